From an optimization exercise on the open Yosys and OpenROAD flow, aimed at small area; shortcuts taken in it are not production practice.
Where RTL was checked, it was by simulation tests only, not by an equivalence proof against the original.
Runs are listed by start time; runs that overlapped did not see each other's results, and the first one shown may already differ from the original design.
The series may have gaps, and a smaller design here may also do less where the tests do not look.
For runs 7, 8, 10 and 14 to 20, only the layout was checked, not whether the RTL still works.

<file path="flow/run.sh">
#!/bin/bash
# synth_recipe.tcl (not shown) runs the flow's synth.tcl, then flattens the netlist and writes it again
# the make line also repeats each setting of config.mk as NAME=value (left out here)
make -C /OpenROAD-flow-scripts/flow DESIGN_CONFIG=/design/flow/config.mk WORK_HOME=/design/flow/orfs CLKGATE_MAP_FILE= SYNTH_SCRIPT=/design/flow/synth_recipe.tcl finish
</file>
<file path="flow/config.mk">
export PLATFORM = sky130hd
export DESIGN_NAME = PSEC6_spi
export DESIGN_NICKNAME = PSEC6_spi
export VERILOG_FILES = /design/flow/design.v
export SDC_FILE = /design/flow/constraint.sdc
export NUM_CORES = 4
export LEC_CHECK = 0
export CAP_MARGIN = 20
export CORE_MARGIN = 2
export CORE_UTILIZATION = 40
export SLEW_MARGIN = 20
</file>
<file path="flow/constraint.sdc">
create_clock -name core_clock -period 25.0 [get_ports {spi_clk}]
set_input_delay 5.0000 -clock core_clock [delete_from_list [all_inputs] [get_ports {spi_clk}]]
set_output_delay 5.0000 -clock core_clock [all_outputs]
set_load 0.01 [all_outputs]
</file>
<file path="flow/design.v">
module latched_rw_reg #(
    parameter logic [7:0] RESET_VAL = 8'h00
) (
    input logic spi_clk,    
    input logic rstn,
    input logic [7:0] data,
    input logic latch_en,
    output logic [7:0] stored_data
);
    always_ff @(negedge spi_clk or negedge rstn) begin
        if (!rstn) begin
            stored_data <= RESET_VAL;
        end
        else if (latch_en) begin
            stored_data <= data;
        end
    end
endmodule
module serdes (
    input logic spi_clk,  
    input logic pico,  
    input logic cs,  
    input logic rstn,  
    output logic [7:0] byte_deser  
);
    logic full_rstn;
    assign full_rstn = cs && rstn;
    always_ff @(posedge spi_clk or negedge full_rstn) begin
        if (!full_rstn) begin
            byte_deser <= 8'b0;
        end
        else begin
            byte_deser <= {byte_deser[6:0], pico};
        end
    end
endmodule
typedef enum logic {
    SPI_ADDR,
    SPI_DATA
} spi_state_t;
module addr_logic (
    input logic spi_clk,
    input logic cs,
    input logic rstn,
    input logic [7:0] byte_deser,  
    output logic is_write,  
    output logic [6:0] addr,  
    output logic [7:0] wdata  
);
    logic [2:0] spi_clk_counter;  
    logic byte_flag;
    spi_state_t spi_state;
    logic full_rstn;
    assign full_rstn = cs && rstn;
    always_ff @(posedge spi_clk or negedge full_rstn) begin
        if (!full_rstn) begin
            spi_clk_counter <= '0;
        end
        else begin
            spi_clk_counter <= spi_clk_counter + 3'd1;
        end
    end 
    assign byte_flag = (spi_clk_counter == 0);
    assign wdata = byte_deser;  
    always_ff @(negedge spi_clk or negedge full_rstn) begin
        if (!full_rstn) begin
            is_write <= 1'b0;
            addr <= '0;
            spi_state <= SPI_ADDR;
        end
        else if (byte_flag) begin
            case (spi_state)
                SPI_ADDR: begin
                    is_write <= byte_deser[7];
                    addr <= byte_deser[6:0];
                    spi_state <= SPI_DATA;
                end
                SPI_DATA: begin
                    if (!is_write) begin
                        addr <= addr + 7'd1;  
                        spi_state <= SPI_DATA;  
                    end
                    else begin 
                        addr <= addr;
                        spi_state <= SPI_ADDR;
                    end
                end
                default: begin
                    spi_state <= SPI_ADDR;
                end
            endcase
        end
    end
endmodule
module spi_frontend (
    input logic spi_clk,
    input logic pico,
    input logic cs,
    input logic rstn,
    output logic is_write,
    output logic [6:0] addr,
    output logic [7:0] wdata
);
    logic [7:0] byte_deser;
    serdes input_deserializer (
        .spi_clk (spi_clk),
        .pico (pico),
        .cs (cs),
        .rstn (rstn),
        .byte_deser(byte_deser)
    );
    addr_logic addressing_logic (
        .spi_clk (spi_clk),
        .cs (cs),
        .rstn (rstn),
        .byte_deser (byte_deser),
        .is_write (is_write),
        .addr (addr),
        .wdata (wdata)
    );
endmodule
module wr_regs #(
    parameter integer NUM_WR_REGS = 11,
    parameter logic [7:0] VCO_DIGITAL_BAND_RST_VAL = 8'h3f,
    parameter logic [7:0] TRIGGER_CHANNEL_MASK_RST_VAL = 8'hff,
    parameter logic [7:0] INSTRUCTION_RST_VAL = 8'h00,
    parameter logic [7:0] MODE_RST_VAL = 8'h03,
    parameter logic [7:0] DISC_POLARITY_RST_VAL = 8'hff,
    parameter logic [7:0] REF_CLK_SEL_RST_VAL = 8'h04,
    parameter logic [7:0] SLOW_MODE_RST_VAL = 8'h00,
    parameter logic [7:0] PFD_SWITCH_RST_VAL = 8'h01,
    parameter logic [7:0] PLL_SWITCH_RST_VAL = 8'h00,
    parameter logic [7:0] TEST_POINT_CONTROL_RST_VAL = 8'h00,
    parameter logic [7:0] LPF_RESISTOR_SEL_RST_VAL = 8'h1f
) (
    input logic spi_clk,
    input logic cs,
    input logic rstn,
    input logic is_write,
    input logic [6:0] addr,
    input logic [7:0] wdata,
    output logic [5:0] vco_digital_band,  
    output logic [7:0] trigger_channel_mask,  
    output logic [1:0] instruction,  
    output logic [1:0] mode,  
    output logic [7:0] disc_polarity,  
    output logic [2:0] ref_clk_sel,  
    output logic slow_mode,  
    output logic pfd_switch,  
    output logic pll_switch,  
    output logic [7:0] test_point_control,  
    output logic [7:0] lpf_resistor_sel,  
    output logic poci_spi,
    output logic start_write
);
    logic full_rstn;
    logic [7:0] rdata;
    logic rdata_ready_flag;  
    logic [7:0] int_vco_digital_band; 
    logic [7:0] int_trigger_channel_mask; 
    logic [7:0] int_instruction; 
    logic [7:0] int_mode; 
    logic [7:0] int_disc_polarity; 
    logic [7:0] int_ref_clk_sel; 
    logic [7:0] int_slow_mode; 
    logic [7:0] int_pfd_switch; 
    logic [7:0] int_pll_switch; 
    logic [7:0] int_test_point_control;
    logic [7:0] int_lpf_resistor_sel; 
    logic [6:0] addr_one;
    logic [6:0] addr_two;
    logic [NUM_WR_REGS-1:0] data_reg_latch_signal;
    logic [NUM_WR_REGS-1:0] data_reg_addr_latch_signal;
    logic data_reg_wdata_flag_latch_signal;
    logic [15:0] spi_clk_counter;
    logic [15:0] aligned_counter;
    assign aligned_counter = spi_clk_counter - 16'd1;
    assign full_rstn = rstn & cs;
    assign data_reg_latch_signal = data_reg_addr_latch_signal & {NUM_WR_REGS{data_reg_wdata_flag_latch_signal}};  
    assign start_write = data_reg_latch_signal[2] && (wdata[1:0] == 2'd3);
    always_comb begin
        vco_digital_band = int_vco_digital_band[5:0];   
        trigger_channel_mask = int_trigger_channel_mask;
        instruction = int_instruction[1:0];             
        mode = int_mode[1:0];                          
        disc_polarity = int_disc_polarity;             
        ref_clk_sel = int_ref_clk_sel[2:0];           
        slow_mode = int_slow_mode[0];                 
        pfd_switch = int_pfd_switch[0];        
        pll_switch = int_pll_switch[0];  
        test_point_control = int_test_point_control;
        lpf_resistor_sel = int_lpf_resistor_sel;             
    end 
    always_ff @(posedge spi_clk or negedge full_rstn) begin
        if (!full_rstn) begin
            spi_clk_counter <= '0;
            addr_one <= '0;
            addr_two <= '0;
        end
        else begin
            spi_clk_counter <= spi_clk_counter + 1;
            addr_one <= addr;
            addr_two <= addr_one;
        end 
    end
    assign data_reg_wdata_flag_latch_signal = is_write && (spi_clk_counter[3:0] == 4'd0) && (spi_clk_counter != '0) && (spi_clk_counter != 16'd8); 
    always_comb begin
        unique case (addr_two)
            7'd1: data_reg_addr_latch_signal = 'b000_0000_0001;  
            7'd2: data_reg_addr_latch_signal = 'b000_0000_0010;  
            7'd3: data_reg_addr_latch_signal = 'b000_0000_0100;  
            7'd4: data_reg_addr_latch_signal = 'b000_0000_1000;  
            7'd5: data_reg_addr_latch_signal = 'b000_0001_0000;  
            7'd6: data_reg_addr_latch_signal = 'b000_0010_0000;  
            7'd7: data_reg_addr_latch_signal = 'b000_0100_0000;  
            7'd8: data_reg_addr_latch_signal = 'b000_1000_0000;  
            7'd9: data_reg_addr_latch_signal = 'b001_0000_0000;  
            7'd10: data_reg_addr_latch_signal = 'b010_0000_0000;  
            7'd11: data_reg_addr_latch_signal = 'b100_0000_0000;  
            default: data_reg_addr_latch_signal = '0;
        endcase
    end
    assign rdata_ready_flag = (spi_clk_counter[2:0] == 'd0) && (spi_clk_counter != 16'd0);
    always_ff @(posedge spi_clk or negedge full_rstn) begin
        if (!full_rstn) begin
            rdata <= '0;
        end
        else begin
            unique case (addr)
                7'd1: rdata <= int_vco_digital_band;
                7'd2: rdata <= int_trigger_channel_mask; 
                7'd3: rdata <= int_instruction;
                7'd4: rdata <= int_mode;
                7'd5: rdata <= int_disc_polarity;
                7'd6: rdata <= int_ref_clk_sel;
                7'd7: rdata <= int_slow_mode;
                7'd8: rdata <= int_pfd_switch;
                7'd9: rdata <= int_pll_switch;
                7'd10: rdata <= int_test_point_control;
                7'd11: rdata <= int_lpf_resistor_sel;
                default: rdata <= '0;
            endcase
        end
    end 
    always_comb begin
        if (!full_rstn || spi_clk_counter <= 16'd8) begin
            poci_spi = 1'b0;
        end
        else if (is_write && (aligned_counter[3] == 1'b0)) begin
            poci_spi = 1'b0;
        end
        else begin
            poci_spi = rdata[-spi_clk_counter[2:0]];  
        end
    end 
    latched_rw_reg #(
        .RESET_VAL (VCO_DIGITAL_BAND_RST_VAL)
    ) vco_digital_band_reg (
        .spi_clk (spi_clk),
        .rstn (rstn), 
        .data (wdata), 
        .latch_en (data_reg_latch_signal[0]),
        .stored_data (int_vco_digital_band)
    );
    latched_rw_reg #(
        .RESET_VAL (TRIGGER_CHANNEL_MASK_RST_VAL)
    ) trigger_channel_mask_reg (
        .spi_clk (spi_clk),
        .rstn (rstn), 
        .data (wdata), 
        .latch_en (data_reg_latch_signal[1]), 
        .stored_data (int_trigger_channel_mask)
    );
    latched_rw_reg #(
        .RESET_VAL (INSTRUCTION_RST_VAL)
    ) instruction_reg (
        .spi_clk (spi_clk),
        .rstn (full_rstn), 
        .data (wdata), 
        .latch_en (data_reg_latch_signal[2]), 
        .stored_data (int_instruction)
    );  
    latched_rw_reg #(
        .RESET_VAL (MODE_RST_VAL)
    ) mode_reg (
        .spi_clk (spi_clk),
        .rstn (rstn), 
        .data (wdata), 
        .latch_en (data_reg_latch_signal[3]), 
        .stored_data (int_mode)
    );
    latched_rw_reg #(
        .RESET_VAL (DISC_POLARITY_RST_VAL)
    ) disc_polarity_reg (
        .spi_clk (spi_clk),
        .rstn (rstn), 
        .data (wdata), 
        .latch_en (data_reg_latch_signal[4]), 
        .stored_data (int_disc_polarity)
    );
    latched_rw_reg #(
        .RESET_VAL (REF_CLK_SEL_RST_VAL)
    ) ref_clk_sel_reg (
        .spi_clk (spi_clk),
        .rstn (rstn), 
        .data (wdata), 
        .latch_en (data_reg_latch_signal[5]), 
        .stored_data (int_ref_clk_sel)
    );
    latched_rw_reg #(
        .RESET_VAL (SLOW_MODE_RST_VAL)
    ) slow_mode_reg (
        .spi_clk (spi_clk),
        .rstn (rstn), 
        .data (wdata), 
        .latch_en (data_reg_latch_signal[6]), 
        .stored_data (int_slow_mode)
    );
    latched_rw_reg #(
        .RESET_VAL (PFD_SWITCH_RST_VAL)
    ) pfd_switch_reg (
        .spi_clk (spi_clk),
        .rstn (rstn), 
        .data (wdata), 
        .latch_en (data_reg_latch_signal[7]), 
        .stored_data (int_pfd_switch)
    );
    latched_rw_reg #(
        .RESET_VAL (PLL_SWITCH_RST_VAL)
    ) pll_switch_reg (
        .spi_clk (spi_clk),
        .rstn (rstn), 
        .data (wdata), 
        .latch_en (data_reg_latch_signal[8]), 
        .stored_data (int_pll_switch)
    );
    latched_rw_reg #(
        .RESET_VAL (TEST_POINT_CONTROL_RST_VAL)
    ) test_point_control_reg (
        .spi_clk (spi_clk),
        .rstn (rstn), 
        .data (wdata), 
        .latch_en (data_reg_latch_signal[9]), 
        .stored_data (int_test_point_control)
    );
    latched_rw_reg #(
        .RESET_VAL (LPF_RESISTOR_SEL_RST_VAL)
    ) lpf_resistor_sel_reg (
        .spi_clk (spi_clk),
        .rstn (rstn), 
        .data (wdata), 
        .latch_en (data_reg_latch_signal[10]), 
        .stored_data (int_lpf_resistor_sel)
    );
endmodule
module inst_driver (
    input logic [1:0] inst_reg,
    input logic cs,
    input logic rstn,
    input logic inst_stop,  
    input logic spi_clk,
    input logic start_write,  
    input logic [7:0] stop_request,
    input logic [7:0] trigger_channel_mask,
    output logic inst_rst,
    output logic inst_readout,
    output logic inst_start,
    output logic clk_enable,
    output logic trigger_out
);
    logic full_rstn;
    assign full_rstn = cs && rstn;
    assign trigger_out = |(stop_request & trigger_channel_mask);
    always_comb begin
        if (!full_rstn) begin
            inst_rst = 0;
            inst_readout = 0;
            inst_start = 0;
        end 
        else if (inst_reg == 2'd1) begin  
            inst_rst = 1;
            inst_readout = 0;
            inst_start = 0;
        end
        else if (inst_reg == 2'd2) begin  
            inst_rst = 0;
            inst_readout = 1;
            inst_start = 0;
        end
        else if (inst_reg == 2'd3) begin  
            inst_rst = 0;
            inst_readout = 0;
            inst_start = 1;
        end
        else begin  
            inst_rst = 0;
            inst_readout = 0;
            inst_start = 0;
        end
    end 
    logic clk_enable_rstn;
    assign clk_enable_rstn = rstn & ~inst_stop;
    always_ff @(negedge spi_clk or negedge clk_enable_rstn) begin
        if (!clk_enable_rstn) begin
            clk_enable <= 1'b0;
        end
        else if (start_write) begin
            clk_enable <= 1'b1;
        end
    end
endmodule
module addr_to_ch_select #(
    parameter integer CH_REG_START_ADDR = 12,  
    parameter integer CH_REG_STOP_ADDR = 67  
) (
    input logic rstn,
    input logic cs,
    input logic spi_clk,
    input logic [6:0] addr,
    output logic [2:0] select_reg
);
    logic full_rstn;
    logic [6:0] addr_one;  
    assign full_rstn = cs && rstn;
    always_ff @(posedge spi_clk or negedge full_rstn) begin
        if (!full_rstn) begin
            addr_one <= '0;
        end 
        else begin
            addr_one <= addr;
        end
    end
    always_comb begin
        if (addr_one >= 7'd12 && addr_one <= 7'd18)      select_reg = addr_one - 7'd12;
        else if (addr_one >= 7'd19 && addr_one <= 7'd25) select_reg = addr_one - 7'd19;
        else if (addr_one >= 7'd26 && addr_one <= 7'd32) select_reg = addr_one - 7'd26;
        else if (addr_one >= 7'd33 && addr_one <= 7'd39) select_reg = addr_one - 7'd33;
        else if (addr_one >= 7'd40 && addr_one <= 7'd46) select_reg = addr_one - 7'd40;
        else if (addr_one >= 7'd47 && addr_one <= 7'd53) select_reg = addr_one - 7'd47;
        else if (addr_one >= 7'd54 && addr_one <= 7'd60) select_reg = addr_one - 7'd54;
        else if (addr_one >= 7'd61 && addr_one <= 7'd67) select_reg = addr_one - 7'd61;
        else                                              select_reg = 3'd7;
    end
endmodule
module ref_clk_sel_decoder (
    input logic rstn,
    input logic [2:0] ref_clk_sel,
    output logic [4:0] tgate_control  
);
    always_comb begin
        if (!rstn) begin
            tgate_control = 5'b00010;
        end
        else begin
            unique case (ref_clk_sel) 
                3'd0 : tgate_control = 5'b00001;
                3'd1 : tgate_control = 5'b00010;
                3'd2 : tgate_control = 5'b00100;
                3'd3 : tgate_control = 5'b01000;
                3'd4 : tgate_control = 5'b10000;
                default : tgate_control = 5'b00010;  
            endcase
        end
    end
endmodule
module readout_mux #(
    parameter integer CH_REG_START_ADDR = 12, 
    parameter integer CH_REG_STOP_ADDR = 67,
    parameter integer NUM_REGS_PER_CH = 7
) (
    input logic spi_clk, 
    input logic [7:0] poci_ch, 
    input logic poci_spi, 
    input logic cs,
    input logic rstn,
    input logic [6:0] addr, 
    output logic poci
);
    logic full_rstn;
    logic [6:0] addr_one;
    assign full_rstn = cs & rstn;
    always_ff @(posedge spi_clk or negedge full_rstn) begin
        if (!full_rstn) begin
            addr_one <= '0;
        end
        else begin
            addr_one <= addr;
        end
    end
    always_comb begin
        if (addr_one == 7'd0)                            poci = 1'b0;
        else if (addr_one >= 7'd12 && addr_one <= 7'd18) poci = poci_ch[0];
        else if (addr_one >= 7'd19 && addr_one <= 7'd25) poci = poci_ch[1];
        else if (addr_one >= 7'd26 && addr_one <= 7'd32) poci = poci_ch[2];
        else if (addr_one >= 7'd33 && addr_one <= 7'd39) poci = poci_ch[3];
        else if (addr_one >= 7'd40 && addr_one <= 7'd46) poci = poci_ch[4];
        else if (addr_one >= 7'd47 && addr_one <= 7'd53) poci = poci_ch[5];
        else if (addr_one >= 7'd54 && addr_one <= 7'd60) poci = poci_ch[6];
        else if (addr_one >= 7'd61 && addr_one <= 7'd67) poci = poci_ch[7];
        else                                              poci = poci_spi;
    end
endmodule
module PSEC6_spi (
    input logic rstn,  
    input logic spi_clk,
    input logic pico,
    input logic cs,  
    input logic trigger_in,  
    input logic [7:0] poci_ch,  
    input logic [7:0] stop_request,
    output logic poci,
    output logic trigger_out,
    output logic [7:0] test_point_control,  
    output logic clk_enable,
    output logic [5:0] vco_digital_band,  
    output logic [4:0] ref_clk_tgate_control,  
    output logic slow_mode,  
    output logic pfd_switch,  
    output logic pll_switch,  
    output logic [7:0] lpf_resistor_sel,  
    output logic [1:0] mode,  
    output logic [7:0] disc_polarity,  
    output logic [2:0] select_reg,  
    output logic inst_rst,  
    output logic inst_readout,  
    output logic inst_start  
);
    logic is_write;
    logic [7:0] wdata;
    logic [6:0] addr;
    logic [1:0] instruction;
    logic [2:0] ref_clk_sel;
    logic [7:0] trigger_channel_mask;
    logic poci_spi;
    logic start_write;
    spi_frontend frontend (
        .spi_clk (spi_clk),
        .pico (pico),
        .cs (cs),
        .rstn (rstn),
        .is_write (is_write),
        .addr (addr),
        .wdata (wdata)
    );
    wr_regs data_registers (
        .spi_clk(spi_clk),
        .cs (cs),
        .rstn (rstn),
        .is_write (is_write),
        .addr (addr),
        .wdata (wdata),
        .vco_digital_band (vco_digital_band),
        .trigger_channel_mask (trigger_channel_mask),
        .instruction (instruction),
        .mode (mode),
        .disc_polarity (disc_polarity),
        .ref_clk_sel (ref_clk_sel),
        .slow_mode (slow_mode),
        .pfd_switch (pfd_switch),
        .pll_switch (pll_switch),
        .test_point_control (test_point_control),
        .lpf_resistor_sel (lpf_resistor_sel),
        .poci_spi (poci_spi),
        .start_write (start_write)
    );
    inst_driver instruction_pulse_gen (
        .inst_reg (instruction),
        .cs (cs),
        .rstn (rstn),
        .inst_stop (trigger_in),
        .spi_clk (spi_clk),
        .start_write (start_write),
        .stop_request (stop_request),
        .trigger_channel_mask(trigger_channel_mask),
        .trigger_out(trigger_out),
        .inst_rst (inst_rst),
        .inst_readout (inst_readout),
        .inst_start (inst_start),
        .clk_enable (clk_enable)
    );
    addr_to_ch_select counter_readout_select (
        .rstn (rstn),
        .cs (cs),
        .spi_clk (spi_clk),
        .addr (addr),
        .select_reg (select_reg)
    );
    ref_clk_sel_decoder ref_clk_control (
        .rstn (rstn),
        .ref_clk_sel (ref_clk_sel),
        .tgate_control (ref_clk_tgate_control)
    );
    readout_mux readout_select (
        .spi_clk (spi_clk),
        .poci_ch (poci_ch),
        .poci_spi (poci_spi),
        .cs (cs),
        .rstn (rstn),
        .addr (addr),
        .poci (poci)
    );
endmodule
</file>
==> run notes, run 1 <==
run status=no timing/DRC/antenna violations; later-pin clock latency in the skew report=0.45 ns; netlist area before placement=7230 sq um; unrepaired setup endpoints after global routing=false; actual transition at the worst max-transition pin=1.00 ns; wire length of the first global-routing pass=31,600 um; detailed-route wire length per cell=21.1 um; number of nets in the layout=737; DR pass1 iterations=5; Max Slew Vio Count=0; area added between synthesis and finish=21.0%; wirelength, routed=19,800 um; Root Buffer Master=sky130_fd_sc_hd__clkbuf_16; initial cell density of the core=40.5%; fraction of registers with async set/reset=100%; Crit. End Element=output pin; First DRT Iteration DRCs=588; post-CTS repair timing setup buffer count=0; number of instances in the synthesized netlist=614; number of synthesized register bits=147; vias per inst=5.88; share of the yosys chip area belonging to registers=51.4%; Hold Path Cell Cnt=1; aggregate global-route resource usage=21.1%; DR vias=5,531; warning count from the yosys run=14; critical setup path kind=register to output pin; floorplan die area=19,200 sq um; count of flip-flops with a built-in enable after synthesis=0; die boundary height=138 um; count of pins on the block boundary=70; number of antenna-violating nets in the routed design=0; crit path max fanout=8; Clock Sinks=147; placed wire-length estimate after detailed placement=13,900 um; reg2reg path depth=5; # resized after CTS=0; hold crit path type=register to register; count of unique library cells instantiated by Yosys=72; Clock H-tree levels=4; antenna diode count=0; largest buffer count on any clock path=2; pin count of the biggest net entering global routing=71; initial antenna violation count=0; CTS tree=yes; number of failing setup endpoints in the final timing report=0; post-route DRC violation count=0; most used flip-flop cell after synthesis=sky130_fd_sc_hd__dfrtn_1; data required time of the worst path=20.00 ns; clock transition at the register clock pins on the worst setup and hold paths after CTS=0.06 ns; final setup skew=0.0575 ns; number of buffers created by CTS=17; final hold violation count=0; overflow left after global routing=0; port buffer count=69; Crit path arrival time=14.81 ns; overall die width=138 um; total number of placement rows=49; Placeable Area=17,800 sq um; RD Place Congestion=0.905; total negative slack=0 ns; worst slew slack as a fraction of its limit=32.9%; ratio of cells with drive above 1 in the final layout=24.7%; critical path startpoint category=register; vias in the first global route=5,576; syn_area_per_cell=11.8 sq um; quantity of hold-fixing buffers added after cts=0; Max-Cap Viols=0
-- logic make-up (layout without fill, tap and decap cells) --
family,Yosys count,after routing,synth area share [%]
and+or+nand+nor,178,178,13.8
buffers and inverters,52,150,3.18
DFF,147,147,51.4
muxes,98,98,15.5
adders and majority gates,17,17,2.94
AOI/OAI and AO/OA,107,107,11.4
xor gates and xnor gates,15,15,1.82
-- final cells by class --
class / count / area, sq um
clock buffer: 19 / 454
clock inverter: 44 / 231
fill: 1563 / 9090
inverter: 14 / 52.6
multi-input combinational: 415 / 3290
sequential: 147 / 3720
tap: 229 / 287
timing repair buffer: 73 / 718
-- path summary, 6_finish.rpt --
check	from	slack, ns	end
worst max register to register	data_registers.spi_clk_counter[3]	9.63	data_registers.pll_switch_reg.stored_data[7]
min in group asynchronous	cs	5.28	frontend.input_deserializer.byte_deser[2]
worst min register to register	frontend.addressing_logic.spi_clk_counter[0]	0.45	frontend.addressing_logic.spi_clk_counter[0]
worst min-delay path	frontend.addressing_logic.spi_clk_counter[0]	0.45	frontend.addressing_logic.spi_clk_counter[0]
worst max-delay path	frontend.addressing_logic.is_write	5.19	poci
max in group asynchronous	rstn	6.65	data_registers.instruction_reg.stored_data[1]
-- sequential cells by signal, indices dropped and copies added (netlist names), 3 cells and up --
register	count
data_registers.mode_reg.stored_data	8
data_registers.trigger_channel_mask_reg.stored_data	8
data_registers.lpf_resistor_sel_reg.stored_data	8
frontend.input_deserializer.byte_deser	8
data_registers.addr_two	7
data_registers.vco_digital_band_reg.stored_data	8
data_registers.test_point_control_reg.stored_data	8
data_registers.spi_clk_counter	16
data_registers.pfd_switch_reg.stored_data	8
data_registers.instruction_reg.stored_data	8
data_registers.slow_mode_reg.stored_data	8
data_registers.disc_polarity_reg.stored_data	8
readout_select.addr_one	6
data_registers.ref_clk_sel_reg.stored_data	8
frontend.addressing_logic.addr	7
data_registers.rdata	8
data_registers.pll_switch_reg.stored_data	8
frontend.addressing_logic.spi_clk_counter	3
-- critical path, cell delays in order, from the launching register on --
cell and delay [ns]:
sky130_fd_sc_hd__dfrtn_1 0.53, sky130_fd_sc_hd__nand2_1 0.08, sky130_fd_sc_hd__o41ai_1 0.28, sky130_fd_sc_hd__nor4_1 0.10, sky130_fd_sc_hd__a311oi_1 0.32, sky130_fd_sc_hd__o21ai_0 0.12, sky130_fd_sc_hd__clkdlybuf4s50_1 0.49
-- synth_stat cells (3+ instances only) --
master	instances	area (sq um)
sky130_fd_sc_hd__and2_1	6	37.5
sky130_fd_sc_hd__a222oi_1	24	240
sky130_fd_sc_hd__a211oi_1	3	22.5
sky130_fd_sc_hd__nor3b_1	4	30.0
sky130_fd_sc_hd__ha_1	17	213
sky130_fd_sc_hd__mux2i_1	6	60.1
sky130_fd_sc_hd__dfrtp_1	49	1230
sky130_fd_sc_hd__nor2b_1	13	81.3
sky130_fd_sc_hd__mux2_2	90	1010
sky130_fd_sc_hd__dfstp_2	31	815
sky130_fd_sc_hd__nand3_1	13	65.1
sky130_fd_sc_hd__o22ai_1	4	25.0
sky130_fd_sc_hd__inv_1	15	56.3
sky130_fd_sc_hd__nand2b_1	6	37.5
sky130_fd_sc_hd__buf_1	4	15.0
sky130_fd_sc_hd__nor4_1	6	37.5
sky130_fd_sc_hd__o21ai_0	15	75.1
sky130_fd_sc_hd__dfrtn_1	67	1680
sky130_fd_sc_hd__nor2_1	30	113
sky130_fd_sc_hd__a22oi_1	13	97.6
sky130_fd_sc_hd__and3_1	18	113
sky130_fd_sc_hd__nand2_2	3	18.8
sky130_fd_sc_hd__xnor2_1	10	87.6
sky130_fd_sc_hd__clkbuf_1	21	78.8
sky130_fd_sc_hd__nand4_1	5	31.3
sky130_fd_sc_hd__nor3_1	8	40.0
sky130_fd_sc_hd__and3b_1	4	35.0
sky130_fd_sc_hd__nand2_1	40	150
sky130_fd_sc_hd__xor2_1	5	43.8
sky130_fd_sc_hd__a21oi_1	16	80.1
sky130_fd_sc_hd__buf_4	8	60.1
sky130_fd_sc_hd__buf_2	4	20.0
-- metrics by stage --
step                      cell area (sq um)  setup WS (ns)  instances  hold WS [ns]  utilization (%)
after floorplan                        7230           4.53        614         0.349                -
after global placement                 8060           5.61        879         0.428             45.2
after detailed placement               8070           5.61        879         0.443             45.2
after CTS                              8750           5.18        941         0.452             49.0
after global routing                   8750           4.95        941         0.465             49.0
final                                  8750           5.19        941         0.448             49.0
-- cell usage in the layout (no fill, tap or decap), types with 3 or more instances in the layout --
master,Yosys,routed
sky130_fd_sc_hd__nor3_1,8,8
sky130_fd_sc_hd__o22ai_1,4,4
sky130_fd_sc_hd__inv_1,15,45
sky130_fd_sc_hd__o21ai_0,15,15
sky130_fd_sc_hd__dfrtn_1,67,67
sky130_fd_sc_hd__and3_1,18,18
sky130_fd_sc_hd__nor3b_2,2,3
sky130_fd_sc_hd__a22oi_1,13,13
sky130_fd_sc_hd__mux2_2,90,90
sky130_fd_sc_hd__dfstp_2,31,31
sky130_fd_sc_hd__dfrtp_1,49,49
sky130_fd_sc_hd__clkinv_4,0,5
sky130_fd_sc_hd__inv_8,0,4
sky130_fd_sc_hd__mux2i_1,6,6
sky130_fd_sc_hd__nand2b_1,6,6
sky130_fd_sc_hd__nor2_1,30,30
sky130_fd_sc_hd__buf_4,8,5
sky130_fd_sc_hd__a222oi_1,24,24
sky130_fd_sc_hd__ha_1,17,17
sky130_fd_sc_hd__xor2_1,5,5
sky130_fd_sc_hd__and3b_1,4,4
sky130_fd_sc_hd__a21oi_1,16,16
sky130_fd_sc_hd__a211oi_1,3,3
sky130_fd_sc_hd__nand2_2,3,3
sky130_fd_sc_hd__nand3_1,13,13
sky130_fd_sc_hd__clkdlybuf4s50_1,0,68
sky130_fd_sc_hd__nor4_1,6,6
sky130_fd_sc_hd__nor3b_1,4,3
sky130_fd_sc_hd__nor2b_1,13,13
sky130_fd_sc_hd__xnor2_1,10,10
sky130_fd_sc_hd__nand4_1,5,5
sky130_fd_sc_hd__nand2_1,40,40
sky130_fd_sc_hd__clkbuf_16,0,18
sky130_fd_sc_hd__and2_1,6,6
-- layer usage --
metal	global-route usage [%]	wire, um	vias to the layer above	part of all wire, %
met3	2.74	1010	36	5.1
met5	0	0	-	0
li1	-	-	2464	-
met1	28.8	8610	2838	43
met4	7.52	395	0	2.0
met2	34.9	9810	193	49
Power of run 1 is not shown: the default activity estimate is doubtful for this run.
==> inputs of run 2 (changes only) <==
==> flow/design.v (replaced) <==
module PSEC6_spi (
    input logic rstn,  
    input logic spi_clk,
    input logic pico,
    input logic cs,  
    input logic trigger_in,  
    input logic [7:0] poci_ch,  
    input logic [7:0] stop_request,
    output logic poci,
    output logic trigger_out,
    output logic [7:0] test_point_control,  
    output logic clk_enable,
    output logic [5:0] vco_digital_band,  
    output logic [4:0] ref_clk_tgate_control,  
    output logic slow_mode,  
    output logic pfd_switch,  
    output logic pll_switch,  
    output logic [7:0] lpf_resistor_sel,  
    output logic [1:0] mode,  
    output logic [7:0] disc_polarity,  
    output logic [2:0] select_reg,  
    output logic inst_rst,  
    output logic inst_readout,  
    output logic inst_start  
);
    logic full_rstn;
    assign full_rstn = cs & rstn;
    logic [7:0] sr;       
    logic [3:0] cnt;      
    logic       past8;    
    logic [6:0] addr;     
    logic       wr_q;     
    logic       rd0;      
    logic       is_write;
    logic [7:0] r_vco, r_mask, r_inst, r_mode, r_pol, r_ref, r_slow, r_pfd, r_pll, r_tpc, r_lpf;
    always_ff @(posedge spi_clk) begin
        sr <= {sr[6:0], pico};
    end
    logic byte_end;    
    logic addr_byte;   
    assign byte_end  = (cnt[2:0] == 3'd0) & (past8 | cnt[3]);
    assign addr_byte = cnt[3] & (~past8 | wr_q);
    always_ff @(posedge spi_clk or negedge full_rstn) begin
        if (!full_rstn) begin
            cnt <= '0;
            past8 <= 1'b0;
            wr_q <= 1'b0;
            addr <= '0;
        end
        else begin
            cnt <= cnt + 4'd1;
            if (cnt == 4'd8) past8 <= 1'b1;
            wr_q <= is_write;
            if (byte_end) begin
                if (addr_byte) addr <= sr[6:0];
                else if (!wr_q) addr <= addr + 7'd1;
            end
        end
    end
    always_ff @(negedge spi_clk or negedge full_rstn) begin
        if (!full_rstn) begin
            is_write <= 1'b0;
        end
        else if ((cnt[2:0] == 3'd0) & cnt[3] & (~past8 | is_write)) begin
            is_write <= sr[7];
        end
    end
    logic we;
    assign we = is_write & (cnt == 4'd0) & past8;
    always_ff @(negedge spi_clk or negedge rstn) begin
        if (!rstn) begin
            r_vco  <= 8'h3f;
            r_mask <= 8'hff;
            r_mode <= 8'h03;
            r_pol  <= 8'hff;
            r_ref  <= 8'h04;
            r_slow <= 8'h00;
            r_pfd  <= 8'h01;
            r_pll  <= 8'h00;
            r_tpc  <= 8'h00;
            r_lpf  <= 8'h1f;
        end
        else if (we) begin
            if (addr == 7'd1)  r_vco  <= sr;
            if (addr == 7'd2)  r_mask <= sr;
            if (addr == 7'd4)  r_mode <= sr;
            if (addr == 7'd5)  r_pol  <= sr;
            if (addr == 7'd6)  r_ref  <= sr;
            if (addr == 7'd7)  r_slow <= sr;
            if (addr == 7'd8)  r_pfd  <= sr;
            if (addr == 7'd9)  r_pll  <= sr;
            if (addr == 7'd10) r_tpc  <= sr;
            if (addr == 7'd11) r_lpf  <= sr;
        end
    end
    always_ff @(negedge spi_clk or negedge full_rstn) begin
        if (!full_rstn) begin
            r_inst <= 8'h00;
        end
        else if (we & (addr == 7'd3)) begin
            r_inst <= sr;
        end
    end
    logic clk_enable_rstn;
    assign clk_enable_rstn = rstn & ~trigger_in;
    always_ff @(negedge spi_clk or negedge clk_enable_rstn) begin
        if (!clk_enable_rstn) begin
            clk_enable <= 1'b0;
        end
        else if (we & (addr == 7'd3) & (sr[1:0] == 2'd3)) begin
            clk_enable <= 1'b1;
        end
    end
    logic [7:0] rdata;
    always_comb begin
        case (addr)
            7'd1:  rdata = r_vco;
            7'd2:  rdata = r_mask;
            7'd3:  rdata = r_inst;
            7'd4:  rdata = r_mode;
            7'd5:  rdata = r_pol;
            7'd6:  rdata = r_ref;
            7'd7:  rdata = r_slow;
            7'd8:  rdata = r_pfd;
            7'd9:  rdata = r_pll;
            7'd10: rdata = r_tpc;
            7'd11: rdata = r_lpf;
            default: rdata = 8'h00;
        endcase
    end
    always_ff @(posedge spi_clk) begin
        rd0 <= rdata[0];
    end
    logic poci_spi;
    always_comb begin
        if (!past8) poci_spi = 1'b0;
        else if (is_write & ((cnt - 4'd1) < 4'd8)) poci_spi = 1'b0;
        else if (cnt[2:0] == 3'd0) poci_spi = rd0;
        else poci_spi = rdata[3'd0 - cnt[2:0]];
    end
    logic in_ch;
    logic [4:0] s1;
    logic [3:0] s2;
    logic [2:0] ch_idx;
    logic [2:0] ch;
    assign in_ch = (addr >= 7'd12) & (addr <= 7'd67);
    assign s1 = {2'b0, addr[2:0]} + {2'b0, addr[5:3]} + {4'b0, addr[6]} + 5'd2;
    assign s2 = {1'b0, s1[2:0]} + {2'b0, s1[4:3]};
    assign ch_idx = (s2 >= 4'd7) ? 3'(s2 - 4'd7) : s2[2:0];    
    assign ch = ch_idx - addr[2:0] + 3'd4;                     
    assign select_reg = in_ch ? ch_idx : 3'd7;
    assign poci = in_ch ? poci_ch[ch] : poci_spi;
    assign vco_digital_band = r_vco[5:0];
    assign mode = r_mode[1:0];
    assign disc_polarity = r_pol;
    assign slow_mode = r_slow[0];
    assign pfd_switch = r_pfd[0];
    assign pll_switch = r_pll[0];
    assign test_point_control = r_tpc;
    assign lpf_resistor_sel = r_lpf;
    assign trigger_out = |(stop_request & r_mask);
    assign inst_rst     = (r_inst[1:0] == 2'd1);
    assign inst_readout = (r_inst[1:0] == 2'd2);
    assign inst_start   = (r_inst[1:0] == 2'd3);
    always_comb begin
        if (!rstn) ref_clk_tgate_control = 5'b00010;
        else begin
            case (r_ref[2:0])
                3'd0: ref_clk_tgate_control = 5'b00001;
                3'd2: ref_clk_tgate_control = 5'b00100;
                3'd3: ref_clk_tgate_control = 5'b01000;
                3'd4: ref_clk_tgate_control = 5'b10000;
                default: ref_clk_tgate_control = 5'b00010;
            endcase
        end
    end
endmodule
==> run 2 against run 1 <==
Effect of this change:
- cell count decreased by 21%
- clock skew is 0.0080 ns higher
- non-clock buffer count is 2 higher
- wire length decreased by 24%
- sequential share of layout area down 2.1 points
- area after synthesis down 21%
- flip-flop and latch count decreased by 35
- first-iteration DRC count down 50%
- critical path type unchanged
==> run notes, run 2 <==
Crit. End Element=output pin; register-to-register path setup slack=9.90 ns; Max-Cap Viols=0; clock transition at the register clock pins on the worst setup and hold paths after CTS=0.05 ns; warning count from the yosys run=1; share of the yosys chip area belonging to registers=48.7%; wirelength, routed=15,100 um; list of most frequent post-synthesis cells=59 x sky130_fd_sc_hd__dfrtn_1, 58 x sky130_fd_sc_hd__mux2_1, 33 x sky130_fd_sc_hd__mux2_2; top library cells by usage in the layout, fill and taps aside=68 x sky130_fd_sc_hd__clkdlybuf4s50_1, 59 x sky130_fd_sc_hd__dfrtn_1, 58 x sky130_fd_sc_hd__mux2_1, 46 x sky130_fd_sc_hd__inv_1, 33 x sky130_fd_sc_hd__mux2_2; aggregate global-route resource usage=21.2%; die boundary height=124 um; detailed-route wire length per cell=20.2 um; hold crit path type=register to register; critical path startpoint category=register; placed wire-length estimate after detailed placement=10,500 um; area taken by multi-input logic gates=2710 sq um; number of antenna-violating nets in the routed design=0; total number of placement rows=43; portion of netlist area occupied by mux cells=19.5%; main combinational cell family by area after synthesis=multiplexers; total negative slack=0 ns; most used flip-flop cell after synthesis=sky130_fd_sc_hd__dfrtn_1; wire length of the first global-routing pass=24,300 um; floorplan die area=15,300 sq um; pre-CTS setup slack=5.30 ns; reg2reg path depth=7; DR vias=4,244; # resized after CTS=0; unrepaired setup endpoints after global routing=false; worst slew slack as a fraction of its limit=48.8%; count of flip-flops with a built-in enable after synthesis=0; port buffer count=69; Clock H-tree levels=3; Yosys top cell by area=sky130_fd_sc_hd__dfrtn_1; fraction of registers with async set/reset=92.0%; Max Slew Vio Count=0; initial cell density of the core=41.2%; antenna diode count=0; post-synthesis share of cell area spent on and, or, nand and nor gates=9.24%; largest buffer count on any clock path=2; CTS tree=yes; run status=no timing/DRC/antenna violations; Crit path arrival time=15.14 ns; actual transition at the worst max-transition pin=0.767 ns; register area=2800 sq um; ranking of synthesized cells by area=sky130_fd_sc_hd__dfrtn_1 26%, sky130_fd_sc_hd__dfstp_2 14%, sky130_fd_sc_hd__mux2_1 11%; number of instances in the synthesized netlist=480; count of unique library cells instantiated by Yosys=59; ratio of cells with drive above 1 in the final layout=18.0%; Worst Min Path Start=r_pll[1]; most common library cell in the layout ignoring fill and taps=sky130_fd_sc_hd__clkdlybuf4s50_1; number of nets in the layout=602; Synth Area in XOR/XNOR=1.37%; First DRT Iteration DRCs=295; DR pass1 iterations=8; quantity of hold-fixing buffers added after cts=0; reg2reg end=r_ref[0]; overall die width=124 um; RD Place Congestion=0.899; r2r startpoint=cnt[0]; Endpoint, Worst Hold=r_pll[1]; synthesized-area fraction occupied by adder cells=4.75%; data required time of the worst path=20.00 ns; Root Buffer Master=sky130_fd_sc_hd__clkbuf_16; overflow left after global routing=0; post-route DRC violation count=0; count of pins on the block boundary=70; fraction of synthesized cell area taken by the top area cell type=25.7%; vias in the first global route=4,298; Hold Path Cell Cnt=1; Layout Utilization=49.6%; crit path max fanout=3; vias per inst=5.69; fraction of the mapped netlist area in compound gates=12.4%; critical setup path kind=register to output pin; number of failing setup endpoints in the final timing report=0; cell with the most instances after synthesis=sky130_fd_sc_hd__dfrtn_1; netlist area before placement=5740 sq um; pin count of the biggest net entering global routing=60; initial antenna violation count=0; Clock Sinks=112; final hold violation count=0; number of buffers created by CTS=9; # fillers=1,245; final setup skew=0.0655 ns; post-layout worst setup margin=4.86 ns; area added between synthesis and finish=20.5%; later-pin clock latency in the skew report=0.41 ns; Placeable Area=13,900 sq um; syn_area_per_cell=12.0 sq um; number of synthesized register bits=112; post-CTS repair timing setup buffer count=0
-- run 2: cell types whose count changed in the layout (fill, tap and decap cells not counted), moves of 9 or more --
cell	previous run	this run
sky130_fd_sc_hd__dfxtp_1	0	9
sky130_fd_sc_hd__dfrtp_1	49	13
sky130_fd_sc_hd__mux2_1	0	58
sky130_fd_sc_hd__a222oi_1	24	14
sky130_fd_sc_hd__nand2_1	40	24
sky130_fd_sc_hd__nor2_1	30	9
sky130_fd_sc_hd__clkbuf_16	18	9
sky130_fd_sc_hd__and3_1	18	2
sky130_fd_sc_hd__mux2_2	90	33
-- run 2: per-stage QoR --
| stage | cell area [sq um] | hold slack (ns) | instances |
|---|---|---|---|
| 6_report | 6920 | 0.436 | 746 |
| 5_1_grt | 6920 | 0.446 | 746 |
| 4_1_cts | 6920 | 0.442 | 746 |
| 3_5_place_dp | 6530 | 0.442 | 700 |
| 3_3_place_gp | 6530 | 0.429 | 700 |
| 2_1_floorplan | 5740 | 0.354 | 480 |
-- run 2: logic make-up after synthesis --
| group | Yosys count |
|---|---|
| xor+xnor | 9 |
| mux | 98 |
| compound gates | 98 |
| simple gates | 92 |
| flops | 112 |
| buf+inv | 51 |
| fa+ha+maj | 20 |
-- run 2: cell type report --
cell class / instances / area share, %
inverter: 15 / 0.814
sequential: 112 / 40.4
clock buffer: 13 / 3.62
clock inverter: 34 / 2.08
timing repair buffer: 75 / 10.6
multi-input combinational: 317 / 39.2
tap: 180 / 3.26
-- run 2: worst max-delay path, stage by stage (launching register included) --
cell	delay, ns
sky130_fd_sc_hd__dfstp_2	0.54
sky130_fd_sc_hd__a222oi_1	0.12
sky130_fd_sc_hd__a211o_1	0.35
sky130_fd_sc_hd__o211ai_2	0.09
sky130_fd_sc_hd__nor4_1	0.06
sky130_fd_sc_hd__nor4_1	0.30
sky130_fd_sc_hd__a31o_1	0.23
sky130_fd_sc_hd__clkdlybuf4s50_1	0.56
-- run 2: worst max path at each step --
| stage | slack, ns | depth (start not counted) | end | start |
|---|---|---|---|---|
| floorplan | 6.00 | 6 | poci | r_vco[0] |
| global placement | 5.33 | 7 | poci | r_vco[0] |
| detailed placement | 5.30 | 7 | poci | r_vco[0] |
| CTS | 4.87 | 7 | poci | r_vco[0] |
| global route | 4.68 | 7 | poci | r_vco[0] |
| finish | 4.86 | 7 | poci | r_vco[0] |
-- run 2: layer usage --
layer / track usage [%] / vias to the layer above / share of wire, %
li1: - / 1932 / -
met1: 30.1 / 2165 / 46
met2: 33.2 / 132 / 48
met3: 4.58 / 15 / 4.8
met4: 5.26 / 0 / 1.2
met5: 0 / - / 0
Power of run 2 is not shown: the default activity estimate is doubtful for this run.
==> inputs of run 3 (changes only) <==
--- a/flow/config.mk
+++ b/flow/config.mk
@@ -9,3 +9,4 @@
 export CORE_MARGIN = 2
 export CORE_UTILIZATION = 40
+export CTS_BUF_LIST = sky130_fd_sc_hd__clkbuf_4 sky130_fd_sc_hd__clkbuf_8
 export SLEW_MARGIN = 20
==> run 3 against run 2 <==
Effect of this change:
- still clean
- core utilization decreased by 0.65 points
- first-iteration DRC count increased by 2.4%
- critical path depth unchanged
- register-to-register slack about the same
- area after synthesis unchanged
- clock-buffer cell count unchanged
- cell count unchanged
- wire length decreased by 0.35%
- sequential share of layout area increased by 0.53 points
- hold slack improved by 0.0013 ns
- die area unchanged
- critical endpoint unchanged
- highest routed layer unchanged
==> run notes, run 3 <==
run status=no timing/DRC/antenna violations; pre-CTS setup slack=5.30 ns; vias per inst=5.75; worst slew slack as a fraction of its limit=47.0%; total number of placement rows=43; post-layout worst setup margin=4.80 ns; number of synthesized register bits=112; number of instances in the synthesized netlist=480; Root Buffer Master=sky130_fd_sc_hd__clkbuf_8; top library cells by usage in the layout, fill and taps aside=68 x sky130_fd_sc_hd__clkdlybuf4s50_1, 59 x sky130_fd_sc_hd__dfrtn_1, 58 x sky130_fd_sc_hd__mux2_1, 46 x sky130_fd_sc_hd__inv_1, 33 x sky130_fd_sc_hd__mux2_2; reg2reg path depth=7; Max-Cap Viols=0; buffers and inverters on the worst path=1; number of nets in the layout=602; Hold Path Cell Cnt=1; unrepaired setup endpoints after global routing=false; aggregate global-route resource usage=21.2%; Yosys top cell by area=sky130_fd_sc_hd__dfrtn_1; hold crit path type=register to register; die boundary height=124 um; count of unique library cells instantiated by Yosys=59; data required time of the worst path=20.00 ns; later-pin clock latency in the skew report=0.43 ns; count of pins on the block boundary=70; critical path startpoint category=register; post-CTS repair timing setup buffer count=0; wire length of the first global-routing pass=24,200 um; number of buffers created by CTS=9; Crit path arrival time=15.20 ns; r2r startpoint=cnt[0]; reg2reg end=r_ref[0]; DR vias=4,286; RD Place Congestion=0.899; crit path max fanout=3; cell with the most instances after synthesis=sky130_fd_sc_hd__dfrtn_1; fraction of synthesized cell area taken by the top area cell type=25.7%; CTS tree=yes; library cell contributing the largest single delay on the critical path=sky130_fd_sc_hd__a222oi_1; netlist area before placement=5740 sq um; wirelength, routed=15,000 um; quantity of hold-fixing buffers added after cts=0; initial antenna violation count=0; total negative slack=0 ns; stage delay of the slowest cell on the critical path=0.49 ns; Max Slew Vio Count=0; Top delay family on crit path=compound AO/OA/AOI/OAI gates; ranking of synthesized cells by area=sky130_fd_sc_hd__dfrtn_1 26%, sky130_fd_sc_hd__dfstp_2 14%, sky130_fd_sc_hd__mux2_1 11%; warning count from the yosys run=1; actual transition at the worst max-transition pin=0.786 ns; vias in the first global route=4,291; count of flip-flops with a built-in enable after synthesis=0; clock transition at the register clock pins on the worst setup and hold paths after CTS=0.07 ns; pin count of the biggest net entering global routing=60; overflow left after global routing=0; most common library cell in the layout ignoring fill and taps=sky130_fd_sc_hd__clkdlybuf4s50_1; DR pass1 iterations=6; ratio of cells with drive above 1 in the final layout=18.6%; register area=2800 sq um; list of most frequent post-synthesis cells=59 x sky130_fd_sc_hd__dfrtn_1, 58 x sky130_fd_sc_hd__mux2_1, 33 x sky130_fd_sc_hd__mux2_2; First DRT Iteration DRCs=302; largest buffer count on any clock path=2; antenna diode count=0; area taken by multi-input logic gates=2710 sq um; placed wire-length estimate after detailed placement=10,500 um; Crit. End Element=output pin; detailed-route wire length per cell=20.2 um; most used flip-flop cell after synthesis=sky130_fd_sc_hd__dfrtn_1; floorplan die area=15,300 sq um; # resized after CTS=0; initial cell density of the core=41.2%; number of antenna-violating nets in the routed design=0; cell occurring most often along the worst timing path=sky130_fd_sc_hd__nor4_1; share of the yosys chip area belonging to registers=48.7%; # fillers=1,260; final hold violation count=0; register-to-register path setup slack=9.90 ns; critical setup path kind=register to output pin; post-route DRC violation count=0; cells traversed along the worst timing path=a222oi_1 > a211o_1 > o211ai_2 > nor4_1 > nor4_1 > a31o_1 > clkdlybuf4s50_1; syn_area_per_cell=12.0 sq um; number of failing setup endpoints in the final timing report=0; Clock Sinks=112; port buffer count=69; overall die width=124 um; fraction of registers with async set/reset=92.0%; area added between synthesis and finish=18.9%; final setup skew=0.0734 ns; Clock H-tree levels=3; Placeable Area=13,900 sq um; Endpoint, Worst Hold=clk_enable; Worst Min Path Start=clk_enable
-- run 3: cell counts after synthesis --
No cell type changed its count.
-- run 3: cell type report --
class                      count  share of cell area, %
clock buffer                  13                   2.35
multi-input combinational    317                   39.7
timing repair buffer          75                   10.7
clock inverter                34                   2.11
tap                          180                   3.30
inverter                      15                  0.825
sequential                   112                   41.0
-- run 3: worst max path at each step --
stage / depth (start not counted) / endpoint / from / slack, ns
4_1_cts: 7 / poci / r_vco[0] / 4.86
5_1_grt: 7 / poci / r_vco[0] / 4.66
2_1_floorplan: 6 / poci / r_vco[0] / 6.00
3_3_place_gp: 7 / poci / r_vco[0] / 5.33
6_report: 7 / poci / r_vco[0] / 4.80
3_5_place_dp: 7 / poci / r_vco[0] / 5.30
-- run 3: metal layers --
layer	up-vias	routed length [um]	global-route usage (%)
li1	1932	-	-
met2	151	7120	32.9
met3	18	962	4.44
met4	0	201	6.11
met5	-	0	0
met1	2185	6760	30.0
-- run 3: cells by family after synthesis --
| family | after synthesis | share of synthesized area, % |
|---|---|---|
| compound gates | 98 | 12.4 |
| buf+inv | 51 | 4.08 |
| simple gates | 92 | 9.24 |
| fa+ha+maj | 20 | 4.75 |
| mux | 98 | 19.5 |
| xor+xnor | 9 | 1.37 |
| flops | 112 | 48.7 |
-- run 3: through the flow --
step                area [sq um]  hold WS (ns)  utilization (%)  cells
finish                      6830         0.437             49.0    746
global route                6830         0.447             49.0    746
CTS                         6830         0.443             49.0    746
detailed placement          6530         0.442             46.8    700
global placement            6530         0.429             46.8    700
floorplan                   5740         0.354                -    480
Power of run 3 is not shown: the default activity estimate is doubtful for this run.
==> inputs of run 4 (changes only) <==
==> flow/flow/run.sh (new file) <==
#!/bin/bash
set -euo pipefail
export BUFFER_PORTS_ARGS="-buffer_cell sky130_fd_sc_hd__buf_1"
bash standard.sh > standard.log 2>&1
==> flow/standard.sh (new file) <==
#!/bin/bash
# synth_recipe.tcl (not shown) runs the flow's synth.tcl, then flattens the netlist and writes it again
# the make line also repeats each setting of config.mk as NAME=value (left out here)
make -C /OpenROAD-flow-scripts/flow DESIGN_CONFIG=/design/flow/config.mk WORK_HOME=/design/flow/orfs CLKGATE_MAP_FILE= SYNTH_SCRIPT=/design/flow/synth_recipe.tcl "${@:-finish}"
removed: flow/run.sh
==> run 4 against run 3 <==
Effect of this change:
- still clean on timing, DRC and antenna
- core utilization is 2.8 points lower
- cell count is 0.13% lower
- first-iteration DRC count is 50% higher
- hold slack worse by 0.023 ns
- flip-flop and latch count stayed put
- critical endpoint unchanged
- largest cell class unchanged
- highest routed layer unchanged
==> run notes, run 4 <==
total negative slack=0 ns; wirelength, routed=15,100 um; # resized after CTS=0; warning count from the yosys run=1; largest buffer count on any clock path=2; list of most frequent post-synthesis cells=59 x sky130_fd_sc_hd__dfrtn_1, 58 x sky130_fd_sc_hd__mux2_1, 33 x sky130_fd_sc_hd__mux2_2; number of antenna-violating nets in the routed design=0; placed wire-length estimate after detailed placement=10,500 um; number of buffers created by CTS=9; crit path max fanout=3; Root Buffer Master=sky130_fd_sc_hd__clkbuf_8; syn_area_per_cell=12.0 sq um; overflow left after global routing=0; number of nets in the layout=601; fraction of synthesized cell area taken by the top area cell type=25.7%; antenna diode count=0; port buffer count=69; detailed-route wire length per cell=20.2 um; final setup skew=0.0566 ns; netlist area before placement=5740 sq um; later-pin clock latency in the skew report=0.42 ns; number of failing setup endpoints in the final timing report=0; max layer used=met4; number of instances in the synthesized netlist=480; area added between synthesis and finish=12.1%; met3 layer wire length in the routed design=719 um; initial antenna violation count=0; Crit path arrival time=14.80 ns; count of unique library cells instantiated by Yosys=59; quantity of hold-fixing buffers added after cts=0; Layout Utilization=46.2%; # fillers=1,315; Clock H-tree levels=3; floorplan die area=15,300 sq um; actual transition at the worst max-transition pin=0.813 ns; post-route DRC violation count=0; routed length on met2=7310 um; ranking of synthesized cells by area=sky130_fd_sc_hd__dfrtn_1 26%, sky130_fd_sc_hd__dfstp_2 14%, sky130_fd_sc_hd__mux2_1 11%; share of the yosys chip area belonging to registers=48.7%; Placeable Area=13,900 sq um; fraction of registers with async set/reset=92.0%; total number of placement rows=43; unrepaired setup endpoints after global routing=false; hold crit path type=register to register; clock transition at the register clock pins on the worst setup and hold paths after CTS=0.07 ns; Yosys top cell by area=sky130_fd_sc_hd__dfrtn_1; vias per inst=5.70; CTS tree=yes; Max Slew Vio Count=0; register-to-register path setup slack=9.84 ns; cell with the most instances after synthesis=sky130_fd_sc_hd__dfrtn_1; RD Place Congestion=0.879; Clock Sinks=112; die boundary height=124 um; data required time of the worst path=20.00 ns; met1 wire length=6910 um; critical setup path kind=register to output pin; most used flip-flop cell after synthesis=sky130_fd_sc_hd__dfrtn_1; Crit. End Element=output pin; critical path startpoint category=register; run status=no timing/DRC/antenna violations; DR pass1 iterations=6; post-CTS repair timing setup buffer count=0; number of synthesized register bits=112; Max-Cap Viols=0; count of pins on the block boundary=70; First DRT Iteration DRCs=454; vias in the first global route=4,256; top library cells by usage in the layout, fill and taps aside=68 x sky130_fd_sc_hd__buf_1, 59 x sky130_fd_sc_hd__dfrtn_1, 58 x sky130_fd_sc_hd__mux2_1, 46 x sky130_fd_sc_hd__inv_1, 33 x sky130_fd_sc_hd__mux2_2; count of flip-flops with a built-in enable after synthesis=0; DR vias=4,249; initial cell density of the core=41.2%; aggregate global-route resource usage=20.9%; final hold violation count=0; ratio of cells with drive above 1 in the final layout=18.6%; pin count of the biggest net entering global routing=54; worst slew slack as a fraction of its limit=45.8%; overall die width=124 um; most common library cell in the layout ignoring fill and taps=sky130_fd_sc_hd__buf_1; wire length of the first global-routing pass=24,000 um
run 4: worst paths after layout:
kind / start / to / cells after the start
worst max-delay path: r_vco[0] / poci / 7
worst min-delay path: clk_enable / clk_enable / 1
worst max register to register: cnt[0] / r_slow[1] / 7
worst min register to register: clk_enable / clk_enable / 1
max in group asynchronous: rstn / clk_enable / 3
min in group asynchronous: cs / past8 / 2
run 4: area by class of cell:
type	instances	area [sq um]	share of cell area, %
tap	180	225	3.50
timing repair buffer	74	300	4.66
inverter	15	56.3	0.874
clock buffer	10	131	2.04
multi-input combinational	317	2710	42.1
clock inverter	37	216	3.36
sequential	112	2800	43.4
run 4: critical path, stage by stage, from the launching register on:
cell                       delay (ns)
sky130_fd_sc_hd__dfstp_2         0.54
sky130_fd_sc_hd__a222oi_1        0.11
sky130_fd_sc_hd__a211o_1         0.35
sky130_fd_sc_hd__o211ai_2        0.09
sky130_fd_sc_hd__nor4_1          0.06
sky130_fd_sc_hd__nor4_1          0.30
sky130_fd_sc_hd__a31o_1          0.25
sky130_fd_sc_hd__buf_1           0.17
run 4: per-stage QoR:
stage | hold WS [ns] | instances | area [sq um] | setup WS, ns
after floorplan | 0.354 | 480 | 5740 | 6.00
after global placement | 0.418 | 699 | 6090 | 5.67
after detailed placement | 0.418 | 699 | 6090 | 5.64
after CTS | 0.419 | 745 | 6440 | 5.19
after global routing | 0.447 | 745 | 6440 | 5.11
final | 0.414 | 745 | 6440 | 5.20
run 4: cells by family (layout without fill, tap and decap cells):
logic type	after synthesis	after routing	share of synthesized area (%)
DFF	112	112	48.7
AOI/OAI and AO/OA	98	98	12.4
muxes	98	98	19.5
and+or+nand+nor	92	92	9.24
buffers and inverters	51	136	4.08
adders and majority gates	20	20	4.75
xor gates and xnor gates	9	9	1.37
run 4: per-layer routing:
| layer | track usage, % | vias up |
|---|---|---|
| li1 | - | 1937 |
| met1 | 28.8 | 2166 |
| met2 | 33.9 | 132 |
| met3 | 4.95 | 14 |
| met4 | 3.91 | 0 |
| met5 | 0 | - |
Power of run 4 is not shown: the default activity estimate is doubtful for this run.
==> inputs of run 5 (changes only) <==
==> flow/flow/run.sh (replaced) <==
#!/bin/bash
set -euo pipefail
export BUFFER_PORTS_ARGS="-buffer_cell sky130_fd_sc_hd__buf_1"
export REMOVE_ABC_BUFFERS=1
export CTS_ARGS="-sink_clustering_enable -repair_clock_nets -dont_use_dummy_load -buf_list {sky130_fd_sc_hd__clkbuf_16} -sink_clustering_size 60 -sink_clustering_max_diameter 300"
bash standard.sh > standard.log 2>&1
--- a/flow/config.mk
+++ b/flow/config.mk
@@ -9,4 +9,3 @@
 export CORE_MARGIN = 2
 export CORE_UTILIZATION = 40
-export CTS_BUF_LIST = sky130_fd_sc_hd__clkbuf_4 sky130_fd_sc_hd__clkbuf_8
 export SLEW_MARGIN = 20
==> run 5 against run 4 <==
Effect of this change:
- still clean on timing, DRC and antenna
- flip-flop and latch count unchanged
- clock skew rose by 0.024 ns
- core utilization did not move
- hold slack improved by 0.0093 ns
- clock-buffer cell count shrank 1
- via count shrank 1.8%
- area after synthesis unchanged
- cell count down 0.81%
==> run notes, run 5 <==
post-route DRC violation count=0; top library cells by usage in the layout, fill and taps aside=68 x sky130_fd_sc_hd__buf_1, 59 x sky130_fd_sc_hd__dfrtn_1, 58 x sky130_fd_sc_hd__mux2_1, 46 x sky130_fd_sc_hd__inv_1, 33 x sky130_fd_sc_hd__mux2_2; Placeable Area=13,900 sq um; Root Buffer Master=sky130_fd_sc_hd__clkbuf_16; DR vias=4,171; vias in the first global route=4,213; warning count from the yosys run=1; synthesized-area fraction occupied by adder cells=4.75%; later-pin clock latency in the skew report=0.42 ns; vias per inst=5.64; # fillers=1,323; critical setup path kind=register to output pin; ranking of synthesized cells by area=sky130_fd_sc_hd__dfrtn_1 26%, sky130_fd_sc_hd__dfstp_2 14%, sky130_fd_sc_hd__mux2_1 11%; Yosys top cell by area=sky130_fd_sc_hd__dfrtn_1; overflow left after global routing=0; CTS tree=yes; initial cell density of the core=41.2%; share of the yosys chip area belonging to registers=48.7%; Clock Sinks=112; wire length of the first global-routing pass=23,200 um; worst slew slack as a fraction of its limit=40.0%; stage delay of the slowest cell on the critical path=0.54 ns; Crit. End Element=output pin; largest buffer count on any clock path=2; reg2reg path depth=7; run status=no timing/DRC/antenna violations; wirelength, routed=14,600 um; aggregate global-route resource usage=20.1%; fraction of registers with async set/reset=92.0%; cell with the most instances after synthesis=sky130_fd_sc_hd__dfrtn_1; quantity of hold-fixing buffers added after cts=0; data required time of the worst path=20.00 ns; Hold Slack=0.424 ns; antenna diode count=0; Max Slew Vio Count=0; fraction of the mapped netlist area in compound gates=12.4%; die boundary height=124 um; syn_area_per_cell=12.0 sq um; Synth Area in XOR/XNOR=1.37%; most common library cell in the layout ignoring fill and taps=sky130_fd_sc_hd__buf_1; number of instances in the synthesized netlist=480; final setup skew=0.0805 ns; RD Place Congestion=0.928; fraction of synthesized cell area taken by the top area cell type=25.7%; unrepaired setup endpoints after global routing=false; count of pins on the block boundary=70; post-synthesis share of cell area spent on and, or, nand and nor gates=9.24%; Max-Cap Viols=0; area added between synthesis and finish=12.1%; netlist area before placement=5740 sq um; critical path startpoint category=register; number of synthesized register bits=112; port buffer count=69; main combinational cell family by area after synthesis=multiplexers; detailed-route wire length per cell=19.7 um; list of most frequent post-synthesis cells=59 x sky130_fd_sc_hd__dfrtn_1, 58 x sky130_fd_sc_hd__mux2_1, 33 x sky130_fd_sc_hd__mux2_2; total negative slack=0 ns; number of antenna-violating nets in the routed design=0; pin count of the biggest net entering global routing=44; clock transition at the register clock pins on the worst setup and hold paths after CTS=0.05 ns; cell occurring most often along the worst timing path=sky130_fd_sc_hd__nor4_1; number of failing setup endpoints in the final timing report=0; Crit path arrival time=14.69 ns; overall die width=124 um; library cell contributing the largest single delay on the critical path=sky130_fd_sc_hd__dfstp_2; ratio of cells with drive above 1 in the final layout=17.5%; cells traversed along the worst timing path=a222oi_1 > a211o_1 > o211ai_2 > nor4_1 > nor4_1 > a31o_1 > buf_1; number of nets in the layout=602; crit path max fanout=3; Hold Path Cell Cnt=1; floorplan die area=15,300 sq um; First DRT Iteration DRCs=309; # resized after CTS=0; count of flip-flops with a built-in enable after synthesis=0; initial antenna violation count=0; most used flip-flop cell after synthesis=sky130_fd_sc_hd__dfrtn_1; final hold violation count=0; count of unique library cells instantiated by Yosys=59; placed wire-length estimate after detailed placement=10,100 um; number of buffers created by CTS=9; hold crit path type=register to register; portion of netlist area occupied by mux cells=19.5%; Clock H-tree levels=3; post-CTS repair timing setup buffer count=0; total number of placement rows=43; DR pass1 iterations=7; actual transition at the worst max-transition pin=0.899 ns
[run 5: stage by stage]
stage | utilization [%] | setup WS [ns] | cell area [sq um] | std cells
final | 46.2 | 5.31 | 6440 | 739
after global routing | 46.2 | 5.12 | 6440 | 739
after CTS | 46.2 | 5.28 | 6440 | 739
after detailed placement | 43.8 | 5.70 | 6100 | 700
after global placement | 43.8 | 5.71 | 6100 | 700
after floorplan | - | 5.94 | 5570 | 445
[run 5: cells by family (layout without fill, tap and decap cells)]
logic type	after synthesis	in the layout
AND/OR/NAND/NOR	92	92
adder cells (fa/ha/maj)	20	20
buffers and inverters	51	130
AO/OA/AOI/OAI	98	98
XOR/XNOR	9	9
flip-flops	112	112
multiplexers	98	98
[run 5: final timing paths]
| path | to | slack (ns) | startpoint |
|---|---|---|---|
| max in group asynchronous | is_write | 6.48 | rstn |
| min | clk_enable | 0.42 | clk_enable |
| min reg2reg | clk_enable | 0.42 | clk_enable |
| max reg2reg | r_slow[1] | 9.93 | cnt[0] |
| min in group asynchronous | cnt[1] | 4.75 | cs |
| max | poci | 5.31 | r_vco[0] |
[run 5: layer usage]
layer,global-route usage [%],share of wire [%],up-vias
met3,3.71,4.9,16
met1,27.6,47,2105
li1,-,-,1934
met2,32.7,47,116
met5,0,0,-
met4,5.40,1.5,0
[run 5: cell type report]
class,count,area (sq um),area share (%)
Timing Repair Buffer,75,308,4.78
Sequential cell,112,2800,43.4
Multi-Input combinational cell,317,2710,42.1
Clock buffer,9,225,3.50
Inverter,15,56.3,0.874
Clock inverter,31,116,1.81
Tap cell,180,225,3.50
[run 5: worst max-delay path: cells and delay by family, from the launching register on]
kind            cells  cell delay (ns)
buf+inv             1             0.16
compound gates      4             0.73
simple gates        2             0.35
flops               1             0.54
Power of run 5 is not shown: the default activity estimate is doubtful for this run.
==> inputs of run 6 (changes only) <==
==> flow/flow/run.sh (replaced) <==
#!/bin/bash
set -euo pipefail
export BUFFER_PORTS_ARGS="-buffer_cell sky130_fd_sc_hd__buf_1"
export REMOVE_ABC_BUFFERS=1
export CTS_ARGS="-sink_clustering_enable -repair_clock_nets -dont_use_dummy_load -buf_list {sky130_fd_sc_hd__clkbuf_4 sky130_fd_sc_hd__clkbuf_8}"
bash standard.sh > standard.log 2>&1
==> run 6 against run 5 <==
Effect of this change:
- worst setup slack got worse by 0.010 ns
- via count decreased by 0.43%
- still clean on timing, DRC and antenna
- register-to-register slack got worse by 0.04 ns
- first-iteration DRC count increased by 11%
- synthesized cell count unchanged
- die area unchanged
- largest cell class unchanged
- critical path depth unchanged
==> run notes, run 6 <==
Hold Path Cell Cnt=1; # resized after CTS=0; Clock H-tree levels=3; Placeable Area=13,900 sq um; fraction of registers with async set/reset=92.0%; antenna diode count=0; reg2reg path depth=7; fraction of synthesized cell area taken by the top area cell type=25.7%; global-route track usage on met3=3.57%; post-CTS repair timing setup buffer count=0; cells traversed along the worst timing path=a222oi_1 > a211o_1 > o211ai_2 > nor4_1 > nor4_1 > a31o_1 > buf_1; total number of placement rows=43; unrepaired setup endpoints after global routing=false; netlist area before placement=5740 sq um; Max-Cap Viols=0; placed wire-length estimate after detailed placement=10,100 um; port buffer count=69; ratio of cells with drive above 1 in the final layout=17.5%; buffers and inverters on the worst path=1; final hold violation count=0; post-route DRC violation count=0; global-route met1 utilization=27.3%; RD Place Congestion=0.928; final setup skew=0.0846 ns; count of pins on the block boundary=70; most common library cell in the layout ignoring fill and taps=sky130_fd_sc_hd__buf_1; DR vias=4,153; warning count from the yosys run=1; initial cell density of the core=41.2%; data required time of the worst path=20.00 ns; most crowded layer after global routing=met2; First DRT Iteration DRCs=343; critical path depth=7; CTS tree=yes; later-pin clock latency in the skew report=0.42 ns; syn_area_per_cell=12.0 sq um; Crit. End Element=output pin; overflow left after global routing=0; clock transition at the register clock pins on the worst setup and hold paths after CTS=0.06 ns; count of unique library cells instantiated by Yosys=59; Crit path arrival time=14.70 ns; overall die width=124 um; share of the yosys chip area belonging to registers=48.7%; vias per inst=5.62; cell with the most instances after synthesis=sky130_fd_sc_hd__dfrtn_1; critical path startpoint category=register; largest buffer count on any clock path=2; wirelength, routed=14,600 um; vias in the first global route=4,219; detailed-route wire length per cell=19.8 um; top library cells by usage in the layout, fill and taps aside=68 x sky130_fd_sc_hd__buf_1, 59 x sky130_fd_sc_hd__dfrtn_1, 58 x sky130_fd_sc_hd__mux2_1, 46 x sky130_fd_sc_hd__inv_1, 33 x sky130_fd_sc_hd__mux2_2; worst slew slack as a fraction of its limit=41.3%; hold crit path type=register to register; list of most frequent post-synthesis cells=59 x sky130_fd_sc_hd__dfrtn_1, 58 x sky130_fd_sc_hd__mux2_1, 33 x sky130_fd_sc_hd__mux2_2; actual transition at the worst max-transition pin=0.881 ns; stage delay of the slowest cell on the critical path=0.54 ns; most used flip-flop cell after synthesis=sky130_fd_sc_hd__dfrtn_1; met2 track demand over resource in global routing=32.9%; number of failing setup endpoints in the final timing report=0; number of nets in the layout=602; initial antenna violation count=0; number of antenna-violating nets in the routed design=0; pin count of the biggest net entering global routing=44; Max Slew Vio Count=0; total negative slack=0 ns; Yosys top cell by area=sky130_fd_sc_hd__dfrtn_1; number of instances in the synthesized netlist=480; DR pass1 iterations=6; number of buffers created by CTS=9; wire length of the first global-routing pass=23,200 um; Root Buffer Master=sky130_fd_sc_hd__clkbuf_8; run status=no timing/DRC/antenna violations; aggregate global-route resource usage=20.0%; number of synthesized register bits=112; critical setup path kind=register to output pin; count of flip-flops with a built-in enable after synthesis=0; quantity of hold-fixing buffers added after cts=0; Clock Sinks=112; crit path max fanout=3; library cell contributing the largest single delay on the critical path=sky130_fd_sc_hd__dfstp_2; Top delay family on crit path=compound AO/OA/AOI/OAI gates; floorplan die area=15,300 sq um; cell occurring most often along the worst timing path=sky130_fd_sc_hd__nor4_1; area added between synthesis and finish=10.4%; ranking of synthesized cells by area=sky130_fd_sc_hd__dfrtn_1 26%, sky130_fd_sc_hd__dfstp_2 14%, sky130_fd_sc_hd__mux2_1 11%; die boundary height=124 um
[run 6: changes by cell type in the layout (fill, tap and decap cells not counted)]
cell,previous run,this run
sky130_fd_sc_hd__clkbuf_8,0,9
sky130_fd_sc_hd__clkbuf_16,9,0
[run 6: final timing paths]
check | startpoint | endpoint | slack (ns)
worst max-delay path | r_vco[0] | poci | 5.30
max in group asynchronous | rstn | is_write | 6.50
worst max register to register | cnt[0] | r_ref[0] | 9.89
worst min register to register | clk_enable | clk_enable | 0.42
min in group asynchronous | cs | cnt[1] | 4.72
worst min-delay path | clk_enable | clk_enable | 0.42
[run 6: final cells by class]
type	count	area [sq um]
clock buffer	9	124
inverter	15	56.3
fill	1334	7600
multi-input combinational	317	2710
timing repair buffer	75	308
tap	180	225
clock inverter	31	116
sequential	112	2800
[run 6: cell families (layout without fill, tap and decap cells)]
logic type | count (synthesis) | in the layout | share of synthesized area (%)
mux | 98 | 98 | 19.5
flops | 112 | 112 | 48.7
buf+inv | 51 | 130 | 4.08
fa+ha+maj | 20 | 20 | 4.75
xor+xnor | 9 | 9 | 1.37
compound gates | 98 | 98 | 12.4
simple gates | 92 | 92 | 9.24
[run 6: worst register-to-register path, delay by kind of cell, from the launching register on]
family	cells	cell delay (ns)
fa+ha+maj	1	0.19
buf+inv	1	0.20
flops	1	0.48
mux	1	0.41
simple gates	4	1.16
[run 6: layer usage]
layer  vias up  routed length [um]  share of wire (%)
met5         -                   0                  0
li1       1936                   -                  -
met2       122                6940                 48
met4         0                 217                1.5
met1      2080                6720                 46
met3        15                 720                4.9
[run 6: metrics by stage]
| step | worst slack (ns) | utilization [%] | hold WS (ns) | instance area (sq um) | cells |
|---|---|---|---|---|---|
| detailed placement | 5.70 | 43.8 | 0.418 | 6100 | 700 |
| global route | 5.10 | 45.5 | 0.450 | 6340 | 739 |
| global placement | 5.71 | 43.8 | 0.427 | 6100 | 700 |
| CTS | 5.26 | 45.5 | 0.426 | 6340 | 739 |
| floorplan | 5.94 | - | 0.417 | 5570 | 445 |
| finish | 5.30 | 45.5 | 0.419 | 6340 | 739 |
Power of run 6 is not shown: the default activity estimate is doubtful for this run.
==> inputs of run 7 (changes only) <==
--- a/flow/design.v
+++ b/flow/design.v
@@ -36,4 +36,5 @@
     always_ff @(posedge spi_clk) begin
         sr <= {sr[6:0], pico};
+        wr_q <= is_write;    
     end
     logic byte_end;    
@@ -45,5 +46,4 @@
             cnt <= '0;
             past8 <= 1'b0;
-            wr_q <= 1'b0;
             addr <= '0;
         end
@@ -51,5 +51,4 @@
             cnt <= cnt + 4'd1;
             if (cnt == 4'd8) past8 <= 1'b1;
-            wr_q <= is_write;
             if (byte_end) begin
                 if (addr_byte) addr <= sr[6:0];
@@ -68,30 +67,45 @@
     logic we;
     assign we = is_write & (cnt == 4'd0) & past8;
+    localparam logic [7:0] RV_VCO  = 8'h3f;
+    localparam logic [7:0] RV_MASK = 8'hff;
+    localparam logic [7:0] RV_MODE = 8'h03;
+    localparam logic [7:0] RV_POL  = 8'hff;
+    localparam logic [7:0] RV_REF  = 8'h04;
+    localparam logic [7:0] RV_PFD  = 8'h01;
+    localparam logic [7:0] RV_LPF  = 8'h1f;
+    logic [7:0] x_vco, x_mask, x_mode, x_pol, x_ref, x_pfd, x_lpf;
     always_ff @(negedge spi_clk or negedge rstn) begin
         if (!rstn) begin
-            r_vco  <= 8'h3f;
-            r_mask <= 8'hff;
-            r_mode <= 8'h03;
-            r_pol  <= 8'hff;
-            r_ref  <= 8'h04;
-            r_slow <= 8'h00;
-            r_pfd  <= 8'h01;
-            r_pll  <= 8'h00;
-            r_tpc  <= 8'h00;
-            r_lpf  <= 8'h1f;
+            x_vco  <= '0;
+            x_mask <= '0;
+            x_mode <= '0;
+            x_pol  <= '0;
+            x_ref  <= '0;
+            r_slow <= '0;
+            x_pfd  <= '0;
+            r_pll  <= '0;
+            r_tpc  <= '0;
+            x_lpf  <= '0;
         end
         else if (we) begin
-            if (addr == 7'd1)  r_vco  <= sr;
-            if (addr == 7'd2)  r_mask <= sr;
-            if (addr == 7'd4)  r_mode <= sr;
-            if (addr == 7'd5)  r_pol  <= sr;
-            if (addr == 7'd6)  r_ref  <= sr;
+            if (addr == 7'd1)  x_vco  <= sr ^ RV_VCO;
+            if (addr == 7'd2)  x_mask <= sr ^ RV_MASK;
+            if (addr == 7'd4)  x_mode <= sr ^ RV_MODE;
+            if (addr == 7'd5)  x_pol  <= sr ^ RV_POL;
+            if (addr == 7'd6)  x_ref  <= sr ^ RV_REF;
             if (addr == 7'd7)  r_slow <= sr;
-            if (addr == 7'd8)  r_pfd  <= sr;
+            if (addr == 7'd8)  x_pfd  <= sr ^ RV_PFD;
             if (addr == 7'd9)  r_pll  <= sr;
             if (addr == 7'd10) r_tpc  <= sr;
-            if (addr == 7'd11) r_lpf  <= sr;
+            if (addr == 7'd11) x_lpf  <= sr ^ RV_LPF;
         end
     end
+    assign r_vco  = x_vco  ^ RV_VCO;
+    assign r_mask = x_mask ^ RV_MASK;
+    assign r_mode = x_mode ^ RV_MODE;
+    assign r_pol  = x_pol  ^ RV_POL;
+    assign r_ref  = x_ref  ^ RV_REF;
+    assign r_pfd  = x_pfd  ^ RV_PFD;
+    assign r_lpf  = x_lpf  ^ RV_LPF;
     always_ff @(negedge spi_clk or negedge full_rstn) begin
         if (!full_rstn) begin
==> run 7 against run 6 <==
Effect of this change:
- cell area down 1.4%
- sequential share of layout area fell by 0.073 points
- via count is 8.9% higher
- register-to-register slack worse by 0.65 ns
- non-clock buffer count shrank 1
- area after synthesis up 0.74%
- wire length increased by 7.4%
- clock skew is 0.047 ns lower
- worst setup slack worse by 0.27 ns
- still clean
==> run notes, run 7 <==
run status=no timing/DRC/antenna violations; data required time of the worst path=20.00 ns; number of buffers created by CTS=9; count of unique library cells instantiated by Yosys=63; Clock Sinks=112; stage delay of the slowest cell on the critical path=0.46 ns; global-route met1 utilization=29.2%; Top delay family on crit path=compound AO/OA/AOI/OAI gates; library cell contributing the largest single delay on the critical path=sky130_fd_sc_hd__a311oi_1; placed cell count=790; ratio of cells with drive above 1 in the final layout=6.95%; list of most frequent post-synthesis cells=90 x sky130_fd_sc_hd__dfrtn_1, 72 x sky130_fd_sc_hd__nand2_1, 49 x sky130_fd_sc_hd__inv_1; final setup skew=0.0373 ns; global-route track usage on met3=3.14%; antenna diode count=0; syn_area_per_cell=10.1 sq um; initial antenna violation count=0; critical path startpoint category=register; fraction of the mapped netlist area in compound gates=15.3%; detailed-route wire length per cell=19.6 um; number of antenna-violating nets in the routed design=0; number of non-filler instances in the completed layout=799; Root Buffer Master=sky130_fd_sc_hd__clkbuf_8; netlist area before placement=5780 sq um; warning count from the yosys run=1; overall die width=124 um; count of flip-flops with a built-in enable after synthesis=0; area after detailed placement=6120 sq um; die boundary height=124 um; critical setup path kind=register to output pin; post-synthesis share of cell area spent on and, or, nand and nor gates=12.5%; Synth Area in XOR/XNOR=1.06%; Yosys top cell by area=sky130_fd_sc_hd__dfrtn_1; clock transition at the register clock pins on the worst setup and hold paths after CTS=0.07 ns; fraction of synthesized cell area taken by the top area cell type=38.9%; number of nets in the layout=662; # fillers=1,388; portion of netlist area occupied by mux cells=12.4%; ranking of synthesized cells by area=sky130_fd_sc_hd__dfrtn_1 39%, sky130_fd_sc_hd__mux2_1 7.8%, sky130_fd_sc_hd__dfrtp_1 5.2%; cells traversed along the worst timing path=nand2b_1 > a311oi_1 > nor4_1 > a2111oi_2 > nand3_1 > o311ai_2 > buf_1; area added between synthesis and finish=8.03%; number of synthesized register bits=112; hold crit path type=register to register; cell with the most instances after synthesis=sky130_fd_sc_hd__dfrtn_1; synthesized-area fraction occupied by adder cells=4.72%; most crowded layer after global routing=met2; DR pass1 iterations=5; vias per inst=5.66; floorplan die area=15,400 sq um; met2 track demand over resource in global routing=31.8%; Max-Cap Viols=0; number of failing setup endpoints in the final timing report=0; Clock H-tree levels=3; # resized after CTS=0; post-route DRC violation count=0; unrepaired setup endpoints after global routing=false; fraction of registers with async set/reset=91.1%; post-CTS repair timing setup buffer count=0; wire length of the first global-routing pass=25,000 um; overflow left after global routing=0; initial cell density of the core=41.4%; Crit path arrival time=14.97 ns; CTS tree=yes; quantity of hold-fixing buffers added after cts=0; total number of placement rows=43; main combinational cell family by area after synthesis=compound AO/OA/AOI/OAI gates; buffers and inverters on the worst path=1; worst slew slack as a fraction of its limit=43.0%; post-layout instance area=6250 sq um; aggregate global-route resource usage=20.7%; Crit. End Element=output pin; top library cells by usage in the layout, fill and taps aside=90 x sky130_fd_sc_hd__dfrtn_1, 72 x sky130_fd_sc_hd__nand2_1, 68 x sky130_fd_sc_hd__buf_1, 49 x sky130_fd_sc_hd__inv_1, 40 x sky130_fd_sc_hd__mux2_1; wirelength, routed=15,700 um; First DRT Iteration DRCs=349; pin count of the biggest net entering global routing=52; crit path max fanout=3; vias in the first global route=4,496; actual transition at the worst max-transition pin=0.853 ns; Max Slew Vio Count=0; register area=2750 sq um; later-pin clock latency in the skew report=0.39 ns; DR vias=4,524; area taken by multi-input logic gates=2660 sq um; port buffer count=69; final hold violation count=0; largest buffer count on any clock path=2; Hold Slack=0.434 ns; total negative slack=0 ns; Placeable Area=14,000 sq um; number of instances in the synthesized netlist=574; most used flip-flop cell after synthesis=sky130_fd_sc_hd__dfrtn_1; RD Place Congestion=0.929; count of pins on the block boundary=70; placed wire-length estimate after detailed placement=10,900 um; most common library cell in the layout ignoring fill and taps=sky130_fd_sc_hd__dfrtn_1; share of the yosys chip area belonging to registers=47.6%
## run 7: worst paths after layout
kind                                  from    endpoint  slack (ns)  depth (start not counted)
max in group asynchronous             rstn   r_inst[7]        6.75                          2
min in group asynchronous               cs     addr[5]        4.72                          2
worst min register to register  clk_enable  clk_enable        0.43                          1
worst min-delay path            clk_enable  clk_enable        0.43                          1
worst max register to register     addr[0]    x_ref[0]        9.24                          6
worst max-delay path              x_lpf[4]        poci        5.03                          7
## run 7: kinds of logic after synthesis
family                     after synthesis
AOI/OAI and AO/OA                      136
xor gates and xnor gates                 7
muxes                                   62
buffers and inverters                   88
adders and majority gates               20
DFF                                    112
and+or+nand+nor                        149
## run 7: per-layer routing
layer  wire length (um)  vias up
met4                367        0
met5                  0        -
met3                744       19
met1               7310     2291
met2               7250      105
li1                   -     2109
## run 7: area by class of cell
| class | count | area share (%) |
|---|---|---|
| Multi-Input combinational cell | 374 | 42.6 |
| Timing Repair Buffer | 74 | 4.81 |
| Inverter | 50 | 3.00 |
| Tap cell | 180 | 3.60 |
| Sequential cell | 112 | 44.1 |
| Clock buffer | 9 | 1.98 |
## run 7: stage by stage
| step | worst slack [ns] | utilization (%) |
|---|---|---|
| 2_1_floorplan | 5.91 | - |
| 3_3_place_gp | 5.51 | 43.8 |
| 3_5_place_dp | 5.48 | 43.8 |
| 4_1_cts | 5.07 | 44.7 |
| 5_1_grt | 4.94 | 44.7 |
| 6_report | 5.03 | 44.7 |
Power of run 7 is not shown: the default activity estimate is doubtful for this run.
==> inputs of run 8 (changes only) <==
--- a/flow/design.v
+++ b/flow/design.v
@@ -36,5 +36,4 @@
     always_ff @(posedge spi_clk) begin
         sr <= {sr[6:0], pico};
-        wr_q <= is_write;    
     end
     logic byte_end;    
@@ -42,8 +41,12 @@
     assign byte_end  = (cnt[2:0] == 3'd0) & (past8 | cnt[3]);
     assign addr_byte = cnt[3] & (~past8 | wr_q);
+    logic ld_addr, inc_addr;
+    assign ld_addr  = byte_end & addr_byte;
+    assign inc_addr = byte_end & ~addr_byte & ~wr_q;
     always_ff @(posedge spi_clk or negedge full_rstn) begin
         if (!full_rstn) begin
             cnt <= '0;
             past8 <= 1'b0;
+            wr_q <= 1'b0;
             addr <= '0;
         end
@@ -51,8 +54,6 @@
             cnt <= cnt + 4'd1;
             if (cnt == 4'd8) past8 <= 1'b1;
-            if (byte_end) begin
-                if (addr_byte) addr <= sr[6:0];
-                else if (!wr_q) addr <= addr + 7'd1;
-            end
+            wr_q <= is_write;
+            addr <= (ld_addr ? sr[6:0] : addr) + {6'd0, inc_addr};
         end
     end
@@ -67,45 +68,30 @@
     logic we;
     assign we = is_write & (cnt == 4'd0) & past8;
-    localparam logic [7:0] RV_VCO  = 8'h3f;
-    localparam logic [7:0] RV_MASK = 8'hff;
-    localparam logic [7:0] RV_MODE = 8'h03;
-    localparam logic [7:0] RV_POL  = 8'hff;
-    localparam logic [7:0] RV_REF  = 8'h04;
-    localparam logic [7:0] RV_PFD  = 8'h01;
-    localparam logic [7:0] RV_LPF  = 8'h1f;
-    logic [7:0] x_vco, x_mask, x_mode, x_pol, x_ref, x_pfd, x_lpf;
     always_ff @(negedge spi_clk or negedge rstn) begin
         if (!rstn) begin
-            x_vco  <= '0;
-            x_mask <= '0;
-            x_mode <= '0;
-            x_pol  <= '0;
-            x_ref  <= '0;
-            r_slow <= '0;
-            x_pfd  <= '0;
-            r_pll  <= '0;
-            r_tpc  <= '0;
-            x_lpf  <= '0;
+            r_vco  <= 8'h3f;
+            r_mask <= 8'hff;
+            r_mode <= 8'h03;
+            r_pol  <= 8'hff;
+            r_ref  <= 8'h04;
+            r_slow <= 8'h00;
+            r_pfd  <= 8'h01;
+            r_pll  <= 8'h00;
+            r_tpc  <= 8'h00;
+            r_lpf  <= 8'h1f;
         end
         else if (we) begin
-            if (addr == 7'd1)  x_vco  <= sr ^ RV_VCO;
-            if (addr == 7'd2)  x_mask <= sr ^ RV_MASK;
-            if (addr == 7'd4)  x_mode <= sr ^ RV_MODE;
-            if (addr == 7'd5)  x_pol  <= sr ^ RV_POL;
-            if (addr == 7'd6)  x_ref  <= sr ^ RV_REF;
+            if (addr == 7'd1)  r_vco  <= sr;
+            if (addr == 7'd2)  r_mask <= sr;
+            if (addr == 7'd4)  r_mode <= sr;
+            if (addr == 7'd5)  r_pol  <= sr;
+            if (addr == 7'd6)  r_ref  <= sr;
             if (addr == 7'd7)  r_slow <= sr;
-            if (addr == 7'd8)  x_pfd  <= sr ^ RV_PFD;
+            if (addr == 7'd8)  r_pfd  <= sr;
             if (addr == 7'd9)  r_pll  <= sr;
             if (addr == 7'd10) r_tpc  <= sr;
-            if (addr == 7'd11) x_lpf  <= sr ^ RV_LPF;
+            if (addr == 7'd11) r_lpf  <= sr;
         end
     end
-    assign r_vco  = x_vco  ^ RV_VCO;
-    assign r_mask = x_mask ^ RV_MASK;
-    assign r_mode = x_mode ^ RV_MODE;
-    assign r_pol  = x_pol  ^ RV_POL;
-    assign r_ref  = x_ref  ^ RV_REF;
-    assign r_pfd  = x_pfd  ^ RV_PFD;
-    assign r_lpf  = x_lpf  ^ RV_LPF;
     always_ff @(negedge spi_clk or negedge full_rstn) begin
         if (!full_rstn) begin
@@ -154,13 +140,18 @@
     end
     logic in_ch;
-    logic [4:0] s1;
-    logic [3:0] s2;
-    logic [2:0] ch_idx;
-    logic [2:0] ch;
+    logic [2:0] ch;       
+    logic [2:0] ch_idx;   
+    always_comb begin
+        ch = 3'd0;
+        if (addr >= 7'd19) ch = 3'd1;
+        if (addr >= 7'd26) ch = 3'd2;
+        if (addr >= 7'd33) ch = 3'd3;
+        if (addr >= 7'd40) ch = 3'd4;
+        if (addr >= 7'd47) ch = 3'd5;
+        if (addr >= 7'd54) ch = 3'd6;
+        if (addr >= 7'd61) ch = 3'd7;
+    end
     assign in_ch = (addr >= 7'd12) & (addr <= 7'd67);
-    assign s1 = {2'b0, addr[2:0]} + {2'b0, addr[5:3]} + {4'b0, addr[6]} + 5'd2;
-    assign s2 = {1'b0, s1[2:0]} + {2'b0, s1[4:3]};
-    assign ch_idx = (s2 >= 4'd7) ? 3'(s2 - 4'd7) : s2[2:0];    
-    assign ch = ch_idx - addr[2:0] + 3'd4;                     
+    assign ch_idx = addr[2:0] + 3'd4 + ch;    
     assign select_reg = in_ch ? ch_idx : 3'd7;
     assign poci = in_ch ? poci_ch[ch] : poci_spi;
==> run 8 against run 7 <==
Effect of this change:
- still clean
- critical path depth increased by 1
- worst setup slack improved by 0.064 ns
- via count decreased by 5.2%
- cell count decreased by 4.0%
- hold slack got worse by 0.0065 ns
- core utilization decreased by 0.15 points
- critical endpoint unchanged
==> run notes, run 8 <==
data required time of the worst path=20.00 ns; wire length of the first global-routing pass=25,400 um; actual transition at the worst max-transition pin=1.07 ns; fraction of synthesized cell area taken by the top area cell type=25.2%; Crit. End Element=output pin; aggregate global-route resource usage=20.9%; register-to-register path setup slack=9.20 ns; floorplan die area=15,600 sq um; DR vias=4,291; initial cell density of the core=40.6%; Endpoint, Worst Hold=clk_enable; r2r startpoint=cnt[0]; reg2reg path depth=7; vias per inst=5.59; Max-Cap Viols=0; quantity of hold-fixing buffers added after cts=0; placed wire-length estimate after detailed placement=11,100 um; Placeable Area=14,400 sq um; overall die width=125 um; critical path startpoint category=register; Yosys top cell by area=sky130_fd_sc_hd__dfrtn_1; die boundary height=125 um; Crit path arrival time=14.91 ns; final setup skew=0.0716 ns; number of failing setup endpoints in the final timing report=0; fraction of registers with async set/reset=92.0%; critical setup path kind=register to output pin; syn_area_per_cell=11.5 sq um; list of most frequent post-synthesis cells=93 x sky130_fd_sc_hd__mux2_2, 59 x sky130_fd_sc_hd__dfrtn_1, 31 x sky130_fd_sc_hd__dfstp_2; Worst Min Path Start=clk_enable; area added between synthesis and finish=9.68%; number of synthesized register bits=112; largest buffer count on any clock path=2; ratio of cells with drive above 1 in the final layout=28.3%; most used flip-flop cell after synthesis=sky130_fd_sc_hd__dfrtn_1; reg2reg end=r_tpc[2]; area taken by multi-input logic gates=2790 sq um; hold crit path type=register to register; vias in the first global route=4,450; number of antenna-violating nets in the routed design=0; run status=no timing/DRC/antenna violations; crit path max fanout=3; number of buffers created by CTS=9; initial antenna violation count=0; detailed-route wire length per cell=20.6 um; number of instances in the synthesized netlist=509; warning count from the yosys run=1; Clock Sinks=112; pin count of the biggest net entering global routing=58; total number of placement rows=44; # resized after CTS=0; met3 layer wire length in the routed design=840 um; post-CTS repair timing setup buffer count=0; number of nets in the layout=614; Hold Path Cell Cnt=1; routed length on met2=7290 um; top library cells by usage in the layout, fill and taps aside=93 x sky130_fd_sc_hd__mux2_2, 68 x sky130_fd_sc_hd__buf_1, 59 x sky130_fd_sc_hd__dfrtn_1, 43 x sky130_fd_sc_hd__inv_1, 31 x sky130_fd_sc_hd__dfstp_2; Clock H-tree levels=3; antenna diode count=0; Worst Setup SP=r_pol[4]; clock transition at the register clock pins on the worst setup and hold paths after CTS=0.06 ns; post-route DRC violation count=0; overflow left after global routing=0; # fillers=1,388; count of flip-flops with a built-in enable after synthesis=0; Layout Utilization=44.5%; Hold Slack=0.427 ns; Root Buffer Master=sky130_fd_sc_hd__clkbuf_8; count of unique library cells instantiated by Yosys=69; count of pins on the block boundary=70; netlist area before placement=5850 sq um; total negative slack=0 ns; RD Place Congestion=0.917; met1 wire length=7370 um; ranking of synthesized cells by area=sky130_fd_sc_hd__dfrtn_1 25%, sky130_fd_sc_hd__mux2_2 18%, sky130_fd_sc_hd__dfstp_2 14%; most common library cell in the layout ignoring fill and taps=sky130_fd_sc_hd__mux2_2; final hold violation count=0; cell with the most instances after synthesis=sky130_fd_sc_hd__mux2_2; share of the yosys chip area belonging to registers=47.8%; register area=2800 sq um; wirelength, routed=15,800 um; worst slew slack as a fraction of its limit=28.7%; unrepaired setup endpoints after global routing=false; Max Slew Vio Count=0; DR pass1 iterations=5; port buffer count=69; First DRT Iteration DRCs=294; later-pin clock latency in the skew report=0.43 ns; CTS tree=yes; max layer used=met4
[run 8: cell count changes in the layout (fill, tap and decap cells not counted), moves of 14 or more]
cell and change:
sky130_fd_sc_hd__mux2i_1 +14, sky130_fd_sc_hd__o21ai_1 -27, sky130_fd_sc_hd__dfrtn_1 -31, sky130_fd_sc_hd__dfstp_2 +31
sky130_fd_sc_hd__nand2_1 -47, sky130_fd_sc_hd__mux2_1 -40, sky130_fd_sc_hd__mux2_2 +75
[run 8: how the worst max path moves through the flow]
stage,to,slack (ns),cells after the start
6_report,poci,5.09,8
3_5_place_dp,poci,5.54,8
3_3_place_gp,poci,5.55,8
5_1_grt,poci,4.92,8
4_1_cts,poci,5.10,8
2_1_floorplan,poci,5.76,7
[run 8: logic make-up (layout without fill, tap and decap cells)]
group	count (synthesis)	in the layout	share of synthesized area (%)
xor+xnor	11	11	1.65
fa+ha+maj	8	8	1.71
flops	112	112	47.8
buf+inv	54	128	4.60
mux	111	111	21.4
compound gates	88	88	11.2
simple gates	125	125	11.6
[run 8: per-stage QoR]
step / setup slack, ns / instance area, sq um / cells
final: 5.09 / 6420 / 767
after global routing: 4.92 / 6420 / 767
after CTS: 5.10 / 6420 / 767
after detailed placement: 5.54 / 6180 / 728
after global placement: 5.55 / 6180 / 728
after floorplan: 5.76 / 5630 / 468
[run 8: final cells by class]
class	count	share of cell area, %
multi-input combinational	343	43.5
clock buffer	9	1.93
clock inverter	31	1.81
inverter	12	0.701
tap	184	3.59
sequential	112	43.6
timing repair buffer	76	4.91
[run 8: layer usage]
metal / up-vias / track usage (%)
li1: 1990 / -
met1: 2165 / 29.2
met2: 112 / 32.5
met3: 24 / 4.66
met4: 0 / 6.80
met5: - / 0
[run 8: critical path, stage by stage (launching register included)]
cell and delay, ns:
sky130_fd_sc_hd__dfstp_2 0.53, sky130_fd_sc_hd__mux2i_1 0.06, sky130_fd_sc_hd__or2_2 0.28, sky130_fd_sc_hd__a31oi_1 0.17, sky130_fd_sc_hd__o21ai_0 0.14, sky130_fd_sc_hd__a221oi_2 0.26
sky130_fd_sc_hd__nor3_1 0.10, sky130_fd_sc_hd__a211oi_2 0.24, sky130_fd_sc_hd__buf_1 0.20
Power of run 8 is not shown: the default activity estimate is doubtful for this run.
==> inputs of run 9 (changes only) <==
--- a/flow/design.v
+++ b/flow/design.v
@@ -41,7 +41,4 @@
     assign byte_end  = (cnt[2:0] == 3'd0) & (past8 | cnt[3]);
     assign addr_byte = cnt[3] & (~past8 | wr_q);
-    logic ld_addr, inc_addr;
-    assign ld_addr  = byte_end & addr_byte;
-    assign inc_addr = byte_end & ~addr_byte & ~wr_q;
     always_ff @(posedge spi_clk or negedge full_rstn) begin
         if (!full_rstn) begin
@@ -55,5 +52,8 @@
             if (cnt == 4'd8) past8 <= 1'b1;
             wr_q <= is_write;
-            addr <= (ld_addr ? sr[6:0] : addr) + {6'd0, inc_addr};
+            if (byte_end) begin
+                if (addr_byte) addr <= sr[6:0];
+                else if (!wr_q) addr <= addr + 7'd1;
+            end
         end
     end
@@ -140,18 +140,13 @@
     end
     logic in_ch;
-    logic [2:0] ch;       
-    logic [2:0] ch_idx;   
-    always_comb begin
-        ch = 3'd0;
-        if (addr >= 7'd19) ch = 3'd1;
-        if (addr >= 7'd26) ch = 3'd2;
-        if (addr >= 7'd33) ch = 3'd3;
-        if (addr >= 7'd40) ch = 3'd4;
-        if (addr >= 7'd47) ch = 3'd5;
-        if (addr >= 7'd54) ch = 3'd6;
-        if (addr >= 7'd61) ch = 3'd7;
-    end
+    logic [4:0] s1;
+    logic [3:0] s2;
+    logic [2:0] ch_idx;
+    logic [2:0] ch;
     assign in_ch = (addr >= 7'd12) & (addr <= 7'd67);
-    assign ch_idx = addr[2:0] + 3'd4 + ch;    
+    assign s1 = {2'b0, addr[2:0]} + {2'b0, addr[5:3]} + {4'b0, addr[6]} + 5'd2;
+    assign s2 = {1'b0, s1[2:0]} + {2'b0, s1[4:3]};
+    assign ch_idx = (s2 >= 4'd7) ? 3'(s2 - 4'd7) : s2[2:0];    
+    assign ch = ch_idx - addr[2:0] + 3'd4;                     
     assign select_reg = in_ch ? ch_idx : 3'd7;
     assign poci = in_ch ? poci_ch[ch] : poci_spi;
==> flow/flow/run.sh (replaced) <==
#!/bin/bash
# The standard layout, with three changes:
#  - the standard synthesis's combinational logic is re-mapped by ABC for area (registers untouched),
#  - each port gets the smallest buffer,
#  - the clock tree uses small clock buffers and no dummy loads.
set -euo pipefail
W=$(pwd)
R=$W/orfs/results/$FLOW_PLATFORM/PSEC6_spi/base
LIB=$FLOW_HOME/platforms/$FLOW_PLATFORM/lib/sky130_fd_sc_hd__tt_025C_1v80.lib
YOSYS=$FLOW_HOME/../tools/install/yosys/bin/yosys
[[ -x $YOSYS ]] || YOSYS=yosys

export BUFFER_PORTS_ARGS="-buffer_cell sky130_fd_sc_hd__buf_1"
export REMOVE_ABC_BUFFERS=1
export CTS_ARGS="-sink_clustering_enable -repair_clock_nets -dont_use_dummy_load -buf_list {sky130_fd_sc_hd__clkbuf_4 sky130_fd_sc_hd__clkbuf_8}"

bash standard.sh synth > synth.log 2>&1

DONT=$(grep -o 'sky130_fd_sc_hd__\(probe\|lpflow\)[a-z0-9_]*' $FLOW_HOME/platforms/$FLOW_PLATFORM/config.mk | sort -u | sed 's/^/-dont_use /' | tr '\n' ' ')
cp $R/1_2_yosys.v $W/std_1_2_yosys.v
sed -e "s#@LIB@#$LIB#g" -e "s#@IN@#$W/std_1_2_yosys.v#" -e "s#@OUT@#$R/1_2_yosys.v#" -e "s#@TOP@#$FLOW_TOP#" \
    -e "s#@DONTUSE@#$DONT#" -e "s#@SCRIPT@#$W/flow/remap.abc#" flow/remap.ys.in > remap.ys
$YOSYS -s remap.ys > remap.log 2>&1
rm -f $R/1_synth.odb $R/1_synth.sdc

bash standard.sh > standard.log 2>&1
==> flow/flow/remap.abc (new file) <==
strash
dch
amap
==> flow/flow/remap.ys.in (new file) <==
# Re-map the standard synthesis's combinational logic for area; registers are kept as they are.
read_liberty -ignore_miss_func @LIB@
blackbox sky130_fd_sc_hd__df* sky130_fd_sc_hd__sdf* sky130_fd_sc_hd__edf* sky130_fd_sc_hd__sedf* sky130_fd_sc_hd__dl* sky130_fd_sc_hd__conb_1
read_verilog @IN@
hierarchy -top @TOP@
flatten
opt_clean -purge
stat
abc -liberty @LIB@ @DONTUSE@ -script @SCRIPT@
opt_clean -purge
hilomap -singleton -hicell sky130_fd_sc_hd__conb_1 HI -locell sky130_fd_sc_hd__conb_1 LO
insbuf -buf sky130_fd_sc_hd__buf_1 A X
splitnets
opt_clean -purge
rename -hide w:*.*
rename -enumerate -pattern rmw_% w:*
rename -enumerate -pattern rmc_% c:*
check
stat -liberty @LIB@
write_verilog -noattr -noexpr -nohex -nodec @OUT@
==> run 9 against run 8 <==
Effect of this change:
- non-clock buffer count fell by 2
- critical path depth rose by 2
- flip-flop and latch count did not move
- largest cell class unchanged
==> run notes, run 9 <==
run status=no timing/DRC/antenna violations; total negative slack=0 ns; quantity of hold-fixing buffers added after cts=0; Crit. End Element=output pin; Root Buffer Master=sky130_fd_sc_hd__clkbuf_8; wire length of the first global-routing pass=25,400 um; ratio of cells with drive above 1 in the final layout=6.70%; number of buffers created by CTS=9; number of nets in the layout=725; later-pin clock latency in the skew report=0.43 ns; vias in the first global route=4,667; data required time of the worst path=20.00 ns; floorplan die area=14,000 sq um; syn_area_per_cell=8.44 sq um; post-route DRC violation count=0; netlist area before placement=5240 sq um; total number of placement rows=41; Crit path arrival time=15.26 ns; hold crit path type=register to register; reg2reg end=r_pfd[1]; overall die width=118 um; overflow left after global routing=0; number of non-filler instances in the completed layout=874; detailed-route wire length per cell=18.1 um; clock transition at the register clock pins on the worst setup and hold paths after CTS=0.09 ns; met3 layer wire length in the routed design=1100 um; pin count of the biggest net entering global routing=80; post-CTS repair timing setup buffer count=0; number of antenna-violating nets in the routed design=0; die boundary height=118 um; aggregate global-route resource usage=23.6%; Max Slew Vio Count=0; placed cell count=835; DR pass1 iterations=5; Worst Setup SP=r_ref[2]; last element of the critical path=poci; final hold violation count=0; number of instances in the synthesized netlist=621; First DRT Iteration DRCs=364; wirelength, routed=15,800 um; area added between synthesis and finish=12.2%; port buffer count=69; initial cell density of the core=41.2%; count of pins on the block boundary=70; final setup skew=0.0693 ns; # resized after CTS=0; RD Place Congestion=0.895; CTS tree=yes; most common library cell in the layout ignoring fill and taps=sky130_fd_sc_hd__clkinv_1; actual transition at the worst max-transition pin=0.989 ns; unrepaired setup endpoints after global routing=false; placed wire-length estimate after detailed placement=11,300 um; vias per inst=5.48; DR vias=4,791; r2r startpoint=addr[0]; critical setup path kind=register to output pin; antenna diode count=0; worst slew slack as a fraction of its limit=34.0%; critical path startpoint category=register; max layer used=met4; largest buffer count on any clock path=2; register-to-register path setup slack=8.50 ns; warning count from the yosys run=1; Clock H-tree levels=3; met1 wire length=7230 um; Placeable Area=12,700 sq um; Max-Cap Viols=0; initial antenna violation count=0; Clock Sinks=112; routed length on met2=7090 um; crit path max fanout=3; number of failing setup endpoints in the final timing report=0; top library cells by usage in the layout, fill and taps aside=106 x sky130_fd_sc_hd__clkinv_1, 100 x sky130_fd_sc_hd__nand2_1, 83 x sky130_fd_sc_hd__o21ai_0, 75 x sky130_fd_sc_hd__nor2_1, 68 x sky130_fd_sc_hd__buf_1; reg2reg path depth=9
run 9: how the worst min path moves through the flow:
stage | slack [ns] | to | cells after the start | from
floorplan | 0.34 | sr[3] | 0 | sr[2]
global placement | 0.34 | sr[7] | 0 | sr[6]
detailed placement | 0.34 | sr[7] | 0 | sr[6]
CTS | 0.36 | sr[7] | 0 | sr[6]
global route | 0.36 | sr[7] | 0 | sr[6]
finish | 0.36 | sr[7] | 0 | sr[6]
run 9: layout make-up:
class	count	area, sq um
clock buffer	9	124
tap	172	215
multi-input combinational	401	2040
fill	1348	6850
clock inverter	31	116
timing repair buffer	74	304
sequential	112	2800
inverter	75	282
run 9: stage by stage:
step | setup slack (ns) | hold WS [ns] | utilization, % | instance area [sq um]
after floorplan | 5.75 | 0.338 | - | 5120
after global placement | 5.18 | 0.345 | 44.2 | 5630
after detailed placement | 5.18 | 0.343 | 44.3 | 5640
after CTS | 4.73 | 0.359 | 46.2 | 5880
after global routing | 4.53 | 0.362 | 46.2 | 5880
final | 4.74 | 0.357 | 46.2 | 5880
run 9: metal layers:
metal	global-route usage [%]	vias up
met5	0	-
met4	9.38	0
met3	3.81	22
met2	36.5	189
met1	33.3	2271
li1	-	2309
run 9: worst max-delay path: stages (launching register included):
cell	delay, ns
sky130_fd_sc_hd__dfstp_2	0.53
sky130_fd_sc_hd__clkinv_1	0.12
sky130_fd_sc_hd__o22ai_1	0.15
sky130_fd_sc_hd__a221oi_1	0.08
sky130_fd_sc_hd__o21ai_0	0.27
sky130_fd_sc_hd__o32a_1	0.22
sky130_fd_sc_hd__a21oi_1	0.07
sky130_fd_sc_hd__o41ai_1	0.39
sky130_fd_sc_hd__o2111ai_1	0.23
sky130_fd_sc_hd__o31ai_1	0.12
sky130_fd_sc_hd__buf_1	0.17
Power of run 9 is not shown: the default activity estimate is doubtful for this run.
==> inputs of run 10 (changes only) <==
==> flow/design.v: back to that of run 7 <==
==> run 10 against run 9 <==
Effect of this change:
- core utilization fell by 0.41 points
- die area shrank 0.76%
- sequential share of layout area fell by 0.14 points
- still clean
- largest cell class unchanged
==> run notes, run 10 <==
run status=no timing/DRC/antenna violations; number of failing setup endpoints in the final timing report=0; overflow left after global routing=0; Max-Cap Viols=0; r2r startpoint=addr[0]; area added between synthesis and finish=11.6%; netlist area before placement=5200 sq um; Root Buffer Master=sky130_fd_sc_hd__clkbuf_8; worst slew slack as a fraction of its limit=33.6%; overall die width=118 um; post-CTS repair timing setup buffer count=0; post-route DRC violation count=0; later-pin clock latency in the skew report=0.38 ns; hold crit path type=register to register; final setup skew=0.0414 ns; RD Place Congestion=0.962; Worst Min Path Start=clk_enable; placed wire-length estimate after detailed placement=12,000 um; Clock Sinks=112; largest buffer count on any clock path=2; number of antenna-violating nets in the routed design=0; wirelength, routed=16,600 um; Placeable Area=12,700 sq um; CTS tree=yes; Max Slew Vio Count=0; number of buffers created by CTS=9; number of nets in the layout=706; unrepaired setup endpoints after global routing=false; final hold violation count=0; placed cell count=846; # resized after CTS=0; critical path startpoint category=register; pin count of the biggest net entering global routing=82; area after detailed placement=5670 sq um; DR pass1 iterations=5; Worst Setup SP=x_pfd[5]; most common library cell in the layout ignoring fill and taps=sky130_fd_sc_hd__clkinv_1; total negative slack=0 ns; quantity of hold-fixing buffers added after cts=0; vias in the first global route=4,755; ratio of cells with drive above 1 in the final layout=2.34%; detailed-route wire length per cell=19.4 um; Layout Utilization=45.8%; Clock H-tree levels=3; crit path max fanout=2; wire length of the first global-routing pass=26,300 um; clock transition at the register clock pins on the worst setup and hold paths after CTS=0.07 ns; Crit. End Element=output pin; number of instances in the synthesized netlist=611; floorplan die area=13,900 sq um; data required time of the worst path=20.00 ns; vias per inst=5.69; Crit path arrival time=15.17 ns; die boundary height=118 um; actual transition at the worst max-transition pin=0.989 ns; critical setup path kind=register to output pin; post-layout instance area=5800 sq um; number of non-filler instances in the completed layout=855; syn_area_per_cell=8.51 sq um; top library cells by usage in the layout, fill and taps aside=128 x sky130_fd_sc_hd__clkinv_1, 95 x sky130_fd_sc_hd__o22ai_1, 94 x sky130_fd_sc_hd__nor2_1, 90 x sky130_fd_sc_hd__dfrtn_1, 68 x sky130_fd_sc_hd__buf_1; count of pins on the block boundary=70; First DRT Iteration DRCs=481; aggregate global-route resource usage=24.3%; initial cell density of the core=41.0%; antenna diode count=0; DR vias=4,866; port buffer count=69; warning count from the yosys run=1; initial antenna violation count=0; total number of placement rows=41
[run 10: worst max-delay path, stage by stage, from the launching register on]
cell	delay, ns
sky130_fd_sc_hd__dfrtn_1	0.40
sky130_fd_sc_hd__clkinv_1	0.07
sky130_fd_sc_hd__o22ai_1	0.16
sky130_fd_sc_hd__a221oi_1	0.10
sky130_fd_sc_hd__nor2_1	0.10
sky130_fd_sc_hd__nor2_1	0.06
sky130_fd_sc_hd__o21ai_0	0.10
sky130_fd_sc_hd__a2111oi_0	0.10
sky130_fd_sc_hd__or4_1	0.57
sky130_fd_sc_hd__nor3_1	0.23
sky130_fd_sc_hd__a41oi_1	0.11
sky130_fd_sc_hd__o31ai_1	0.13
sky130_fd_sc_hd__buf_1	0.18
[run 10: worst paths after layout]
| kind | end | slack [ns] | cells past startpoint |
|---|---|---|---|
| max | poci | 4.83 | 12 |
| min | clk_enable | 0.43 | 1 |
| max reg2reg | x_pol[7] | 8.76 | 8 |
| min reg2reg | clk_enable | 0.43 | 1 |
| max in group asynchronous | r_inst[3] | 6.62 | 5 |
| min in group asynchronous | cnt[0] | 4.70 | 3 |
[run 10: metrics by stage]
stage                     setup slack, ns  hold WS [ns]
after floorplan                      5.74         0.381
after global placement               5.32         0.413
after detailed placement             5.21         0.414
after CTS                            4.83         0.426
after global routing                 4.61         0.461
final                                4.83         0.425
[run 10: layout make-up]
class	count	area, sq um
repair buffers	74	304
fillers	1302	6870
flip-flops and latches	112	2750
clock buffers	9	124
multi-input cells	360	1930
well taps	172	215
inverters	128	480
[run 10: layer usage]
| layer | routed length [um] | vias up | GRT usage, % |
|---|---|---|---|
| met1 | 7480 | 2347 | 34.1 |
| li1 | - | 2280 | - |
| met5 | 0 | - | 0 |
| met4 | 390 | 0 | 7.61 |
| met3 | 1090 | 37 | 4.89 |
| met2 | 7650 | 202 | 37.9 |
Power of run 10 is not shown: the default activity estimate is doubtful for this run.
==> inputs of run 11 (changes only) <==
--- a/flow/design.v
+++ b/flow/design.v
@@ -127,19 +127,11 @@
     end
     logic [7:0] rdata;
+    logic [10:0] rsel;
     always_comb begin
-        case (addr)
-            7'd1:  rdata = r_vco;
-            7'd2:  rdata = r_mask;
-            7'd3:  rdata = r_inst;
-            7'd4:  rdata = r_mode;
-            7'd5:  rdata = r_pol;
-            7'd6:  rdata = r_ref;
-            7'd7:  rdata = r_slow;
-            7'd8:  rdata = r_pfd;
-            7'd9:  rdata = r_pll;
-            7'd10: rdata = r_tpc;
-            7'd11: rdata = r_lpf;
-            default: rdata = 8'h00;
-        endcase
+        for (int i = 0; i < 11; i++) rsel[i] = (addr == 7'(i + 1));
+        rdata = ({8{rsel[0]}} & r_vco) | ({8{rsel[1]}} & r_mask) | ({8{rsel[2]}} & r_inst)
+              | ({8{rsel[3]}} & r_mode) | ({8{rsel[4]}} & r_pol) | ({8{rsel[5]}} & r_ref)
+              | ({8{rsel[6]}} & r_slow) | ({8{rsel[7]}} & r_pfd) | ({8{rsel[8]}} & r_pll)
+              | ({8{rsel[9]}} & r_tpc) | ({8{rsel[10]}} & r_lpf);
     end
     always_ff @(posedge spi_clk) begin
@@ -154,13 +146,18 @@
     end
     logic in_ch;
-    logic [4:0] s1;
-    logic [3:0] s2;
+    logic [2:0] ch;
     logic [2:0] ch_idx;
-    logic [2:0] ch;
+    always_comb begin
+        ch = 3'd0;
+        if (addr >= 7'd19) ch = 3'd1;
+        if (addr >= 7'd26) ch = 3'd2;
+        if (addr >= 7'd33) ch = 3'd3;
+        if (addr >= 7'd40) ch = 3'd4;
+        if (addr >= 7'd47) ch = 3'd5;
+        if (addr >= 7'd54) ch = 3'd6;
+        if (addr >= 7'd61) ch = 3'd7;
+    end
     assign in_ch = (addr >= 7'd12) & (addr <= 7'd67);
-    assign s1 = {2'b0, addr[2:0]} + {2'b0, addr[5:3]} + {4'b0, addr[6]} + 5'd2;
-    assign s2 = {1'b0, s1[2:0]} + {2'b0, s1[4:3]};
-    assign ch_idx = (s2 >= 4'd7) ? 3'(s2 - 4'd7) : s2[2:0];    
-    assign ch = ch_idx - addr[2:0] + 3'd4;                     
+    assign ch_idx = addr[2:0] + 3'd4 + ch;
     assign select_reg = in_ch ? ch_idx : 3'd7;
     assign poci = in_ch ? poci_ch[ch] : poci_spi;
--- a/flow/flow/run.sh
+++ b/flow/flow/run.sh
@@ -17,5 +17,5 @@
 bash standard.sh synth > synth.log 2>&1
 
-DONT=$(grep -o 'sky130_fd_sc_hd__\(probe\|lpflow\)[a-z0-9_]*' $FLOW_HOME/platforms/$FLOW_PLATFORM/config.mk | sort -u | sed 's/^/-dont_use /' | tr '\n' ' ')
+DONT="$(grep -o 'sky130_fd_sc_hd__\(probe\|lpflow\)[a-z0-9_]*' $FLOW_HOME/platforms/$FLOW_PLATFORM/config.mk | sort -u | sed 's/^/-dont_use /' | tr '\n' ' ') -dont_use *clkbuf* -dont_use *clkinv* -dont_use *dly* -dont_use *buf_* -dont_use sky130_fd_sc_hd__inv_2 -dont_use sky130_fd_sc_hd__inv_4 -dont_use sky130_fd_sc_hd__inv_6 -dont_use sky130_fd_sc_hd__inv_8 -dont_use sky130_fd_sc_hd__inv_12 -dont_use sky130_fd_sc_hd__inv_16"
 cp $R/1_2_yosys.v $W/std_1_2_yosys.v
 sed -e "s#@LIB@#$LIB#g" -e "s#@IN@#$W/std_1_2_yosys.v#" -e "s#@OUT@#$R/1_2_yosys.v#" -e "s#@TOP@#$FLOW_TOP#" \
==> run 11 against run 10 <==
Effect of this change:
- highest routed layer unchanged
- first-iteration DRC count is 1.0% lower
- via count rose by 0.82%
- clock-buffer cell count stayed put
- largest cell class unchanged
- core utilization is 0.27 points lower
- clock skew shrank 0.0099 ns
- worst setup slack improved by 0.13 ns
- hold slack better by 0.0097 ns
- non-clock buffer count shrank 1
- register-to-register slack about the same
- critical endpoint unchanged
- wire length grew 9.1%
- cell area decreased by 1.4%
- still clean on timing, DRC and antenna
==> run notes, run 11 <==
run status=no timing/DRC/antenna violations; detailed-route wire length per cell=21.8 um; reg2reg end=r_slow[6]; post-route DRC violation count=0; wire length of the first global-routing pass=27,200 um; syn_area_per_cell=8.71 sq um; vias in the first global route=4,614; floorplan die area=13,700 sq um; # fillers=1,289; stage delay of the slowest cell on the critical path=0.48 ns; CTS tree=yes; vias per inst=5.90; Endpoint, Worst Hold=x_mode[3]; actual transition at the worst max-transition pin=1.05 ns; number of instances in the synthesized netlist=589; Placeable Area=12,600 sq um; DR vias=4,906; ratio of cells with drive above 1 in the final layout=2.27%; die boundary height=117 um; r2r startpoint=addr[5]; Worst Min Path Start=x_mode[3]; DR pass1 iterations=5; antenna diode count=0; placed wire-length estimate after detailed placement=13,300 um; aggregate global-route resource usage=27.4%; First DRT Iteration DRCs=476; quantity of hold-fixing buffers added after cts=0; warning count from the yosys run=1; data required time of the worst path=20.00 ns; total number of placement rows=41; overall die width=117 um; Root Buffer Master=sky130_fd_sc_hd__clkbuf_8; hold crit path type=register to register; Max Slew Vio Count=0; worst slew slack as a fraction of its limit=29.6%; initial antenna violation count=0; cells traversed along the worst timing path=nor2_1 > a2111oi_0 > nor3_1 > nor4_1 > nor4_1 > nor4_1 > o41ai_1 > buf_1; reg2reg path depth=11; count of pins on the block boundary=70; clock transition at the register clock pins on the worst setup and hold paths after CTS=0.06 ns; pin count of the biggest net entering global routing=56; register-to-register path setup slack=8.77 ns; Max-Cap Viols=0; Clock H-tree levels=3; crit path max fanout=2; post-CTS repair timing setup buffer count=0; critical setup path kind=register to output pin; port buffer count=69; unrepaired setup endpoints after global routing=false; area added between synthesis and finish=11.6%; most common library cell in the layout ignoring fill and taps=sky130_fd_sc_hd__inv_1; number of antenna-violating nets in the routed design=0; netlist area before placement=5130 sq um; library cell contributing the largest single delay on the critical path=sky130_fd_sc_hd__a2111oi_0; initial cell density of the core=40.8%; number of nets in the layout=683; largest buffer count on any clock path=2; Hold Path Cell Cnt=2; Crit. End Element=output pin; top library cells by usage in the layout, fill and taps aside=120 x sky130_fd_sc_hd__inv_1, 90 x sky130_fd_sc_hd__dfrtn_1, 83 x sky130_fd_sc_hd__o22ai_1, 80 x sky130_fd_sc_hd__nor2_1, 68 x sky130_fd_sc_hd__buf_1; Crit path arrival time=15.04 ns; total negative slack=0 ns; # resized after CTS=0; cell occurring most often along the worst timing path=sky130_fd_sc_hd__nor4_1; Clock Sinks=112; critical path startpoint category=register; later-pin clock latency in the skew report=0.39 ns; wirelength, routed=18,100 um; RD Place Congestion=1.04; number of buffers created by CTS=9; final hold violation count=0; Hold Slack=0.435 ns; number of failing setup endpoints in the final timing report=0; final setup skew=0.0315 ns; overflow left after global routing=0
-- run 11: metrics by stage --
stage                     instances  setup slack (ns)  utilization (%)  cell area, sq um
final                           832              4.96             45.5              5720
after global routing            832              4.88             45.5              5720
after CTS                       832              5.04             45.5              5720
after detailed placement        823              5.43             44.5              5600
after global placement          823              5.48             44.5              5600
after floorplan                 578              5.84                -              5090
-- run 11: worst max-delay path by stage --
stage	from	to	slack, ns	cells after the start
floorplan	r_tpc[0]	poci	5.84	8
global placement	r_inst[4]	poci	5.48	9
detailed placement	x_mask[4]	poci	5.43	8
CTS	x_mask[4]	poci	5.04	8
global route	x_ref[0]	poci	4.88	9
finish	x_mask[4]	poci	4.96	8
-- run 11: worst max-delay path, delay by kind of cell (launching register included) --
kind                   cells  cell delay, ns
flip-flops                 1            0.42
AO/OA/AOI/OAI              2            0.64
buffers and inverters      1            0.16
AND/OR/NAND/NOR            5            0.97
-- run 11: area by class of cell --
class / instances / area (sq um) / share of cell area (%)
flip-flops and latches: 112 / 2750 / 48.1
inverters: 120 / 450 / 7.87
multi-input cells: 346 / 1890 / 33.0
clock buffers: 9 / 124 / 2.17
well taps: 172 / 215 / 3.76
repair buffers: 73 / 293 / 5.12
-- run 11: per-layer routing --
metal / wire length (um) / GRT usage, % / share of wire [%]
met3: 1290 / 5.20 / 7.1
met1: 8190 / 39.5 / 45
met4: 633 / 11.3 / 3.5
met5: 0 / 0 / 0
met2: 8020 / 40.5 / 44
Power of run 11 is not shown: the default activity estimate is doubtful for this run.
==> inputs of run 12 (changes only) <==
==> flow/flow/run.sh (replaced) <==
#!/bin/bash
# The standard layout, with three changes:
#  - the standard synthesis's combinational logic is re-mapped by ABC for area (registers are
#    kept as the standard synthesis made them); several ABC runs are tried and the smallest kept,
#  - each port gets the smallest buffer,
#  - the clock tree uses small clock buffers and no dummy loads.
set -euo pipefail
W=$(pwd)
R=$W/orfs/results/$FLOW_PLATFORM/PSEC6_spi/base
LIB=$FLOW_HOME/platforms/$FLOW_PLATFORM/lib/sky130_fd_sc_hd__tt_025C_1v80.lib
YOSYS=$FLOW_HOME/../tools/install/yosys/bin/yosys
[[ -x $YOSYS ]] || YOSYS=yosys
NJ=${NUM_CORES:-4}

export BUFFER_PORTS_ARGS="-buffer_cell sky130_fd_sc_hd__buf_1"
export REMOVE_ABC_BUFFERS=1
export CTS_ARGS="-sink_clustering_enable -repair_clock_nets -dont_use_dummy_load -buf_list {sky130_fd_sc_hd__clkbuf_4 sky130_fd_sc_hd__clkbuf_8}"

bash standard.sh synth > synth.log 2>&1

DONT="$(grep -o 'sky130_fd_sc_hd__\(probe\|lpflow\)[a-z0-9_]*' $FLOW_HOME/platforms/$FLOW_PLATFORM/config.mk | sort -u | sed 's/^/-dont_use /' | tr '\n' ' ')"
for c in buf_2 buf_4 buf_6 buf_8 buf_12 buf_16 inv_2 inv_4 inv_6 inv_8 inv_12 inv_16; do DONT="$DONT -dont_use sky130_fd_sc_hd__$c"; done
DONT="$DONT -dont_use *clkbuf* -dont_use *clkinv* -dont_use *dly* -dont_use *bufbuf* -dont_use *bufinv*"
cp $R/1_2_yosys.v $W/std_1_2_yosys.v

mkdir -p $W/remap
# candidate ABC scripts: plain area mapping, and deep AIG synthesis with several seeds
printf 'strash\ndch\namap\n' > $W/remap/c0.abc
for s in 0 1 2 3 4 5 6 7; do
  printf 'strash\n&get -n\n&deepsyn -T 30 -S %d\n&put\ndch -f\namap -A 20 -F 2\n' $s > $W/remap/c$((s+1)).abc
done
run_one() {
  local n=$1
  sed -e "s#@LIB@#$LIB#g" -e "s#@IN@#$W/std_1_2_yosys.v#" -e "s#@OUT@#$W/remap/$n.v#" -e "s#@TOP@#$FLOW_TOP#" \
      -e "s#@DONTUSE@#$DONT#" -e "s#@SCRIPT@#$W/remap/$n.abc#" flow/remap.ys.in > $W/remap/$n.ys
  $YOSYS -s $W/remap/$n.ys > $W/remap/$n.log 2>&1 || true
}
i=0
for f in $W/remap/c*.abc; do
  n=$(basename $f .abc)
  run_one $n &
  i=$((i+1))
  if (( i % NJ == 0 )); then wait; fi
done
wait
best=""; besta=""
for f in $W/remap/c*.log; do
  n=$(basename $f .log)
  a=$(grep "Chip area for module" $f | tail -1 | awk '{print $NF}')
  [[ -n "$a" && -s $W/remap/$n.v ]] || continue
  echo "$n $a" >> $W/remap/areas.txt
  if [[ -z "$besta" ]] || awk -v a=$a -v b=$besta 'BEGIN{exit !(a<b)}'; then best=$n; besta=$a; fi
done
echo "best $best $besta" >> $W/remap/areas.txt
cp $W/remap/$best.v $R/1_2_yosys.v
rm -f $R/1_synth.odb $R/1_synth.sdc

bash standard.sh > standard.log 2>&1
removed: flow/flow/remap.abc
==> run 12 against run 11 <==
Effect of this change:
- still clean
- first-iteration DRC count is 24% lower
- critical path depth down 2
- synthesized cell count down 7.0%
- global-route usage down 3.3 points
==> run notes, run 12 <==
run status=no timing/DRC/antenna violations; RD Place Congestion=0.889; DR vias=4,465; worst slew slack as a fraction of its limit=29.4%; number of failing setup endpoints in the final timing report=0; Crit path arrival time=14.74 ns; Clock Sinks=112; unrepaired setup endpoints after global routing=false; Worst Setup SP=x_ref[1]; number of instances in the synthesized netlist=548; critical setup path kind=register to output pin; Clock H-tree levels=3; number of antenna-violating nets in the routed design=0; critical path startpoint category=register; # resized after CTS=0; data required time of the worst path=20.00 ns; placed wire-length estimate after detailed placement=10,700 um; # fillers=1,208; Placeable Area=12,000 sq um; overflow left after global routing=0; total number of placement rows=40; antenna diode count=0; Max Slew Vio Count=0; count of pins on the block boundary=70; Max-Cap Viols=0; post-CTS repair timing setup buffer count=0; Crit. End Element=output pin; syn_area_per_cell=8.93 sq um; total negative slack=0 ns; ratio of cells with drive above 1 in the final layout=2.59%; area added between synthesis and finish=11.5%; Hold Path Cell Cnt=0; netlist area before placement=4900 sq um; CTS tree=yes; quantity of hold-fixing buffers added after cts=0; reg2reg path depth=7; First DRT Iteration DRCs=361; wire length of the first global-routing pass=23,900 um; aggregate global-route resource usage=24.1%; detailed-route wire length per cell=19.6 um; crit path max fanout=3; initial cell density of the core=40.9%; r2r startpoint=addr[4]; floorplan die area=13,100 sq um; pin count of the biggest net entering global routing=82; Worst Min Path Start=sr[6]; top library cells by usage in the layout, fill and taps aside=121 x sky130_fd_sc_hd__nor2_1, 90 x sky130_fd_sc_hd__dfrtn_1, 82 x sky130_fd_sc_hd__inv_1, 68 x sky130_fd_sc_hd__buf_1, 61 x sky130_fd_sc_hd__o22ai_1; post-route DRC violation count=0; Root Buffer Master=sky130_fd_sc_hd__clkbuf_8; overall die width=115 um; largest buffer count on any clock path=2; later-pin clock latency in the skew report=0.38 ns; clock transition at the register clock pins on the worst setup and hold paths after CTS=0.09 ns; final setup skew=0.0394 ns; port buffer count=69; die boundary height=115 um; initial antenna violation count=0; number of nets in the layout=641; number of buffers created by CTS=9; final hold violation count=0; wirelength, routed=15,000 um; warning count from the yosys run=1; vias in the first global route=4,278; DR pass1 iterations=6; actual transition at the worst max-transition pin=1.05 ns; most common library cell in the layout ignoring fill and taps=sky130_fd_sc_hd__nor2_1; vias per inst=5.84; hold crit path type=register to register
-- run 12: final timing paths --
| kind | end | slack (ns) |
|---|---|---|
| worst max-delay path | poci | 5.26 |
| worst min-delay path | sr[7] | 0.41 |
| worst max register to register | x_lpf[4] | 9.22 |
| worst min register to register | sr[7] | 0.41 |
| max in group asynchronous | r_inst[4] | 6.74 |
| min in group asynchronous | cnt[3] | 4.70 |
-- run 12: per-layer routing --
metal | global-route usage (%) | vias up | wire (um)
met3 | 4.45 | 29 | 1070
met5 | 0 | - | 0
met1 | 34.5 | 2168 | 6870
li1 | - | 2060 | -
met4 | 10.8 | 0 | 481
met2 | 35.6 | 208 | 6560
-- run 12: final cells by class --
cell class | instances | area (sq um) | share of cell area [%]
inverter | 82 | 308 | 5.64
timing repair buffer | 72 | 289 | 5.29
clock buffer | 9 | 124 | 2.27
multi-input combinational | 343 | 1800 | 33.0
sequential | 112 | 2750 | 50.4
tap | 147 | 184 | 3.37
-- run 12: worst max-delay path, cell delays in order (launching register included) --
cell                        delay [ns]
sky130_fd_sc_hd__dfrtn_1          0.45
sky130_fd_sc_hd__o22ai_1          0.10
sky130_fd_sc_hd__a2111oi_0        0.66
sky130_fd_sc_hd__o41ai_1          0.15
sky130_fd_sc_hd__o311a_1          0.18
sky130_fd_sc_hd__o32ai_1          0.16
sky130_fd_sc_hd__buf_1            0.20
-- run 12: through the flow --
stage | worst slack (ns) | utilization, % | cell area, sq um | std cells | hold slack (ns)
2_1_floorplan | 6.07 | - | 4850 | 537 | 0.365
3_3_place_gp | 5.67 | 44.5 | 5320 | 755 | 0.392
3_5_place_dp | 5.68 | 44.5 | 5320 | 755 | 0.394
4_1_cts | 5.29 | 45.5 | 5440 | 764 | 0.410
5_1_grt | 5.17 | 45.6 | 5460 | 765 | 0.429
6_report | 5.26 | 45.6 | 5460 | 765 | 0.406
Power of run 12 is not shown: the default activity estimate is doubtful for this run.
==> inputs of run 13 (changes only) <==
--- a/flow/flow/run.sh
+++ b/flow/flow/run.sh
@@ -28,5 +28,5 @@
 printf 'strash\ndch\namap\n' > $W/remap/c0.abc
 for s in 0 1 2 3 4 5 6 7; do
-  printf 'strash\n&get -n\n&deepsyn -T 30 -S %d\n&put\ndch -f\namap -A 20 -F 2\n' $s > $W/remap/c$((s+1)).abc
+  printf 'strash\n&get -n\n&deepsyn -T 30 -S %d\n&put\ndch -f\namap -A 50 -F 4 -C 2000\n' $s > $W/remap/c$((s+1)).abc
 done
 run_one() {
--- a/flow/config.mk
+++ b/flow/config.mk
@@ -9,3 +9,4 @@
 export CORE_MARGIN = 2
 export CORE_UTILIZATION = 40
+export GPL_TIMING_DRIVEN = 0
 export SLEW_MARGIN = 20
==> run 13 against run 12 <==
Effect of this change:
- via count decreased by 0.49%
- cell area about the same
- synthesized cell count decreased by 2.7%
- hold slack improved by 0.0080 ns
- first-iteration DRC count increased by 1.7%
- global-route usage decreased by 0.58 points
- die area decreased by 0.44%
- clock-buffer cell count unchanged
- flip-flop and latch count unchanged
- register-to-register slack about the same
==> run notes, run 13 <==
number of antenna-violating nets in the routed design=0; actual transition at the worst max-transition pin=1.06 ns; antenna diode count=0; Clock H-tree levels=3; pin count of the biggest net entering global routing=31; detailed-route wire length per cell=20.1 um; floorplan die area=13,100 sq um; number of instances in the synthesized netlist=533; placed cell count=741; hold crit path type=register to register; total number of placement rows=40; # fillers=1,183; unrepaired setup endpoints after global routing=false; port buffer count=69; Max Slew Vio Count=0; clock transition at the register clock pins on the worst setup and hold paths after CTS=0.07 ns; initial cell density of the core=40.7%; critical setup path kind=register to output pin; Clock Sinks=112; warning count from the yosys run=1; stage delay of the slowest cell on the critical path=0.51 ns; post-CTS repair timing setup buffer count=0; aggregate global-route resource usage=23.5%; top library cells by usage in the layout, fill and taps aside=107 x sky130_fd_sc_hd__nor2_1, 90 x sky130_fd_sc_hd__dfrtn_1, 83 x sky130_fd_sc_hd__inv_1, 68 x sky130_fd_sc_hd__buf_1, 66 x sky130_fd_sc_hd__o22ai_1; final setup skew=0.0386 ns; Hold Path Cell Cnt=1; number of non-filler instances in the completed layout=750; count of pins on the block boundary=70; critical path startpoint category=register; cells traversed along the worst timing path=inv_1 > nor2_1 > a2111oi_0 > a211oi_1 > o41ai_1 > a222oi_1 > o32ai_1 > buf_1; total negative slack=0 ns; number of failing setup endpoints in the final timing report=0; die boundary height=114 um; largest buffer count on any clock path=2; number of nets in the layout=626; worst slew slack as a fraction of its limit=29.4%; placed wire-length estimate after detailed placement=10,900 um; Root Buffer Master=sky130_fd_sc_hd__clkbuf_8; # resized after CTS=0; DR vias=4,443; most common library cell in the layout ignoring fill and taps=sky130_fd_sc_hd__nor2_1; ratio of cells with drive above 1 in the final layout=2.32%; Crit path arrival time=14.96 ns; wirelength, routed=15,000 um; vias per inst=5.92; number of buffers created by CTS=9; initial antenna violation count=0; library cell contributing the largest single delay on the critical path=sky130_fd_sc_hd__a222oi_1; First DRT Iteration DRCs=367; quantity of hold-fixing buffers added after cts=0; run status=no timing/DRC/antenna violations; DR pass1 iterations=5; area taken by multi-input logic gates=1770 sq um; Max-Cap Viols=0; wire length of the first global-routing pass=23,100 um; area added between synthesis and finish=11.9%; final hold violation count=0; Crit. End Element=output pin; syn_area_per_cell=9.14 sq um; register area=2750 sq um; crit path max fanout=3; CTS tree=yes; Placeable Area=12,000 sq um; Layout Utilization=45.6%; later-pin clock latency in the skew report=0.39 ns; RD Place Congestion=0.910; Hold Slack=0.414 ns; netlist area before placement=4870 sq um; overall die width=114 um; vias in the first global route=4,156; post-route DRC violation count=0; overflow left after global routing=0; data required time of the worst path=20.00 ns; reg2reg path depth=8
[run 13: final timing paths]
check	slack (ns)	startpoint	endpoint
max	5.04	x_pol[1]	poci
min	0.41	clk_enable	clk_enable
max reg2reg	9.23	addr[0]	x_vco[4]
min reg2reg	0.41	clk_enable	clk_enable
max in group asynchronous	6.51	rstn	r_inst[0]
min in group asynchronous	4.75	cs	cnt[0]
[run 13: routing by layer]
| layer | up-vias | share of wire, % | global-route usage [%] |
|---|---|---|---|
| met2 | 186 | 46 | 36.8 |
| met3 | 23 | 6.1 | 3.07 |
| met4 | 0 | 2.2 | 8.70 |
| met5 | - | 0 | 0 |
| met1 | 2198 | 46 | 33.5 |
| li1 | 2036 | - | - |
[run 13: per-stage QoR]
step                      cell area (sq um)  worst slack (ns)
after detailed placement               5330              5.49
after floorplan                        4830              5.99
final                                  5450              5.04
after CTS                              5450              5.09
after global placement                 5280              1.84
after global routing                   5450              4.91
[run 13: critical path, delay by kind of cell (launching register included)]
kind,cells,cell delay (ns)
simple gates,1,0.10
flops,1,0.40
buf+inv,2,0.23
compound gates,5,1.36
[run 13: cell type report]
cell class | count | share of cell area (%)
repair buffers | 72 | 5.71
inverters | 83 | 5.71
clock buffers | 9 | 2.27
flip-flops and latches | 112 | 50.5
multi-input cells | 327 | 32.5
well taps | 147 | 3.37
Power of run 13 is not shown: the default activity estimate is doubtful for this run.
==> inputs of run 14 (changes only) <==
--- a/flow/design.v
+++ b/flow/design.v
@@ -46,13 +46,14 @@
             cnt <= '0;
             past8 <= 1'b0;
-            addr <= '0;
         end
         else begin
             cnt <= cnt + 4'd1;
             if (cnt == 4'd8) past8 <= 1'b1;
-            if (byte_end) begin
-                if (addr_byte) addr <= sr[6:0];
-                else if (!wr_q) addr <= addr + 7'd1;
-            end
+        end
+    end
+    always_ff @(posedge spi_clk) begin
+        if (byte_end) begin
+            if (addr_byte) addr <= sr[6:0];
+            else if (!wr_q) addr <= addr + 7'd1;
         end
     end
@@ -158,5 +159,5 @@
         if (addr >= 7'd61) ch = 3'd7;
     end
-    assign in_ch = (addr >= 7'd12) & (addr <= 7'd67);
+    assign in_ch = past8 & (addr >= 7'd12) & (addr <= 7'd67);
     assign ch_idx = addr[2:0] + 3'd4 + ch;
     assign select_reg = in_ch ? ch_idx : 3'd7;
--- a/flow/flow/run.sh
+++ b/flow/flow/run.sh
@@ -4,5 +4,6 @@
 #    kept as the standard synthesis made them); several ABC runs are tried and the smallest kept,
 #  - each port gets the smallest buffer,
-#  - the clock tree uses small clock buffers and no dummy loads.
+#  - the clock tree uses small clock buffers and no dummy loads,
+#  - after synthesis the resizer may use only small buffers.
 set -euo pipefail
 W=$(pwd)
@@ -56,3 +57,5 @@
 rm -f $R/1_synth.odb $R/1_synth.sdc
 
+# after synthesis, keep the resizer to small buffers
+export DONT_USE_CELLS="sky130_fd_sc_hd__buf_6 sky130_fd_sc_hd__buf_8 sky130_fd_sc_hd__buf_12 sky130_fd_sc_hd__buf_16"
 bash standard.sh > standard.log 2>&1
==> run 14 against run 13 <==
Effect of this change:
- first-iteration DRC count rose by 33%
- cell count rose by 0.80%
- non-clock buffer count rose by 3
- worst setup slack improved by 0.11 ns
- critical endpoint unchanged
- largest cell class unchanged
==> run notes, run 14 <==
post-route DRC violation count=0; reg2reg end=x_ref[1]; register-to-register path setup slack=9.21 ns; netlist area before placement=4900 sq um; vias in the first global route=4,065; aggregate global-route resource usage=22.5%; top library cells by usage in the layout, fill and taps aside=102 x sky130_fd_sc_hd__nor2_1, 91 x sky130_fd_sc_hd__inv_1, 90 x sky130_fd_sc_hd__dfrtn_1, 68 x sky130_fd_sc_hd__buf_1, 61 x sky130_fd_sc_hd__a21oi_1; quantity of hold-fixing buffers added after cts=0; post-layout instance area=5560 sq um; Top delay family on crit path=compound AO/OA/AOI/OAI gates; total negative slack=0 ns; crit path max fanout=4; wire length of the first global-routing pass=22,400 um; pre-CTS setup slack=5.59 ns; overall die width=115 um; Crit path arrival time=14.85 ns; data required time of the worst path=20.00 ns; cell occurring most often along the worst timing path=sky130_fd_sc_hd__nor2_1; number of antenna-violating nets in the routed design=0; DR vias=4,393; actual transition at the worst max-transition pin=1.09 ns; syn_area_per_cell=9.15 sq um; number of nets in the layout=632; number of buffers created by CTS=9; CTS tree=yes; final hold violation count=0; library cell contributing the largest single delay on the critical path=sky130_fd_sc_hd__o41ai_1; wirelength, routed=14,500 um; Max Slew Vio Count=0; initial antenna violation count=0; ratio of cells with drive above 1 in the final layout=3.61%; placed wire-length estimate after detailed placement=10,900 um; Clock Sinks=112; clock transition at the register clock pins on the worst setup and hold paths after CTS=0.09 ns; post-CTS repair timing setup buffer count=0; number of failing setup endpoints in the final timing report=0; vias per inst=5.81; area added between synthesis and finish=13.4%; reg2reg path depth=7; most common library cell in the layout ignoring fill and taps=sky130_fd_sc_hd__nor2_1; post-layout worst setup margin=5.15 ns; Endpoint, Worst Hold=sr[7]; Crit. End Element=output pin; buffers and inverters on the worst path=2; stage delay of the slowest cell on the critical path=0.44 ns; largest buffer count on any clock path=2; area after detailed placement=5430 sq um; cells traversed along the worst timing path=inv_1 > o22ai_1 > a2111oi_0 > a32oi_1 > nor2_1 > a31oi_1 > nor2_1 > o41ai_1 > buf_1; Worst Min Path Start=sr[6]; number of instances in the synthesized netlist=536; hold crit path type=register to register; DR pass1 iterations=6; critical path startpoint category=register; overflow left after global routing=0; detailed-route wire length per cell=19.1 um; floorplan die area=13,200 sq um; Hold Path Cell Cnt=0; pin count of the biggest net entering global routing=26; die boundary height=115 um; warning count from the yosys run=1; antenna diode count=0; later-pin clock latency in the skew report=0.37 ns; count of pins on the block boundary=70; First DRT Iteration DRCs=487; Worst Setup SP=r_inst[1]; unrepaired setup endpoints after global routing=false; critical setup path kind=register to output pin; Root Buffer Master=sky130_fd_sc_hd__clkbuf_8; r2r startpoint=addr[5]; # resized after CTS=0; worst slew slack as a fraction of its limit=26.8%; run status=no timing/DRC/antenna violations; Clock H-tree levels=3; port buffer count=69; Layout Utilization=46.3%; Max-Cap Viols=0; total number of placement rows=40; initial cell density of the core=40.8%; final setup skew=0.0330 ns; Placeable Area=12,000 sq um; RD Place Congestion=0.976
-- run 14: layer usage --
metal	global-route usage (%)	share of wire [%]	up-vias	wire length (um)
li1	-	-	2047	-
met1	31.6	44	2164	6410
met2	36.1	48	152	6910
met3	2.59	5.3	30	769
met4	8.84	2.5	0	364
met5	0	0	-	0
-- run 14: metrics by stage --
| step | hold WS [ns] | cells |
|---|---|---|
| finish | 0.407 | 756 |
| global route | 0.413 | 756 |
| CTS | 0.404 | 756 |
| detailed placement | 0.392 | 747 |
| global placement | 0.388 | 741 |
| floorplan | 0.365 | 525 |
-- run 14: area by class of cell --
cell class                 count  area (sq um)
clock buffer                   9           124
fill                        1210          6450
inverter                      91           342
multi-input combinational    322          1760
sequential                   112          2790
tap                          147           184
timing repair buffer          75           365
-- run 14: how the worst max path moves through the flow --
stage	slack, ns	to	cells after the start
4_1_cts	5.18	poci	9
6_report	5.15	poci	9
2_1_floorplan	5.98	poci	7
3_3_place_gp	2.34	r_inst[6]	3
5_1_grt	4.98	poci	9
3_5_place_dp	5.59	poci	9
Power of run 14 is not shown: the default activity estimate is doubtful for this run.
==> inputs of run 15 (changes only) <==
--- a/flow/flow/run.sh
+++ b/flow/flow/run.sh
@@ -58,4 +58,4 @@
 
 # after synthesis, keep the resizer to small buffers
-export DONT_USE_CELLS="sky130_fd_sc_hd__buf_6 sky130_fd_sc_hd__buf_8 sky130_fd_sc_hd__buf_12 sky130_fd_sc_hd__buf_16"
+export DONT_USE_CELLS="sky130_fd_sc_hd__buf_4 sky130_fd_sc_hd__buf_6 sky130_fd_sc_hd__buf_8 sky130_fd_sc_hd__buf_12 sky130_fd_sc_hd__buf_16"
 bash standard.sh > standard.log 2>&1
==> run 15 against run 14 <==
Effect of this change:
- worst setup slack did not move
- clock-buffer cell count did not move
- first-iteration DRC count did not move
- clock skew did not move
==> run notes, run 15 <==
hold crit path type=register to register; top library cells by usage in the layout, fill and taps aside=102 x sky130_fd_sc_hd__nor2_1, 91 x sky130_fd_sc_hd__inv_1, 90 x sky130_fd_sc_hd__dfrtn_1, 68 x sky130_fd_sc_hd__buf_1, 61 x sky130_fd_sc_hd__a21oi_1; largest buffer count on any clock path=2; syn_area_per_cell=9.15 sq um; Crit path arrival time=14.85 ns; overflow left after global routing=0; r2r startpoint=addr[5]; DR vias=4,393; critical setup path kind=register to output pin; total negative slack=0 ns; reg2reg end=x_ref[1]; quantity of hold-fixing buffers added after cts=0; Endpoint, Worst Hold=sr[7]; initial cell density of the core=40.8%; Hold Path Cell Cnt=0; vias in the first global route=4,065; register-to-register path setup slack=9.21 ns; DR pass1 iterations=6; placed wire-length estimate after detailed placement=10,900 um; initial antenna violation count=0; # fillers=1,210; wire length of the first global-routing pass=22,400 um; RD Place Congestion=0.976; First DRT Iteration DRCs=487; antenna diode count=0; crit path max fanout=4; unrepaired setup endpoints after global routing=false; die boundary height=115 um; Worst Min Path Start=sr[6]; number of instances in the synthesized netlist=536; final hold violation count=0; worst slew slack as a fraction of its limit=26.8%; reg2reg path depth=7; warning count from the yosys run=1; later-pin clock latency in the skew report=0.37 ns; Root Buffer Master=sky130_fd_sc_hd__clkbuf_8; vias per inst=5.81; netlist area before placement=4900 sq um; CTS tree=yes; Clock H-tree levels=3; Crit. End Element=output pin; final setup skew=0.0330 ns; most common library cell in the layout ignoring fill and taps=sky130_fd_sc_hd__nor2_1; total number of placement rows=40; Max Slew Vio Count=0; pre-CTS setup slack=5.59 ns; ratio of cells with drive above 1 in the final layout=3.61%; aggregate global-route resource usage=22.5%; detailed-route wire length per cell=19.1 um; number of nets in the layout=632; port buffer count=69; wirelength, routed=14,500 um; count of pins on the block boundary=70; Placeable Area=12,000 sq um; post-CTS repair timing setup buffer count=0; floorplan die area=13,200 sq um; critical path startpoint category=register; Max-Cap Viols=0; placed cell count=747; number of failing setup endpoints in the final timing report=0; Clock Sinks=112; # resized after CTS=0; actual transition at the worst max-transition pin=1.09 ns; overall die width=115 um; number of antenna-violating nets in the routed design=0; data required time of the worst path=20.00 ns; run status=no timing/DRC/antenna violations; clock transition at the register clock pins on the worst setup and hold paths after CTS=0.09 ns; post-route DRC violation count=0; post-layout worst setup margin=5.15 ns; number of buffers created by CTS=9; area added between synthesis and finish=13.4%; number of non-filler instances in the completed layout=756; pin count of the biggest net entering global routing=26
-- run 15: worst max path at each step --
stage	start	end	slack [ns]	cells past startpoint
after floorplan	r_tpc[3]	poci	5.98	7
after global placement	rstn	r_inst[6]	2.34	3
after detailed placement	r_inst[1]	poci	5.59	9
after CTS	r_inst[1]	poci	5.18	9
after global routing	r_inst[1]	poci	4.98	9
final	r_inst[1]	poci	5.15	9
-- run 15: metrics by stage --
stage / cell area (sq um) / util [%] / hold slack [ns]
after floorplan: 4860 / - / 0.365
after global placement: 5300 / 44.2 / 0.388
after detailed placement: 5430 / 45.2 / 0.392
after CTS: 5560 / 46.3 / 0.404
after global routing: 5560 / 46.3 / 0.413
final: 5560 / 46.3 / 0.407
-- run 15: per-layer routing --
metal	up-vias	GRT usage, %	wire length, um
li1	2047	-	-
met2	152	36.1	6910
met1	2164	31.6	6410
met4	0	8.84	364
met5	-	0	0
met3	30	2.59	769
-- run 15: cell type report --
cell class / instances / area [sq um] / share of cell area (%)
Clock buffer: 9 / 124 / 2.23
Sequential cell: 112 / 2790 / 50.1
Timing Repair Buffer: 75 / 365 / 6.57
Inverter: 91 / 342 / 6.14
Tap cell: 147 / 184 / 3.31
Multi-Input combinational cell: 322 / 1760 / 31.6
-- run 15: worst max-delay path, stage by stage, from the launching register on --
cell                        delay [ns]
sky130_fd_sc_hd__dfrtn_1          0.41
sky130_fd_sc_hd__inv_1            0.10
sky130_fd_sc_hd__o22ai_1          0.20
sky130_fd_sc_hd__a2111oi_0        0.10
sky130_fd_sc_hd__a32oi_1          0.24
sky130_fd_sc_hd__nor2_1           0.05
sky130_fd_sc_hd__a31oi_1          0.18
sky130_fd_sc_hd__nor2_1           0.06
sky130_fd_sc_hd__o41ai_1          0.44
sky130_fd_sc_hd__buf_1            0.21
Power of run 15 is not shown: the default activity estimate is doubtful for this run.
==> inputs of run 16 (changes only) <==
--- a/flow/flow/run.sh
+++ b/flow/flow/run.sh
@@ -5,5 +5,6 @@
 #  - each port gets the smallest buffer,
 #  - the clock tree uses small clock buffers and no dummy loads,
-#  - after synthesis the resizer may use only small buffers.
+#  - the reset input's ~90 loads are split among a few small buffers up front, so the resizer
+#    does not build a chain of large buffers for it.
 set -euo pipefail
 W=$(pwd)
@@ -54,8 +55,6 @@
 done
 echo "best $best $besta" >> $W/remap/areas.txt
-cp $W/remap/$best.v $R/1_2_yosys.v
+python3 flow/fanout.py $W/remap/$best.v $R/1_2_yosys.v rstn:24 sky130_fd_sc_hd__buf_2 > $W/remap/fanout.log 2>&1
 rm -f $R/1_synth.odb $R/1_synth.sdc
 
-# after synthesis, keep the resizer to small buffers
-export DONT_USE_CELLS="sky130_fd_sc_hd__buf_4 sky130_fd_sc_hd__buf_6 sky130_fd_sc_hd__buf_8 sky130_fd_sc_hd__buf_12 sky130_fd_sc_hd__buf_16"
 bash standard.sh > standard.log 2>&1
==> flow/flow/fanout.py (new file) <==
#!/usr/bin/env python3
"""Split the loads of high-fanout nets of a yosys-written netlist among small buffers.

usage: fanout.py IN.v OUT.v NET:GROUP[,NET:GROUP...] BUFCELL
Each listed net's load pins (one '.PIN(net)' connection per line, as yosys writes them) are
split, in netlist order, into groups of at most GROUP loads, each driven by its own BUFCELL
whose input is the original net."""
import re, sys

src, dst, spec, cell = sys.argv[1:5]
lines = open(src).read().split('\n')
out_mod_end = max(i for i, l in enumerate(lines) if l.strip() == 'endmodule')
extra_decl, extra_inst = [], []
for item in spec.split(','):
    net, group = item.split(':')
    group = int(group)
    pat = re.compile(r'^(\s*\.\w+\()' + re.escape(net) + r'(\)\,?\s*)$')
    loads = [i for i, l in enumerate(lines) if pat.match(l)]
    # skip connections that are outputs of cells (drivers) -- a port net has none
    if len(loads) <= group:
        continue
    ngroups = (len(loads) + group - 1) // group
    per = (len(loads) + ngroups - 1) // ngroups
    for g in range(ngroups):
        bn = f'{net}_fo{g}'
        extra_decl.append(f'  wire {bn};')
        extra_inst.append(f'  {cell} {bn}_buf (\n    .A({net}),\n    .X({bn})\n  );')
        for i in loads[g * per:(g + 1) * per]:
            lines[i] = pat.sub(lambda m: m.group(1) + bn + m.group(2), lines[i])
# declarations go right after the module header's port list ends (first line ending with ');')
hdr = next(i for i, l in enumerate(lines) if l.rstrip().endswith(');'))
lines = lines[:hdr + 1] + extra_decl + lines[hdr + 1:out_mod_end] + extra_inst + lines[out_mod_end:]
open(dst, 'w').write('\n'.join(lines))
==> run 16 against run 15 <==
Effect of this change:
- global-route usage down 0.10 points
- hold slack better by 0.00066 ns
- area after synthesis up 0.41%
- die area up 0.39%
- via count down 1.2%
- sequential share of layout area up 0.41 points
- clock-buffer cell count unchanged
- register-to-register slack better by 0.13 ns
- worst setup slack better by 0.0033 ns
- wire length down 0.30%
- cell count down 0.13%
- synthesized cell count up 0.75%
==> run notes, run 16 <==
data required time of the worst path=20.00 ns; most crowded layer after global routing=met2; pin count of the biggest net entering global routing=34; DR pass1 iterations=6; overall die width=115 um; RD Place Congestion=0.974; Crit path arrival time=14.84 ns; met2 track demand over resource in global routing=36.4%; global-route met1 utilization=30.6%; number of buffers created by CTS=9; initial antenna violation count=0; Crit. End Element=output pin; overflow left after global routing=0; antenna diode count=0; vias in the first global route=4,204; count of pins on the block boundary=70; number of instances in the synthesized netlist=540; critical path startpoint category=register; port buffer count=69; First DRT Iteration DRCs=424; die boundary height=115 um; Clock H-tree levels=3; most common library cell in the layout ignoring fill and taps=sky130_fd_sc_hd__nor2_1; Clock Sinks=112; placed wire-length estimate after detailed placement=10,800 um; initial cell density of the core=41.0%; area added between synthesis and finish=12.0%; number of antenna-violating nets in the routed design=0; total negative slack=0 ns; clock transition at the register clock pins on the worst setup and hold paths after CTS=0.10 ns; netlist area before placement=4920 sq um; detailed-route wire length per cell=19.1 um; hold crit path type=register to register; aggregate global-route resource usage=22.4%; post-CTS repair timing setup buffer count=0; final setup skew=0.0363 ns; top library cells by usage in the layout, fill and taps aside=103 x sky130_fd_sc_hd__nor2_1, 91 x sky130_fd_sc_hd__inv_1, 90 x sky130_fd_sc_hd__dfrtn_1, 68 x sky130_fd_sc_hd__buf_1, 61 x sky130_fd_sc_hd__a21oi_1; Placeable Area=12,000 sq um; critical setup path kind=register to output pin; worst slew slack as a fraction of its limit=29.4%; # fillers=1,181; syn_area_per_cell=9.12 sq um; crit path max fanout=4; placed cell count=746; wirelength, routed=14,400 um; run status=no timing/DRC/antenna violations; vias per inst=5.75; warning count from the yosys run=1; Max Slew Vio Count=0; wire length of the first global-routing pass=22,400 um; total number of placement rows=40; CTS tree=yes; DR vias=4,339; number of non-filler instances in the completed layout=755; Root Buffer Master=sky130_fd_sc_hd__clkbuf_8; global-route track usage on met3=4.38%; final hold violation count=0; largest buffer count on any clock path=2; # resized after CTS=0; number of failing setup endpoints in the final timing report=0; quantity of hold-fixing buffers added after cts=0; floorplan die area=13,200 sq um; later-pin clock latency in the skew report=0.37 ns; Max-Cap Viols=0; number of nets in the layout=631; post-route DRC violation count=0; unrepaired setup endpoints after global routing=false; actual transition at the worst max-transition pin=1.05 ns; ratio of cells with drive above 1 in the final layout=3.29%
run 16: final cells by class:
class | count | area (sq um) | share of cell area, %
sequential | 112 | 2790 | 50.6
tap | 147 | 184 | 3.34
inverter | 91 | 342 | 6.19
multi-input combinational | 322 | 1750 | 31.8
clock buffer | 9 | 124 | 2.25
timing repair buffer | 74 | 323 | 5.85
run 16: final timing paths:
| check | startpoint | to | slack [ns] | cells after the start |
|---|---|---|---|---|
| min in group asynchronous | cs | past8 | 4.87 | 2 |
| max reg2reg | addr[3] | r_inst[1] | 9.34 | 9 |
| min | sr[6] | sr[7] | 0.41 | 0 |
| max | r_inst[1] | poci | 5.16 | 9 |
| max in group asynchronous | rstn | r_inst[7] | 6.61 | 3 |
| min reg2reg | sr[6] | sr[7] | 0.41 | 0 |
run 16: stage by stage:
stage                     instance area (sq um)  utilization [%]  setup slack, ns  hold slack (ns)
after CTS                                  5510             45.9             5.19            0.410
after floorplan                            4860                -             5.98            0.365
final                                      5510             45.9             5.16            0.408
after global routing                       5510             45.9             4.96            0.421
after detailed placement                   5390             44.9             5.59            0.390
after global placement                     5300             44.2             2.35            0.391
run 16: worst max-delay path, stage by stage, from the launching register on:
cell and delay, ns:
sky130_fd_sc_hd__dfrtn_1 0.41, sky130_fd_sc_hd__inv_1 0.10, sky130_fd_sc_hd__o22ai_1 0.21, sky130_fd_sc_hd__a2111oi_0 0.10, sky130_fd_sc_hd__a32oi_1 0.23, sky130_fd_sc_hd__nor2_1 0.06, sky130_fd_sc_hd__a31oi_1 0.16, sky130_fd_sc_hd__nor2_1 0.06
sky130_fd_sc_hd__o41ai_1 0.47, sky130_fd_sc_hd__buf_1 0.21
run 16: routing by layer:
layer	wire length, um	vias to the layer above	part of all wire [%]
met3	925	21	6.4
met1	6310	2100	44
met4	278	0	1.9
met5	0	-	0
met2	6900	183	48
li1	-	2035	-
Power of run 16 is not shown: the default activity estimate is doubtful for this run.
==> inputs of run 17 (changes only) <==
--- a/flow/flow/run.sh
+++ b/flow/flow/run.sh
@@ -16,5 +16,5 @@
 
 export BUFFER_PORTS_ARGS="-buffer_cell sky130_fd_sc_hd__buf_1"
-export REMOVE_ABC_BUFFERS=1
+export REMOVE_ABC_BUFFERS=0
 export CTS_ARGS="-sink_clustering_enable -repair_clock_nets -dont_use_dummy_load -buf_list {sky130_fd_sc_hd__clkbuf_4 sky130_fd_sc_hd__clkbuf_8}"
 
==> run 17 against run 16 <==
Effect of this change:
- sequential share of layout area shrank 0.17 points
- cell area grew 0.34%
- die area is the same
- via count grew 1.8%
- clock skew is essentially flat
- critical path depth shrank 3
- clock-buffer cell count is the same
- worst setup slack lost 0.0087 ns
==> run notes, run 17 <==
run status=no timing/DRC/antenna violations; RD Place Congestion=0.961; number of failing setup endpoints in the final timing report=0; Max-Cap Viols=0; critical path startpoint category=register; Root Buffer Master=sky130_fd_sc_hd__clkbuf_8; number of instances in the synthesized netlist=540; worst slew slack as a fraction of its limit=31.8%; syn_area_per_cell=9.12 sq um; post-CTS repair timing setup buffer count=0; # resized after CTS=0; post-layout instance area=5530 sq um; vias per inst=5.76; wirelength, routed=15,100 um; overflow left after global routing=0; # fillers=1,211; Crit path arrival time=14.85 ns; overall die width=115 um; pin count of the biggest net entering global routing=22; later-pin clock latency in the skew report=0.38 ns; quantity of hold-fixing buffers added after cts=0; detailed-route wire length per cell=19.7 um; hold crit path type=register to register; routed length on met2=6860 um; met1 wire length=6850 um; r2r startpoint=addr[3]; First DRT Iteration DRCs=486; crit path max fanout=3; post-route DRC violation count=0; wire length of the first global-routing pass=23,100 um; largest buffer count on any clock path=2; max layer used=met4; number of antenna-violating nets in the routed design=0; Hold Slack=0.413 ns; final hold violation count=0; vias in the first global route=4,088; Max Slew Vio Count=0; area after detailed placement=5410 sq um; final setup skew=0.0360 ns; area added between synthesis and finish=12.4%; initial antenna violation count=0; initial cell density of the core=41.0%; Clock H-tree levels=3; clock transition at the register clock pins on the worst setup and hold paths after CTS=0.10 ns; Worst Setup SP=x_lpf[4]; placed wire-length estimate after detailed placement=11,200 um; data required time of the worst path=20.00 ns; unrepaired setup endpoints after global routing=false; Worst Min Path Start=sr[6]; floorplan die area=13,200 sq um; total negative slack=0 ns; critical setup path kind=register to output pin; met3 layer wire length in the routed design=950 um; aggregate global-route resource usage=23.4%; library cell contributing the largest single delay on the critical path=sky130_fd_sc_hd__a2111oi_0; stage delay of the slowest cell on the critical path=0.64 ns; Clock Sinks=112; DR vias=4,417; cells traversed along the worst timing path=inv_1 > a222oi_1 > o21ai_0 > a2111oi_0 > o41ai_1 > buf_1; ratio of cells with drive above 1 in the final layout=3.55%; Placeable Area=12,000 sq um; number of buffers created by CTS=9; count of pins on the block boundary=70; die boundary height=115 um; Crit. End Element=output pin; total number of placement rows=40; antenna diode count=0; number of nets in the layout=643; actual transition at the worst max-transition pin=1.02 ns; DR pass1 iterations=7; most common library cell in the layout ignoring fill and taps=sky130_fd_sc_hd__nor2_1; top library cells by usage in the layout, fill and taps aside=102 x sky130_fd_sc_hd__nor2_1, 91 x sky130_fd_sc_hd__inv_1, 90 x sky130_fd_sc_hd__dfrtn_1, 79 x sky130_fd_sc_hd__buf_1, 61 x sky130_fd_sc_hd__a21oi_1; warning count from the yosys run=1; port buffer count=68; netlist area before placement=4920 sq um; CTS tree=yes
[run 17: area by class of cell]
class | instances | area, sq um | area share (%)
multi-input combinational | 322 | 1760 | 31.8
timing repair buffer | 71 | 278 | 5.02
buffer | 15 | 61.3 | 1.11
clock buffer | 9 | 124 | 2.24
sequential | 112 | 2790 | 50.4
inverter | 91 | 342 | 6.17
tap | 147 | 184 | 3.32
[run 17: through the flow]
step / setup WS, ns / cells / util, %
after floorplan: 5.98 / 540 / -
after global placement: 5.54 / 755 / 44.6
after detailed placement: 5.60 / 758 / 45.0
after CTS: 5.17 / 767 / 46.0
final: 5.15 / 767 / 46.1
after global routing: 5.13 / 767 / 46.1
[run 17: worst paths after layout]
kind	slack, ns	depth (start not counted)	end
worst max register to register	9.46	8	r_inst[4]
worst min register to register	0.41	0	sr[7]
min in group asynchronous	4.81	2	past8
worst max-delay path	5.15	6	poci
max in group asynchronous	6.65	3	is_write
worst min-delay path	0.41	0	sr[7]
[run 17: per-layer routing]
| layer | GRT usage [%] | vias to the layer above |
|---|---|---|
| met5 | 0 | - |
| met4 | 9.16 | 0 |
| met3 | 3.69 | 25 |
| met2 | 36.0 | 195 |
| met1 | 33.4 | 2136 |
| li1 | - | 2061 |
[run 17: worst max-delay path: cells and delay by family, from the launching register on]
| kind | cells | cell delay [ns] |
|---|---|---|
| buf+inv | 2 | 0.24 |
| compound gates | 4 | 1.38 |
| flops | 1 | 0.39 |
Power of run 17 is not shown: the default activity estimate is doubtful for this run.
==> inputs of run 18 (changes only) <==
--- a/flow/flow/remap.ys.in
+++ b/flow/flow/remap.ys.in
@@ -5,4 +5,5 @@
 hierarchy -top @TOP@
 flatten
+rename -hide w:* i:* o:* %u %d
 opt_clean -purge
 stat
==> run 18 against run 17 <==
Effect of this change:
- still clean
- first-iteration DRC count is 15% lower
- synthesized cell count is 2.0% lower
- die area is 0.81% lower
- critical endpoint unchanged
==> run notes, run 18 <==
Max Slew Vio Count=0; post-CTS repair timing setup buffer count=0; RD Place Congestion=0.963; crit path max fanout=3; quantity of hold-fixing buffers added after cts=0; total number of placement rows=40; initial antenna violation count=0; unrepaired setup endpoints after global routing=false; Hold Slack=0.401 ns; actual transition at the worst max-transition pin=1.13 ns; syn_area_per_cell=9.23 sq um; pin count of the biggest net entering global routing=22; Clock Sinks=112; Crit. End Element=output pin; register-to-register path setup slack=9.26 ns; area taken by multi-input logic gates=1750 sq um; Clock H-tree levels=3; ratio of cells with drive above 1 in the final layout=3.45%; clock transition at the register clock pins on the worst setup and hold paths after CTS=0.11 ns; later-pin clock latency in the skew report=0.38 ns; worst slew slack as a fraction of its limit=24.4%; CTS tree=yes; detailed-route wire length per cell=19.8 um; Placeable Area=12,000 sq um; largest buffer count on any clock path=2; netlist area before placement=4880 sq um; stage delay of the slowest cell on the critical path=0.65 ns; DR pass1 iterations=5; number of nets in the layout=632; DR vias=4,346; post-route DRC violation count=0; critical path startpoint category=register; final setup skew=0.0481 ns; aggregate global-route resource usage=23.9%; initial cell density of the core=40.8%; Root Buffer Master=sky130_fd_sc_hd__clkbuf_8; vias in the first global route=4,174; Max-Cap Viols=0; # fillers=1,180; Top delay family on crit path=compound AO/OA/AOI/OAI gates; wire length of the first global-routing pass=23,300 um; data required time of the worst path=20.00 ns; cells traversed along the worst timing path=inv_1 > a222oi_1 > o21ai_0 > a2111oi_0 > o41ai_1 > buf_1; final hold violation count=0; First DRT Iteration DRCs=411; number of antenna-violating nets in the routed design=0; run status=no timing/DRC/antenna violations; top library cells by usage in the layout, fill and taps aside=103 x sky130_fd_sc_hd__nor2_1, 91 x sky130_fd_sc_hd__inv_1, 90 x sky130_fd_sc_hd__dfrtn_1, 68 x sky130_fd_sc_hd__buf_1, 61 x sky130_fd_sc_hd__a21oi_1; most common library cell in the layout ignoring fill and taps=sky130_fd_sc_hd__nor2_1; library cell contributing the largest single delay on the critical path=sky130_fd_sc_hd__a2111oi_0; number of failing setup endpoints in the final timing report=0; die boundary height=114 um; critical setup path kind=register to output pin; antenna diode count=0; vias per inst=5.75; area added between synthesis and finish=12.5%; wirelength, routed=15,000 um; port buffer count=68; overall die width=114 um; warning count from the yosys run=1; number of buffers created by CTS=9; placed wire-length estimate after detailed placement=11,100 um; count of pins on the block boundary=70; register area=2790 sq um; number of instances in the synthesized netlist=529; # resized after CTS=0; Crit path arrival time=14.93 ns; total negative slack=0 ns; hold crit path type=register to register; overflow left after global routing=0; floorplan die area=13,100 sq um; buffers and inverters on the worst path=2
-- run 18: cell count changes in the layout (fill, tap and decap cells not counted), sizes merged --
cell  before  now
buf       86   75
-- run 18: metrics by stage --
stage          setup WS [ns]  cell area [sq um]  utilization (%)  cells
2_1_floorplan           5.98               4880                -    529
6_report                5.07               5490             45.9    756
4_1_cts                 5.15               5490             45.9    756
5_1_grt                 5.02               5490             45.9    756
3_3_place_gp            5.54               5320             44.5    744
3_5_place_dp            5.58               5370             44.9    747
-- run 18: area by class of cell --
class / count / share of cell area, %
well taps: 147 / 3.35
clock buffers: 9 / 2.26
flip-flops and latches: 112 / 50.8
plain buffers: 4 / 0.365
inverters: 91 / 6.22
multi-input cells: 322 / 32.0
repair buffers: 71 / 5.06
-- run 18: per-layer routing --
layer  GRT usage, %  vias to the layer above  share of wire [%]
li1               -                     2041                  -
met3           3.97                       24                7.4
met1           34.1                     2109                 44
met5              0                        -                  0
met4           9.11                        0                2.7
met2           36.6                      172                 46
-- run 18: final timing paths --
path	end	cells after the start	start
hold / removal	sr[7]	0	sr[6]
hold reg to reg	sr[7]	0	sr[6]
max in group asynchronous	r_inst[1]	3	rstn
setup reg to reg	x_ref[0]	7	addr[5]
setup / recovery	poci	6	x_lpf[4]
min in group asynchronous	past8	2	cs
Power of run 18 is not shown: the default activity estimate is doubtful for this run.
==> inputs of run 19 (changes only) <==
--- a/flow/flow/run.sh
+++ b/flow/flow/run.sh
@@ -17,5 +17,5 @@
 export BUFFER_PORTS_ARGS="-buffer_cell sky130_fd_sc_hd__buf_1"
 export REMOVE_ABC_BUFFERS=0
-export CTS_ARGS="-sink_clustering_enable -repair_clock_nets -dont_use_dummy_load -buf_list {sky130_fd_sc_hd__clkbuf_4 sky130_fd_sc_hd__clkbuf_8}"
+export CTS_ARGS="-repair_clock_nets -dont_use_dummy_load -buf_list {sky130_fd_sc_hd__clkbuf_8}"
 
 bash standard.sh synth > synth.log 2>&1
==> run 19 against run 18 <==
Effect of this change:
- wire length unchanged
- critical endpoint unchanged
- critical path depth unchanged
- clock-buffer cell count unchanged
- core utilization unchanged
- register-to-register slack about the same
- still clean
- sequential share of layout area unchanged
==> run notes, run 19 <==
DR pass1 iterations=5; library cell contributing the largest single delay on the critical path=sky130_fd_sc_hd__a2111oi_0; post-CTS repair timing setup buffer count=0; CTS tree=yes; floorplan die area=13,100 sq um; Root Buffer Master=sky130_fd_sc_hd__clkbuf_8; placed wire-length estimate after detailed placement=11,100 um; antenna diode count=0; actual transition at the worst max-transition pin=1.13 ns; total negative slack=0 ns; Hold Path Cell Cnt=0; largest buffer count on any clock path=2; port buffer count=68; quantity of hold-fixing buffers added after cts=0; wire length of the first global-routing pass=23,300 um; worst slew slack as a fraction of its limit=24.4%; reg2reg path depth=7; netlist area before placement=4880 sq um; top library cells by usage in the layout, fill and taps aside=103 x sky130_fd_sc_hd__nor2_1, 91 x sky130_fd_sc_hd__inv_1, 90 x sky130_fd_sc_hd__dfrtn_1, 68 x sky130_fd_sc_hd__buf_1, 61 x sky130_fd_sc_hd__a21oi_1; vias per inst=5.75; area added between synthesis and finish=12.5%; # resized after CTS=0; number of failing setup endpoints in the final timing report=0; # fillers=1,180; crit path max fanout=3; First DRT Iteration DRCs=411; Clock H-tree levels=3; wirelength, routed=15,000 um; most common library cell in the layout ignoring fill and taps=sky130_fd_sc_hd__nor2_1; overall die width=114 um; Top delay family on crit path=compound AO/OA/AOI/OAI gates; vias in the first global route=4,174; aggregate global-route resource usage=23.9%; clock transition at the register clock pins on the worst setup and hold paths after CTS=0.11 ns; unrepaired setup endpoints after global routing=false; ratio of cells with drive above 1 in the final layout=3.45%; Max Slew Vio Count=0; run status=no timing/DRC/antenna violations; later-pin clock latency in the skew report=0.38 ns; Max-Cap Viols=0; data required time of the worst path=20.00 ns; DR vias=4,346; RD Place Congestion=0.963; critical setup path kind=register to output pin; number of nets in the layout=632; final hold violation count=0; warning count from the yosys run=1; number of buffers created by CTS=9; syn_area_per_cell=9.23 sq um; post-route DRC violation count=0; stage delay of the slowest cell on the critical path=0.65 ns; die boundary height=114 um; Clock Sinks=112; Crit. End Element=output pin; number of antenna-violating nets in the routed design=0; pin count of the biggest net entering global routing=22; initial cell density of the core=40.8%; final setup skew=0.0481 ns; number of instances in the synthesized netlist=529; total number of placement rows=40; overflow left after global routing=0; Placeable Area=12,000 sq um; count of pins on the block boundary=70; critical path startpoint category=register; cells traversed along the worst timing path=inv_1 > a222oi_1 > o21ai_0 > a2111oi_0 > o41ai_1 > buf_1; Crit path arrival time=14.93 ns; hold crit path type=register to register; buffers and inverters on the worst path=2; initial antenna violation count=0; detailed-route wire length per cell=19.8 um; critical path depth=6
run 19: per-stage QoR:
stage	std cells	util (%)	hold WS, ns	area, sq um	setup WS, ns
6_report	756	45.9	0.401	5490	5.07
5_1_grt	756	45.9	0.430	5490	5.02
4_1_cts	756	45.9	0.409	5490	5.15
3_5_place_dp	747	44.9	0.389	5370	5.58
3_3_place_gp	744	44.5	0.398	5320	5.54
2_1_floorplan	529	-	0.365	4880	5.98
run 19: area by class of cell:
type | count | area, sq um | share of cell area (%)
Timing Repair Buffer | 71 | 278 | 5.06
Buffer | 4 | 20.0 | 0.365
Tap cell | 147 | 184 | 3.35
Inverter | 91 | 342 | 6.22
Sequential cell | 112 | 2790 | 50.8
Multi-Input combinational cell | 322 | 1750 | 32.0
Clock buffer | 9 | 124 | 2.26
run 19: routing by layer:
metal  up-vias  global-route usage, %  part of all wire, %
li1       2041                      -                    -
met1      2109                   34.1                   44
met2       172                   36.6                   46
met3        24                   3.97                  7.4
met4         0                   9.11                  2.7
met5         -                      0                    0
run 19: path summary, 6_finish.rpt:
| path | from | to | slack [ns] |
|---|---|---|---|
| min in group asynchronous | cs | past8 | 4.79 |
| max in group asynchronous | rstn | r_inst[1] | 6.67 |
| worst max register to register | addr[5] | x_ref[0] | 9.26 |
| worst min register to register | sr[6] | sr[7] | 0.40 |
| worst max-delay path | x_lpf[4] | poci | 5.07 |
| worst min-delay path | sr[6] | sr[7] | 0.40 |
Power of run 19 is not shown: the default activity estimate is doubtful for this run.
==> inputs of run 20 (changes only) <==
--- a/flow/flow/run.sh
+++ b/flow/flow/run.sh
@@ -17,5 +17,5 @@
 export BUFFER_PORTS_ARGS="-buffer_cell sky130_fd_sc_hd__buf_1"
 export REMOVE_ABC_BUFFERS=0
-export CTS_ARGS="-repair_clock_nets -dont_use_dummy_load -buf_list {sky130_fd_sc_hd__clkbuf_8}"
+export CTS_ARGS="-sink_clustering_enable -sink_clustering_size 30 -sink_clustering_max_diameter 400 -sink_clustering_levels 1 -repair_clock_nets -dont_use_dummy_load -buf_list {sky130_fd_sc_hd__clkbuf_16}"
 
 bash standard.sh synth > synth.log 2>&1
==> run 20 against run 19 <==
Effect of this change:
- still clean on timing, DRC and antenna
- wire length is 0.15% lower
- flip-flop and latch count stayed put
- global-route usage is 0.094 points lower
- die area stayed put
- critical path type unchanged
==> run notes, run 20 <==
port buffer count=68; overflow left after global routing=0; total negative slack=0 ns; Clock Sinks=112; data required time of the worst path=20.00 ns; actual transition at the worst max-transition pin=1.12 ns; number of failing setup endpoints in the final timing report=0; quantity of hold-fixing buffers added after cts=0; final setup skew=0.0151 ns; initial cell density of the core=40.8%; netlist area before placement=4880 sq um; wire length of the first global-routing pass=23,300 um; detailed-route wire length per cell=19.8 um; reg2reg path depth=7; vias per inst=5.75; floorplan die area=13,100 sq um; register-to-register path setup slack=9.26 ns; run status=no timing/DRC/antenna violations; number of instances in the synthesized netlist=529; RD Place Congestion=0.963; critical setup path kind=register to output pin; post-route DRC violation count=0; total number of placement rows=40; top library cells by usage in the layout, fill and taps aside=103 x sky130_fd_sc_hd__nor2_1, 91 x sky130_fd_sc_hd__inv_1, 90 x sky130_fd_sc_hd__dfrtn_1, 68 x sky130_fd_sc_hd__buf_1, 61 x sky130_fd_sc_hd__a21oi_1; pin count of the biggest net entering global routing=22; overall die width=114 um; most common library cell in the layout ignoring fill and taps=sky130_fd_sc_hd__nor2_1; placed wire-length estimate after detailed placement=11,100 um; stage delay of the slowest cell on the critical path=0.63 ns; r2r startpoint=addr[5]; crit path max fanout=3; warning count from the yosys run=1; area taken by multi-input logic gates=1750 sq um; First DRT Iteration DRCs=392; ratio of cells with drive above 1 in the final layout=3.45%; Max-Cap Viols=0; unrepaired setup endpoints after global routing=false; vias in the first global route=4,172; Endpoint, Worst Hold=sr[7]; CTS tree=yes; # resized after CTS=0; cells traversed along the worst timing path=inv_1 > a222oi_1 > o21ai_0 > a2111oi_0 > o41ai_1 > buf_1; number of antenna-violating nets in the routed design=0; number of buffers created by CTS=9; initial antenna violation count=0; aggregate global-route resource usage=23.8%; count of pins on the block boundary=70; hold crit path type=register to register; largest buffer count on any clock path=2; wirelength, routed=15,000 um; DR vias=4,350; post-CTS repair timing setup buffer count=0; Worst Min Path Start=sr[6]; Placeable Area=12,000 sq um; Top delay family on crit path=compound AO/OA/AOI/OAI gates; die boundary height=114 um; Hold Path Cell Cnt=0; antenna diode count=0; # fillers=1,166; Root Buffer Master=sky130_fd_sc_hd__clkbuf_16; syn_area_per_cell=9.23 sq um; library cell contributing the largest single delay on the critical path=sky130_fd_sc_hd__a2111oi_0; Max Slew Vio Count=0; later-pin clock latency in the skew report=0.35 ns; buffers and inverters on the worst path=2; Clock H-tree levels=3; critical path startpoint category=register; clock transition at the register clock pins on the worst setup and hold paths after CTS=0.07 ns; Crit. End Element=output pin; reg2reg end=x_ref[2]; DR pass1 iterations=6; area added between synthesis and finish=14.5%; register area=2790 sq um; number of nets in the layout=632; worst slew slack as a fraction of its limit=24.8%; final hold violation count=0; Crit path arrival time=14.88 ns
==> run 20: cell types whose count changed in the layout (fill, tap and decap cells not counted) <==
cell,before,now
sky130_fd_sc_hd__clkbuf_16,0,9
sky130_fd_sc_hd__clkbuf_8,9,0
==> run 20: worst max-delay path by stage <==
stage,end,slack (ns),depth (start not counted),start
CTS,poci,5.17,6,x_lpf[4]
detailed placement,poci,5.58,6,x_lpf[4]
floorplan,poci,5.98,7,r_tpc[3]
global placement,poci,5.54,6,x_lpf[4]
finish,poci,5.12,6,x_lpf[4]
global route,poci,5.03,6,x_lpf[4]
==> run 20: metrics by stage <==
stage               std cells  hold slack, ns  util [%]  instance area (sq um)  setup slack (ns)
floorplan                 529           0.365         -                   4880              5.98
global placement          744           0.398      44.5                   5320              5.54
detailed placement        747           0.389      44.9                   5370              5.58
CTS                       756           0.403      46.7                   5590              5.17
global route              756           0.424      46.7                   5590              5.03
finish                    756           0.399      46.7                   5590              5.12
==> run 20: layout make-up <==
class | count | area share [%]
Sequential cell | 112 | 49.9
Multi-Input combinational cell | 322 | 31.4
Inverter | 91 | 6.11
Timing Repair Buffer | 71 | 4.97
Clock buffer | 9 | 4.03
Tap cell | 147 | 3.29
Buffer | 4 | 0.358
==> run 20: per-layer routing <==
metal | vias up | GRT usage [%] | wire, um
li1 | 2047 | - | -
met1 | 2106 | 33.9 | 6790
met2 | 175 | 36.5 | 6860
met3 | 22 | 4.55 | 951
met4 | 0 | 8.37 | 371
met5 | - | 0 | 0
Power of run 20 is not shown: the default activity estimate is doubtful for this run.
==> inputs of run 21 (changes only) <==
--- a/flow/design.v
+++ b/flow/design.v
@@ -46,14 +46,13 @@
             cnt <= '0;
             past8 <= 1'b0;
+            addr <= '0;
         end
         else begin
             cnt <= cnt + 4'd1;
             if (cnt == 4'd8) past8 <= 1'b1;
-        end
-    end
-    always_ff @(posedge spi_clk) begin
-        if (byte_end) begin
-            if (addr_byte) addr <= sr[6:0];
-            else if (!wr_q) addr <= addr + 7'd1;
+            if (byte_end) begin
+                if (addr_byte) addr <= sr[6:0];
+                else if (!wr_q) addr <= addr + 7'd1;
+            end
         end
     end
@@ -159,5 +158,5 @@
         if (addr >= 7'd61) ch = 3'd7;
     end
-    assign in_ch = past8 & (addr >= 7'd12) & (addr <= 7'd67);
+    assign in_ch = (addr >= 7'd12) & (addr <= 7'd67);
     assign ch_idx = addr[2:0] + 3'd4 + ch;
     assign select_reg = in_ch ? ch_idx : 3'd7;
--- a/flow/flow/run.sh
+++ b/flow/flow/run.sh
@@ -17,5 +17,5 @@
 export BUFFER_PORTS_ARGS="-buffer_cell sky130_fd_sc_hd__buf_1"
 export REMOVE_ABC_BUFFERS=0
-export CTS_ARGS="-sink_clustering_enable -sink_clustering_size 30 -sink_clustering_max_diameter 400 -sink_clustering_levels 1 -repair_clock_nets -dont_use_dummy_load -buf_list {sky130_fd_sc_hd__clkbuf_16}"
+export CTS_ARGS="-sink_clustering_enable -repair_clock_nets -dont_use_dummy_load -buf_list {sky130_fd_sc_hd__clkbuf_4 sky130_fd_sc_hd__clkbuf_8}"
 
 bash standard.sh synth > synth.log 2>&1
==> run 21 against run 20 <==
Effect of this change:
- first-iteration DRC count up 5.9%
- cell count fell by 0.66%
- wire length rose by 2.5%
- clock skew rose by 0.048 ns
- global-route usage increased by 0.87 points
- critical path depth is 1 higher
- hold slack improved by 0.025 ns
- worst setup slack lost 0.14 ns
- via count up 0.71%
- synthesized cell count down 0.57%
- sequential share of layout area rose by 0.81 points
==> run notes, run 21 <==
vias in the first global route=4,268; ratio of cells with drive above 1 in the final layout=2.65%; vias per inst=5.83; Crit path arrival time=15.02 ns; register area=2750 sq um; number of failing setup endpoints in the final timing report=0; antenna diode count=0; Clock Sinks=112; final setup skew=0.0635 ns; overflow left after global routing=0; RD Place Congestion=0.872; initial antenna violation count=0; port buffer count=68; initial cell density of the core=40.7%; syn_area_per_cell=9.22 sq um; pre-CTS setup slack=5.47 ns; # resized after CTS=0; number of nets in the layout=627; final hold violation count=0; number of antenna-violating nets in the routed design=0; die boundary height=114 um; critical setup path kind=register to output pin; library cell contributing the largest single delay on the critical path=sky130_fd_sc_hd__a2111oi_0; most common library cell in the layout ignoring fill and taps=sky130_fd_sc_hd__nor2_1; post-CTS repair timing setup buffer count=0; worst slew slack as a fraction of its limit=26.2%; wirelength, routed=15,300 um; top library cells by usage in the layout, fill and taps aside=106 x sky130_fd_sc_hd__nor2_1, 90 x sky130_fd_sc_hd__dfrtn_1, 83 x sky130_fd_sc_hd__inv_1, 68 x sky130_fd_sc_hd__buf_1, 66 x sky130_fd_sc_hd__o22ai_1; actual transition at the worst max-transition pin=1.10 ns; total number of placement rows=40; critical path startpoint category=register; Max Slew Vio Count=0; detailed-route wire length per cell=20.4 um; Root Buffer Master=sky130_fd_sc_hd__clkbuf_8; crit path max fanout=3; floorplan die area=13,000 sq um; pin count of the biggest net entering global routing=22; Crit. End Element=output pin; number of buffers created by CTS=9; wire length of the first global-routing pass=23,800 um; largest buffer count on any clock path=2; netlist area before placement=4850 sq um; Max-Cap Viols=0; placed wire-length estimate after detailed placement=11,100 um; number of non-filler instances in the completed layout=751; count of pins on the block boundary=70; overall die width=114 um; hold crit path type=register to register; Placeable Area=11,900 sq um; Hold Slack=0.424 ns; clock transition at the register clock pins on the worst setup and hold paths after CTS=0.12 ns; DR vias=4,381; area added between synthesis and finish=11.9%; First DRT Iteration DRCs=415; stage delay of the slowest cell on the critical path=0.74 ns; warning count from the yosys run=1; # fillers=1,232; post-layout worst setup margin=4.98 ns; DR pass1 iterations=5; unrepaired setup endpoints after global routing=false; aggregate global-route resource usage=24.7%; number of instances in the synthesized netlist=526; placed cell count=742; later-pin clock latency in the skew report=0.40 ns; area taken by multi-input logic gates=1770 sq um; Clock H-tree levels=3; CTS tree=yes; quantity of hold-fixing buffers added after cts=0; post-route DRC violation count=0; run status=no timing/DRC/antenna violations; cells traversed along the worst timing path=o22ai_1 > a2111oi_0 > a211oi_1 > o41ai_1 > a222oi_1 > o32ai_1 > buf_1; total negative slack=0 ns; data required time of the worst path=20.00 ns
run 21: path summary, 6_finish.rpt:
path,from,end,slack [ns],cells past startpoint
min,sr[6],sr[7],0.42,0
min in group asynchronous,cs,cnt[0],4.62,2
max,x_ref[1],poci,4.98,7
min reg2reg,sr[6],sr[7],0.42,0
max reg2reg,addr[0],x_vco[0],9.22,8
max in group asynchronous,rstn,is_write,6.79,4
run 21: per-stage QoR:
step / area [sq um] / utilization, %
2_1_floorplan: 4850 / -
3_3_place_gp: 5290 / 44.4
3_5_place_dp: 5310 / 44.5
4_1_cts: 5430 / 45.6
5_1_grt: 5430 / 45.6
6_report: 5430 / 45.6
run 21: area by class of cell:
type	instances	share of cell area (%)
multi-input combinational	327	32.6
timing repair buffer	69	4.91
clock buffer	9	2.28
tap	147	3.39
sequential	112	50.7
buffer	4	0.369
inverter	83	5.74
run 21: worst max-delay path, delay by kind of cell, from the launching register on:
family                 cells  cell delay [ns]
DFF                        1             0.45
buffers and inverters      1             0.19
AOI/OAI and AO/OA          6             1.52
run 21: per-layer routing:
layer,wire length (um),GRT usage [%]
met1,6750,33.9
met2,7300,39.2
met3,960,4.98
met4,324,8.46
met5,0,0
Power of run 21 is not shown: the default activity estimate is doubtful for this run.
==> inputs of run 22 (changes only) <==
--- a/flow/flow/run.sh
+++ b/flow/flow/run.sh
@@ -27,31 +27,43 @@
 
 mkdir -p $W/remap
-# candidate ABC scripts: plain area mapping, and deep AIG synthesis with several seeds
-printf 'strash\ndch\namap\n' > $W/remap/c0.abc
-for s in 0 1 2 3 4 5 6 7; do
-  printf 'strash\n&get -n\n&deepsyn -T 30 -S %d\n&put\ndch -f\namap -A 50 -F 4 -C 2000\n' $s > $W/remap/c$((s+1)).abc
-done
-run_one() {
-  local n=$1
-  sed -e "s#@LIB@#$LIB#g" -e "s#@IN@#$W/std_1_2_yosys.v#" -e "s#@OUT@#$W/remap/$n.v#" -e "s#@TOP@#$FLOW_TOP#" \
+run_one() {  # run_one NAME INPUT: re-map INPUT with the ABC script remap/NAME.abc
+  local n=$1 in=$2
+  sed -e "s#@LIB@#$LIB#g" -e "s#@IN@#$in#" -e "s#@OUT@#$W/remap/$n.v#" -e "s#@TOP@#$FLOW_TOP#" \
       -e "s#@DONTUSE@#$DONT#" -e "s#@SCRIPT@#$W/remap/$n.abc#" flow/remap.ys.in > $W/remap/$n.ys
   $YOSYS -s $W/remap/$n.ys > $W/remap/$n.log 2>&1 || true
 }
-i=0
-for f in $W/remap/c*.abc; do
-  n=$(basename $f .abc)
-  run_one $n &
-  i=$((i+1))
-  if (( i % NJ == 0 )); then wait; fi
-done
-wait
-best=""; besta=""
-for f in $W/remap/c*.log; do
-  n=$(basename $f .log)
-  a=$(grep "Chip area for module" $f | tail -1 | awk '{print $NF}')
-  [[ -n "$a" && -s $W/remap/$n.v ]] || continue
-  echo "$n $a" >> $W/remap/areas.txt
-  if [[ -z "$besta" ]] || awk -v a=$a -v b=$besta 'BEGIN{exit !(a<b)}'; then best=$n; besta=$a; fi
-done
+run_round() {  # run_round INPUT NAME...: run each candidate, NUM_CORES at a time
+  local in=$1; shift
+  local i=0
+  for n in "$@"; do
+    run_one $n $in &
+    i=$((i+1))
+    if (( i % NJ == 0 )); then wait; fi
+  done
+  wait
+}
+pick_best() {  # pick_best NAME...: the candidate with the smallest cell area
+  best=""; besta=""
+  for n in "$@"; do
+    a=$(grep "Chip area for module" $W/remap/$n.log 2>/dev/null | tail -1 | awk '{print $NF}')
+    [[ -n "$a" && -s $W/remap/$n.v ]] || continue
+    echo "$n $a" >> $W/remap/areas.txt
+    if [[ -z "$besta" ]] || awk -v a=$a -v b=$besta 'BEGIN{exit !(a<b)}'; then best=$n; besta=$a; fi
+  done
+}
+deep() { printf 'strash\n&get -n\n&deepsyn -T 30 -S %d\n&put\ndch -f\namap -A 50 -F 4 -C 2000\n' $1; }
+
+# round 1, from the standard synthesis: plain area mapping, and deep AIG synthesis with 8 seeds
+printf 'strash\ndch\namap\n' > $W/remap/a0.abc
+names="a0"
+for s in 0 1 2 3 4 5 6 7; do deep $s > $W/remap/a$((s+1)).abc; names="$names a$((s+1))"; done
+run_round $W/std_1_2_yosys.v $names
+pick_best $names
+r1=$best; r1a=$besta
+# round 2, from round 1's best: 4 more seeds
+names2=""
+for s in 10 11 12 13; do deep $s > $W/remap/b$s.abc; names2="$names2 b$s"; done
+run_round $W/remap/$r1.v $names2
+pick_best $r1 $names2
 echo "best $best $besta" >> $W/remap/areas.txt
 python3 flow/fanout.py $W/remap/$best.v $R/1_2_yosys.v rstn:24 sky130_fd_sc_hd__buf_2 > $W/remap/fanout.log 2>&1
==> run 22 against run 21 <==
Effect of this change:
- core utilization hardly changed
- die area grew 0.19%
- clock-buffer cell count stayed put
- via count shrank 0.27%
- non-clock buffer count rose by 2
- synthesized cell count rose by 1.1%
- wire length shrank 1.1%
- largest cell class unchanged
==> run notes, run 22 <==
hold crit path type=register to register; Clock H-tree levels=3; port buffer count=68; most common library cell in the layout ignoring fill and taps=sky130_fd_sc_hd__nor2_1; post-layout worst setup margin=5.12 ns; antenna diode count=0; die boundary height=114 um; RD Place Congestion=0.879; CTS tree=yes; library cell contributing the largest single delay on the critical path=sky130_fd_sc_hd__dfrtn_1; Placeable Area=12,000 sq um; cells traversed along the worst timing path=nor3_1 > a221oi_1 > nor2_1 > nor2_1 > o221a_1 > o41ai_1 > o2111ai_1 > o21ai_0 > buf_1; Max Slew Vio Count=0; critical setup path kind=register to output pin; critical path depth=9; data required time of the worst path=20.00 ns; Crit path arrival time=14.88 ns; critical path startpoint category=register; unrepaired setup endpoints after global routing=false; syn_area_per_cell=9.14 sq um; wirelength, routed=15,200 um; # resized after CTS=0; area added between synthesis and finish=12.3%; run status=no timing/DRC/antenna violations; First DRT Iteration DRCs=348; warning count from the yosys run=1; ratio of cells with drive above 1 in the final layout=3.10%; overall die width=114 um; top library cells by usage in the layout, fill and taps aside=104 x sky130_fd_sc_hd__nor2_1, 90 x sky130_fd_sc_hd__dfrtn_1, 82 x sky130_fd_sc_hd__inv_1, 68 x sky130_fd_sc_hd__buf_1, 67 x sky130_fd_sc_hd__o22ai_1; number of antenna-violating nets in the routed design=0; number of failing setup endpoints in the final timing report=0; vias per inst=5.76; Top delay family on crit path=compound AO/OA/AOI/OAI gates; Max-Cap Viols=0; netlist area before placement=4860 sq um; detailed-route wire length per cell=20.0 um; Clock Sinks=112; post-layout instance area=5460 sq um; Crit. End Element=output pin; worst slew slack as a fraction of its limit=30.5%; later-pin clock latency in the skew report=0.37 ns; overflow left after global routing=0; area after detailed placement=5320 sq um; number of instances in the synthesized netlist=532; actual transition at the worst max-transition pin=1.04 ns; DR vias=4,369; total negative slack=0 ns; number of nets in the layout=635; initial cell density of the core=40.6%; pre-CTS setup slack=5.57 ns; quantity of hold-fixing buffers added after cts=0; vias in the first global route=4,245; reg2reg path depth=8; Layout Utilization=45.6%; wire length of the first global-routing pass=23,700 um; DR pass1 iterations=5; cell occurring most often along the worst timing path=sky130_fd_sc_hd__nor2_1; total number of placement rows=40; aggregate global-route resource usage=24.1%; post-route DRC violation count=0; placed wire-length estimate after detailed placement=11,000 um; crit path max fanout=2; final setup skew=0.0385 ns; clock transition at the register clock pins on the worst setup and hold paths after CTS=0.06 ns; initial antenna violation count=0; Hold Path Cell Cnt=1; floorplan die area=13,100 sq um; Root Buffer Master=sky130_fd_sc_hd__clkbuf_8; pin count of the biggest net entering global routing=22; count of pins on the block boundary=70; largest buffer count on any clock path=2; number of buffers created by CTS=9; buffers and inverters on the worst path=1; stage delay of the slowest cell on the critical path=0.36 ns; post-CTS repair timing setup buffer count=0; final hold violation count=0
## run 22: per-layer routing
layer	part of all wire, %	GRT usage (%)	vias to the layer above	wire length (um)
met1	44	33.0	2122	6740
met2	48	39.3	175	7260
met5	0	0	-	0
met4	2.1	9.76	0	316
li1	-	-	2052	-
met3	5.6	2.96	20	854
## run 22: worst paths after layout
| path | slack, ns | startpoint | end |
|---|---|---|---|
| setup / recovery | 5.12 | x_mask[1] | poci |
| hold / removal | 0.43 | clk_enable | clk_enable |
| setup reg to reg | 9.27 | addr[0] | x_vco[4] |
| hold reg to reg | 0.43 | clk_enable | clk_enable |
| max in group asynchronous | 6.79 | rstn | is_write |
| min in group asynchronous | 5.02 | cs | cnt[1] |
## run 22: final cells by class
type	count	area, sq um
flip-flops and latches	112	2750
inverters	82	308
multi-input cells	334	1790
fillers	1167	6500
repair buffers	71	282
plain buffers	4	20.0
well taps	147	184
clock buffers	9	124
## run 22: stage by stage
step	std cells	hold slack, ns
after floorplan	532	0.365
after global placement	747	0.424
after detailed placement	749	0.437
after CTS	758	0.442
after global routing	759	0.451
final	759	0.433
Power of run 22 is not shown: the default activity estimate is doubtful for this run.
==> inputs of run 23 (changes only) <==
--- a/flow/config.mk
+++ b/flow/config.mk
@@ -8,5 +8,6 @@
 export CAP_MARGIN = 20
 export CORE_MARGIN = 2
-export CORE_UTILIZATION = 40
+export CORE_UTILIZATION = 65
 export GPL_TIMING_DRIVEN = 0
+export PLACE_DENSITY = 0.8
 export SLEW_MARGIN = 20
==> run 23 against run 22 <==
Effect of this change:
- still clean on timing, DRC and antenna
- register-to-register slack worse by 0.11 ns
- core utilization up 29 points
- cell area down 1.3%
- clock-buffer cell count unchanged
- synthesized cell count unchanged
==> run notes, run 23 <==
run status=no timing/DRC/antenna violations; Root Buffer Master=sky130_fd_sc_hd__clkbuf_8; pre-CTS setup slack=5.55 ns; overflow left after global routing=0; RD Place Congestion=0.948; final setup skew=0.0384 ns; Placeable Area=7250 sq um; quantity of hold-fixing buffers added after cts=0; clock transition at the register clock pins on the worst setup and hold paths after CTS=0.10 ns; critical setup path kind=register to output pin; Crit path arrival time=15.08 ns; hold crit path type=register to register; aggregate global-route resource usage=34.6%; later-pin clock latency in the skew report=0.37 ns; number of instances in the synthesized netlist=532; actual transition at the worst max-transition pin=1.07 ns; Max Slew Vio Count=0; overall die width=90.5 um; unrepaired setup endpoints after global routing=false; data required time of the worst path=20.00 ns; Crit. End Element=output pin; detailed-route wire length per cell=19.4 um; vias per inst=6.42; # resized after CTS=0; syn_area_per_cell=9.14 sq um; critical path startpoint category=register; port buffer count=68; CTS tree=yes; Clock Sinks=112; post-route DRC violation count=0; vias in the first global route=4,404; post-layout worst setup margin=4.92 ns; placed cell count=700; total negative slack=0 ns; Clock H-tree levels=3; number of non-filler instances in the completed layout=710; number of nets in the layout=634; final hold violation count=0; First DRT Iteration DRCs=450; number of failing setup endpoints in the final timing report=0; most common library cell in the layout ignoring fill and taps=sky130_fd_sc_hd__nor2_1; wire length of the first global-routing pass=22,100 um; count of pins on the block boundary=70; initial antenna violation count=0; worst slew slack as a fraction of its limit=28.4%; ratio of cells with drive above 1 in the final layout=2.78%; placed wire-length estimate after detailed placement=9990 um; top library cells by usage in the layout, fill and taps aside=105 x sky130_fd_sc_hd__nor2_1, 90 x sky130_fd_sc_hd__dfrtn_1, 82 x sky130_fd_sc_hd__inv_1, 68 x sky130_fd_sc_hd__buf_1, 67 x sky130_fd_sc_hd__o22ai_1; DR pass1 iterations=5; antenna diode count=0; largest buffer count on any clock path=2; die boundary height=90.5 um; post-CTS repair timing setup buffer count=0; DR vias=4,559; number of antenna-violating nets in the routed design=0; netlist area before placement=4860 sq um; crit path max fanout=3; # fillers=574; number of buffers created by CTS=9; area added between synthesis and finish=10.8%; initial cell density of the core=67.0%; wirelength, routed=13,800 um; floorplan die area=8190 sq um; total number of placement rows=31; pin count of the biggest net entering global routing=22; warning count from the yosys run=1; Max-Cap Viols=0
## run 23: final cells by class
type	count	area, sq um	area share, %
clock buffers	9	124	2.30
flip-flops and latches	112	2750	51.1
well taps	99	124	2.30
repair buffers	70	274	5.08
plain buffers	4	20.0	0.371
inverters	82	308	5.71
multi-input cells	334	1790	33.2
## run 23: path summary, 6_finish.rpt
| kind | start | endpoint | slack, ns | cells after the start |
|---|---|---|---|---|
| worst max-delay path | x_pol[7] | poci | 4.92 | 10 |
| worst min-delay path | sr[6] | sr[7] | 0.40 | 0 |
| worst max register to register | addr[0] | x_vco[5] | 9.16 | 8 |
| worst min register to register | sr[6] | sr[7] | 0.40 | 0 |
| max in group asynchronous | rstn | r_inst[4] | 6.59 | 4 |
| min in group asynchronous | cs | cnt[3] | 4.81 | 2 |
## run 23: metrics by stage
step                util [%]  cell area, sq um  hold WS, ns
floorplan                  -              4860        0.365
global placement        72.3              5240        0.382
detailed placement      72.5              5260        0.386
CTS                     74.2              5380        0.402
global route            74.3              5390        0.415
finish                  74.3              5390        0.400
## run 23: layer usage
layer,part of all wire [%],up-vias,GRT usage (%),wire (um)
met3,9.2,44,4.09,1260
met2,48,281,56.0,6600
met5,0,-,0,0
met1,39,2182,47.0,5440
li1,-,2052,-,-
met4,3.5,0,16.8,489
## run 23: worst max-delay path: stages (launching register included)
cell and delay, ns:
sky130_fd_sc_hd__dfrtn_1 0.39, sky130_fd_sc_hd__inv_1 0.06, sky130_fd_sc_hd__o22ai_1 0.15, sky130_fd_sc_hd__o22ai_1 0.14, sky130_fd_sc_hd__a2111oi_0 0.62, sky130_fd_sc_hd__a31oi_1 0.10
sky130_fd_sc_hd__o311ai_0 0.17, sky130_fd_sc_hd__o41ai_1 0.17, sky130_fd_sc_hd__o2111ai_1 0.15, sky130_fd_sc_hd__o21ai_0 0.13, sky130_fd_sc_hd__buf_1 0.14
Power of run 23 is not shown: the default activity estimate is doubtful for this run.
==> inputs of run 24 (changes only) <==
--- a/flow/flow/run.sh
+++ b/flow/flow/run.sh
@@ -1,10 +1,13 @@
 #!/bin/bash
-# The standard layout, with three changes:
-#  - the standard synthesis's combinational logic is re-mapped by ABC for area (registers are
-#    kept as the standard synthesis made them); several ABC runs are tried and the smallest kept,
-#  - each port gets the smallest buffer,
-#  - the clock tree uses small clock buffers and no dummy loads,
-#  - the reset input's ~90 loads are split among a few small buffers up front, so the resizer
-#    does not build a chain of large buffers for it.
+# The standard layout (standard.sh), with these changes:
+#  - the standard synthesis's combinational logic is re-mapped by ABC for area; the registers
+#    are kept exactly as the standard synthesis made them (names and cells). Several ABC runs
+#    (plain area mapping, and &deepsyn with different seeds) are tried and the smallest is kept;
+#  - the reset input's ~90 loads are split among a few small buffers up front (fanout.py), so
+#    the resizer does not build a chain of large buffers for it;
+#  - each port gets the smallest buffer (buffer_ports -buffer_cell buf_1);
+#  - the clock tree uses clkbuf_4/clkbuf_8 and no dummy loads.
+# Every tool's output goes to a log file in the work folder: synth.log, remap/*.log,
+# remap/fanout.log, standard.log (and ORFS's own logs under orfs/logs).
 set -euo pipefail
 W=$(pwd)
@@ -52,18 +55,12 @@
   done
 }
-deep() { printf 'strash\n&get -n\n&deepsyn -T 30 -S %d\n&put\ndch -f\namap -A 50 -F 4 -C 2000\n' $1; }
+deep() { printf 'strash\n&get -n\n&deepsyn -T 60 -S %d\n&put\ndch -f\namap -A 50 -F 4 -C 2000\n' $1; }
 
-# round 1, from the standard synthesis: plain area mapping, and deep AIG synthesis with 8 seeds
+# from the standard synthesis: plain area mapping, and deep AIG synthesis with 12 seeds
 printf 'strash\ndch\namap\n' > $W/remap/a0.abc
 names="a0"
-for s in 0 1 2 3 4 5 6 7; do deep $s > $W/remap/a$((s+1)).abc; names="$names a$((s+1))"; done
+for s in 0 1 2 3 4 5 6 7 8 9 10 11; do deep $s > $W/remap/a$((s+1)).abc; names="$names a$((s+1))"; done
 run_round $W/std_1_2_yosys.v $names
 pick_best $names
-r1=$best; r1a=$besta
-# round 2, from round 1's best: 4 more seeds
-names2=""
-for s in 10 11 12 13; do deep $s > $W/remap/b$s.abc; names2="$names2 b$s"; done
-run_round $W/remap/$r1.v $names2
-pick_best $r1 $names2
 echo "best $best $besta" >> $W/remap/areas.txt
 python3 flow/fanout.py $W/remap/$best.v $R/1_2_yosys.v rstn:24 sky130_fd_sc_hd__buf_2 > $W/remap/fanout.log 2>&1
--- a/flow/config.mk
+++ b/flow/config.mk
@@ -8,6 +8,5 @@
 export CAP_MARGIN = 20
 export CORE_MARGIN = 2
-export CORE_UTILIZATION = 65
+export CORE_UTILIZATION = 40
 export GPL_TIMING_DRIVEN = 0
-export PLACE_DENSITY = 0.8
 export SLEW_MARGIN = 20
==> run 24 against run 23 <==
Effect of this change:
- die area increased by 59%
- critical path type unchanged
- global-route usage down 10 points
- critical endpoint unchanged
- hold slack better by 0.033 ns
- largest cell class unchanged
- core utilization shrank 29 points
- flip-flop and latch count unchanged
- still clean
==> run notes, run 24 <==
overall die width=114 um; crit path max fanout=2; antenna diode count=0; top library cells by usage in the layout, fill and taps aside=104 x sky130_fd_sc_hd__nor2_1, 90 x sky130_fd_sc_hd__dfrtn_1, 82 x sky130_fd_sc_hd__inv_1, 68 x sky130_fd_sc_hd__buf_1, 67 x sky130_fd_sc_hd__o22ai_1; die boundary height=114 um; post-CTS repair timing setup buffer count=0; vias per inst=5.76; count of pins on the block boundary=70; RD Place Congestion=0.879; vias in the first global route=4,245; buffers and inverters on the worst path=1; Max Slew Vio Count=0; Worst Min Path Start=clk_enable; placed cell count=749; Crit path arrival time=14.88 ns; post-route DRC violation count=0; wirelength, routed=15,200 um; r2r startpoint=addr[0]; Crit. End Element=output pin; number of buffers created by CTS=9; # resized after CTS=0; netlist area before placement=4860 sq um; critical path startpoint category=register; wire length of the first global-routing pass=23,700 um; clock transition at the register clock pins on the worst setup and hold paths after CTS=0.06 ns; warning count from the yosys run=1; number of failing setup endpoints in the final timing report=0; DR pass1 iterations=5; quantity of hold-fixing buffers added after cts=0; DR vias=4,369; worst slew slack as a fraction of its limit=30.5%; detailed-route wire length per cell=20.0 um; floorplan die area=13,100 sq um; library cell contributing the largest single delay on the critical path=sky130_fd_sc_hd__dfrtn_1; number of nets in the layout=635; final hold violation count=0; area added between synthesis and finish=12.3%; critical setup path kind=register to output pin; initial cell density of the core=40.6%; total negative slack=0 ns; cell occurring most often along the worst timing path=sky130_fd_sc_hd__nor2_1; pin count of the biggest net entering global routing=22; Root Buffer Master=sky130_fd_sc_hd__clkbuf_8; placed wire-length estimate after detailed placement=11,000 um; stage delay of the slowest cell on the critical path=0.36 ns; ratio of cells with drive above 1 in the final layout=3.10%; port buffer count=68; unrepaired setup endpoints after global routing=false; actual transition at the worst max-transition pin=1.04 ns; later-pin clock latency in the skew report=0.37 ns; most common library cell in the layout ignoring fill and taps=sky130_fd_sc_hd__nor2_1; Max-Cap Viols=0; number of instances in the synthesized netlist=532; number of antenna-violating nets in the routed design=0; data required time of the worst path=20.00 ns; largest buffer count on any clock path=2; Top delay family on crit path=compound AO/OA/AOI/OAI gates; CTS tree=yes; number of non-filler instances in the completed layout=759; final setup skew=0.0385 ns; initial antenna violation count=0; total number of placement rows=40; First DRT Iteration DRCs=348; Clock Sinks=112; run status=no timing/DRC/antenna violations; aggregate global-route resource usage=24.1%; syn_area_per_cell=9.14 sq um; hold crit path type=register to register; cells traversed along the worst timing path=nor3_1 > a221oi_1 > nor2_1 > nor2_1 > o221a_1 > o41ai_1 > o2111ai_1 > o21ai_0 > buf_1; # fillers=1,167; overflow left after global routing=0; Worst Setup SP=x_mask[1]; Placeable Area=12,000 sq um; Clock H-tree levels=3
[run 24: worst reg2reg max path: stages (launching register included)]
cell and delay, ns:
sky130_fd_sc_hd__dfrtp_1 0.45, sky130_fd_sc_hd__inv_1 0.15, sky130_fd_sc_hd__nor2_1 0.40, sky130_fd_sc_hd__inv_1 0.43, sky130_fd_sc_hd__nor2_1 0.47, sky130_fd_sc_hd__inv_1 0.18
sky130_fd_sc_hd__nor2_1 0.66, sky130_fd_sc_hd__inv_1 0.29, sky130_fd_sc_hd__o22ai_1 0.19
[run 24: path summary, 6_finish.rpt]
check                      depth (start not counted)  slack [ns]         end
max in group asynchronous                          4        6.79    is_write
min reg2reg                                        1        0.43  clk_enable
max reg2reg                                        8        9.27    x_vco[4]
min                                                1        0.43  clk_enable
max                                                9        5.12        poci
min in group asynchronous                          3        5.02      cnt[1]
[run 24: final cells by class]
cell class / count / area, sq um / share of cell area [%]
flip-flops and latches: 112 / 2750 / 50.4
multi-input cells: 334 / 1790 / 32.8
inverters: 82 / 308 / 5.64
repair buffers: 71 / 282 / 5.16
well taps: 147 / 184 / 3.37
clock buffers: 9 / 124 / 2.27
plain buffers: 4 / 20.0 / 0.367
[run 24: metrics by stage]
step | area, sq um | worst slack, ns | hold slack [ns] | util [%]
floorplan | 4860 | 5.94 | 0.365 | -
global placement | 5300 | 5.08 | 0.424 | 44.3
detailed placement | 5320 | 5.57 | 0.437 | 44.5
CTS | 5450 | 5.15 | 0.442 | 45.5
global route | 5460 | 4.80 | 0.451 | 45.6
finish | 5460 | 5.12 | 0.433 | 45.6
[run 24: per-layer routing]
layer	vias to the layer above	track usage, %	routed length, um
met2	175	39.3	7260
met4	0	9.76	316
met3	20	2.96	854
li1	2052	-	-
met5	-	0	0
met1	2122	33.0	6740
Power of run 24 is not shown: the default activity estimate is doubtful for this run.
==> inputs of run 25 (changes only) <==
--- a/flow/config.mk
+++ b/flow/config.mk
@@ -6,7 +6,8 @@
 export NUM_CORES = 4
 export LEC_CHECK = 0
-export CAP_MARGIN = 20
+export CAP_MARGIN = 5
 export CORE_MARGIN = 2
-export CORE_UTILIZATION = 40
+export CORE_UTILIZATION = 65
 export GPL_TIMING_DRIVEN = 0
-export SLEW_MARGIN = 20
+export PLACE_DENSITY = 0.8
+export SLEW_MARGIN = 5
==> run 25 against run 24 <==
Effect of this change:
- still clean on timing, DRC and antenna
- sequential share of layout area up 0.72 points
- first-iteration DRC count up 17%
- global-route usage up 10 points
- via count up 4.5%
- worst setup slack better by 0.014 ns
- cell count down 6.6%
- critical path depth unchanged
- wire length down 9.2%
- clock skew down 0.00076 ns
- cell area down 1.4%
==> run notes, run 25 <==
run status=no timing/DRC/antenna violations; count of pins on the block boundary=70; final setup skew=0.0377 ns; global-route track usage on met3=6.09%; detailed-route wire length per cell=19.4 um; number of antenna-violating nets in the routed design=0; wire length of the first global-routing pass=22,000 um; most common library cell in the layout ignoring fill and taps=sky130_fd_sc_hd__nor2_1; number of failing setup endpoints in the final timing report=0; critical path startpoint category=register; critical setup path kind=register to output pin; largest buffer count on any clock path=2; floorplan die area=8190 sq um; initial antenna violation count=0; number of nets in the layout=633; worst slew slack as a fraction of its limit=26.9%; met2 track demand over resource in global routing=56.2%; actual transition at the worst max-transition pin=1.09 ns; CTS tree=yes; top library cells by usage in the layout, fill and taps aside=106 x sky130_fd_sc_hd__nor2_1, 90 x sky130_fd_sc_hd__dfrtn_1, 82 x sky130_fd_sc_hd__inv_1, 68 x sky130_fd_sc_hd__buf_1, 67 x sky130_fd_sc_hd__o22ai_1; Clock Sinks=112; Crit path arrival time=14.86 ns; DR vias=4,564; Root Buffer Master=sky130_fd_sc_hd__clkbuf_8; ratio of cells with drive above 1 in the final layout=2.46%; area added between synthesis and finish=10.7%; Max-Cap Viols=0; unrepaired setup endpoints after global routing=false; hold crit path type=register to register; later-pin clock latency in the skew report=0.37 ns; aggregate global-route resource usage=34.4%; Max Slew Vio Count=0; initial cell density of the core=67.0%; overflow left after global routing=0; antenna diode count=0; # resized after CTS=0; Crit. End Element=output pin; Clock H-tree levels=3; crit path max fanout=3; number of non-filler instances in the completed layout=709; number of buffers created by CTS=9; post-CTS repair timing setup buffer count=0; RD Place Congestion=0.948; global-route met1 utilization=45.4%; warning count from the yosys run=1; syn_area_per_cell=9.14 sq um; quantity of hold-fixing buffers added after cts=0; final hold violation count=0; netlist area before placement=4860 sq um; number of instances in the synthesized netlist=532; # fillers=579; overall die width=90.5 um; placed wire-length estimate after detailed placement=10,100 um; register-to-register path setup slack=9.30 ns; placed cell count=700; port buffer count=68; total negative slack=0 ns; clock transition at the register clock pins on the worst setup and hold paths after CTS=0.11 ns; vias per inst=6.44; pin count of the biggest net entering global routing=22; post-route DRC violation count=0; die boundary height=90.5 um; total number of placement rows=31; First DRT Iteration DRCs=407; vias in the first global route=4,408; wirelength, routed=13,800 um; DR pass1 iterations=5; data required time of the worst path=20.00 ns; Placeable Area=7250 sq um; most crowded layer after global routing=met2
==> run 25: cell types whose count changed in the layout (fill, tap and decap cells not counted), sizes merged <==
cell / previous run / this run
buf: 75 / 73
==> run 25: path summary, 6_finish.rpt <==
check,depth (start not counted),to,start
worst max-delay path,9,poci,r_tpc[7]
worst min-delay path,0,sr[7],sr[6]
worst max register to register,7,r_inst[1],addr[1]
worst min register to register,0,sr[7],sr[6]
max in group asynchronous,4,r_inst[3],rstn
min in group asynchronous,2,addr[0],cs
==> run 25: metal layers <==
metal / wire length (um) / vias to the layer above
met2: 6660 / 268
met5: 0 / -
met1: 5490 / 2201
li1: - / 2054
met3: 1140 / 41
met4: 490 / 0
==> run 25: worst max-delay path, stage by stage (launching register included) <==
cell                        delay [ns]
sky130_fd_sc_hd__dfrtn_1          0.45
sky130_fd_sc_hd__o22ai_1          0.10
sky130_fd_sc_hd__nor3_1           0.35
sky130_fd_sc_hd__a2111oi_0        0.14
sky130_fd_sc_hd__a31oi_1          0.16
sky130_fd_sc_hd__o311ai_0         0.17
sky130_fd_sc_hd__o41ai_1          0.11
sky130_fd_sc_hd__o2111ai_1        0.23
sky130_fd_sc_hd__o21ai_0          0.12
sky130_fd_sc_hd__buf_1            0.16
==> run 25: through the flow <==
step                      instance area, sq um  hold slack (ns)  worst slack, ns  util [%]
after floorplan                           4860            0.365             5.94         -
after global placement                    5240            0.382             5.12      72.3
after detailed placement                  5260            0.384             5.54      72.5
after CTS                                 5380            0.404             5.15      74.2
after global routing                      5380            0.409             5.00      74.2
final                                     5380            0.406             5.14      74.2
==> run 25: layout make-up <==
type | count | area (sq um) | share of cell area, %
Clock buffer | 9 | 124 | 2.30
Inverter | 82 | 308 | 5.72
Tap cell | 99 | 124 | 2.30
Multi-Input combinational cell | 334 | 1780 | 33.1
Timing Repair Buffer | 69 | 270 | 5.02
Buffer | 4 | 20.0 | 0.372
Sequential cell | 112 | 2750 | 51.1
Power of run 25 is not shown: the default activity estimate is doubtful for this run.
==> inputs of run 26 (changes only) <==
--- a/flow/config.mk
+++ b/flow/config.mk
@@ -8,6 +8,5 @@
 export CAP_MARGIN = 5
 export CORE_MARGIN = 2
-export CORE_UTILIZATION = 65
+export CORE_UTILIZATION = 40
 export GPL_TIMING_DRIVEN = 0
-export PLACE_DENSITY = 0.8
 export SLEW_MARGIN = 5
==> run 26 against run 25 <==
Effect of this change:
- flip-flop and latch count unchanged
- highest routed layer unchanged
- critical endpoint unchanged
- clock-buffer cell count did not move
- critical path depth decreased by 2
==> run notes, run 26 <==
crit path max fanout=2; Crit path arrival time=14.88 ns; clock transition at the register clock pins on the worst setup and hold paths after CTS=0.06 ns; # resized after CTS=0; overall die width=114 um; overflow left after global routing=0; total negative slack=0 ns; DR pass1 iterations=6; pin count of the biggest net entering global routing=22; number of failing setup endpoints in the final timing report=0; post-route DRC violation count=0; warning count from the yosys run=1; total number of placement rows=40; floorplan die area=13,100 sq um; Hold Path Cell Cnt=1; Clock H-tree levels=3; wire length of the first global-routing pass=23,800 um; CTS tree=yes; worst slew slack as a fraction of its limit=14.7%; aggregate global-route resource usage=24.1%; Crit. End Element=output pin; run status=no timing/DRC/antenna violations; reg2reg path depth=8; Max Slew Vio Count=0; largest buffer count on any clock path=2; die boundary height=114 um; post-CTS repair timing setup buffer count=0; r2r startpoint=addr[0]; final hold violation count=0; quantity of hold-fixing buffers added after cts=0; antenna diode count=0; Clock Sinks=112; initial cell density of the core=40.6%; later-pin clock latency in the skew report=0.36 ns; critical setup path kind=register to output pin; number of instances in the synthesized netlist=532; Endpoint, Worst Hold=clk_enable; reg2reg end=x_vco[4]; Worst Min Path Start=clk_enable; initial antenna violation count=0; critical path startpoint category=register; ratio of cells with drive above 1 in the final layout=2.46%; number of buffers created by CTS=9; area added between synthesis and finish=11.9%; register-to-register path setup slack=9.33 ns; final setup skew=0.0331 ns; wirelength, routed=15,000 um; most common library cell in the layout ignoring fill and taps=sky130_fd_sc_hd__nor2_1; Placeable Area=12,000 sq um; data required time of the worst path=20.00 ns; port buffer count=68; Max-Cap Viols=0; hold crit path type=register to register; syn_area_per_cell=9.14 sq um; netlist area before placement=4860 sq um; Root Buffer Master=sky130_fd_sc_hd__clkbuf_8; placed wire-length estimate after detailed placement=11,000 um; number of nets in the layout=633; vias in the first global route=4,261; actual transition at the worst max-transition pin=1.27 ns; top library cells by usage in the layout, fill and taps aside=106 x sky130_fd_sc_hd__nor2_1, 90 x sky130_fd_sc_hd__dfrtn_1, 82 x sky130_fd_sc_hd__inv_1, 68 x sky130_fd_sc_hd__buf_1, 67 x sky130_fd_sc_hd__o22ai_1; detailed-route wire length per cell=19.8 um; First DRT Iteration DRCs=473; unrepaired setup endpoints after global routing=false; count of pins on the block boundary=70; DR vias=4,392; vias per inst=5.80; RD Place Congestion=0.879; number of antenna-violating nets in the routed design=0
[run 26: cell counts in the layout (fill, tap and decap cells not counted)]
No cell type changed its count.
[run 26: layout make-up]
| cell class | instances | area, sq um |
|---|---|---|
| fill | 1190 | 6520 |
| multi-input combinational | 334 | 1780 |
| inverter | 82 | 308 |
| sequential | 112 | 2750 |
| clock buffer | 9 | 124 |
| timing repair buffer | 69 | 270 |
| tap | 147 | 184 |
| buffer | 4 | 20.0 |
[run 26: layer usage]
metal	track usage, %	wire length [um]	vias to the layer above
li1	-	-	2051
met1	34.1	6640	2157
met2	38.9	7280	166
met3	2.75	844	18
met4	7.89	264	0
met5	0	0	-
[run 26: worst max path at each step]
stage / start / to / slack (ns) / cells after the start
after floorplan: rstn / is_write / 5.94 / 3
after global placement: rstn / is_write / 5.08 / 3
after detailed placement: x_ref[3] / poci / 5.57 / 7
after CTS: x_ref[3] / poci / 5.16 / 7
after global routing: x_pol[7] / poci / 4.80 / 10
final: x_ref[3] / poci / 5.12 / 7
[run 26: worst max-delay path, stage by stage, from the launching register on]
cell and delay (ns):
sky130_fd_sc_hd__dfrtn_1 0.42, sky130_fd_sc_hd__o22ai_1 0.09, sky130_fd_sc_hd__a211oi_1 0.41, sky130_fd_sc_hd__a2111oi_0 0.14
sky130_fd_sc_hd__o41ai_1 0.44, sky130_fd_sc_hd__o2111ai_1 0.24, sky130_fd_sc_hd__o21ai_0 0.14, sky130_fd_sc_hd__buf_1 0.17
[run 26: per-stage QoR]
| stage | hold slack (ns) | instance area, sq um | setup WS [ns] | util (%) | std cells |
|---|---|---|---|---|---|
| 6_report | 0.432 | 5440 | 5.12 | 45.5 | 757 |
| 5_1_grt | 0.442 | 5440 | 4.80 | 45.5 | 757 |
| 4_1_cts | 0.431 | 5440 | 5.16 | 45.5 | 757 |
| 3_5_place_dp | 0.429 | 5320 | 5.57 | 44.5 | 748 |
| 3_3_place_gp | 0.424 | 5300 | 5.08 | 44.3 | 747 |
| 2_1_floorplan | 0.365 | 4860 | 5.94 | - | 532 |
Power of run 26 is not shown: the default activity estimate is doubtful for this run.
==> inputs of run 27 (changes only) <==
--- a/flow/flow/run.sh
+++ b/flow/flow/run.sh
@@ -5,5 +5,6 @@
 #    (plain area mapping, and &deepsyn with different seeds) are tried and the smallest is kept;
 #  - the reset input's ~90 loads are split among a few small buffers up front (fanout.py), so
-#    the resizer does not build a chain of large buffers for it;
+#    the resizer does not build a chain of large buffers for it, and a gate driving 20 or more
+#    loads gets its next drive strength instead of a repair buffer;
 #  - each port gets the smallest buffer (buffer_ports -buffer_cell buf_1);
 #  - the clock tree uses clkbuf_4/clkbuf_8 and no dummy loads.
@@ -57,12 +58,12 @@
 deep() { printf 'strash\n&get -n\n&deepsyn -T 60 -S %d\n&put\ndch -f\namap -A 50 -F 4 -C 2000\n' $1; }
 
-# from the standard synthesis: plain area mapping, and deep AIG synthesis with 12 seeds
+# from the standard synthesis: plain area mapping, and deep AIG synthesis with 16 seeds
 printf 'strash\ndch\namap\n' > $W/remap/a0.abc
 names="a0"
-for s in 0 1 2 3 4 5 6 7 8 9 10 11; do deep $s > $W/remap/a$((s+1)).abc; names="$names a$((s+1))"; done
+for s in 0 1 2 3 4 5 6 7 8 9 10 11 12 13 14 15; do deep $s > $W/remap/a$((s+1)).abc; names="$names a$((s+1))"; done
 run_round $W/std_1_2_yosys.v $names
 pick_best $names
 echo "best $best $besta" >> $W/remap/areas.txt
-python3 flow/fanout.py $W/remap/$best.v $R/1_2_yosys.v rstn:24 sky130_fd_sc_hd__buf_2 > $W/remap/fanout.log 2>&1
+python3 flow/fanout.py $W/remap/$best.v $R/1_2_yosys.v rstn:24 sky130_fd_sc_hd__buf_2 20 $LIB > $W/remap/fanout.log 2>&1
 rm -f $R/1_synth.odb $R/1_synth.sdc
 
--- a/flow/flow/fanout.py
+++ b/flow/flow/fanout.py
@@ -2,11 +2,14 @@
 """Split the loads of high-fanout nets of a yosys-written netlist among small buffers.
 
-usage: fanout.py IN.v OUT.v NET:GROUP[,NET:GROUP...] BUFCELL
+usage: fanout.py IN.v OUT.v NET:GROUP[,NET:GROUP...] BUFCELL [UPSIZE_LOADS LIBERTY]
 Each listed net's load pins (one '.PIN(net)' connection per line, as yosys writes them) are
 split, in netlist order, into groups of at most GROUP loads, each driven by its own BUFCELL
-whose input is the original net."""
+whose input is the original net.  With UPSIZE_LOADS, a gate of drive strength 0 or 1 that
+drives at least UPSIZE_LOADS loads is given its drive-strength-2 variant from LIBERTY."""
 import re, sys
 
 src, dst, spec, cell = sys.argv[1:5]
+upsize = int(sys.argv[5]) if len(sys.argv) > 6 else 0
+libcells = set(re.findall(r'cell *\( *"?(\w+)"? *\)', open(sys.argv[6]).read())) if upsize else set()
 lines = open(src).read().split('\n')
 out_mod_end = max(i for i, l in enumerate(lines) if l.strip() == 'endmodule')
@@ -31,3 +34,17 @@
 hdr = next(i for i, l in enumerate(lines) if l.rstrip().endswith(');'))
 lines = lines[:hdr + 1] + extra_decl + lines[hdr + 1:out_mod_end] + extra_inst + lines[out_mod_end:]
+if upsize:
+    text = '\n'.join(lines)
+    insts = list(re.finditer(r'^(\s*)(sky130_fd_sc_hd__\w+?)_([01])(\s+\S+\s*\()(.*?)\);', text, re.S | re.M))
+    loads = {}
+    for m in re.finditer(r'\.(\w+)\(([^()]*)\)', text):
+        if m.group(1) not in ('X', 'Y', 'Q', 'Q_N', 'HI', 'LO'):
+            loads[m.group(2).strip()] = loads.get(m.group(2).strip(), 0) + 1
+    for m in reversed(insts):
+        outs = re.findall(r'\.(?:X|Y)\(([^()]*)\)', m.group(5))
+        big = m.group(2) + '_2'
+        if outs and loads.get(outs[0].strip(), 0) >= upsize and big in libcells and '__df' not in m.group(2):
+            print(f'upsized {m.group(2)}_{m.group(3)} driving {outs[0].strip()} ({loads[outs[0].strip()]} loads)')
+            text = text[:m.start(2)] + big + text[m.end(3):]
+    lines = text.split('\n')
 open(dst, 'w').write('\n'.join(lines))
==> run 27 against run 26 <==
Effect of this change:
- global-route usage hardly changed
- first-iteration DRC count shrank 24%
- still clean
- sequential share of layout area up 0.14 points
- largest cell class unchanged
- flip-flop and latch count is the same
- critical path depth did not move
- die area about the same
- via count is 1.5% lower
- synthesized cell count stayed put
- register-to-register slack is essentially flat
==> run notes, run 27 <==
run status=no timing/DRC/antenna violations; quantity of hold-fixing buffers added after cts=0; initial antenna violation count=0; final setup skew=0.0389 ns; stage delay of the slowest cell on the critical path=0.46 ns; total number of placement rows=40; number of antenna-violating nets in the routed design=0; clock transition at the register clock pins on the worst setup and hold paths after CTS=0.07 ns; initial cell density of the core=40.7%; floorplan die area=13,100 sq um; number of nets in the layout=632; worst slew slack as a fraction of its limit=17.5%; placed wire-length estimate after detailed placement=10,900 um; area added between synthesis and finish=11.6%; post-route DRC violation count=0; Hold Slack=0.440 ns; die boundary height=114 um; # resized after CTS=0; Max Slew Vio Count=0; port buffer count=68; Crit. End Element=output pin; hold crit path type=register to register; crit path max fanout=2; Max-Cap Viols=0; antenna diode count=0; cells traversed along the worst timing path=o22ai_1 > o32ai_1 > a2111oi_0 > o41ai_1 > o2111ai_1 > o21ai_0 > buf_1; vias per inst=5.72; final hold violation count=0; Root Buffer Master=sky130_fd_sc_hd__clkbuf_8; total negative slack=0 ns; overflow left after global routing=0; detailed-route wire length per cell=19.9 um; critical path startpoint category=register; most common library cell in the layout ignoring fill and taps=sky130_fd_sc_hd__nor2_1; count of pins on the block boundary=70; later-pin clock latency in the skew report=0.38 ns; post-CTS repair timing setup buffer count=0; pin count of the biggest net entering global routing=22; First DRT Iteration DRCs=358; DR vias=4,327; overall die width=114 um; number of instances in the synthesized netlist=532; syn_area_per_cell=9.14 sq um; critical setup path kind=register to output pin; warning count from the yosys run=1; CTS tree=yes; data required time of the worst path=20.00 ns; actual transition at the worst max-transition pin=1.23 ns; unrepaired setup endpoints after global routing=false; top library cells by usage in the layout, fill and taps aside=106 x sky130_fd_sc_hd__nor2_1, 90 x sky130_fd_sc_hd__dfrtn_1, 82 x sky130_fd_sc_hd__inv_1, 68 x sky130_fd_sc_hd__buf_1, 67 x sky130_fd_sc_hd__o22ai_1; wire length of the first global-routing pass=23,700 um; Worst Setup SP=r_pll[3]; number of failing setup endpoints in the final timing report=0; Clock H-tree levels=3; DR pass1 iterations=5; Layout Utilization=45.4%; ratio of cells with drive above 1 in the final layout=2.30%; Worst Min Path Start=clk_enable; wirelength, routed=15,100 um; aggregate global-route resource usage=24.1%; Clock Sinks=112; largest buffer count on any clock path=2; Placeable Area=12,000 sq um; vias in the first global route=4,266; RD Place Congestion=0.878; library cell contributing the largest single delay on the critical path=sky130_fd_sc_hd__o41ai_1; Crit path arrival time=14.89 ns; r2r startpoint=addr[0]; netlist area before placement=4860 sq um; number of buffers created by CTS=9
==> run 27: cell count changes in the layout (fill, tap and decap cells not counted) <==
cell                    change
sky130_fd_sc_hd__buf_8      -1
==> run 27: worst paths after layout <==
path                       cells past startpoint  slack [ns]    endpoint
max                                            7        5.11        poci
min                                            1        0.44  clk_enable
max reg2reg                                    8        9.34    x_vco[4]
min reg2reg                                    1        0.44  clk_enable
max in group asynchronous                      3        6.33    is_write
min in group asynchronous                      2        4.95       past8
==> run 27: routing by layer <==
| metal | global-route usage, % | wire length [um] | part of all wire [%] | vias to the layer above |
|---|---|---|---|---|
| met5 | 0 | 0 | 0 | - |
| met3 | 4.02 | 826 | 5.5 | 24 |
| met1 | 33.2 | 6760 | 45 | 2096 |
| met2 | 38.3 | 7130 | 47 | 162 |
| met4 | 9.43 | 366 | 2.4 | 0 |
| li1 | - | - | - | 2045 |
==> run 27: stage by stage <==
step	instances	instance area (sq um)	setup slack (ns)
global placement	747	5300	5.53
detailed placement	747	5300	5.55
finish	756	5430	5.11
floorplan	532	4860	5.99
global route	756	5430	4.97
CTS	756	5430	5.12
==> run 27: critical path: cells and delay by family, from the launching register on <==
family	cells	cell delay [ns]
compound gates	6	1.44
flops	1	0.41
buf+inv	1	0.17
==> run 27: cell type report <==
cell class	instances	area, sq um
Timing Repair Buffer	68	255
Tap cell	147	184
Clock buffer	9	124
Fill cell	1192	6530
Sequential cell	112	2750
Multi-Input combinational cell	334	1780
Buffer	4	20.0
Inverter	82	308
Power of run 27 is not shown: the default activity estimate is doubtful for this run.
